Background: an optimization exercise with open tools, aiming at a short achievable clock period and few clock cycles. Do not read the settings as production practice. RTL that was checked went through simulation tests only; none was proved equivalent to the original. Order is by start time. A run may have started before the one above it ended, and the first run may already hold edits. Not every run is shown, and edits may drop behaviour that the tests do not exercise. Only the layout flow was run in runs 5 to 7, 9 to 12, 22 and 23; the RTL was not checked for function there.

--- design/flow/design.v ---
module alu(
    output[16 - 1:0] data_out,
	 output 							  valid_out,
	 output 							  cmd_out,
	 input [16 - 1:0] data_in,
	 input 							  valid_in,
	 input 							  cmd_in,
	 output 									 amm_read,
	 output[8 - 1:0] amm_address,
	 input [8 - 1:0] amm_readdata,
	 input 									 amm_waitrequest,
	 input[1:0] 							 amm_response,
	 input clk,
	 input rst_n
    );
	reg[2:0] state;
	reg[5:0] nof_operands; 				 
	reg[3:0] opcode; 						 
	reg[7:0] operand[0:63];				 
	reg error;								 
	reg[11:0] result;						 
	reg[5:0] last_index;					 
	reg[5:0] current_index;				 
	reg[5:0] nof;							 
	reg      first_indirect;			 
	reg[7:0] shiftop1, shiftop2;
	wire[1:0] mod = data_in[9:8];		 
	wire[7:0] operand_dir = data_in[7:0];
	wire[7:0] cur_address = operand[current_index];
	wire      bad_address = (cur_address > 'h0F && cur_address < 'h30) || (cur_address > 'h7F && cur_address < 'hA0);
	wire      payload_beat = valid_in && !cmd_in;
	always @(posedge clk) begin
		if(!rst_n) begin
			state <= 3'd0;
		end
		else begin
		case(state)
			3'd0: begin
						if(cmd_in == 1 && valid_in == 1) begin
							opcode <= data_in[11:8];
							nof_operands <= data_in[5:0];
							nof <= data_in[5:0];
							last_index <= 0;
							current_index <= 0;
							first_indirect <= 0;
							shiftop1 <= 0;
							shiftop2 <= 0;
							error <= 0;
							result <= (data_in[11:8] == 1) ? 12'hFFF : 12'h000;
							state <= 3'd1;
							if(data_in[5:0] == 0) begin
								error <= 1;
								state <= 3'd2;
							end
							if(data_in[5:0] != 1 && (data_in[11:8] == 4 || data_in[11:8] == 5 || data_in[11:8] == 6 || data_in[11:8] == 7)) begin
								error <= 1;
								state <= 3'd2;
							end
							if(data_in[5:0] != 2 && (data_in[11:8] == 8 || data_in[11:8] == 9))
								error <= 1;
						end
			end
			3'd1: begin
						if(payload_beat) begin
							if(mod == 2'b00) begin
								case(opcode)
									0: result <= result + operand_dir;
									1: result <= result & operand_dir;
									2:  result <= result | operand_dir;
									3: result <= result ^ operand_dir;
									4: result <= ~{4'b0, operand_dir};
									5: result <= operand_dir + 12'd1;
									6: result <= operand_dir - 12'd1;
									7: result <= ~{4'b0, operand_dir} + 12'd1;
									8, 9: begin
										if(nof == nof_operands) shiftop1 <= operand_dir;
										else shiftop2 <= operand_dir;
									end
									default: ;
								endcase
							end
							if(mod == 2'b01) begin
								operand[last_index] <= operand_dir;
								last_index <= last_index + 1;
								if(nof == nof_operands) first_indirect <= 1;
							end
							nof <= nof - 1;
							if(nof == 1) begin
								if(error || (last_index == 0 && mod != 2'b01))
									state <= 3'd2;
								else
									state <= 3'd4;
							end
						end
			end
			3'd4: begin
				if(bad_address) begin
					error <= 1;
					state <= 3'd2;
				end
				else if(amm_waitrequest == 0) begin
					if(amm_response != 2'b00) begin
						error <= 1;
						state <= 3'd2;
					end
					else begin
						current_index <= current_index + 1;
						case(opcode)
							0: result <= result + amm_readdata;
							1: result <= result & amm_readdata;
							2:  result <= result | amm_readdata;
							3: result <= result ^ amm_readdata;
							4: result <= ~{4'b0, amm_readdata};
							5: result <= amm_readdata + 12'd1;
							6: result <= amm_readdata - 12'd1;
							7: result <= ~{4'b0, amm_readdata} + 12'd1;
							8, 9: begin
								if(first_indirect && current_index == 0) shiftop1 <= amm_readdata;
								else shiftop2 <= amm_readdata;
							end
							default: ;
						endcase
						if(current_index + 1 == last_index)
							state <= 3'd2;
					end
				end
			end
			3'd2: state <= 3'd3;
			default: state <= 3'd0;
		endcase
		end
	end
	reg[16 - 1:0]  		reg_data_out;
	reg 							  		reg_valid_out;
	reg 							  		reg_cmd_out;
	reg[11:0]                     final_result;
	always @(*) begin
		final_result = result;
		if(opcode == 4 || opcode == 7)
			final_result = {4'b0, result[7:0]};
		if(opcode == 8)
			final_result = {4'b0, shiftop1} >> shiftop2;
		if(opcode == 9)
			final_result = {4'b0, shiftop1 << shiftop2};
		if(error == 1)
			final_result = 12'hBAD;
		reg_data_out = 0;
		reg_valid_out = 0;
		reg_cmd_out = 0;
		if(state == 3'd2) begin
			reg_data_out[4] = error;
			reg_data_out[3:0] = opcode;
			reg_valid_out = 1;
			reg_cmd_out = 1;
		end
		if(state == 3'd3) begin
			reg_data_out[11:0] = final_result;
			reg_valid_out = 1;
		end
	end
	assign data_out = reg_data_out;
	assign valid_out = reg_valid_out;
	assign cmd_out = reg_cmd_out;
	assign amm_address = cur_address;
	assign amm_read = (state == 3'd4) && !bad_address;
endmodule
--- design/flow/run.sh ---
#!/bin/bash
# synth_recipe.tcl (not shown) runs the flow's synth.tcl, then flattens the netlist and writes it again
# the make line also repeats each setting of config.mk as NAME=value (left out here)
make -C /OpenROAD-flow-scripts/flow DESIGN_CONFIG=/design/flow/config.mk WORK_HOME=/design/flow/orfs CLKGATE_MAP_FILE= SYNTH_SCRIPT=/design/flow/synth_recipe.tcl finish
--- design/flow/config.mk ---
export PLATFORM = sky130hd
export DESIGN_NAME = alu
export DESIGN_NICKNAME = alu
export VERILOG_FILES = /design/flow/design.v
export SDC_FILE = /design/flow/constraint.sdc
export NUM_CORES = 4
export LEC_CHECK = 0
export CAP_MARGIN = 20
export CORE_MARGIN = 2
export CORE_UTILIZATION = 40
export PLACE_DENSITY = 0.6
export SLEW_MARGIN = 20
--- design/flow/constraint.sdc ---
create_clock -name core_clock -period 6.5 [get_ports {clk}]
set_input_delay 1.3000 -clock core_clock [delete_from_list [all_inputs] [get_ports {clk}]]
set_output_delay 1.3000 -clock core_clock [all_outputs]
set_load 0.01 [all_outputs]
==> results.json, run 1 <==
{
  "reg2reg_to": "result[5]",
  "io_pins": 58,
  "synth-async-reset-ratio": 0,
  "rsz0062_at_grt": "false",
  "place_ws_ps": 1250,
  "ys_seq_elements": 579,
  "rows": 94,
  "via_per_inst": 5.88,
  "crit_required_ps": 5200,
  "fmax_mhz": 170,
  "seq_area_mm2": 0.0173,
  "synth_ff_type": "edfxtp_1",
  "die_w_um": 262,
  "setup_ws_ps": 627,
  "slew_headroom": 0.302,
  "fin_tns_setup_ps": 0,
  "fin_crit_sh": 0.904,
  "grt_pass1_vias": 15400,
  "cp.arrival_ps": 4570,
  "grt_antenna_before_repair": 2,
  "clk_path_buf_depth": 3,
  "antenna_cells": 0,
  "crit_path_start_kind": "register",
  "ant_nets": 0,
  "worstHoldStart": "current_index[1]",
  "drc": 0,
  "wirelength_um": 67900,
  "layout_min_cycle_time_ps": 5870,
  "grt_overflow_total": 0,
  "drt_pass1_iterations": 5,
  "drv_slew": 0,
  "grtUsageTotal": 0.199,
  "grt_max_degree": 73,
  "synth_warnings": 1,
  "drt_iter0_drc": 1769,
  "netlist_instances": 1709,
  "dieHeight_um": 262,
  "endpoint_kind": "primary output",
  "synth_area_leaders": "edfxtp_1 (64%), mux4_2 (13%), nor2_1 (2.2%), ha_1 (2.1%), xnor2_1 (1.3%)",
  "final_cell_mix": "edfxtp_1 (570), nor2_1 (154), mux4_2 (152)",
  "cts_setup_buffers": 0,
  "worst_pin_slew_ps": 1050,
  "postSynthAreaPerCell_um2": 15.6,
  "vias": 15700,
  "multi_input_comb_area_mm2": 0.00861,
  "layout_commonest_cell": "edfxtp_1",
  "holdCritPathClass": "reg2reg",
  "htree_levels": 2,
  "portBuffers": 49,
  "ys_seq_area_frac": 0.650,
  "gp_congestion": 0.895,
  "cts_tree": "yes",
  "yosysTopAreaCell": "edfxtp_1",
  "netlist.area_leader.share": 0.643,
  "clk_latency_ps": 650,
  "synthDistinctLibCells": 83,
  "finalHoldViolCount": 0,
  "cts_made_buffers": 59,
  "status": "timing/DRC/antenna clean",
  "area_growth_pct": 12.1,
  "dieArea_mm2": 0.0686,
  "start_util": 0.404,
  "cp-endpoint": "amm_read",
  "grt_pass1_wl_um": 101000,
  "dp_hpwl_um": 44100,
  "design.core.area_mm2": 0.0659,
  "synth_edf_count": 570,
  "fillerInstances": 5784,
  "drive_gt1_frac": 0.169,
  "path_max_fanout": 23,
  "postCtsResizedCells": 0,
  "cts.reportedPaths.clkPinSlew_ps": 60,
  "worstSetupPathType": "reg2out",
  "wl_per_cell_um": 25.4,
  "setup_viol": 0,
  "syn-cell-area_mm2": 0.0266,
  "root_buffer": "clkbuf_16",
  "cts.sinks": 579,
  "drv_cap": 0,
  "ff2ff_path_depth": 10,
  "rrSetupSlack_ps": 2030,
  "hold_buffers": 0,
  "skew_ps": 44.6,
  "finalNetCount": 1836
}
## sequential cells by signal (all words and copies together), names as in the netlist, named ones only
name and cells:
operand 512, current_index 6, last_index 6, error 1, nof 6, first_indirect 1
state 3, nof_operands 6, shiftop2 8, opcode 4, shiftop1 8, result 12
## worst max-delay path: stages (launching register included)
cell	delay, ps
dfxtp_4	660
buf_12	280
buf_4	290
mux4_2	530
mux2i_1	240
o211ai_1	200
o2bb2ai_1	210
nand2b_1	200
mux2i_4	510
nor2_1	230
clkdlybuf4s50_1	530
## kinds of logic (layout without fill, tap and decap cells)
kind of cell,after synthesis,in the layout,share of synthesized area
buf+inv,154,250,0.0280
mux,187,187,0.142
xor+xnor,56,56,0.0184
flops,579,579,0.650
fa+ha+maj,46,46,0.0222
simple gates,418,418,0.0741
compound gates,268,268,0.0652
other cells,1,4,0.000141
## Yosys cell counts (all sizes together) (3+ instances only)
cell and count:
dfxtp 9, nor3 31, mux4 152, o32ai 3, a221o 3, nand4 9
or4 10, a21boi 5, or3 12, o221ai 6, and3 9, nand3b 8
a21oi 64, xor2 15, o21a 6, nor2b 4, nand2b 20, xnor2 41
a221oi 11, nand3 35, a22oi 7, clkbuf 64, nor4 16, edfxtp 570
and2 3, o22a 3, a211oi 10, mux2 5, nor2 154, o22ai 38
ha 44, or2 6, o21ai 58, inv 45, o21bai 7, a31oi 7
nand2 93, a21o 5, o31ai 3, buf 42, clkinv 3, mux2i 30
o211ai 6
## how the worst min path moves through the flow
stage / depth (start not counted) / slack [ps] / to
after global routing: 2 / 630 / register
after floorplan: 2 / 520 / register
after CTS: 2 / 590 / register
final: 2 / 590 / register
after global placement: 2 / 560 / register
after detailed placement: 2 / 580 / register
## routing by layer
layer	wire length, um	GRT usage
met5	13	0
met4	1350	0.0480
met3	4730	0.0289
met2	32100	0.315
met1	29800	0.292
## cell type report
cell class                 count  share of cell area
clock buffer                  74              0.0513
clock inverter                36              0.0119
inverter                      48             0.00604
multi-input combinational    979               0.288
sequential                   579               0.580
tap                          864              0.0362
timing repair buffer          92              0.0263
## through the flow
stage | area [um^2] | utilization | cells | hold slack, ps
after global placement | 28000 | 0.425 | 2562 | 560
final | 29800 | 0.453 | 2672 | 591
after CTS | 29800 | 0.453 | 2672 | 594
after global routing | 29800 | 0.453 | 2672 | 630
after detailed placement | 28000 | 0.425 | 2562 | 579
after floorplan | 26600 | - | 1712 | 515
Power of run 1 is not shown: the default activity estimate is doubtful for this run.
==> run 2: changes to the inputs <==
==> design/flow/design.v (replaced) <==
module alu(
    output [15:0] data_out,
    output        valid_out,
    output        cmd_out,
    input  [15:0] data_in,
    input         valid_in,
    input         cmd_in,
    output        amm_read,
    output [7:0]  amm_address,
    input  [7:0]  amm_readdata,
    input         amm_waitrequest,
    input  [1:0]  amm_response,
    input clk,
    input rst_n
    );
    reg        idle;         
    reg        inpkt;        
    reg        vo_r, co_r;   
    reg [11:0] do_r;
    reg        ar_r;         
    reg [7:0]  aa_r;
    reg [3:0]  opc;
    reg [5:0]  rem;          
    reg        pay_done;
    reg        first;        
    reg        err;
    reg        stopq;        
    reg        killq;        
    reg        b0_ind;       
    reg        first_rd;     
    reg [7:0]  fifo [0:63];
    reg [5:0]  wptr, rptr;
    reg [7:0]  dq;  reg dq_v, dq_first;
    reg [7:0]  rq;  reg rq_v, rq_a;
    reg [11:0] acc;
    reg [7:0]  lor, lxor, lnand;
    reg        hasop;
    reg [7:0]  opa, opb;
    wire [7:0] din   = data_in[7:0];
    wire [1:0] mod   = data_in[9:8];
    wire [3:0] op_in = data_in[11:8];
    wire [5:0] nof_in = data_in[5:0];
    wire hdr_in   = valid_in & cmd_in;
    wire beat     = valid_in & ~cmd_in & inpkt & ~pay_done;
    wire dir      = beat & (mod == 2'b00);
    wire ind      = beat & (mod == 2'b01);
    wire forb     = (din[7:4] == 4'h1) | (din[7:4] == 4'h2) |
                    (din[7:4] == 4'h8) | (din[7:4] == 4'h9);
    wire last_beat = beat & (rem == 6'd1);
    wire unary_in = (op_in[3:2] == 2'b01);
    wire shift_in = (op_in == 4'd8) | (op_in == 4'd9);
    wire reject   = (nof_in == 6'd0) | (unary_in & (nof_in != 6'd1));
    wire sherr    = shift_in & (nof_in != 6'd2);
    wire rdone    = ar_r & ~amm_waitrequest;
    wire rbad     = rdone & (amm_response != 2'b00);
    wire rgood    = rdone & (amm_response == 2'b00);
    wire eng_free = ~ar_r | rdone;
    wire qne      = (rptr != wptr);
    wire good_ind = ind & ~forb & ~stopq & ~rbad;
    wire issue_q  = eng_free & qne & ~killq & ~rbad;
    wire bypass   = eng_free & ~qne & good_ind;
    wire enq      = good_ind & ~bypass;
    wire rd_next  = (ar_r & amm_waitrequest) | issue_q | bypass;
    wire comp     = inpkt & (pay_done | last_beat) & ~rd_next;
    wire err_next = err | (ind & forb) | rbad;
    wire [11:0] acc_n   = acc + {4'b0, dq} + {4'b0, rq};
    wire [7:0]  lor_n   = lor | dq | rq;
    wire [7:0]  lxor_n  = lxor ^ dq ^ rq;
    wire [7:0]  lnand_n = lnand | (dq_v ? ~dq : 8'h00) | (rq_v ? ~rq : 8'h00);
    wire        hasop_n = hasop | dq_v | rq_v;
    wire [7:0]  opa_n   = (dq_v & dq_first) ? dq : (rq_v & rq_a) ? rq : opa;
    wire [7:0]  opb_n   = (dq_v & ~dq_first) ? dq : (rq_v & ~rq_a) ? rq : opb;
    reg [11:0] res;
    always @(*) begin
        case (opc)
            4'd0: res = acc_n;
            4'd1: res = hasop_n ? {4'b0, ~lnand_n} : 12'hFFF;
            4'd2: res = {4'b0, lor_n};
            4'd3: res = {4'b0, lxor_n};
            4'd4: res = hasop_n ? {4'b0, ~lor_n} : 12'h000;
            4'd5: res = hasop_n ? {4'b0, lor_n} + 12'd1 : 12'h000;
            4'd6: res = hasop_n ? {4'b0, lor_n} - 12'd1 : 12'h000;
            4'd7: res = hasop_n ? {4'b0, 8'd0 - lor_n} : 12'h000;
            4'd8: res = {4'b0, opa_n} >> opb_n;
            4'd9: res = {4'b0, opa_n << opb_n};
            default: res = 12'h000;
        endcase
    end
    integer i;
    always @(posedge clk) begin
        if (~(ar_r & amm_waitrequest))
            aa_r <= qne ? fifo[rptr] : din;
        fifo[wptr] <= din;
        rq   <= rgood ? amm_readdata : 8'h00;
        rq_v <= rgood;
        rq_a <= first_rd & b0_ind;
        dq   <= dir ? din : 8'h00;
        dq_v <= dir;
        dq_first <= first;
        if (vo_r & co_r) begin
            vo_r <= 1'b1;
            co_r <= 1'b0;
            do_r <= err ? 12'hBAD : res;
        end else begin
            vo_r <= (idle & hdr_in & reject) | comp;
            co_r <= 1'b1;
            do_r <= {7'b0, idle | err_next, idle ? op_in : opc};
        end
        if (idle) begin
            opc      <= op_in;
            rem      <= nof_in;
            pay_done <= 1'b0;
            first    <= 1'b1;
            err      <= reject | sherr;
            stopq    <= sherr;
            killq    <= 1'b0;
            b0_ind   <= 1'b0;
            first_rd <= 1'b1;
            wptr     <= 6'd0;
            rptr     <= 6'd0;
            acc      <= 12'd0;
            lor      <= 8'd0;
            lxor     <= 8'd0;
            lnand    <= 8'd0;
            hasop    <= 1'b0;
            opa      <= 8'd0;
            opb      <= 8'd0;
        end else begin
            if (beat) begin
                rem   <= rem - 6'd1;
                first <= 1'b0;
                if (first & (mod == 2'b01)) b0_ind <= 1'b1;
            end
            if (last_beat) pay_done <= 1'b1;
            err <= err_next;
            if ((ind & forb) | rbad) stopq <= 1'b1;
            if (rbad) killq <= 1'b1;
            if (rdone) first_rd <= 1'b0;
            if (enq) wptr <= wptr + 6'd1;
            if (issue_q) rptr <= rptr + 6'd1;
            acc   <= acc_n;
            lor   <= lor_n;
            lxor  <= lxor_n;
            lnand <= lnand_n;
            hasop <= hasop_n;
            opa   <= opa_n;
            opb   <= opb_n;
        end
        if (~rst_n) begin
            idle  <= 1'b1;
            inpkt <= 1'b0;
            vo_r  <= 1'b0;
            ar_r  <= 1'b0;
        end else begin
            idle  <= (vo_r & ~co_r) | (idle & ~hdr_in);
            inpkt <= (idle & hdr_in & ~reject) | (inpkt & ~comp);
            ar_r  <= inpkt & rd_next;
        end
    end
    assign data_out    = {4'b0, do_r};
    assign valid_out   = vo_r;
    assign cmd_out     = co_r;
    assign amm_read    = ar_r;
    assign amm_address = aa_r;
endmodule
==> run 2 against run 1 <==
Still clean. Clock skew down 1.4 ps. Routed wire length down 7.7%. Non-clock buffer count down 19. Die area decreased by 0.16%. Register-to-register slack gained 710 ps. Sequential share of layout area up 2.0 points. First-iteration DRC count decreased by 25%. Area after synthesis fell by 0.16%. Critical endpoint is now wptr[4].
==> results.json, run 2 <==
{
  "reg2reg_from": "rq_v",
  "worstHoldStart": "first",
  "ant_nets": 0,
  "layout_min_cycle_time_ps": 3840,
  "portBuffers": 49,
  "slowest_stage": "nor4b_1",
  "setup_viol": 0,
  "hold-path-endpoint": "dq_first",
  "status": "timing/DRC/antenna clean",
  "postSynthAreaPerCell_um2": 16.5,
  "rsz0062_at_grt": "false",
  "cts_setup_buffers": 0,
  "synthDistinctLibCells": 63,
  "synth_edf_count": 527,
  "synth_common_cells": "edfxtp_1 (527), nor2_1 (175), mux4_2 (170)",
  "drc": 0,
  "crit_chain": "clkdlybuf4s50_1 > nand4bb_1 > nor3b_1 > nor4b_1 > nand2_1 > nor3_1 > xnor2_1 > nor2_1",
  "fmax_mhz": 260,
  "synth_warnings": 1,
  "area_growth_pct": 13.4,
  "wl_per_cell_um": 24.3,
  "cts.reportedPaths.clkPinSlew_ps": 60,
  "cts_made_buffers": 70,
  "netlist.area_leader.share": 0.595,
  "cp.arrival_ps": 4300,
  "synth-async-reset-ratio": 0,
  "finalHoldViolCount": 0,
  "dieHeight_um": 262,
  "reg2reg_to": "do_r[1]",
  "vias": 14400,
  "io_pins": 58,
  "path_max_fanout": 7,
  "synth_area_leaders": "edfxtp_1 (60%), mux4_2 (14%), dfxtp_1 (8.4%), nor2_1 (2.5%), xnor2_1 (1.1%)",
  "grtUsageTotal": 0.186,
  "grt_antenna_before_repair": 4,
  "grt_pass1_vias": 14500,
  "critical-path-max-stage-delay_ps": 780,
  "drt_iter0_drc": 1325,
  "syn-cell-area_mm2": 0.0266,
  "drt_pass1_iterations": 5,
  "synth.most_common_cell": "edfxtp_1",
  "dieArea_mm2": 0.0685,
  "slew_headroom": 0.275,
  "crit_path_start_kind": "input port",
  "cp_top_family": "simple AND/OR/NAND/NOR gates",
  "rows": 94,
  "ys_seq_area_frac": 0.680,
  "registers.top_by_ff_count": "fifo",
  "cp.depth": 8,
  "finalNonFillerCells": 2585,
  "worstSetupPathType": "in2reg",
  "rrSetupSlack_ps": 2740,
  "finalNetCount": 1719,
  "start_util": 0.404,
  "fin_tns_setup_ps": 0,
  "layout_commonest_cell": "edfxtp_1",
  "htree_levels": 3,
  "final_cell_mix": "edfxtp_1 (527), nor2_1 (175), mux4_2 (170)",
  "ys_seq_elements": 639,
  "ff2ff_path_depth": 7,
  "via_per_inst": 5.59,
  "design.core.area_mm2": 0.0657,
  "dp_hpwl_um": 39100,
  "die_w_um": 262,
  "holdCritPathClass": "reg2reg",
  "crit_buf_inv": 1,
  "drive_gt1_frac": 0.195,
  "largest_register_ffs": 512,
  "crit_required_ps": 6960,
  "drv_slew": 0,
  "cts.sinks": 639,
  "endpoint_kind": "register",
  "netlist_instances": 1613,
  "clk_latency_ps": 620,
  "root_buffer": "clkbuf_16",
  "grt_overflow_total": 0,
  "hold_buffers": 0,
  "synth_ff_type": "edfxtp_1",
  "reg.largest.list": "fifo (512), acc (12), do_r (12)",
  "fillerInstances": 5597,
  "whs_path_depth": 0,
  "placedCellCount": 2456,
  "grt_max_degree": 107,
  "fin_crit_sh": 0.591,
  "yosysTopAreaCell": "edfxtp_1",
  "clk_path_buf_depth": 3,
  "postCtsResizedCells": 0,
  "skew_ps": 43.2,
  "worst_pin_slew_ps": 1080,
  "drv_cap": 0,
  "grt_pass1_wl_um": 93700,
  "wirelength_um": 62700,
  "gp_congestion": 0.900,
  "cts_tree": "yes"
}
-- run 2: cell count changes after synthesis, moves of 16 or more --
cell	previous run	this run
nand3_1	35	17
ha_1	44	15
mux2_2	4	20
mux4_2	152	170
nand2_1	93	60
and2_1	3	22
dfxtp_1	9	112
edfxtp_1	570	527
a21oi_1	64	39
o22ai_1	38	6
nor2_1	154	175
-- run 2: layout make-up --
class                      instances  area (um^2)  share of cell area
inverter                          39          146             0.00485
timing repair buffer              73          668              0.0222
clock buffer                      92         1890              0.0625
multi-input combinational        841         7970               0.264
clock inverter                    35          323              0.0107
antenna                            2         5.00            0.000166
sequential                       639        18100               0.599
tap                              864         1080              0.0358
-- run 2: cell families after synthesis --
logic type      share of synthesized area
compound gates                     0.0444
xor+xnor                           0.0165
fa+ha+maj                          0.0138
buf+inv                            0.0209
flops                               0.680
mux                                 0.159
other cells                      0.000141
simple gates                       0.0653
-- run 2: how the worst max path moves through the flow --
stage / from / end / slack [ps]
2_1_floorplan: rptr[0] / aa_r[0] / 3550
3_3_place_gp: cmd_in / wptr[4] / 2030
3_5_place_dp: data_in[7] / wptr[4] / 1950
4_1_cts: cmd_in / wptr[4] / 2610
5_1_grt: cmd_in / wptr[4] / 2330
6_report: cmd_in / wptr[4] / 2660
-- run 2: stage by stage --
step | hold WS, ps | setup slack [ps] | instance area, um^2 | util
after global placement | 359 | 2030 | 27900 | 0.425
after CTS | 376 | 2610 | 30200 | 0.459
final | 376 | 2660 | 30200 | 0.459
after floorplan | 352 | 3550 | 26600 | -
after detailed placement | 367 | 1950 | 27900 | 0.425
after global routing | 388 | 2330 | 30200 | 0.459
-- run 2: layer usage --
metal | share of wire | routed length [um] | GRT usage | vias up
li1 | - | - | - | 6403
met1 | 0.43 | 26900 | 0.258 | 7473
met2 | 0.48 | 30100 | 0.295 | 472
met3 | 0.069 | 4300 | 0.0403 | 92
met4 | 0.022 | 1370 | 0.0574 | 0
met5 | 0 | 0 | 0 | -
-- run 2: worst reg2reg max path: stages (launching register included) --
cell	delay, ps
dfxtp_1	800
nand2b_1	580
mux2_2	450
a221o_1	430
or3_1	510
o21ai_0	280
a22oi_1	130
o41ai_1	420
Testbench counts for the RTL of run 2, summed over its fixed seeds: cycles 204,229.
Power of run 2 is not shown: the default activity estimate is doubtful for this run.
==> run 3: changes to the inputs <==
--- a/design/flow/config.mk
+++ b/design/flow/config.mk
@@ -7,2 +7,3 @@
 export LEC_CHECK = 0
+export ABC_CLOCK_PERIOD_IN_PS = 2000
 export CAP_MARGIN = 20
@@ -11,2 +12,4 @@
 export PLACE_DENSITY = 0.6
+export SETUP_SLACK_MARGIN = 4.0
 export SLEW_MARGIN = 20
+export TNS_END_PERCENT = 100
==> run 3 against run 2 <==
Still clean. Via count rose by 4.9%. Routed wire length rose by 8.0%. Non-clock buffer count rose by 70. Area after synthesis did not move. Final area rose by 6.2%. Critical endpoint is now aa_r[1].
==> results.json, run 3 <==
{
  "area_growth_pct": 20.5,
  "synthDistinctLibCells": 63,
  "design.core.area_mm2": 0.0657,
  "vias": 15100,
  "grt_antenna_before_repair": 1,
  "dieHeight_um": 262,
  "synth_mux_area_frac": 0.159,
  "status": "timing/DRC/antenna clean",
  "endpoint_kind": "register",
  "holdCritPathClass": "reg2reg",
  "fmax_mhz": 338,
  "ant_nets": 0,
  "grt_pass1_wl_um": 99400,
  "cts.reportedPaths.clkPinSlew_ps": 60,
  "drv_cap": 0,
  "synth_compound_area_frac": 0.0444,
  "synth_common_cells": "edfxtp_1 (527), nor2_1 (175), mux4_2 (170)",
  "synth_edf_count": 527,
  "htree_levels": 3,
  "worstSetupPathType": "reg2reg",
  "rows": 94,
  "synthSimpleGateAreaFrac": 0.0653,
  "root_buffer": "clkbuf_16",
  "largest_register_ffs": 512,
  "grt_overflow_total": 0,
  "reg.largest.list": "fifo (512), acc (12), do_r (12)",
  "syn-cell-area_mm2": 0.0266,
  "synth_xor_area_frac": 0.0165,
  "wl_per_cell_um": 25.5,
  "clk_path_buf_depth": 3,
  "wirelength_um": 67700,
  "setup_viol": 0,
  "registers.top_by_ff_count": "fifo",
  "netlist.area_leader.share": 0.595,
  "drive_gt1_frac": 0.315,
  "netlist_instances": 1613,
  "cp.arrival_ps": 3330,
  "gp_congestion": 0.892,
  "grt_pass1_vias": 15200,
  "synth_area_leaders": "edfxtp_1 (60%), mux4_2 (14%), dfxtp_1 (8.4%), nor2_1 (2.5%), xnor2_1 (1.1%)",
  "slew_headroom": 0.391,
  "grtUsageTotal": 0.198,
  "finalHoldViolCount": 0,
  "io_pins": 58,
  "path_max_fanout": 6,
  "cts_made_buffers": 70,
  "cts.sinks": 639,
  "synth_top_family_by_area": "multiplexers",
  "finalNetCount": 1789,
  "crit_required_ps": 6870,
  "synth_warnings": 1,
  "synth-async-reset-ratio": 0,
  "fin_tns_setup_ps": 0,
  "skew_ps": 28.1,
  "drv_slew": 0,
  "ys_seq_elements": 639,
  "layout_min_cycle_time_ps": 2960,
  "hold_buffers": 0,
  "grt_max_degree": 69,
  "rsz0062_at_grt": "true",
  "cts_tree": "yes",
  "antenna_cells": 0,
  "fin_crit_sh": 0.455,
  "die_w_um": 262,
  "clk_latency_ps": 620,
  "start_util": 0.404,
  "drt_iter0_drc": 1477,
  "synthAdderAreaFrac": 0.0138,
  "synth_ff_type": "edfxtp_1",
  "layout_commonest_cell": "edfxtp_1",
  "dieArea_mm2": 0.0685,
  "worst_pin_slew_ps": 911,
  "yosysTopAreaCell": "edfxtp_1",
  "synth.most_common_cell": "edfxtp_1",
  "postSynthAreaPerCell_um2": 16.5,
  "crit_path_start_kind": "register",
  "via_per_inst": 5.71,
  "ys_seq_area_frac": 0.680,
  "final_cell_mix": "edfxtp_1 (527), mux4_2 (170), nor2_1 (147)",
  "portBuffers": 49,
  "drc": 0,
  "dp_hpwl_um": 39000,
  "drt_pass1_iterations": 5
}
[run 3: cell counts after synthesis]
Identical to the previous run, type by type.
[run 3: final timing paths]
check,start,end,cells after the start,slack (ps)
setup / recovery,rptr[0],aa_r[1],7,3540
hold / removal,first,dq_first,0,380
setup reg to reg,rptr[0],aa_r[1],7,3540
hold reg to reg,first,dq_first,0,380
[run 3: area by class of cell]
type / instances / area, um^2
fill: 5464 / 33700
sequential: 639 / 18100
multi-input combinational: 841 / 8630
clock buffer: 92 / 1950
timing repair buffer: 143 / 1650
tap: 864 / 1080
clock inverter: 36 / 432
inverter: 39 / 146
[run 3: cells by family after synthesis]
group / count (synthesis)
and+or+nand+nor: 374
DFF: 639
AOI/OAI and AO/OA: 181
other: 1
xor gates and xnor gates: 50
muxes: 208
adders and majority gates: 24
buffers and inverters: 136
[run 3: repair_timing]
action | in CTS | in global routing
setup buffers | 35 | 19
setup endpoints to repair | 90 | 193
gates cloned | 10 | 6
gates resized for setup | 192 | 84
pin swaps | 29 | 23
[run 3: worst max-delay path, cell delays in order, from the launching register on]
cell and delay [ps]:
dfxtp_4 390, buf_12 130, buf_12 160, clkbuf_16 190
mux4_2 530, mux4_2 560, mux4_2 470, mux2_4 270
[run 3: per-stage QoR]
stage               hold slack (ps)  utilization  std cells  setup WS [ps]  area (um^2)
floorplan                       352            -       1616           3860        26800
global placement                359        0.426       2456           2820        28000
detailed placement              371        0.426       2456           2820        28000
CTS                             377        0.478       2629           3560        31400
global route                    395        0.487       2654           3510        32000
finish                          376        0.487       2654           3540        32000
[run 3: layer usage]
| metal | vias up | track usage | wire length (um) | part of all wire |
|---|---|---|---|---|
| met3 | 113 | 0.0391 | 4650 | 0.069 |
| met5 | - | 0 | 0 | 0 |
| met4 | 0 | 0.0563 | 1690 | 0.025 |
| met2 | 546 | 0.311 | 32100 | 0.47 |
| li1 | 6555 | - | - | - |
| met1 | 7935 | 0.282 | 29300 | 0.43 |
Power of run 3 is not shown: the default activity estimate is doubtful for this run.
==> run 4: changes to the inputs <==
--- a/design/flow/config.mk
+++ b/design/flow/config.mk
@@ -12,3 +12,3 @@
 export PLACE_DENSITY = 0.6
-export SETUP_SLACK_MARGIN = 4.0
+export SETUP_SLACK_MARGIN = 4.6
 export SLEW_MARGIN = 20
==> run 4 against run 3 <==
Utilization increased by 1.7 points. First-iteration DRC count is 1.5% higher. Critical path depth stayed put. Critical endpoint is now aa_r[3]. Largest cell class unchanged.
==> results.json, run 4 <==
{
  "syn-cell-area_mm2": 0.0266,
  "drive_gt1_frac": 0.380,
  "final_cell_mix": "edfxtp_1 (527), mux4_2 (170), nor2_1 (97)",
  "yosysTopAreaCell": "edfxtp_1",
  "finalNetCount": 1848,
  "wl_per_cell_um": 26.3,
  "wirelength_um": 71500,
  "synth_area_leaders": "edfxtp_1 (60%), mux4_2 (14%), dfxtp_1 (8.4%), nor2_1 (2.5%), xnor2_1 (1.1%)",
  "drt_iter0_drc": 1499,
  "synth_mux_area_frac": 0.159,
  "root_buffer": "clkbuf_16",
  "synth_ff_type": "edfxtp_1",
  "grt_pass1_wl_um": 104000,
  "cts.reportedPaths.clkPinSlew_ps": 60,
  "hold_buffers": 0,
  "fmax_mhz": 341,
  "die_w_um": 262,
  "ys_seq_elements": 639,
  "dp_hpwl_um": 40100,
  "skew_ps": 31.1,
  "reg.largest.list": "fifo (512), acc (12), do_r (12)",
  "netlist.area_leader.share": 0.595,
  "cts.sinks": 639,
  "grt_pass1_vias": 15600,
  "synth_edf_count": 527,
  "path_max_fanout": 6,
  "htree_levels": 3,
  "fin_crit_sh": 0.451,
  "grt_overflow_total": 0,
  "grt_antenna_before_repair": 2,
  "largest_register_ffs": 512,
  "setup_viol": 0,
  "io_pins": 58,
  "grtUsageTotal": 0.209,
  "layout_commonest_cell": "edfxtp_1",
  "status": "timing/DRC/antenna clean",
  "crit_required_ps": 6850,
  "synth_top_family_by_area": "multiplexers",
  "postSynthAreaPerCell_um2": 16.5,
  "finalHoldViolCount": 0,
  "drt_pass1_iterations": 8,
  "ys_seq_area_frac": 0.680,
  "clk_path_buf_depth": 3,
  "synth.most_common_cell": "edfxtp_1",
  "crit_path_start_kind": "register",
  "portBuffers": 49,
  "synthAdderAreaFrac": 0.0138,
  "area_growth_pct": 24.8,
  "slew_headroom": 0.319,
  "via_per_inst": 5.76,
  "worst_pin_slew_ps": 1010,
  "holdCritPathClass": "reg2reg",
  "rows": 94,
  "dieArea_mm2": 0.0685,
  "drv_slew": 0,
  "post-route-util": 0.504,
  "registers.top_by_ff_count": "fifo",
  "endpoint_kind": "register",
  "cts_made_buffers": 69,
  "worstSetupPathType": "reg2reg",
  "synthSimpleGateAreaFrac": 0.0653,
  "dieHeight_um": 262,
  "cts_tree": "yes",
  "synth_compound_area_frac": 0.0444,
  "clk_latency_ps": 610,
  "grt_max_degree": 68,
  "drv_cap": 0,
  "netlist_instances": 1613,
  "synthDistinctLibCells": 63,
  "synth-async-reset-ratio": 0,
  "ant_nets": 0,
  "start_util": 0.404,
  "drc": 0,
  "synth_xor_area_frac": 0.0165,
  "cp.arrival_ps": 3280,
  "layout_min_cycle_time_ps": 2930,
  "gp_congestion": 0.894,
  "synth_warnings": 1,
  "fin_tns_setup_ps": 0,
  "vias": 15600,
  "design.core.area_mm2": 0.0657,
  "synth_common_cells": "edfxtp_1 (527), nor2_1 (175), mux4_2 (170)",
  "rsz0062_at_grt": "true"
}
[run 4: cell counts after synthesis]
Identical to the previous run, type by type.
[run 4: routing by layer]
| metal | track usage | up-vias | wire length [um] |
|---|---|---|---|
| met3 | 0.0313 | 92 | 4570 |
| met1 | 0.298 | 8262 | 30700 |
| li1 | - | 6679 | - |
| met2 | 0.336 | 587 | 34700 |
| met4 | 0.0571 | 0 | 1500 |
| met5 | 0 | - | 0 |
[run 4: layout make-up]
cell class                 instances  area, um^2
antenna                            1        2.50
clock buffer                      93        1890
clock inverter                    32         262
fill                            5279       32600
inverter                          39         146
multi-input combinational        842        9230
sequential                       639       18100
tap                              864        1080
timing repair buffer             202        2420
[run 4: worst paths after layout]
kind            from       end  slack [ps]  depth (start not counted)
max          rptr[0]   aa_r[3]        3570                          7
min            first  dq_first         380                          0
max reg2reg  rptr[0]   aa_r[3]        3570                          7
min reg2reg    first  dq_first         380                          0
[run 4: worst max-delay path: stages, from the launching register on]
cell,delay [ps]
dfxtp_4,360
buf_12,150
buf_12,170
buf_12,160
mux4_2,500
mux4_2,590
mux4_2,480
mux2_2,270
[run 4: logic make-up (layout without fill, tap and decap cells)]
family,Yosys count,count (layout)
and+or+nand+nor,374,374
xor gates and xnor gates,50,50
other,1,5
adders and majority gates,24,24
AOI/OAI and AO/OA,181,182
DFF,639,639
muxes,208,208
buffers and inverters,136,366
[run 4: through the flow]
step                      std cells  setup slack, ps  hold WS, ps  area [um^2]
after floorplan                1616             3860          352        27000
after global placement         2453             2720          361        28200
after detailed placement       2453             2620          367        28200
after CTS                      2677             3590          378        32500
after global routing           2711             3530          394        33200
final                          2712             3570          376        33200
[run 4: repair_timing]
action,CTS,global route
endpoints found under the hold margin,0,0
buffers inserted,86,30
setup endpoints to repair,743,358
pin swaps,45,47
gates resized for setup,367,98
cloned,13,4
Power of run 4 is not shown: the default activity estimate is doubtful for this run.
==> run 5: changes to the inputs <==
==> design/flow/design.v (replaced) <==
module alu(
    output [15:0] data_out,
    output        valid_out,
    output        cmd_out,
    input  [15:0] data_in,
    input         valid_in,
    input         cmd_in,
    output        amm_read,
    output [7:0]  amm_address,
    input  [7:0]  amm_readdata,
    input         amm_waitrequest,
    input  [1:0]  amm_response,
    input clk,
    input rst_n
    );
    localparam QN = 63;
    reg        idle;         
    reg        inpkt;        
    reg        vo_r, co_r;   
    reg [11:0] do_r;
    reg        ar_r;         
    reg [7:0]  aa_r;
    reg [3:0]  opc;
    reg [5:0]  rem;          
    reg        pay_done;
    reg        first;        
    reg        err;
    reg        stopq;        
    reg        killq;        
    reg        b0_ind;       
    reg        first_rd;     
    reg [7:0]  q [0:QN-1];   
    reg [QN-1:0] qv;         
    reg [11:0] sum_s, sum_c;
    reg [7:0]  lor, lxor, lnand;
    reg        hasop;
    reg [7:0]  opa, opb;
    wire [7:0] din    = data_in[7:0];
    wire [1:0] mod    = data_in[9:8];
    wire [3:0] op_in  = data_in[11:8];
    wire [5:0] nof_in = data_in[5:0];
    wire hdr_in    = valid_in & cmd_in;
    wire beat      = valid_in & ~cmd_in & inpkt & ~pay_done;
    wire dir       = beat & (mod == 2'b00);
    wire ind       = beat & (mod == 2'b01);
    wire forb      = (din[7:4] == 4'h1) | (din[7:4] == 4'h2) |
                     (din[7:4] == 4'h8) | (din[7:4] == 4'h9);
    wire last_beat = beat & (rem == 6'd1);
    wire unary_in = (op_in[3:2] == 2'b01);
    wire shift_in = (op_in == 4'd8) | (op_in == 4'd9);
    wire reject   = (nof_in == 6'd0) | (unary_in & (nof_in != 6'd1));
    wire sherr    = shift_in & (nof_in != 6'd2);
    wire rdone  = ar_r & ~amm_waitrequest;
    wire rbad   = rdone & (amm_response != 2'b00);
    wire rgood  = rdone & (amm_response == 2'b00);
    wire push   = ind & ~forb & ~stopq & ~rbad;
    wire pop    = rdone;
    wire kill_n = killq | rbad;
    reg [7:0]    q_n [0:QN-1];
    reg [QN-1:0] qv_n;
    integer i;
    always @(*) begin
        for (i = 0; i < QN; i = i + 1) begin
            if (pop) begin
                q_n[i] = (i < QN-1 && qv[i < QN-1 ? i+1 : 0]) ? q[i < QN-1 ? i+1 : 0] : din;
                qv_n[i] = push ? qv[i] : (i < QN-1 ? qv[i < QN-1 ? i+1 : 0] : 1'b0);
            end else begin
                q_n[i] = qv[i] ? q[i] : din;
                qv_n[i] = push ? (i == 0 ? 1'b1 : qv[i > 0 ? i-1 : 0]) : qv[i];
            end
        end
    end
    wire rd_next  = qv_n[0] & ~kill_n;
    wire comp     = inpkt & (pay_done | last_beat) & ~rd_next;
    wire err_next = err | (ind & forb) | rbad;
    wire [7:0]  dg = dir ? din : 8'h00;
    wire [7:0]  rg = rgood ? amm_readdata : 8'h00;
    wire        rd_a = first_rd & b0_ind;
    wire [11:0] t1 = sum_s ^ sum_c ^ {4'b0, dg};
    wire [11:0] c1 = {(sum_s[10:0] & sum_c[10:0]) | (sum_s[10:0] & {3'b0, dg}) |
                      (sum_c[10:0] & {3'b0, dg}), 1'b0};
    wire [11:0] s2 = t1 ^ c1 ^ {4'b0, rg};
    wire [11:0] c2 = {(t1[10:0] & c1[10:0]) | (t1[10:0] & {3'b0, rg}) |
                      (c1[10:0] & {3'b0, rg}), 1'b0};
    wire [11:0] total = sum_s + sum_c;
    reg  [11:0] res;
    always @(*) begin
        case (opc)
            4'd0: res = total;
            4'd1: res = hasop ? {4'b0, ~lnand} : 12'hFFF;
            4'd2: res = {4'b0, lor};
            4'd3: res = {4'b0, lxor};
            4'd4: res = hasop ? {4'b0, ~lor} : 12'h000;
            4'd5: res = hasop ? {4'b0, lor} + 12'd1 : 12'h000;
            4'd6: res = hasop ? {4'b0, lor} - 12'd1 : 12'h000;
            4'd7: res = hasop ? {4'b0, 8'd0 - lor} : 12'h000;
            4'd8: res = {4'b0, opa} >> opb;
            4'd9: res = {4'b0, opa << opb};
            default: res = 12'h000;
        endcase
    end
    always @(posedge clk) begin
        for (i = 0; i < QN; i = i + 1)
            q[i] <= q_n[i];
        aa_r <= qv_n[0] ? q_n[0] : 8'h00;
        if (vo_r & co_r) begin
            vo_r <= 1'b1;
            co_r <= 1'b0;
            do_r <= err ? 12'hBAD : res;
        end else begin
            vo_r <= (idle & hdr_in & reject) | comp;
            co_r <= 1'b1;
            do_r <= {7'b0, idle | err_next, idle ? op_in : opc};
        end
        if (idle) begin
            opc      <= op_in;
            rem      <= nof_in;
            pay_done <= 1'b0;
            first    <= 1'b1;
            err      <= reject | sherr;
            stopq    <= sherr;
            killq    <= 1'b0;
            b0_ind   <= 1'b0;
            first_rd <= 1'b1;
            qv       <= {QN{1'b0}};
            sum_s    <= 12'd0;
            sum_c    <= 12'd0;
            lor      <= 8'd0;
            lxor     <= 8'd0;
            lnand    <= 8'd0;
            hasop    <= 1'b0;
            opa      <= 8'd0;
            opb      <= 8'd0;
        end else begin
            if (beat) begin
                rem   <= rem - 6'd1;
                first <= 1'b0;
                if (first & (mod == 2'b01)) b0_ind <= 1'b1;
            end
            if (last_beat) pay_done <= 1'b1;
            err <= err_next;
            if ((ind & forb) | rbad) stopq <= 1'b1;
            if (rbad) killq <= 1'b1;
            if (rdone) first_rd <= 1'b0;
            qv    <= qv_n;
            sum_s <= s2;
            sum_c <= c2;
            lor   <= lor | dg | rg;
            lxor  <= lxor ^ dg ^ rg;
            lnand <= lnand | (dir ? ~din : 8'h00) | (rgood ? ~amm_readdata : 8'h00);
            hasop <= hasop | dir | rgood;
            if (dir & first) opa <= din;
            else if (rgood & rd_a) opa <= amm_readdata;
            if (dir & ~first) opb <= din;
            else if (rgood & ~rd_a) opb <= amm_readdata;
        end
        if (~rst_n) begin
            idle  <= 1'b1;
            inpkt <= 1'b0;
            vo_r  <= 1'b0;
            ar_r  <= 1'b0;
        end else begin
            idle  <= (vo_r & ~co_r) | (idle & ~hdr_in);
            inpkt <= (idle & hdr_in & ~reject) | (inpkt & ~comp);
            ar_r  <= inpkt & rd_next;
        end
    end
    assign data_out    = {4'b0, do_r};
    assign valid_out   = vo_r;
    assign cmd_out     = co_r;
    assign amm_read    = ar_r;
    assign amm_address = aa_r;
endmodule
==> run 5 against run 4 <==
Still clean on timing, DRC and antenna. Sequential share of layout area shrank 25 points. Count of clock-buffer cells in the layout grew 14. Routed wire length grew 60%. Critical endpoint is now sum_s[4]. Largest cell class is now multi-input combinational cells.
==> results.json, run 5 <==
{
  "status": "timing/DRC/antenna clean",
  "rows": 96,
  "slew_headroom": 0.342,
  "gp_congestion": 0.870,
  "synth_warnings": 3,
  "wl_per_cell_um": 25.4,
  "dp_hpwl_um": 50800,
  "synth_common_cells": "nor2_1 (852), dfxtp_1 (666), o22ai_1 (497)",
  "layout_min_cycle_time_ps": 2740,
  "synth-async-reset-ratio": 0,
  "layout_commonest_cell": "dfxtp_1",
  "yosysTopAreaCell": "dfxtp_1",
  "design.core.area_mm2": 0.0682,
  "crit_required_ps": 7060,
  "fin_crit_sh": 0.422,
  "cts.sinks": 673,
  "portBuffers": 49,
  "worst_pin_slew_ps": 985,
  "drt_pass1_iterations": 7,
  "grt_antenna_before_repair": 1,
  "endpoint_kind": "register",
  "die_w_um": 266,
  "worstSetupPathType": "in2reg",
  "drc": 0,
  "finalHoldViolCount": 0,
  "grtUsageTotal": 0.277,
  "start_util": 0.403,
  "root_buffer": "clkbuf_16",
  "drt_iter0_drc": 2122,
  "setup_viol": 0,
  "drive_gt1_frac": 0.519,
  "fmax_mhz": 364,
  "netlist_instances": 3341,
  "vias": 28400,
  "grt_max_degree": 89,
  "grt_pass1_wl_um": 156000,
  "cts.reportedPaths.clkPinSlew_ps": 60,
  "ant_nets": 0,
  "crit_chain": "buf_8 > nand4bb_4 > nor3_4 > buf_12 > nand2_8 > fa_1 > inv_2 > fa_2 > nor2b_1",
  "drv_slew": 0,
  "cts_tree": "yes",
  "hold_buffers": 0,
  "synthAdderAreaFrac": 0.0215,
  "netlist.area_leader.share": 0.485,
  "rrSetupSlack_ps": 4110,
  "synth_top_family_by_area": "compound AO/OA/AOI/OAI gates",
  "area_growth_pct": 68.8,
  "finalNetCount": 3630,
  "ys_seq_elements": 673,
  "synth_edf_count": 7,
  "largest_register_ffs": 504,
  "synth.most_common_cell": "nor2_1",
  "synth_area_leaders": "dfxtp_1 (49%), nor2_1 (12%), o22ai_1 (11%), nand2_1 (3.4%), clkbuf_1 (3.3%)",
  "cp.arrival_ps": 3300,
  "clk_path_buf_depth": 3,
  "skew_ps": 28.2,
  "final_cell_mix": "dfxtp_1 (641), nor2_1 (548), o22ai_2 (431)",
  "htree_levels": 3,
  "synth_xor_area_frac": 0.00861,
  "grt_pass1_vias": 27300,
  "rsz0062_at_grt": "true",
  "synth_compound_area_frac": 0.211,
  "drv_cap": 0,
  "synthDistinctLibCells": 77,
  "fin_tns_setup_ps": 0,
  "crit_path_start_kind": "input port",
  "dieHeight_um": 266,
  "wirelength_um": 115000,
  "postSynthAreaPerCell_um2": 8.22,
  "critical-path-max-stage-delay_ps": 550,
  "synth_mux_area_frac": 0.0175,
  "reg.largest.list": "q (504), qv (63)",
  "ys_seq_area_frac": 0.493,
  "synth_ff_type": "dfxtp_1",
  "cts_made_buffers": 75,
  "clk_latency_ps": 640,
  "slowest_stage": "fa_1",
  "syn-cell-area_mm2": 0.0275,
  "holdCritPathClass": "reg2reg",
  "path_max_fanout": 8,
  "registers.top_by_ff_count": "q",
  "grt_overflow_total": 0,
  "via_per_inst": 6.29,
  "synthSimpleGateAreaFrac": 0.201,
  "io_pins": 58,
  "dieArea_mm2": 0.0708
}
-- run 5: changes by cell type after synthesis, moves of 52 or more --
cell | before | now
nor2_1 | 175 | 852
dfxtp_1 | 112 | 666
edfxtp_1 | 527 | 7
o22ai_1 | 6 | 497
nand2_1 | 60 | 252
clkbuf_1 | 55 | 238
mux4_2 | 170 | 8
a31oi_1 | 5 | 135
nand3_1 | 17 | 86
a22oi_1 | 1 | 58
a21oi_1 | 39 | 91
-- run 5: stage by stage --
stage / worst slack, ps / hold WS [ps] / cell area, um^2 / cells / util
floorplan: 3270 / 426 / 32300 / 3344 / -
global placement: 1840 / 435 / 31600 / 4012 / 0.464
detailed placement: 1800 / 448 / 31600 / 4012 / 0.464
CTS: 3720 / 462 / 41600 / 4411 / 0.610
global route: 3720 / 468 / 46300 / 4505 / 0.679
finish: 3760 / 460 / 46300 / 4505 / 0.679
-- run 5: per-layer routing --
layer  up-vias  part of all wire  global-route usage
met5         -                 0                   0
met4         0             0.054               0.124
met3       397             0.062              0.0473
met2      1190              0.50               0.473
met1     14200              0.39               0.341
li1      12600                 -                   -
-- run 5: layout make-up --
class / instances / area, um^2
clock buffer: 107 / 2250
antenna: 1 / 2.50
timing repair buffer: 343 / 5230
tap: 882 / 1100
multi-input combinational: 2421 / 23700
fill: 4473 / 21900
clock inverter: 30 / 304
sequential: 673 / 13600
inverter: 48 / 199
-- run 5: timing repair --
| item | in CTS | in global routing |
|---|---|---|
| buffers inserted | 165 | 68 |
| endpoints found under the setup margin | 692 | 661 |
| pin swaps | 597 | 379 |
| endpoints found under the hold margin | 0 | 0 |
| gates cloned | 97 | 25 |
| resized for setup | 1022 | 781 |
-- run 5: worst paths after layout --
kind,start,cells past startpoint,end
worst max register to register,pay_done,8,sum_s[4]
worst max-delay path,cmd_in,9,sum_s[4]
worst min-delay path,first_rd,1,first_rd
worst min register to register,first_rd,1,first_rd
-- run 5: cell families after synthesis --
logic type | Yosys count
buffers and inverters | 329
DFF | 673
and+or+nand+nor | 1333
AOI/OAI and AO/OA | 905
xor gates and xnor gates | 27
adders and majority gates | 37
muxes | 36
other | 1
-- run 5: worst max-delay path, delay by kind of cell --
kind	cells	cell delay, ps
simple gates	4	590
buf+inv	3	350
fa+ha+maj	2	1050
Power of run 5 is not shown: the default activity estimate is doubtful for this run.
==> run 6: changes to the inputs <==
==> design/flow/design.v (replaced) <==
module alu(
    output [15:0] data_out,
    output        valid_out,
    output        cmd_out,
    input  [15:0] data_in,
    input         valid_in,
    input         cmd_in,
    output        amm_read,
    output [7:0]  amm_address,
    input  [7:0]  amm_readdata,
    input         amm_waitrequest,
    input  [1:0]  amm_response,
    input clk,
    input rst_n
    );
    localparam QN = 63;
    reg        idle;         
    reg        inpkt;        
    reg        taking;       
    reg        vo_r, co_r;   
    reg [11:0] do_r;
    reg        ar_r;         
    reg [7:0]  aa_r;
    reg [3:0]  opc;
    reg [5:0]  rem;          
    reg        first;        
    reg        err;
    reg        stopq;        
    reg        killq;        
    reg        b0_ind;       
    reg        first_rd;     
    reg [7:0]  q [0:QN-1];   
    reg [5:0]  qcnt;         
    reg [7:0]  rq;
    reg        rq_v, rq_a;
    reg [11:0] sum_s, sum_c;
    reg [7:0]  lor, lxor, lnand;
    reg        hasop;
    reg [7:0]  opa, opb;
    wire [7:0] din    = data_in[7:0];
    wire [1:0] mod    = data_in[9:8];
    wire [3:0] op_in  = data_in[11:8];
    wire [5:0] nof_in = data_in[5:0];
    wire hdr_in    = valid_in & cmd_in;
    wire beat      = valid_in & ~cmd_in & taking;
    wire dir       = beat & (mod == 2'b00);
    wire ind       = beat & (mod == 2'b01);
    wire forb      = (din[7:4] == 4'h1) | (din[7:4] == 4'h2) |
                     (din[7:4] == 4'h8) | (din[7:4] == 4'h9);
    wire last_beat = beat & (rem == 6'd1);
    wire unary_in = (op_in[3:2] == 2'b01);
    wire shift_in = (op_in == 4'd8) | (op_in == 4'd9);
    wire reject   = (nof_in == 6'd0) | (unary_in & (nof_in != 6'd1));
    wire sherr    = shift_in & (nof_in != 6'd2);
    wire rdone  = ar_r & ~amm_waitrequest;
    wire rbad   = rdone & (amm_response != 2'b00);
    wire rgood  = rdone & (amm_response == 2'b00);
    wire push   = ind & ~forb & ~stopq & ~rbad;
    wire pop    = rdone;
    wire kill_n = killq | rbad;
    reg [QN:0] qv;           
    integer i;
    always @(*)
        for (i = 0; i <= QN; i = i + 1)
            qv[i] = (qcnt > i);
    reg [7:0] q_n [0:QN-1];
    always @(*)
        for (i = 0; i < QN; i = i + 1)
            if (pop)
                q_n[i] = (i < QN-1 && qv[i+1]) ? q[i < QN-1 ? i+1 : 0] : din;
            else
                q_n[i] = qv[i] ? q[i] : din;
    wire [5:0] qcnt_n = (push & ~pop) ? qcnt + 6'd1 :
                        (pop & ~push) ? qcnt - 6'd1 : qcnt;
    wire q0_n     = push | qv[1] | (qv[0] & ~pop);
    wire rd_next  = q0_n & ~kill_n;
    wire comp     = inpkt & (~taking | last_beat) & ~rd_next;
    wire err_next = err | (ind & forb) | rbad;
    wire        live = ~idle;
    wire [11:0] s0  = live ? sum_s : 12'd0;
    wire [11:0] c0  = live ? sum_c : 12'd0;
    wire [7:0]  rqg = rq_v ? rq : 8'h00;
    wire [11:0] s1 = s0 ^ c0 ^ {4'b0, rqg};
    wire [11:0] c1 = {(s0[10:0] & c0[10:0]) | (s0[10:0] & {3'b0, rqg}) |
                      (c0[10:0] & {3'b0, rqg}), 1'b0};
    wire [11:0] s2 = s1 ^ c1 ^ {4'b0, din};
    wire [11:0] c2 = {(s1[10:0] & c1[10:0]) | (s1[10:0] & {3'b0, din}) |
                      (c1[10:0] & {3'b0, din}), 1'b0};
    wire [7:0]  lor0   = live ? (lor | rqg) : 8'h00;
    wire [7:0]  lxor0  = live ? (lxor ^ rqg) : 8'h00;
    wire [7:0]  lnand0 = live ? (lnand | (rq_v ? ~rq : 8'h00)) : 8'h00;
    wire        has0   = live & (hasop | rq_v);
    wire [7:0]  opa0   = ~live ? 8'h00 : (rq_v & rq_a) ? rq : opa;
    wire [7:0]  opb0   = ~live ? 8'h00 : (rq_v & ~rq_a) ? rq : opb;
    wire [11:0] total = s1 + c1;
    reg  [11:0] res;
    always @(*) begin
        case (opc)
            4'd0: res = total;
            4'd1: res = has0 ? {4'b0, ~lnand0} : 12'hFFF;
            4'd2: res = {4'b0, lor0};
            4'd3: res = {4'b0, lxor0};
            4'd4: res = has0 ? {4'b0, ~lor0} : 12'h000;
            4'd5: res = has0 ? {4'b0, lor0} + 12'd1 : 12'h000;
            4'd6: res = has0 ? {4'b0, lor0} - 12'd1 : 12'h000;
            4'd7: res = has0 ? {4'b0, 8'd0 - lor0} : 12'h000;
            4'd8: res = {4'b0, opa0} >> opb0;
            4'd9: res = {4'b0, opa0 << opb0};
            default: res = 12'h000;
        endcase
    end
    always @(posedge clk) begin
        for (i = 0; i < QN; i = i + 1)
            q[i] <= q_n[i];
        aa_r <= q0_n ? q_n[0] : 8'h00;
        rq   <= amm_readdata;
        rq_v <= rgood;
        rq_a <= first_rd & b0_ind;
        if (vo_r & co_r) begin
            vo_r <= 1'b1;
            co_r <= 1'b0;
            do_r <= err ? 12'hBAD : res;
        end else begin
            vo_r <= (idle & hdr_in & reject) | comp;
            co_r <= 1'b1;
            do_r <= {7'b0, idle | err_next, idle ? op_in : opc};
        end
        sum_s <= dir ? s2 : s1;
        sum_c <= dir ? c2 : c1;
        lor   <= dir ? (lor0 | din) : lor0;
        lxor  <= dir ? (lxor0 ^ din) : lxor0;
        lnand <= dir ? (lnand0 | ~din) : lnand0;
        hasop <= has0 | dir;
        opa   <= (dir & first) ? din : opa0;
        opb   <= (dir & ~first) ? din : opb0;
        if (idle) begin
            opc      <= op_in;
            rem      <= nof_in;
            first    <= 1'b1;
            err      <= reject | sherr;
            stopq    <= sherr;
            killq    <= 1'b0;
            b0_ind   <= 1'b0;
            first_rd <= 1'b1;
            qcnt     <= 6'd0;
        end else begin
            if (beat) begin
                rem   <= rem - 6'd1;
                first <= 1'b0;
                if (first & (mod == 2'b01)) b0_ind <= 1'b1;
            end
            err <= err_next;
            if ((ind & forb) | rbad) stopq <= 1'b1;
            if (rbad) killq <= 1'b1;
            if (rdone) first_rd <= 1'b0;
            qcnt <= qcnt_n;
        end
        if (~rst_n) begin
            idle   <= 1'b1;
            inpkt  <= 1'b0;
            taking <= 1'b0;
            vo_r   <= 1'b0;
            ar_r   <= 1'b0;
        end else begin
            idle   <= (vo_r & ~co_r) | (idle & ~hdr_in);
            inpkt  <= (idle & hdr_in & ~reject) | (inpkt & ~comp);
            taking <= (idle & hdr_in & ~reject) | (taking & ~last_beat);
            ar_r   <= inpkt & rd_next;
        end
    end
    assign data_out    = {4'b0, do_r};
    assign valid_out   = vo_r;
    assign cmd_out     = co_r;
    assign amm_read    = ar_r;
    assign amm_address = aa_r;
endmodule
--- a/design/flow/config.mk
+++ b/design/flow/config.mk
@@ -10,4 +10,4 @@
 export CORE_MARGIN = 2
-export CORE_UTILIZATION = 40
-export PLACE_DENSITY = 0.6
+export CORE_UTILIZATION = 60
+export PLACE_DENSITY = 0.7
 export SETUP_SLACK_MARGIN = 4.6
==> run 6 against run 5 <==
The run now fails in global routing (5_1_grt). Synthesized cell count fell by 13%. Area after synthesis decreased by 7.4%.
==> results.json, run 6 <==
{
  "status": "stopped before the end",
  "stop_stage": "global routing (5_1_grt)",
  "tool.error": "[ERROR DPL-0038] Utilization greater than 100%, impossible to legalize",
  "rows": 75,
  "placed_area_mm2": 0.0277,
  "hold_buffers": 0,
  "gp_congestion": 0.914,
  "synth_area_leaders": "dfxtp_1 (49%), o22ai_1 (11%), a31oi_1 (7.4%), nor2_1 (5.0%), nand2_1 (3.1%)",
  "synth_edf_count": 7,
  "syn-cell-area_mm2": 0.0254,
  "synth_warnings": 3,
  "ys_seq_elements": 626,
  "postSynthAreaPerCell_um2": 8.76,
  "ys_seq_area_frac": 0.495,
  "portBuffers": 49,
  "htree_levels": 2,
  "netlist_instances": 2904,
  "placedCellCount": 3299,
  "dp_hpwl_um": 48900,
  "root_buffer": "clkbuf_16",
  "worstEndpointGrtRepair": "do_r[5]$_SDFF_PN0_/D",
  "synthDistinctLibCells": 78,
  "place_ws_ps": 2350,
  "clk_path_buf_depth": 3,
  "cts.sinks": 626,
  "start_util": 0.607,
  "synth-async-reset-ratio": 0,
  "yosysTopAreaCell": "dfxtp_1",
  "grt_max_degree": 50,
  "io_pins": 58,
  "dieHeight_um": 210,
  "synth_common_cells": "dfxtp_1 (619), o22ai_1 (461), nor2_1 (340)",
  "cts_made_buffers": 61,
  "synth_ff_type": "dfxtp_1",
  "endpoint_type": "register input",
  "synth.most_common_cell": "dfxtp_1",
  "netlist.area_leader.share": 0.487,
  "die_w_um": 210
}
-- run 6: cell types whose count changed after synthesis, moves of 45 or more --
| cell | change |
|---|---|
| o21ai_0 | +45 |
| nor2_1 | -512 |
| dfxtp_1 | -47 |
| a22oi_1 | -48 |
| a31oi_1 | +164 |
| nand3_1 | -63 |
| clkbuf_1 | -46 |
-- run 6: timing repair --
action,in CTS
buffers inserted,214
gates resized for setup,810
endpoints found under the setup margin,635
cloned,74
pin swaps,240
-- run 6: kinds of logic after synthesis --
group	count (synthesis)	synth area share
multiplexers	36	0.0151
buffers and inverters	299	0.0456
XOR/XNOR	50	0.0172
AND/OR/NAND/NOR	725	0.126
AO/OA/AOI/OAI	1130	0.279
other	1	0.000147
flip-flops	626	0.495
adder cells (fa/ha/maj)	37	0.0223
-- run 6: worst max path at each step --
stage                         start        to  cells after the start
floorplan                      idle   do_r[5]                     17
global placement    amm_waitrequest  q[17][3]                      6
detailed placement  amm_waitrequest  q[17][6]                      6
CTS                            rq_v   do_r[5]                     13
-- run 6: stage by stage --
step            util  hold WS, ps
4_1_cts        0.861          461
3_5_place_dp   0.660          448
3_3_place_gp   0.660          429
2_1_floorplan      -          418
==> run 7: changes to the inputs <==
--- a/design/flow/config.mk
+++ b/design/flow/config.mk
@@ -10,4 +10,4 @@
 export CORE_MARGIN = 2
-export CORE_UTILIZATION = 60
-export PLACE_DENSITY = 0.7
+export CORE_UTILIZATION = 40
+export PLACE_DENSITY = 0.6
 export SETUP_SLACK_MARGIN = 4.6
==> run 7 against run 6 <==
Synthesized cell count stayed put. Area after synthesis unchanged. Now clean on timing, DRC and antenna.
==> results.json, run 7 <==
{
  "status": "timing/DRC/antenna clean",
  "via_per_inst": 6.49,
  "rows": 92,
  "postSynthAreaPerCell_um2": 8.76,
  "crit_required_ps": 7000,
  "rrSetupSlack_ps": 3560,
  "drv_slew": 0,
  "worst_pin_slew_ps": 866,
  "cts.reportedPaths.clkPinSlew_ps": 60,
  "worstSetupPathType": "reg2reg",
  "whs_path_depth": 2,
  "yosysTopAreaCell": "dfxtp_1",
  "dieArea_mm2": 0.0656,
  "dp_hpwl_um": 49300,
  "place_ws_ps": 2330,
  "crit_path_start_kind": "register",
  "setup_ws_ps": 3560,
  "slew_headroom": 0.422,
  "drt_pass1_iterations": 7,
  "rsz0062_at_grt": "true",
  "synth_ff_type": "dfxtp_1",
  "ff2ff_path_depth": 12,
  "path_max_fanout": 4,
  "ys_seq_area_frac": 0.495,
  "dieHeight_um": 256,
  "setup_viol": 0,
  "fillerInstances": 4549,
  "finalNetCount": 3261,
  "crit_chain": "nand2_4 > fa_1 > inv_2 > ha_4 > fa_2 > nand3_2 > o211ai_1 > xor2_1 > a2111oi_4 > o221ai_2 > nand2_1 > o21ai_1",
  "grt_pass1_vias": 25200,
  "slowest_stage": "fa_1",
  "layout_min_cycle_time_ps": 2940,
  "largest_register_ffs": 504,
  "cts.sinks": 626,
  "wirelength_um": 103000,
  "cts_tree": "yes",
  "grtUsageTotal": 0.283,
  "gp_congestion": 0.894,
  "grt_antenna_before_repair": 2,
  "root_buffer": "clkbuf_16",
  "vias": 26500,
  "die_w_um": 256,
  "start_util": 0.404,
  "reg2reg_to": "do_r[5]",
  "portBuffers": 49,
  "holdCritPathClass": "reg2reg",
  "ant_nets": 0,
  "ys_seq_elements": 626,
  "fin_tns_setup_ps": 0,
  "htree_levels": 3,
  "netlist.area_leader.share": 0.487,
  "drive_gt1_frac": 0.441,
  "grt_max_degree": 44,
  "synth_warnings": 3,
  "final_cell_mix": "dfxtp_1 (591), o22ai_2 (343), a31oi_1 (287)",
  "fmax_mhz": 340,
  "skew_ps": 35.8,
  "io_pins": 58,
  "fin_crit_sh": 0.453,
  "design.core.area_mm2": 0.0630,
  "layout_commonest_cell": "dfxtp_1",
  "synth-async-reset-ratio": 0,
  "critical-path-max-stage-delay_ps": 580,
  "synth_area_leaders": "dfxtp_1 (49%), o22ai_1 (11%), a31oi_1 (7.4%), nor2_1 (5.0%), nand2_1 (3.1%)",
  "crit_buf_inv": 1,
  "synth_common_cells": "dfxtp_1 (619), o22ai_1 (461), nor2_1 (340)",
  "cp.arrival_ps": 3440,
  "syn-cell-area_mm2": 0.0254,
  "finalHoldViolCount": 0,
  "drv_cap": 0,
  "clk_latency_ps": 630,
  "drt_iter0_drc": 3182,
  "hold_buffers": 0,
  "clk_path_buf_depth": 3,
  "wl_per_cell_um": 25.2,
  "synth.most_common_cell": "dfxtp_1",
  "netlist_instances": 2904,
  "antenna_cells": 0,
  "area_growth_pct": 55.4,
  "cts_made_buffers": 68,
  "reg2reg_from": "rq_v",
  "endpoint_kind": "register",
  "synth_edf_count": 7,
  "drc": 0,
  "reg.largest.list": "q (504), do_r (12), sum_s (12)",
  "synthDistinctLibCells": 78,
  "hold-path-endpoint": "first_rd",
  "grt_overflow_total": 0,
  "registers.top_by_ff_count": "q",
  "grt_pass1_wl_um": 148000,
  "cp_top_family": "adder cells",
  "worstHoldStart": "first_rd"
}
-- run 7: cell counts after synthesis --
Identical to the previous run, type by type.
-- run 7: stage by stage --
step	cells	util	hold WS (ps)	area, um^2
floorplan	2907	-	418	28400
finish	4088	0.628	450	39500
CTS	4021	0.578	449	36400
detailed placement	3610	0.446	433	28100
global route	4088	0.628	501	39500
global placement	3610	0.446	433	28100
-- run 7: cells by family (layout without fill, tap and decap cells) --
kind of cell	Yosys count	after routing	share of synthesized area
other	1	4	0.000147
xor gates and xnor gates	50	50	0.0172
muxes	36	36	0.0151
adders and majority gates	37	37	0.0223
AOI/OAI and AO/OA	1130	1152	0.279
buffers and inverters	299	580	0.0456
DFF	626	626	0.495
and+or+nand+nor	725	757	0.126
-- run 7: worst max-delay path by stage --
stage / to / start / slack, ps / cells after the start
CTS: do_r[5] / idle / 3550 / 13
global placement: q[61][2] / amm_waitrequest / 2400 / 8
finish: do_r[5] / rq_v / 3560 / 12
global route: do_r[5] / idle / 3490 / 13
detailed placement: q[39][3] / amm_waitrequest / 2330 / 6
floorplan: do_r[5] / idle / 3260 / 17
-- run 7: worst register-to-register path, stage by stage, from the launching register on --
cell and delay [ps]:
dfxtp_4 410, nand2_4 70, fa_1 580, inv_2 60
ha_4 160, fa_2 410, nand3_2 120, o211ai_1 110
xor2_1 190, a2111oi_4 380, o221ai_2 170, nand2_1 100
o21ai_1 70
-- run 7: final cells by class --
cell class | count | area [um^2] | area share
multi-input combinational | 2036 | 18300 | 0.463
sequential | 626 | 12700 | 0.320
timing repair buffer | 379 | 4810 | 0.122
clock buffer | 97 | 1930 | 0.0488
tap | 846 | 1060 | 0.0268
inverter | 75 | 433 | 0.0109
clock inverter | 22 | 243 | 0.00614
timing repair inverter | 7 | 98.8 | 0.00250
-- run 7: repair_timing --
item                       in CTS  in global routing
setup endpoints to repair     635                634
resized for setup             843                486
gates cloned                   71                 12
buffers inserted              221                 55
pin swaps                     279                192
-- run 7: metal layers --
layer | vias up | GRT usage | wire [um]
li1 | 11600 | - | -
met1 | 13300 | 0.370 | 41700
met2 | 1294 | 0.458 | 48000
met3 | 341 | 0.0491 | 8280
met4 | 2 | 0.124 | 5080
met5 | - | 0 | 11
Power of run 7 is not shown: the default activity estimate is doubtful for this run.
==> run 8: changes to the inputs <==
--- a/design/flow/design.v
+++ b/design/flow/design.v
@@ -33,4 +33,2 @@
     reg [5:0]  qcnt;         
-    reg [7:0]  rq;
-    reg        rq_v, rq_a;
     reg [11:0] sum_s, sum_c;
@@ -72,4 +70,6 @@
                 q_n[i] = qv[i] ? q[i] : din;
-    wire [5:0] qcnt_n = (push & ~pop) ? qcnt + 6'd1 :
-                        (pop & ~push) ? qcnt - 6'd1 : qcnt;
+    wire [5:0] qb     = idle ? 6'd0 : qcnt;
+    wire [5:0] qinc   = qb + 6'd1;
+    wire [5:0] qdec   = qb - 6'd1;
+    wire [5:0] qcnt_n = push ? (pop ? qb : qinc) : (pop ? qdec : qb);
     wire q0_n     = push | qv[1] | (qv[0] & ~pop);
@@ -81,16 +81,20 @@
     wire [11:0] c0  = live ? sum_c : 12'd0;
-    wire [7:0]  rqg = rq_v ? rq : 8'h00;
-    wire [11:0] s1 = s0 ^ c0 ^ {4'b0, rqg};
-    wire [11:0] c1 = {(s0[10:0] & c0[10:0]) | (s0[10:0] & {3'b0, rqg}) |
-                      (c0[10:0] & {3'b0, rqg}), 1'b0};
-    wire [11:0] s2 = s1 ^ c1 ^ {4'b0, din};
-    wire [11:0] c2 = {(s1[10:0] & c1[10:0]) | (s1[10:0] & {3'b0, din}) |
-                      (c1[10:0] & {3'b0, din}), 1'b0};
-    wire [7:0]  lor0   = live ? (lor | rqg) : 8'h00;
-    wire [7:0]  lxor0  = live ? (lxor ^ rqg) : 8'h00;
-    wire [7:0]  lnand0 = live ? (lnand | (rq_v ? ~rq : 8'h00)) : 8'h00;
-    wire        has0   = live & (hasop | rq_v);
-    wire [7:0]  opa0   = ~live ? 8'h00 : (rq_v & rq_a) ? rq : opa;
-    wire [7:0]  opb0   = ~live ? 8'h00 : (rq_v & ~rq_a) ? rq : opb;
-    wire [11:0] total = s1 + c1;
+    wire [7:0]  rg  = rgood ? amm_readdata : 8'h00;
+    wire        rd_a = first_rd & b0_ind;
+    wire [11:0] xs = s0 ^ c0 ^ {4'b0, din};
+    wire [11:0] xc = {(s0[10:0] & c0[10:0]) | (s0[10:0] & {3'b0, din}) |
+                      (c0[10:0] & {3'b0, din}), 1'b0};
+    wire [11:0] ys = xs ^ xc ^ {4'b0, rg};
+    wire [11:0] yc = {(xs[10:0] & xc[10:0]) | (xs[10:0] & {3'b0, rg}) |
+                      (xc[10:0] & {3'b0, rg}), 1'b0};
+    wire [11:0] zs = s0 ^ c0 ^ {4'b0, rg};
+    wire [11:0] zc = {(s0[10:0] & c0[10:0]) | (s0[10:0] & {3'b0, rg}) |
+                      (c0[10:0] & {3'b0, rg}), 1'b0};
+    wire [7:0]  lor0   = live ? (lor | rg) : 8'h00;
+    wire [7:0]  lxor0  = live ? (lxor ^ rg) : 8'h00;
+    wire [7:0]  lnand0 = live ? (lnand | (rgood ? ~amm_readdata : 8'h00)) : 8'h00;
+    wire        has0   = live & (hasop | rgood);
+    wire [7:0]  opa0   = ~live ? 8'h00 : (rgood & rd_a) ? amm_readdata : opa;
+    wire [7:0]  opb0   = ~live ? 8'h00 : (rgood & ~rd_a) ? amm_readdata : opb;
+    wire [11:0] total = sum_s + sum_c;
     reg  [11:0] res;
@@ -99,11 +103,11 @@
             4'd0: res = total;
-            4'd1: res = has0 ? {4'b0, ~lnand0} : 12'hFFF;
-            4'd2: res = {4'b0, lor0};
-            4'd3: res = {4'b0, lxor0};
-            4'd4: res = has0 ? {4'b0, ~lor0} : 12'h000;
-            4'd5: res = has0 ? {4'b0, lor0} + 12'd1 : 12'h000;
-            4'd6: res = has0 ? {4'b0, lor0} - 12'd1 : 12'h000;
-            4'd7: res = has0 ? {4'b0, 8'd0 - lor0} : 12'h000;
-            4'd8: res = {4'b0, opa0} >> opb0;
-            4'd9: res = {4'b0, opa0 << opb0};
+            4'd1: res = hasop ? {4'b0, ~lnand} : 12'hFFF;
+            4'd2: res = {4'b0, lor};
+            4'd3: res = {4'b0, lxor};
+            4'd4: res = hasop ? {4'b0, ~lor} : 12'h000;
+            4'd5: res = hasop ? {4'b0, lor} + 12'd1 : 12'h000;
+            4'd6: res = hasop ? {4'b0, lor} - 12'd1 : 12'h000;
+            4'd7: res = hasop ? {4'b0, 8'd0 - lor} : 12'h000;
+            4'd8: res = {4'b0, opa} >> opb;
+            4'd9: res = {4'b0, opa << opb};
             default: res = 12'h000;
@@ -115,5 +119,2 @@
         aa_r <= q0_n ? q_n[0] : 8'h00;
-        rq   <= amm_readdata;
-        rq_v <= rgood;
-        rq_a <= first_rd & b0_ind;
         if (vo_r & co_r) begin
@@ -127,4 +128,4 @@
         end
-        sum_s <= dir ? s2 : s1;
-        sum_c <= dir ? c2 : c1;
+        sum_s <= dir ? ys : zs;
+        sum_c <= dir ? yc : zc;
         lor   <= dir ? (lor0 | din) : lor0;
@@ -133,2 +134,3 @@
         hasop <= has0 | dir;
+        qcnt  <= qcnt_n;
         opa   <= (dir & first) ? din : opa0;
@@ -144,3 +146,2 @@
             first_rd <= 1'b1;
-            qcnt     <= 6'd0;
         end else begin
@@ -155,3 +156,2 @@
             if (rdone) first_rd <= 1'b0;
-            qcnt <= qcnt_n;
         end
==> run 8 against run 7 <==
Still clean. Sequential share of layout area is 0.38 points lower. Die area is 1.0% higher. Via count is 1.5% lower. Largest cell class unchanged.
==> results.json, run 8 <==
{
  "status": "timing/DRC/antenna clean",
  "syn-cell-area_mm2": 0.0257,
  "setup_viol": 0,
  "portBuffers": 49,
  "dp_hpwl_um": 49100,
  "drive_gt1_frac": 0.438,
  "grt_max_degree": 43,
  "synth.most_common_cell": "dfxtp_1",
  "vias": 26100,
  "crit_path_start_kind": "input port",
  "finalHoldViolCount": 0,
  "synth_common_cells": "dfxtp_1 (593), o22ai_1 (443), nor2_1 (328)",
  "crit_chain": "buf_12 > nand2b_4 > buf_12 > buf_12 > nor3_4 > buf_6 > buf_12 > nand2_4 > xor2_2 > nor2_1 > xnor2_1",
  "fmax_mhz": 422,
  "drt_pass1_iterations": 10,
  "ys_seq_elements": 616,
  "clk_latency_ps": 620,
  "grt_antenna_before_repair": 1,
  "synth_edf_count": 23,
  "dieHeight_um": 258,
  "hold_buffers": 0,
  "gp_congestion": 0.894,
  "cts_made_buffers": 68,
  "synth_ff_type": "dfxtp_1",
  "worst_pin_slew_ps": 839,
  "io_pins": 58,
  "drv_slew": 0,
  "finalNetCount": 3263,
  "rsz0062_at_grt": "true",
  "ant_nets": 0,
  "synth_warnings": 3,
  "cp.arrival_ps": 2880,
  "fin_crit_sh": 0.365,
  "crit_required_ps": 7010,
  "fin_tns_setup_ps": 0,
  "htree_levels": 3,
  "cts.sinks": 616,
  "cts_tree": "yes",
  "die_w_um": 258,
  "drt_iter0_drc": 2788,
  "root_buffer": "clkbuf_16",
  "slew_headroom": 0.440,
  "rows": 92,
  "synthDistinctLibCells": 90,
  "cts.reportedPaths.clkPinSlew_ps": 50,
  "via_per_inst": 6.40,
  "reg.largest.list": "q (504), do_r (12), sum_s (12)",
  "layout_min_cycle_time_ps": 2370,
  "wl_per_cell_um": 24.9,
  "critical-path-max-stage-delay_ps": 200,
  "setup_ws_ps": 4130,
  "grt_pass1_wl_um": 147000,
  "slowest_stage": "nor3_4",
  "yosysTopAreaCell": "dfxtp_1",
  "ys_seq_area_frac": 0.489,
  "final_cell_mix": "dfxtp_1 (565), o22ai_2 (299), nor2_1 (273)",
  "drv_cap": 0,
  "area_growth_pct": 55.3,
  "netlist.area_leader.share": 0.462,
  "layout_commonest_cell": "dfxtp_1",
  "netlist_instances": 2890,
  "postSynthAreaPerCell_um2": 8.89,
  "antenna_cells": 0,
  "largest_register_ffs": 504,
  "wirelength_um": 102000,
  "skew_ps": 24.0,
  "synth-async-reset-ratio": 0,
  "start_util": 0.406,
  "dieArea_mm2": 0.0663,
  "clk_path_buf_depth": 3,
  "path_max_fanout": 6,
  "place_ws_ps": 2170,
  "registers.top_by_ff_count": "q",
  "grt_overflow_total": 0,
  "grt_pass1_vias": 25000,
  "cpMostUsedCell": "buf_12",
  "holdCritPathClass": "reg2reg",
  "design.core.area_mm2": 0.0633,
  "grtUsageTotal": 0.278,
  "endpoint_kind": "register",
  "worstSetupPathType": "in2reg",
  "synth_area_leaders": "dfxtp_1 (46%), o22ai_1 (11%), a31oi_1 (5.9%), nor2_1 (4.8%), a21oi_1 (3.1%)",
  "drc": 0
}
-- run 8: cell count changes after synthesis, sizes merged, moves of 16 or more --
cell	before	now
clkbuf	192	136
edfxtp	7	23
o22ai	461	443
o21ai	114	97
a21oi	124	160
inv	65	85
a222oi	36	56
a31oi	299	243
buf	32	91
xnor2	37	21
dfxtp	619	593
mux2i	17	40
-- run 8: final timing paths --
kind,slack [ps],to,from,depth (start not counted)
worst min register to register,440,q[62][0],q[62][0],2
worst min-delay path,440,q[62][0],q[62][0],2
worst max-delay path,4130,lxor[3],amm_waitrequest,11
worst max register to register,4270,q[16][0],qcnt[1],6
-- run 8: layout make-up --
type                    count  area [um^2]
flip-flops and latches    616        12600
clock buffers              98         2040
well taps                 846         1060
clock inverters            23          293
inverters                  87          357
repair buffers            400         5180
fillers                  4529        23400
multi-input cells        2013        18400
-- run 8: repair_timing --
item                                    4_1_cts  5_1_grt
endpoints found under the setup margin      652      640
cloned                                       68       10
pin swaps                                   325      240
buffers inserted                            214       83
resized for setup                           833      434
-- run 8: metal layers --
metal / track usage / vias up / routed length (um)
met3: 0.0533 / 361 / 7830
li1: - / 11600 / -
met4: 0.114 / 2 / 5630
met1: 0.353 / 12900 / 40700
met2: 0.464 / 1284 / 47500
met5: 0 / - / 15
-- run 8: stage by stage --
| step | hold slack, ps | cell area (um^2) | cells | util |
|---|---|---|---|---|
| floorplan | 425 | 28300 | 2893 | - |
| global placement | 436 | 28100 | 3587 | 0.443 |
| detailed placement | 439 | 28100 | 3587 | 0.443 |
| CTS | 449 | 36800 | 3990 | 0.582 |
| global route | 481 | 39900 | 4083 | 0.631 |
| finish | 445 | 39900 | 4083 | 0.631 |
-- run 8: kinds of logic (layout without fill, tap and decap cells) --
| kind of cell | Yosys count | in the layout | synth area share |
|---|---|---|---|
| simple gates | 716 | 753 | 0.126 |
| mux | 52 | 52 | 0.0217 |
| other cells | 1 | 4 | 0.000146 |
| xor+xnor | 42 | 42 | 0.0143 |
| compound gates | 1102 | 1115 | 0.274 |
| fa+ha+maj | 47 | 47 | 0.0251 |
| flops | 616 | 616 | 0.489 |
| buf+inv | 314 | 608 | 0.0506 |
-- run 8: worst max-delay path, delay by kind of cell --
family,cells,cell delay [ps]
xor+xnor,2,320
buf+inv,5,680
simple gates,4,560
Testbench counts for the RTL of run 8, summed over its fixed seeds: cycles 204,229.
Power of run 8 is not shown: the default activity estimate is doubtful for this run.
==> run 9: changes to the inputs <==
--- a/design/flow/design.v
+++ b/design/flow/design.v
@@ -15,3 +15,2 @@
     );
-    localparam QN = 63;
     reg        idle;         
@@ -31,4 +30,6 @@
     reg        first_rd;     
-    reg [7:0]  q [0:QN-1];   
-    reg [5:0]  qcnt;         
+    reg [7:0]  mem [0:63];   
+    reg [5:0]  wptr, rptr, rptr1;
+    reg [7:0]  hd;           
+    reg [7:0]  cur;          
     reg [11:0] sum_s, sum_c;
@@ -56,22 +57,12 @@
     wire push   = ind & ~forb & ~stopq & ~rbad;
-    wire pop    = rdone;
     wire kill_n = killq | rbad;
-    reg [QN:0] qv;           
-    integer i;
-    always @(*)
-        for (i = 0; i <= QN; i = i + 1)
-            qv[i] = (qcnt > i);
-    reg [7:0] q_n [0:QN-1];
-    always @(*)
-        for (i = 0; i < QN; i = i + 1)
-            if (pop)
-                q_n[i] = (i < QN-1 && qv[i+1]) ? q[i < QN-1 ? i+1 : 0] : din;
-            else
-                q_n[i] = qv[i] ? q[i] : din;
-    wire [5:0] qb     = idle ? 6'd0 : qcnt;
-    wire [5:0] qinc   = qb + 6'd1;
-    wire [5:0] qdec   = qb - 6'd1;
-    wire [5:0] qcnt_n = push ? (pop ? qb : qinc) : (pop ? qdec : qb);
-    wire q0_n     = push | qv[1] | (qv[0] & ~pop);
-    wire rd_next  = q0_n & ~kill_n;
+    wire hold    = ar_r & amm_waitrequest;      
+    wire free    = ~hold;
+    wire mne     = (rptr != wptr);              
+    wire eq1     = (rptr1 == wptr);
+    wire issue_m = free & mne & ~kill_n;        
+    wire bypass  = free & ~mne & push;          
+    wire wr      = push & ~bypass;
+    wire rd_next = hold | issue_m | bypass;
+    wire [7:0] a_next = hold ? cur : (mne ? hd : din);
     wire comp     = inpkt & (~taking | last_beat) & ~rd_next;
@@ -116,5 +107,9 @@
     always @(posedge clk) begin
-        for (i = 0; i < QN; i = i + 1)
-            q[i] <= q_n[i];
-        aa_r <= q0_n ? q_n[0] : 8'h00;
+        mem[wptr] <= din;
+        cur  <= a_next;
+        aa_r <= rd_next ? a_next : 8'h00;
+        if (issue_m)
+            hd <= eq1 ? din : mem[rptr1];
+        else
+            hd <= (rptr == wptr) ? din : mem[rptr];
         if (vo_r & co_r) begin
@@ -134,3 +129,2 @@
         hasop <= has0 | dir;
-        qcnt  <= qcnt_n;
         opa   <= (dir & first) ? din : opa0;
@@ -146,2 +140,5 @@
             first_rd <= 1'b1;
+            wptr     <= 6'd0;
+            rptr     <= 6'd0;
+            rptr1    <= 6'd1;
         end else begin
@@ -156,2 +153,7 @@
             if (rdone) first_rd <= 1'b0;
+            if (wr) wptr <= wptr + 6'd1;
+            if (issue_m) begin
+                rptr  <= rptr + 6'd1;
+                rptr1 <= rptr1 + 6'd1;
+            end
         end
==> run 9 against run 8 <==
Still clean. Register-to-register slack got worse by 310 ps. Final area increased by 5.0%. Sequential share of layout area is 13 points higher. Non-clock buffer count is 95 lower. Clock skew is 8.8 ps lower. Count of clock-buffer cells in the layout grew 1. Worst hold slack gained 7.8 ps. First-iteration DRC count is 6.9% lower. Global-route usage down 2.1 points. Worst setup slack worse by 170 ps. Synthesized cell count decreased by 23%. Maximum frequency shrank 6.8%. Critical path type is now reg2reg. Critical endpoint is now hd[7].
==> results.json, run 9 <==
{
  "vias": 22200,
  "crit_required_ps": 6970,
  "synth_ff_type": "edfxtp_1",
  "hold_buffers": 0,
  "cts_tree": "yes",
  "ff2ff_path_depth": 7,
  "ant_nets": 0,
  "die_w_um": 290,
  "largest_register_ffs": 512,
  "drv_slew": 0,
  "cts.sinks": 664,
  "skew_ps": 15.2,
  "slew_headroom": 0.401,
  "cp.arrival_ps": 3010,
  "design.core.area_mm2": 0.0807,
  "layout_min_cycle_time_ps": 2540,
  "fin_tns_setup_ps": 0,
  "gp_congestion": 0.967,
  "wl_per_cell_um": 30.3,
  "synth_common_cells": "edfxtp_1 (535), mux4_2 (227), nor2_1 (190)",
  "synthDistinctLibCells": 79,
  "synth.most_common_cell": "edfxtp_1",
  "crit_chain": "buf_12 > buf_12 > buf_12 > mux4_2 > mux4_2 > a221oi_2 > nand4_1",
  "cts_made_buffers": 72,
  "rsz0062_at_grt": "true",
  "drt_pass1_iterations": 5,
  "ys_seq_area_frac": 0.571,
  "ys_seq_elements": 664,
  "clk_path_buf_depth": 3,
  "drc": 0,
  "grt_overflow_total": 0,
  "synth_area_leaders": "edfxtp_1 (49%), mux4_2 (16%), dfxtp_1 (7.9%), mux2i_1 (3.6%), nor2_1 (2.2%)",
  "grt_pass1_vias": 22100,
  "multi_input_comb_area_mm2": 0.0153,
  "synth_warnings": 1,
  "slowest_stage": "mux4_2",
  "crit_buf_inv": 3,
  "cpMostUsedCell": "buf_12",
  "worstSetupPathType": "reg2reg",
  "final_cell_mix": "edfxtp_1 (535), mux4_2 (239), nand2_1 (128)",
  "drive_gt1_frac": 0.413,
  "netlist.area_leader.share": 0.492,
  "synth-async-reset-ratio": 0,
  "critical-path-max-stage-delay_ps": 580,
  "yosysTopAreaCell": "edfxtp_1",
  "fin_crit_sh": 0.391,
  "dieArea_mm2": 0.0840,
  "setup_viol": 0,
  "reg.largest.list": "mem (512), do_r (12), sum_s (12)",
  "root_buffer": "clkbuf_16",
  "drv_cap": 0,
  "finalHoldViolCount": 0,
  "io_pins": 58,
  "netlist_instances": 2221,
  "cts.reportedPaths.clkPinSlew_ps": 60,
  "clk_latency_ps": 620,
  "portBuffers": 49,
  "path_max_fanout": 6,
  "syn-cell-area_mm2": 0.0327,
  "endpoint_kind": "register",
  "grt_max_degree": 66,
  "synth_edf_count": 535,
  "holdCritPathClass": "reg2reg",
  "status": "timing/DRC/antenna clean",
  "fmax_mhz": 393,
  "htree_levels": 3,
  "cp.depth": 7,
  "grt_antenna_before_repair": 3,
  "finalNetCount": 2522,
  "seq_area_mm2": 0.0187,
  "dp_hpwl_um": 61500,
  "grtUsageTotal": 0.257,
  "registers.top_by_ff_count": "mem",
  "rows": 104,
  "drt_iter0_drc": 2597,
  "area_growth_pct": 28.3,
  "postSynthAreaPerCell_um2": 14.7,
  "worst_pin_slew_ps": 898,
  "grt_pass1_wl_um": 155000,
  "dieHeight_um": 290,
  "crit_path_start_kind": "register",
  "start_util": 0.405,
  "via_per_inst": 6.22,
  "wirelength_um": 108000,
  "fillerInstances": 6410,
  "whs_path_depth": 2,
  "layout_commonest_cell": "edfxtp_1",
  "cp_top_family": "multiplexers"
}
## run 9: cell types whose count changed in the layout (fill, tap and decap cells not counted), sizes merged, moves of 56 or more
cell    before  now
a222oi      56    0
edfxtp      23  535
nand2      221  159
mux4         2  251
a21oi      160   59
dfxtp      593  129
inv         90   26
nor2       331  190
a31oi      243   13
buf        370  283
o22ai      443   24
mux2i       40  119
## run 9: final cells by class
cell class                 instances  share of cell area
tap                             1060              0.0316
inverter                          24             0.00233
timing repair buffer             305              0.0983
sequential                       664               0.447
clock buffer                      99              0.0480
clock inverter                    29             0.00773
multi-input combinational       1378               0.365
antenna                            2            0.000119
## run 9: per-layer routing
metal	up-vias	GRT usage	share of wire
met5	-	0	0.00033
met4	2	0.0985	0.047
met3	250	0.0555	0.10
met2	1173	0.402	0.46
met1	11400	0.353	0.40
li1	9304	-	-
## run 9: metrics by stage
step / cells / setup WS (ps) / util / hold slack (ps) / cell area (um^2)
after detailed placement: 3206 / 2640 / 0.427 / 450 / 34400
final: 3561 / 3960 / 0.520 / 453 / 41900
after CTS: 3518 / 4020 / 0.508 / 455 / 41000
after global routing: 3559 / 3960 / 0.519 / 465 / 41900
after floorplan: 2224 / 3880 / - / 425 / 33300
after global placement: 3206 / 2670 / 0.427 / 435 / 34400
## run 9: kinds of logic (layout without fill, tap and decap cells)
kind of cell	count (synthesis)	count (layout)	share of synthesized area
adders and majority gates	46	46	0.0195
and+or+nand+nor	557	558	0.0799
buffers and inverters	183	457	0.0273
AOI/OAI and AO/OA	318	318	0.0674
DFF	664	664	0.571
xor gates and xnor gates	71	71	0.0190
muxes	381	381	0.216
other	1	6	0.000115
## run 9: tightest hold or removal path: cells and delay by family (launching register included)
kind          cells  cell delay (ps)
simple gates      2              100
flops             1              320
## run 9: worst paths after layout
| path | start | slack [ps] | end |
|---|---|---|---|
| worst min-delay path | inpkt | 450 | ar_r |
| worst max register to register | register | 3960 | hd[7] |
| worst max-delay path | register | 3960 | hd[7] |
| worst min register to register | inpkt | 450 | ar_r |
## run 9: what timing repair did
action / CTS / global route
setup endpoints to repair: 1087 / 446
gates cloned: 31 / 1
pin swaps: 112 / 93
gates resized for setup: 623 / 132
setup buffers: 153 / 40
Power of run 9 is not shown: the default activity estimate is doubtful for this run.
==> run 10: changes to the inputs <==
--- a/design/flow/design.v
+++ b/design/flow/design.v
@@ -38,2 +38,4 @@
     reg [7:0]  opa, opb;
+    reg [7:0]  dq, rq;
+    reg        dq_v, dq_f, rq_v, rq_a;
     wire [7:0] din    = data_in[7:0];
@@ -83,8 +85,10 @@
                       (c0[10:0] & {3'b0, rg}), 1'b0};
-    wire [7:0]  lor0   = live ? (lor | rg) : 8'h00;
-    wire [7:0]  lxor0  = live ? (lxor ^ rg) : 8'h00;
-    wire [7:0]  lnand0 = live ? (lnand | (rgood ? ~amm_readdata : 8'h00)) : 8'h00;
-    wire        has0   = live & (hasop | rgood);
-    wire [7:0]  opa0   = ~live ? 8'h00 : (rgood & rd_a) ? amm_readdata : opa;
-    wire [7:0]  opb0   = ~live ? 8'h00 : (rgood & ~rd_a) ? amm_readdata : opb;
+    wire [7:0]  dqg     = dq_v ? dq : 8'h00;
+    wire [7:0]  rqg     = rq_v ? rq : 8'h00;
+    wire [7:0]  lor_n   = (live ? lor : 8'h00) | dqg | rqg;
+    wire [7:0]  lxor_n  = (live ? lxor : 8'h00) ^ dqg ^ rqg;
+    wire [7:0]  lnand_n = (live ? lnand : 8'h00) | (dq_v ? ~dq : 8'h00) | (rq_v ? ~rq : 8'h00);
+    wire        has_n   = (live & hasop) | dq_v | rq_v;
+    wire [7:0]  opa_n   = (dq_v & dq_f) ? dq : (rq_v & rq_a) ? rq : (live ? opa : 8'h00);
+    wire [7:0]  opb_n   = (dq_v & ~dq_f) ? dq : (rq_v & ~rq_a) ? rq : (live ? opb : 8'h00);
     wire [11:0] total = sum_s + sum_c;
@@ -94,11 +98,11 @@
             4'd0: res = total;
-            4'd1: res = hasop ? {4'b0, ~lnand} : 12'hFFF;
-            4'd2: res = {4'b0, lor};
-            4'd3: res = {4'b0, lxor};
-            4'd4: res = hasop ? {4'b0, ~lor} : 12'h000;
-            4'd5: res = hasop ? {4'b0, lor} + 12'd1 : 12'h000;
-            4'd6: res = hasop ? {4'b0, lor} - 12'd1 : 12'h000;
-            4'd7: res = hasop ? {4'b0, 8'd0 - lor} : 12'h000;
-            4'd8: res = {4'b0, opa} >> opb;
-            4'd9: res = {4'b0, opa << opb};
+            4'd1: res = has_n ? {4'b0, ~lnand_n} : 12'hFFF;
+            4'd2: res = {4'b0, lor_n};
+            4'd3: res = {4'b0, lxor_n};
+            4'd4: res = has_n ? {4'b0, ~lor_n} : 12'h000;
+            4'd5: res = has_n ? {4'b0, lor_n} + 12'd1 : 12'h000;
+            4'd6: res = has_n ? {4'b0, lor_n} - 12'd1 : 12'h000;
+            4'd7: res = has_n ? {4'b0, 8'd0 - lor_n} : 12'h000;
+            4'd8: res = {4'b0, opa_n} >> opb_n;
+            4'd9: res = {4'b0, opa_n << opb_n};
             default: res = 12'h000;
@@ -125,8 +129,14 @@
         sum_c <= dir ? yc : zc;
-        lor   <= dir ? (lor0 | din) : lor0;
-        lxor  <= dir ? (lxor0 ^ din) : lxor0;
-        lnand <= dir ? (lnand0 | ~din) : lnand0;
-        hasop <= has0 | dir;
-        opa   <= (dir & first) ? din : opa0;
-        opb   <= (dir & ~first) ? din : opb0;
+        lor   <= lor_n;
+        lxor  <= lxor_n;
+        lnand <= lnand_n;
+        hasop <= has_n;
+        opa   <= opa_n;
+        opb   <= opb_n;
+        dq    <= din;
+        dq_v  <= dir;
+        dq_f  <= first;
+        rq    <= amm_readdata;
+        rq_v  <= rgood;
+        rq_a  <= rd_a;
         if (idle) begin
==> run 10 against run 9 <==
Utilization increased by 0.70 points. Cell count increased by 0.20%. Critical path type unchanged. Non-clock buffer count increased by 44.
==> results.json, run 10 <==
{
  "status": "timing/DRC/antenna clean",
  "synth_edf_count": 519,
  "synthDistinctLibCells": 82,
  "layout_min_cycle_time_ps": 2810,
  "root_buffer": "clkbuf_16",
  "ant_nets": 0,
  "via_per_inst": 6.17,
  "worstSetupPathType": "reg2reg",
  "reg.largest.list": "mem (512), do_r (12), sum_s (12)",
  "slew_headroom": 0.415,
  "grt_overflow_total": 0,
  "largest_register_ffs": 512,
  "fillerInstances": 6427,
  "htree_levels": 3,
  "ys_seq_elements": 684,
  "drv_slew": 0,
  "io_pins": 58,
  "area_growth_pct": 31.0,
  "finalHoldViolCount": 0,
  "drt_pass1_iterations": 5,
  "fmax_mhz": 356,
  "grtUsageTotal": 0.255,
  "synth_warnings": 1,
  "setup_viol": 0,
  "gp_congestion": 0.903,
  "clk_path_buf_depth": 3,
  "skew_ps": 28.1,
  "final_cell_mix": "edfxtp_1 (519), mux4_2 (293), buf_4 (152)",
  "dp_hpwl_um": 59100,
  "cts.sinks": 684,
  "busiest_layer": "met2",
  "cts.reportedPaths.clkPinSlew_ps": 60,
  "grt_antenna_before_repair": 5,
  "drc": 0,
  "synth-async-reset-ratio": 0,
  "grt_pass1_vias": 22100,
  "grt_max_degree": 70,
  "whs_path_depth": 0,
  "ff2ff_path_depth": 7,
  "crit_required_ps": 7010,
  "dieHeight_um": 290,
  "yosysTopAreaCell": "edfxtp_1",
  "endpoint_kind": "register",
  "holdCritPathClass": "reg2reg",
  "multi_input_comb_area_mm2": 0.0152,
  "layout_commonest_cell": "edfxtp_1",
  "design.core.area_mm2": 0.0816,
  "vias": 22000,
  "portBuffers": 49,
  "grt_pass1_wl_um": 155000,
  "wl_per_cell_um": 30.9,
  "grt.met2_usage": 0.405,
  "use_met3": 0.0611,
  "cts_made_buffers": 77,
  "post-route-util": 0.527,
  "met1_usage": 0.339,
  "postSynthAreaPerCell_um2": 15.4,
  "worst_pin_slew_ps": 875,
  "registers.top_by_ff_count": "mem",
  "synth_ff_type": "edfxtp_1",
  "syn-cell-area_mm2": 0.0328,
  "synth.most_common_cell": "edfxtp_1",
  "drv_cap": 0,
  "die_w_um": 290,
  "drt_iter0_drc": 2616,
  "dieArea_mm2": 0.0843,
  "netlist.area_leader.share": 0.475,
  "seq_area_mm2": 0.0190,
  "start_util": 0.402,
  "synth_area_leaders": "edfxtp_1 (48%), mux4_2 (20%), dfxtp_1 (10%), mux2i_1 (2.9%), nor2_1 (1.9%)",
  "crit_path_start_kind": "register",
  "fin_tns_setup_ps": 0,
  "rrSetupSlack_ps": 3690,
  "cts_tree": "yes",
  "rsz0062_at_grt": "true",
  "path_max_fanout": 8,
  "clk_latency_ps": 660,
  "drive_gt1_frac": 0.431,
  "cp.arrival_ps": 3320,
  "ys_seq_area_frac": 0.576,
  "wirelength_um": 110000,
  "finalNetCount": 2510,
  "fin_crit_sh": 0.432,
  "netlist_instances": 2131,
  "synth_common_cells": "edfxtp_1 (519), mux4_2 (293), nor2_1 (167)",
  "rows": 105
}
-- run 10: cell types whose count changed in the layout (fill, tap and decap cells not counted), sizes merged, moves of 10 or more --
cell    before  now
a211oi      17    6
a221oi      19    2
a22o        14    0
buf        283  317
clkinv      20   31
dfxtp      129  165
edfxtp     535  519
mux2i      119   95
mux4       251  293
nand2      159  122
nor2       190  167
o21a         4   14
o22ai       24   14
-- run 10: critical path, stage by stage, from the launching register on --
cell,delay (ps)
dfxtp_4,500
buf_12,180
buf_16,170
mux4_2,520
mux4_2,550
mux2i_4,270
o21ai_1,100
or3_1,350
-- run 10: layout make-up --
type / count / share of cell area
clock inverters: 43 / 0.0140
clock buffers: 97 / 0.0481
inverters: 29 / 0.00300
well taps: 1070 / 0.0312
repair buffers: 349 / 0.109
repair inverters: 1 / 0.000175
multi-input cells: 1291 / 0.353
diodes: 4 / 0.000233
flip-flops and latches: 684 / 0.442
-- run 10: stage by stage --
stage	hold WS, ps	cells	instance area (um^2)	setup WS (ps)
finish	365	3568	43000	3690
global route	375	3564	42900	3680
floorplan	344	2134	33300	3860
global placement	354	3160	34700	2620
detailed placement	364	3161	34700	2600
CTS	366	3501	41700	3760
-- run 10: cells by family after synthesis --
group	after synthesis	share of synthesized area
and+or+nand+nor	497	0.0722
muxes	399	0.234
xor gates and xnor gates	68	0.0190
AOI/OAI and AO/OA	277	0.0577
adders and majority gates	46	0.0194
DFF	684	0.576
buffers and inverters	159	0.0220
other	1	0.000114
-- run 10: final timing paths --
path,startpoint,end
worst min register to register,first,dq_f
worst min-delay path,first,dq_f
worst max-delay path,register,hd[3]
worst max register to register,register,hd[3]
-- run 10: per-layer routing --
layer  wire length, um  up-vias
li1                  -     9180
met1             42900    11400
met2             51800     1177
met3             10800      238
met4              4680        4
met5                32        -
-- run 10: repair_timing --
action,CTS,global route
setup buffers,163,57
hold buffers,0,0
endpoints found under the setup margin,774,343
pin swaps,102,89
gates cloned,37,6
gates resized for setup,577,115
Power of run 10 is not shown: the default activity estimate is doubtful for this run.
==> run 11: changes to the inputs <==
--- a/design/flow/design.v
+++ b/design/flow/design.v
@@ -15,2 +15,3 @@
     );
+    localparam QN = 63;
     reg        idle;         
@@ -30,6 +31,4 @@
     reg        first_rd;     
-    reg [7:0]  mem [0:63];   
-    reg [5:0]  wptr, rptr, rptr1;
-    reg [7:0]  hd;           
-    reg [7:0]  cur;          
+    reg [7:0]  q [0:QN-1];   
+    reg [5:0]  qcnt;         
     reg [11:0] sum_s, sum_c;
@@ -59,12 +58,22 @@
     wire push   = ind & ~forb & ~stopq & ~rbad;
+    wire pop    = rdone;
     wire kill_n = killq | rbad;
-    wire hold    = ar_r & amm_waitrequest;      
-    wire free    = ~hold;
-    wire mne     = (rptr != wptr);              
-    wire eq1     = (rptr1 == wptr);
-    wire issue_m = free & mne & ~kill_n;        
-    wire bypass  = free & ~mne & push;          
-    wire wr      = push & ~bypass;
-    wire rd_next = hold | issue_m | bypass;
-    wire [7:0] a_next = hold ? cur : (mne ? hd : din);
+    reg [QN:0] qv;           
+    integer i;
+    always @(*)
+        for (i = 0; i <= QN; i = i + 1)
+            qv[i] = (qcnt > i);
+    reg [7:0] q_n [0:QN-1];
+    always @(*)
+        for (i = 0; i < QN; i = i + 1)
+            if (pop)
+                q_n[i] = (i < QN-1 && qv[i+1]) ? q[i < QN-1 ? i+1 : 0] : din;
+            else
+                q_n[i] = qv[i] ? q[i] : din;
+    wire [5:0] qb     = idle ? 6'd0 : qcnt;
+    wire [5:0] qinc   = qb + 6'd1;
+    wire [5:0] qdec   = qb - 6'd1;
+    wire [5:0] qcnt_n = push ? (pop ? qb : qinc) : (pop ? qdec : qb);
+    wire q0_n     = push | qv[1] | (qv[0] & ~pop);
+    wire rd_next  = q0_n & ~kill_n;
     wire comp     = inpkt & (~taking | last_beat) & ~rd_next;
@@ -111,9 +120,5 @@
     always @(posedge clk) begin
-        mem[wptr] <= din;
-        cur  <= a_next;
-        aa_r <= rd_next ? a_next : 8'h00;
-        if (issue_m)
-            hd <= eq1 ? din : mem[rptr1];
-        else
-            hd <= (rptr == wptr) ? din : mem[rptr];
+        for (i = 0; i < QN; i = i + 1)
+            q[i] <= q_n[i];
+        aa_r <= q0_n ? q_n[0] : 8'h00;
         if (vo_r & co_r) begin
@@ -133,2 +138,3 @@
         hasop <= has_n;
+        qcnt  <= qcnt_n;
         opa   <= opa_n;
@@ -150,5 +156,2 @@
             first_rd <= 1'b1;
-            wptr     <= 6'd0;
-            rptr     <= 6'd0;
-            rptr1    <= 6'd1;
         end else begin
@@ -163,7 +166,2 @@
             if (rdone) first_rd <= 1'b0;
-            if (wr) wptr <= wptr + 6'd1;
-            if (issue_m) begin
-                rptr  <= rptr + 6'd1;
-                rptr1 <= rptr1 + 6'd1;
-            end
         end
==> run 11 against run 10 <==
Count of clock-buffer cells in the layout is 12 higher. Non-clock buffer count up 25. Routed wire length fell by 0.83%. Clock skew rose by 19 ps. Worst hold slack improved by 28 ps. Highest routed layer is now met4. Die area down 20%. Via count increased by 21%. Sequential cell count shrank 48. First-iteration DRC count rose by 15%. Cell count grew 15%. Global-route usage grew 4.5 points.
==> results.json, run 11 <==
{
  "hold_buffers": 0,
  "synth-async-reset-ratio": 0,
  "rrSetupSlack_ps": 4090,
  "endpoint_kind": "register",
  "fillerInstances": 4668,
  "htree_levels": 3,
  "layout_commonest_cell": "dfxtp_1",
  "dieHeight_um": 259,
  "dp_hpwl_um": 52100,
  "registers.top_by_ff_count": "q",
  "fin_tns_setup_ps": 0,
  "worst_pin_slew_ps": 817,
  "placedCellCount": 3623,
  "synth_common_cells": "dfxtp_1 (629), o22ai_1 (444), nor2_1 (298)",
  "grt_antenna_before_repair": 1,
  "grt_max_degree": 44,
  "root_buffer": "clkbuf_16",
  "syn-cell-area_mm2": 0.0260,
  "ys_seq_area_frac": 0.492,
  "finalHoldViolCount": 0,
  "synth_top_family_by_area": "compound AO/OA/AOI/OAI gates",
  "die_w_um": 259,
  "drv_slew": 0,
  "ff2ff_path_depth": 9,
  "cts_made_buffers": 69,
  "io_pins": 58,
  "setup_viol": 0,
  "cts.sinks": 636,
  "holdCritPathClass": "reg2reg",
  "postSynthAreaPerCell_um2": 8.96,
  "fin_crit_sh": 0.371,
  "clk_latency_ps": 650,
  "largest_register_ffs": 504,
  "synth_ff_type": "dfxtp_1",
  "wl_per_cell_um": 26.6,
  "cp.arrival_ps": 2910,
  "drt_pass1_iterations": 9,
  "synth_edf_count": 7,
  "status": "timing/DRC/antenna clean",
  "drv_cap": 0,
  "grt_overflow_total": 0,
  "gp_congestion": 0.908,
  "synth_area_leaders": "dfxtp_1 (48%), o22ai_1 (11%), a31oi_1 (6.5%), nor2_1 (4.3%), nand2_1 (2.8%)",
  "synth_mux_area_frac": 0.0129,
  "critPathLaunch": "rq_v",
  "drive_gt1_frac": 0.431,
  "portBuffers": 49,
  "yosysTopAreaCell": "dfxtp_1",
  "rows": 93,
  "grt_pass1_wl_um": 156000,
  "path_max_fanout": 7,
  "crit_path_start_kind": "register",
  "area_growth_pct": 55.6,
  "via_per_inst": 6.51,
  "post-route-util": 0.629,
  "start_util": 0.404,
  "cp-endpoint": "do_r[4]",
  "reg2reg_from": "rq_v",
  "ant_nets": 0,
  "ys_seq_elements": 636,
  "seq_area_mm2": 0.0129,
  "crit_required_ps": 7000,
  "synth_compound_area_frac": 0.284,
  "vias": 26700,
  "finalNetCount": 3274,
  "worstSetupPathType": "reg2reg",
  "grtUsageTotal": 0.299,
  "grt_pass1_vias": 25900,
  "slew_headroom": 0.455,
  "netlist_instances": 2903,
  "rsz0062_at_grt": "true",
  "clk_path_buf_depth": 3,
  "reg.largest.list": "q (504), do_r (12), sum_s (12)",
  "finalNonFillerCells": 4106,
  "synthAdderAreaFrac": 0.0252,
  "synth_warnings": 3,
  "netlist.area_leader.share": 0.484,
  "reg2reg_to": "do_r[4]",
  "dieArea_mm2": 0.0671,
  "layout_min_cycle_time_ps": 2410,
  "synthSimpleGateAreaFrac": 0.123,
  "synthDistinctLibCells": 95,
  "cts_tree": "yes",
  "design.core.area_mm2": 0.0643,
  "synth_xor_area_frac": 0.0158,
  "cts.reportedPaths.clkPinSlew_ps": 60,
  "fmax_mhz": 414,
  "drt_iter0_drc": 3004,
  "wirelength_um": 109000,
  "drc": 0,
  "multi_input_comb_area_mm2": 0.0185,
  "skew_ps": 47.2,
  "synth.most_common_cell": "dfxtp_1",
  "final_cell_mix": "dfxtp_1 (599), o22ai_2 (273), nor2_1 (245)"
}
## run 11: cell types whose count changed in the layout (fill, tap and decap cells not counted), sizes merged, moves of 25 or more
| cell | delta |
|---|---|
| mux4 | -293 |
| a31oi | +259 |
| mux2i | -75 |
| nand2 | +107 |
| a222oi | +56 |
| dfxtp | +464 |
| nor2 | +134 |
| o22ai | +430 |
| xor2 | -25 |
| a21oi | +84 |
| inv | +74 |
| edfxtp | -512 |
## run 11: what timing repair did
item / 4_1_cts / 5_1_grt
setup buffers: 208 / 62
resized for setup: 875 / 357
cloned: 80 / 8
setup endpoints to repair: 610 / 584
pin swaps: 246 / 165
## run 11: logic make-up (layout without fill, tap and decap cells)
| group | count (synthesis) | in the layout |
|---|---|---|
| other cells | 1 | 5 |
| flops | 636 | 636 |
| fa+ha+maj | 48 | 48 |
| compound gates | 1127 | 1134 |
| xor+xnor | 47 | 47 |
| buf+inv | 311 | 610 |
| mux | 32 | 32 |
| simple gates | 701 | 739 |
## run 11: area by class of cell
class | count | share of cell area
Clock inverter | 15 | 0.00622
Inverter | 102 | 0.0134
Timing Repair Buffer | 374 | 0.124
Timing Repair inverter | 10 | 0.00257
Clock buffer | 109 | 0.0511
Multi-Input combinational cell | 2004 | 0.458
Antenna cell | 1 | 0.0000618
Tap cell | 855 | 0.0264
Sequential cell | 636 | 0.318
## run 11: worst min path at each step
stage	startpoint	to	slack [ps]	depth (start not counted)
6_report	first	dq_f	390	0
5_1_grt	first	dq_f	410	0
4_1_cts	first	dq_f	400	0
3_5_place_dp	first	dq_f	390	0
3_3_place_gp	first	dq_f	390	0
2_1_floorplan	first	dq_f	350	0
## run 11: metrics by stage
| stage | area, um^2 | hold WS (ps) | worst slack (ps) |
|---|---|---|---|
| 2_1_floorplan | 28800 | 351 | 3720 |
| 3_3_place_gp | 28700 | 390 | 2040 |
| 3_5_place_dp | 28700 | 387 | 2040 |
| 4_1_cts | 37800 | 400 | 4090 |
| 5_1_grt | 40500 | 414 | 4040 |
| 6_report | 40500 | 393 | 4090 |
## run 11: critical path, stage by stage, from the launching register on
cell       delay, ps
dfxtp_4          420
buf_8            150
buf_12           110
nand2b_4          80
a311oi_2         320
or2_4            260
mux2i_2          260
o22a_1           270
a2111oi_2         90
a221o_1          320
## run 11: layer usage
metal,GRT usage,vias to the layer above,part of all wire
met4,0.160,0,0.063
li1,-,11700,-
met5,0,-,0
met3,0.0561,441,0.082
met2,0.499,1377,0.47
met1,0.367,13200,0.39
Power of run 11 is not shown: the default activity estimate is doubtful for this run.
==> run 12: changes to the inputs <==
--- a/design/flow/design.v
+++ b/design/flow/design.v
@@ -15,3 +15,2 @@
     );
-    localparam QN = 63;
     reg        idle;         
@@ -31,4 +30,8 @@
     reg        first_rd;     
-    reg [7:0]  q [0:QN-1];   
-    reg [5:0]  qcnt;         
+    reg [7:0]  mem [0:63];   
+    reg [5:0]  wptr;
+    reg [63:0] roh;          
+    reg [5:0]  cnt;          
+    reg [7:0]  hd;           
+    reg [7:0]  cur;          
     reg [11:0] sum_s, sum_c;
@@ -37,4 +40,2 @@
     reg [7:0]  opa, opb;
-    reg [7:0]  dq, rq;
-    reg        dq_v, dq_f, rq_v, rq_a;
     wire [7:0] din    = data_in[7:0];
@@ -58,22 +59,25 @@
     wire push   = ind & ~forb & ~stopq & ~rbad;
-    wire pop    = rdone;
     wire kill_n = killq | rbad;
-    reg [QN:0] qv;           
+    wire hold    = ar_r & amm_waitrequest;      
+    wire free    = ~hold;
+    wire [5:0] cb = idle ? 6'd0 : cnt;
+    wire mne     = (cb != 6'd0);                
+    wire eq1     = (cb == 6'd1);
+    wire issue_m = free & mne & ~kill_n;        
+    wire bypass  = free & ~mne & push;          
+    wire wr      = push & ~bypass;
+    wire rd_next = hold | issue_m | bypass;
+    wire [7:0] a_next = hold ? cur : (mne ? hd : din);
+    reg [7:0] m0, m1;
     integer i;
-    always @(*)
-        for (i = 0; i <= QN; i = i + 1)
-            qv[i] = (qcnt > i);
-    reg [7:0] q_n [0:QN-1];
-    always @(*)
-        for (i = 0; i < QN; i = i + 1)
-            if (pop)
-                q_n[i] = (i < QN-1 && qv[i+1]) ? q[i < QN-1 ? i+1 : 0] : din;
-            else
-                q_n[i] = qv[i] ? q[i] : din;
-    wire [5:0] qb     = idle ? 6'd0 : qcnt;
-    wire [5:0] qinc   = qb + 6'd1;
-    wire [5:0] qdec   = qb - 6'd1;
-    wire [5:0] qcnt_n = push ? (pop ? qb : qinc) : (pop ? qdec : qb);
-    wire q0_n     = push | qv[1] | (qv[0] & ~pop);
-    wire rd_next  = q0_n & ~kill_n;
+    always @(*) begin
+        m0 = 8'h00;
+        m1 = 8'h00;
+        for (i = 0; i < 64; i = i + 1) begin
+            m0 = m0 | ({8{roh[i]}} & mem[i]);
+            m1 = m1 | ({8{roh[i]}} & mem[(i + 1) % 64]);
+        end
+    end
+    wire [5:0] cinc   = cb + 6'd1;
+    wire [5:0] cdec   = cb - 6'd1;
     wire comp     = inpkt & (~taking | last_beat) & ~rd_next;
@@ -94,10 +98,8 @@
                       (c0[10:0] & {3'b0, rg}), 1'b0};
-    wire [7:0]  dqg     = dq_v ? dq : 8'h00;
-    wire [7:0]  rqg     = rq_v ? rq : 8'h00;
-    wire [7:0]  lor_n   = (live ? lor : 8'h00) | dqg | rqg;
-    wire [7:0]  lxor_n  = (live ? lxor : 8'h00) ^ dqg ^ rqg;
-    wire [7:0]  lnand_n = (live ? lnand : 8'h00) | (dq_v ? ~dq : 8'h00) | (rq_v ? ~rq : 8'h00);
-    wire        has_n   = (live & hasop) | dq_v | rq_v;
-    wire [7:0]  opa_n   = (dq_v & dq_f) ? dq : (rq_v & rq_a) ? rq : (live ? opa : 8'h00);
-    wire [7:0]  opb_n   = (dq_v & ~dq_f) ? dq : (rq_v & ~rq_a) ? rq : (live ? opb : 8'h00);
+    wire [7:0]  lor0   = live ? (lor | rg) : 8'h00;
+    wire [7:0]  lxor0  = live ? (lxor ^ rg) : 8'h00;
+    wire [7:0]  lnand0 = live ? (lnand | (rgood ? ~amm_readdata : 8'h00)) : 8'h00;
+    wire        has0   = live & (hasop | rgood);
+    wire [7:0]  opa0   = ~live ? 8'h00 : (rgood & rd_a) ? amm_readdata : opa;
+    wire [7:0]  opb0   = ~live ? 8'h00 : (rgood & ~rd_a) ? amm_readdata : opb;
     wire [11:0] total = sum_s + sum_c;
@@ -107,11 +109,11 @@
             4'd0: res = total;
-            4'd1: res = has_n ? {4'b0, ~lnand_n} : 12'hFFF;
-            4'd2: res = {4'b0, lor_n};
-            4'd3: res = {4'b0, lxor_n};
-            4'd4: res = has_n ? {4'b0, ~lor_n} : 12'h000;
-            4'd5: res = has_n ? {4'b0, lor_n} + 12'd1 : 12'h000;
-            4'd6: res = has_n ? {4'b0, lor_n} - 12'd1 : 12'h000;
-            4'd7: res = has_n ? {4'b0, 8'd0 - lor_n} : 12'h000;
-            4'd8: res = {4'b0, opa_n} >> opb_n;
-            4'd9: res = {4'b0, opa_n << opb_n};
+            4'd1: res = hasop ? {4'b0, ~lnand} : 12'hFFF;
+            4'd2: res = {4'b0, lor};
+            4'd3: res = {4'b0, lxor};
+            4'd4: res = hasop ? {4'b0, ~lor} : 12'h000;
+            4'd5: res = hasop ? {4'b0, lor} + 12'd1 : 12'h000;
+            4'd6: res = hasop ? {4'b0, lor} - 12'd1 : 12'h000;
+            4'd7: res = hasop ? {4'b0, 8'd0 - lor} : 12'h000;
+            4'd8: res = {4'b0, opa} >> opb;
+            4'd9: res = {4'b0, opa << opb};
             default: res = 12'h000;
@@ -120,5 +122,10 @@
     always @(posedge clk) begin
-        for (i = 0; i < QN; i = i + 1)
-            q[i] <= q_n[i];
-        aa_r <= q0_n ? q_n[0] : 8'h00;
+        mem[wptr] <= din;
+        cur  <= a_next;
+        aa_r <= rd_next ? a_next : 8'h00;
+        if (issue_m)
+            hd <= eq1 ? din : m1;
+        else
+            hd <= mne ? m0 : din;
+        cnt <= wr ? (issue_m ? cb : cinc) : (issue_m ? cdec : cb);
         if (vo_r & co_r) begin
@@ -134,15 +141,8 @@
         sum_c <= dir ? yc : zc;
-        lor   <= lor_n;
-        lxor  <= lxor_n;
-        lnand <= lnand_n;
-        hasop <= has_n;
-        qcnt  <= qcnt_n;
-        opa   <= opa_n;
-        opb   <= opb_n;
-        dq    <= din;
-        dq_v  <= dir;
-        dq_f  <= first;
-        rq    <= amm_readdata;
-        rq_v  <= rgood;
-        rq_a  <= rd_a;
+        lor   <= dir ? (lor0 | din) : lor0;
+        lxor  <= dir ? (lxor0 ^ din) : lxor0;
+        lnand <= dir ? (lnand0 | ~din) : lnand0;
+        hasop <= has0 | dir;
+        opa   <= (dir & first) ? din : opa0;
+        opb   <= (dir & ~first) ? din : opb0;
         if (idle) begin
@@ -156,2 +156,4 @@
             first_rd <= 1'b1;
+            wptr     <= 6'd0;
+            roh      <= 64'd1;
         end else begin
@@ -166,2 +168,4 @@
             if (rdone) first_rd <= 1'b0;
+            if (wr) wptr <= wptr + 6'd1;
+            if (issue_m) roh <= {roh[62:0], roh[63]};
         end
==> run 12 against run 11 <==
Still clean on timing, DRC and antenna. Final area is 8.6% higher. Worst setup slack worse by 2.5 ps. Critical path depth is 1 higher. Register-to-register slack better by 50 ps. Die area is 21% higher. Clock skew is 0.74 ps lower. Sequential share of layout area is 13 points higher. Worst hold slack better by 78 ps. Critical path type is now in2reg.
==> results.json, run 12 <==
{
  "clk_path_buf_depth": 3,
  "root_buffer": "clkbuf_16",
  "start_util": 0.405,
  "skew_ps": 46.4,
  "grt_max_degree": 73,
  "synth_area_leaders": "edfxtp_1 (51%), dfxtp_1 (11%), a22oi_1 (7.3%), nand2_1 (2.9%), a22o_1 (2.9%)",
  "finalNonFillerCells": 4089,
  "drive_gt1_frac": 0.397,
  "cp.arrival_ps": 2950,
  "netlist_instances": 2586,
  "wl_per_cell_um": 40.5,
  "netlist.area_leader.share": 0.511,
  "vias": 29100,
  "finalNetCount": 3064,
  "design.core.area_mm2": 0.0776,
  "layout_commonest_cell": "edfxtp_1",
  "drt_iter0_drc": 5323,
  "drv_slew": 0,
  "rsz0062_at_grt": "true",
  "ant_nets": 0,
  "holdCritPathClass": "reg2reg",
  "worstSetupPathType": "in2reg",
  "ys_seq_area_frac": 0.622,
  "registers.top_by_ff_count": "mem",
  "drv_cap": 0,
  "status": "timing/DRC/antenna clean",
  "post-route-util": 0.566,
  "layout_min_cycle_time_ps": 2420,
  "portBuffers": 49,
  "gp_congestion": 1.00,
  "slowest_stage": "nor3_4",
  "critical-path-max-stage-delay_ps": 350,
  "path_max_fanout": 6,
  "grt_overflow_total": 0,
  "crit_required_ps": 7030,
  "largest_register_ffs": 512,
  "drc": 0,
  "place_ws_ps": 2270,
  "wirelength_um": 166000,
  "dp_hpwl_um": 88300,
  "io_pins": 58,
  "synth.most_common_cell": "edfxtp_1",
  "fmax_mhz": 414,
  "finalHoldViolCount": 0,
  "hold_buffers": 0,
  "synth_common_cells": "edfxtp_1 (535), a22oi_1 (306), nand2_1 (244)",
  "grt_antenna_before_repair": 4,
  "syn-cell-area_mm2": 0.0315,
  "grtUsageTotal": 0.391,
  "worst_pin_slew_ps": 843,
  "placedCellCount": 3568,
  "synth-async-reset-ratio": 0,
  "area_growth_pct": 39.6,
  "cts.sinks": 710,
  "postSynthAreaPerCell_um2": 12.2,
  "dieHeight_um": 284,
  "yosysTopAreaCell": "edfxtp_1",
  "setup_ws_ps": 4080,
  "cts_made_buffers": 77,
  "synth_ff_type": "edfxtp_1",
  "die_w_um": 284,
  "rows": 102,
  "drt_pass1_iterations": 7,
  "grt_pass1_vias": 27300,
  "endpoint_kind": "register",
  "crit_chain": "buf_6 > or2_4 > buf_12 > a21oi_4 > buf_6 > o21ai_4 > buf_12 > buf_4 > nor3_4 > a211oi_2",
  "via_per_inst": 7.12,
  "dieArea_mm2": 0.0809,
  "cts_tree": "yes",
  "synth_warnings": 1,
  "fin_crit_sh": 0.372,
  "crit_path_start_kind": "input port",
  "reg.largest.list": "mem (512), roh (64)",
  "ys_seq_elements": 710,
  "cts.reportedPaths.clkPinSlew_ps": 60,
  "final_cell_mix": "edfxtp_1 (535), a22oi_1 (297), buf_4 (254)",
  "grt_pass1_wl_um": 219000,
  "setup_viol": 0,
  "synth_edf_count": 535,
  "synthDistinctLibCells": 86,
  "fin_tns_setup_ps": 0,
  "clk_latency_ps": 670,
  "slew_headroom": 0.436,
  "htree_levels": 3
}
[run 12: cell types whose count changed in the layout (fill, tap and decap cells not counted), moves of 56 or more]
cell and delta:
nand4_1 +67, a31oi_1 -234, nor2_1 -155, o22ai_2 -273, a221oi_1 +80, a22o_1 +100, dfxtp_1 -478, edfxtp_1 +528
buf_4 +121, o22ai_1 -122, a22oi_1 +294, a222oi_1 -56, inv_1 -56
[run 12: cell type report]
| type | count | area (um^2) |
|---|---|---|
| Fill cell | 6070 | 33700 |
| Sequential cell | 710 | 19700 |
| Multi-Input combinational cell | 1651 | 14100 |
| Timing Repair Buffer | 515 | 6160 |
| Clock buffer | 98 | 2090 |
| Tap cell | 1040 | 1300 |
| Clock inverter | 41 | 412 |
| Inverter | 31 | 139 |
| Antenna cell | 3 | 7.51 |
[run 12: routing by layer]
layer	part of all wire	track usage	wire length, um	up-vias
met5	0.00072	0.00833	120	-
met4	0.091	0.267	15100	6
met3	0.18	0.188	29600	872
met2	0.40	0.541	66400	2980
met1	0.33	0.479	54600	14200
li1	-	-	-	11000
[run 12: timing repair]
item | 4_1_cts | 5_1_grt
resized for setup | 660 | 332
gates cloned | 26 | 8
pin swaps | 206 | 194
setup buffers | 269 | 76
endpoints found under the setup margin | 824 | 367
[run 12: cells by family (layout without fill, tap and decap cells)]
group	Yosys count	after routing	synth area share
AO/OA/AOI/OAI	773	774	0.185
XOR/XNOR	54	54	0.0150
adder cells (fa/ha/maj)	47	47	0.0206
buffers and inverters	243	685	0.0323
flip-flops	710	710	0.622
multiplexers	37	37	0.0141
other	1	7	0.000119
AND/OR/NAND/NOR	721	735	0.110
[run 12: worst paths after layout]
path / from / to / slack [ps] / cells after the start
max: amm_response[0] / hd[3] / 4080 / 10
min: inpkt / ar_r / 470 / 2
max reg2reg: roh[51] / hd[0] / 4140 / 8
min reg2reg: inpkt / ar_r / 470 / 2
[run 12: worst max-delay path, delay by kind of cell]
family / cells / cell delay [ps]
simple gates: 2 / 620
compound gates: 3 / 290
buf+inv: 5 / 710
[run 12: through the flow]
stage	instance area (um^2)	hold slack (ps)
3_5_place_dp	33700	435
3_3_place_gp	33600	432
6_report	43900	471
4_1_cts	41700	448
5_1_grt	43900	494
2_1_floorplan	32100	421
Power of run 12 is not shown: the default activity estimate is doubtful for this run.
==> run 13: changes to the inputs <==
==> design/flow/design.v: back to that of run 8 <==
--- a/design/flow/config.mk
+++ b/design/flow/config.mk
@@ -11,2 +11,4 @@
 export CORE_UTILIZATION = 40
+export CTS_CLUSTER_DIAMETER = 100
+export CTS_CLUSTER_SIZE = 30
 export PLACE_DENSITY = 0.6
==> run 13 against run 12 <==
Sequential share of layout area fell by 12 points. Count of clock-buffer cells in the layout decreased by 69. Global-route usage fell by 13 points. Cell count is 2.5% lower. Largest cell class is now multi-input combinational cells.
==> results.json, run 13 <==
{
  "registers.top_by_ff_count": "q",
  "busiest_layer": "met2",
  "grt_pass1_wl_um": 142000,
  "synth_edf_count": 23,
  "cts.sinks": 616,
  "rsz0062_at_grt": "true",
  "portBuffers": 49,
  "rows": 92,
  "rrSetupSlack_ps": 4200,
  "netlist.area_leader.share": 0.462,
  "synth_warnings": 3,
  "grt_max_degree": 47,
  "design.core.area_mm2": 0.0633,
  "synth_area_leaders": "dfxtp_1 (46%), o22ai_1 (11%), a31oi_1 (5.9%), nor2_1 (4.8%), a21oi_1 (3.1%)",
  "drt_iter0_drc": 2599,
  "gp_congestion": 0.894,
  "fillerInstances": 4820,
  "area_growth_pct": 49.3,
  "dieHeight_um": 258,
  "crit_buf_inv": 1,
  "cts_tree": "yes",
  "grt_antenna_before_repair": 0,
  "status": "timing/DRC/antenna clean",
  "syn-cell-area_mm2": 0.0257,
  "clk_path_buf_depth": 3,
  "endpoint_kind": "primary output",
  "synth-async-reset-ratio": 0,
  "grt_pass1_vias": 24100,
  "worstSetupPathType": "reg2out",
  "reg.largest.list": "q (504), do_r (12), sum_s (12)",
  "synth_common_cells": "dfxtp_1 (593), o22ai_1 (443), nor2_1 (328)",
  "wl_per_cell_um": 24.7,
  "wirelength_um": 98500,
  "worstHoldStart": "q[16][1]",
  "holdCritPathClass": "reg2reg",
  "root_buffer": "clkbuf_16",
  "via_per_inst": 6.41,
  "netlist_instances": 2890,
  "slowest_stage": "dfxtp_4",
  "finalNetCount": 3209,
  "reg2reg_from": "qcnt[2]",
  "grt.met2_usage": 0.454,
  "use_met3": 0.0394,
  "hold-path-endpoint": "q[16][1]",
  "crit_required_ps": 5200,
  "dp_hpwl_um": 49100,
  "finalHoldViolCount": 0,
  "layout_commonest_cell": "dfxtp_1",
  "fin_tns_setup_ps": 0,
  "crit_path_start_kind": "register",
  "htree_levels": 1,
  "final_cell_mix": "dfxtp_1 (557), nor2_1 (287), o22ai_2 (285)",
  "cp_top_family": "flip-flops",
  "skew_ps": 28.5,
  "final_area_mm2": 0.0384,
  "io_pins": 58,
  "vias": 25600,
  "reg2reg_to": "qcnt[5]",
  "ant_nets": 0,
  "largest_register_ffs": 504,
  "cts_made_buffers": 27,
  "ff2ff_path_depth": 6,
  "whs_path_depth": 2,
  "path_max_fanout": 2,
  "drc": 0,
  "clk_latency_ps": 640,
  "multi_input_comb_area_mm2": 0.0186,
  "crit_chain": "buf_6",
  "fin_crit_sh": 0.367,
  "fmax_mhz": 419,
  "cts.reportedPaths.clkPinSlew_ps": 120,
  "setup_viol": 0,
  "antenna_cells": 0,
  "drt_pass1_iterations": 8,
  "synth.most_common_cell": "dfxtp_1",
  "dieArea_mm2": 0.0663,
  "place_ws_ps": 2170,
  "placed_area_mm2": 0.0281,
  "postSynthAreaPerCell_um2": 8.89,
  "die_w_um": 258,
  "hold_buffers": 0,
  "met1_usage": 0.343,
  "slew_headroom": 0.335,
  "ys_seq_area_frac": 0.489,
  "layout_min_cycle_time_ps": 2380,
  "critical-path-max-stage-delay_ps": 360,
  "ys_seq_elements": 616,
  "synthDistinctLibCells": 90,
  "grt_overflow_total": 0,
  "start_util": 0.406,
  "grtUsageTotal": 0.266,
  "drive_gt1_frac": 0.424,
  "worst_pin_slew_ps": 997,
  "drv_slew": 0,
  "setup_ws_ps": 4120,
  "cp.arrival_ps": 1080,
  "drv_cap": 0,
  "synth_ff_type": "dfxtp_1",
  "yosysTopAreaCell": "dfxtp_1",
  "seq_area_mm2": 0.0126
}
run 13: changes by cell type in the layout (fill, tap and decap cells not counted), moves of 102 or more:
cell	before	now
a22oi_1	297	10
edfxtp_1	535	23
buf_4	254	144
nor2_1	90	287
o22ai_1	10	112
o22ai_2	0	285
dfxtp_1	121	557
a31oi_1	10	215
run 13: metal layers:
layer | share of wire | vias to the layer above
met1 | 0.40 | 12700
met2 | 0.48 | 1189
li1 | - | 11400
met4 | 0.044 | 0
met5 | 0 | -
met3 | 0.071 | 247
run 13: timing repair:
| action | 4_1_cts | 5_1_grt |
|---|---|---|
| gates resized for setup | 834 | 430 |
| gates cloned | 59 | 17 |
| setup endpoints to repair | 652 | 636 |
| pin swaps | 326 | 261 |
| setup buffers | 217 | 69 |
run 13: kinds of logic (layout without fill, tap and decap cells):
logic type | count (synthesis) | after routing | share of synthesized area
AO/OA/AOI/OAI | 1102 | 1116 | 0.274
AND/OR/NAND/NOR | 716 | 751 | 0.126
flip-flops | 616 | 616 | 0.489
buffers and inverters | 314 | 512 | 0.0506
multiplexers | 52 | 52 | 0.0217
adder cells (fa/ha/maj) | 47 | 47 | 0.0251
XOR/XNOR | 42 | 42 | 0.0143
other | 1 | 4 | 0.000146
run 13: layout make-up:
type / instances / area share
sequential: 616 / 0.329
multi-input combinational: 2012 / 0.484
inverter: 87 / 0.00922
tap: 846 / 0.0276
timing repair buffer: 388 / 0.129
clock inverter: 8 / 0.00319
clock buffer: 29 / 0.0178
run 13: how the worst max path moves through the flow:
stage | startpoint | to | slack (ps) | depth (start not counted)
after floorplan | data_in[7] | qcnt[4] | 3790 | 7
after global placement | amm_waitrequest | qcnt[4] | 2240 | 7
after detailed placement | amm_waitrequest | inpkt | 2170 | 7
after CTS | ar_r | amm_read | 4090 | 1
after global routing | cmd_in | qcnt[4] | 4090 | 8
final | ar_r | amm_read | 4120 | 1
run 13: worst register-to-register path, cell delays in order, from the launching register on:
cell and delay, ps:
dfxtp_4 460, or3_4 630, or3_4 540, nor2_1 250, mux2i_4 110, nand3b_1 100, o211ai_1 100
run 13: through the flow:
step / std cells / util / hold WS [ps]
2_1_floorplan: 2893 / - / 425
3_3_place_gp: 3587 / 0.443 / 436
3_5_place_dp: 3587 / 0.443 / 439
4_1_cts: 3900 / 0.556 / 457
5_1_grt: 3986 / 0.606 / 487
6_report: 3986 / 0.606 / 460
Testbench counts for the RTL of run 13, summed over its fixed seeds: cycles 204,229.
Power of run 13 is not shown: the default activity estimate is doubtful for this run.
==> run 14: changes to the inputs <==
--- a/design/flow/config.mk
+++ b/design/flow/config.mk
@@ -10,6 +10,4 @@
 export CORE_MARGIN = 2
-export CORE_UTILIZATION = 40
-export CTS_CLUSTER_DIAMETER = 100
-export CTS_CLUSTER_SIZE = 30
-export PLACE_DENSITY = 0.6
+export CORE_UTILIZATION = 45
+export PLACE_DENSITY = 0.65
 export SETUP_SLACK_MARGIN = 4.6
==> run 14 against run 13 <==
Still clean on timing, DRC and antenna. Sequential cell count is the same. Critical path depth grew 9. Worst hold slack improved by 5.4 ps. Critical endpoint is now qcnt[3]. Highest routed layer unchanged.
==> results.json, run 14 <==
{
  "postSynthAreaPerCell_um2": 8.89,
  "wl_met1_um": 39900,
  "dieArea_mm2": 0.0591,
  "rsz0062_at_grt": "true",
  "htree_levels": 3,
  "grt_overflow_total": 0,
  "fin_tns_setup_ps": 0,
  "setup_viol": 0,
  "final_area_mm2": 0.0398,
  "design.core.area_mm2": 0.0564,
  "dp_hpwl_um": 47800,
  "start_util": 0.456,
  "root_buffer": "clkbuf_16",
  "synth_edf_count": 23,
  "antenna_cells": 0,
  "drv_cap": 0,
  "io_pins": 58,
  "netlist_instances": 2890,
  "ant_nets": 0,
  "ys_seq_elements": 616,
  "grt_antenna_before_repair": 0,
  "via_per_inst": 6.89,
  "syn-cell-area_mm2": 0.0257,
  "synth.most_common_cell": "dfxtp_1",
  "finalHoldViolCount": 0,
  "cp.arrival_ps": 2940,
  "layout_commonest_cell": "dfxtp_1",
  "grt_max_degree": 56,
  "final_cell_mix": "dfxtp_1 (556), o22ai_2 (274), nor2_1 (241)",
  "critPathLaunch": "cmd_in",
  "status": "timing/DRC/antenna clean",
  "endpoint_kind": "register",
  "worstSetupPathType": "in2reg",
  "rows": 87,
  "clk_latency_ps": 630,
  "ys_seq_area_frac": 0.489,
  "worstHoldStart": "q[2][2]",
  "post-route-util": 0.705,
  "drt_iter0_drc": 3403,
  "portBuffers": 49,
  "vias": 27500,
  "netlist.area_leader.share": 0.462,
  "synth_common_cells": "dfxtp_1 (593), o22ai_1 (443), nor2_1 (328)",
  "crit_path_start_kind": "input port",
  "layout_min_cycle_time_ps": 2450,
  "wl_met3_um": 10900,
  "placed_area_mm2": 0.0280,
  "crit_required_ps": 6980,
  "synth-async-reset-ratio": 0,
  "synth_warnings": 3,
  "path_max_fanout": 4,
  "finalNetCount": 3260,
  "die_w_um": 243,
  "wirelength_um": 109000,
  "fin_crit_sh": 0.377,
  "slew_headroom": 0.500,
  "fmax_mhz": 408,
  "cts.sinks": 616,
  "maxUsedRoutingLayer": "met4",
  "drive_gt1_frac": 0.448,
  "yosysTopAreaCell": "dfxtp_1",
  "wl_per_cell_um": 27.3,
  "cts_tree": "yes",
  "synth_area_leaders": "dfxtp_1 (46%), o22ai_1 (11%), a31oi_1 (5.9%), nor2_1 (4.8%), a21oi_1 (3.1%)",
  "wl_met2_um": 50800,
  "drt_pass1_iterations": 13,
  "drv_slew": 0,
  "skew_ps": 28.2,
  "synth_ff_type": "dfxtp_1",
  "drc": 0,
  "grtUsageTotal": 0.307,
  "cts_made_buffers": 67,
  "synthDistinctLibCells": 90,
  "gp_congestion": 0.892,
  "worst_pin_slew_ps": 750,
  "grt_pass1_vias": 25000,
  "dieHeight_um": 243,
  "cts.reportedPaths.clkPinSlew_ps": 60,
  "clk_path_buf_depth": 3,
  "holdCritPathClass": "reg2reg",
  "grt_pass1_wl_um": 145000,
  "reg2reg_from": "qcnt[2]",
  "reg.largest.list": "q (504), do_r (12), sum_s (12)",
  "largest_register_ffs": 504,
  "registers.top_by_ff_count": "q",
  "area_growth_pct": 54.7
}
-- run 14: cell types whose count changed in the layout (fill, tap and decap cells not counted), moves of 8 or more --
cell	change
nor2_1	-46
clkbuf_16	+43
nor2_2	+23
nor2_4	+23
o21ai_2	+16
clkinv_2	+15
clkbuf_8	+13
nand2_1	+13
o22ai_2	-11
a31oi_1	+10
nand2_2	-10
o21ai_1	-9
a31oi_4	-8
-- run 14: layout make-up --
type	instances	area (um^2)
tap	756	946
clock inverter	26	203
inverter	87	387
multi-input combinational	2014	18600
fill	3567	16600
sequential	616	12600
clock buffer	91	1950
timing repair buffer	397	5070
-- run 14: kinds of logic (layout without fill, tap and decap cells) --
| group | Yosys count | after routing | synth area share |
|---|---|---|---|
| compound gates | 1102 | 1115 | 0.274 |
| xor+xnor | 42 | 42 | 0.0143 |
| fa+ha+maj | 47 | 47 | 0.0251 |
| buf+inv | 314 | 601 | 0.0506 |
| flops | 616 | 616 | 0.489 |
| mux | 52 | 52 | 0.0217 |
| other cells | 1 | 4 | 0.000146 |
| simple gates | 716 | 754 | 0.126 |
-- run 14: worst paths after layout --
check	slack (ps)	to	cells past startpoint
worst max-delay path	4050	qcnt[3]	10
worst min-delay path	460	q[2][2]	2
worst max register to register	4120	q[21][2]	7
worst min register to register	460	q[2][2]	2
-- run 14: timing repair --
action,in CTS,in global routing
endpoints found under the hold margin,0,0
cloned,63,14
resized for setup,853,457
pin swaps,334,239
hold buffers,0,0
setup buffers,199,98
setup endpoints to repair,650,639
-- run 14: worst max-delay path: stages --
cell      delay [ps]
buf_8            100
nand3b_4         180
nor3b_4          220
nor4b_4          260
buf_4            180
buf_12           120
buf_12           110
nor2_4            40
a22oi_2          230
o221ai_2         180
-- run 14: through the flow --
stage / hold slack (ps) / worst slack, ps / instances
after floorplan: 425 / 3790 / 2893
after global placement: 438 / 2400 / 3496
after detailed placement: 447 / 2330 / 3496
after CTS: 457 / 4110 / 3875
after global routing: 483 / 3970 / 3987
final: 465 / 4050 / 3987
-- run 14: per-layer routing --
layer,up-vias,global-route usage
met1,13400,0.392
met5,-,0
met3,594,0.0608
met4,0,0.125
li1,11600,-
met2,1872,0.509
Power of run 14 is not shown: the default activity estimate is doubtful for this run.
==> run 15: changes to the inputs <==
--- a/design/flow/config.mk
+++ b/design/flow/config.mk
@@ -10,5 +10,5 @@
 export CORE_MARGIN = 2
-export CORE_UTILIZATION = 45
-export PLACE_DENSITY = 0.65
-export SETUP_SLACK_MARGIN = 4.6
+export CORE_UTILIZATION = 50
+export PLACE_DENSITY = 0.7
+export SETUP_SLACK_MARGIN = 4.4
 export SLEW_MARGIN = 20
==> run 15 against run 14 <==
Register-to-register slack got worse by 130 ps. Maximum frequency decreased by 8.1%. Global-route usage decreased by 0.18 points. Worst setup slack worse by 220 ps. Utilization increased by 1.7 points. Synthesized cell count did not move. Sequential cell count unchanged. First-iteration DRC count down 3.8%.
==> results.json, run 15 <==
{
  "dp_hpwl_um": 47100,
  "clk_latency_ps": 620,
  "dieArea_mm2": 0.0532,
  "layout_commonest_cell": "dfxtp_1",
  "grt_pass1_vias": 23700,
  "io_pins": 58,
  "seq_area_mm2": 0.0126,
  "holdCritPathClass": "reg2reg",
  "vias": 27000,
  "layout_min_cycle_time_ps": 2670,
  "crit_required_ps": 6980,
  "start_util": 0.503,
  "cts_made_buffers": 66,
  "fin_tns_setup_ps": 0,
  "fin_hold_ws_ps": 460,
  "synth_common_cells": "dfxtp_1 (593), o22ai_1 (443), nor2_1 (328)",
  "synth_ff_type": "dfxtp_1",
  "ys_seq_elements": 616,
  "netlist.area_leader.share": 0.462,
  "rows": 83,
  "clk_path_buf_depth": 3,
  "status": "timing/DRC/antenna clean",
  "crit_chain": "clkdlybuf4s15_2 > nor3b_4 > nor4b_4 > buf_4 > buf_8 > mux2i_4 > mux2_4 > o32ai_2",
  "gp_congestion": 0.878,
  "fmax_mhz": 374,
  "drv_slew": 0,
  "yosysTopAreaCell": "dfxtp_1",
  "postSynthAreaPerCell_um2": 8.89,
  "slowest_stage": "nor3b_4",
  "synth_area_leaders": "dfxtp_1 (46%), o22ai_1 (11%), a31oi_1 (5.9%), nor2_1 (4.8%), a21oi_1 (3.1%)",
  "root_buffer": "clkbuf_16",
  "slew_headroom": 0.298,
  "design.core.area_mm2": 0.0511,
  "hold_buffers": 0,
  "synth_edf_count": 23,
  "drv_cap": 0,
  "path_max_fanout": 7,
  "dieHeight_um": 231,
  "synthDistinctLibCells": 90,
  "area_growth_pct": 43.4,
  "cp_top_family": "buffers and inverters",
  "finalHoldViolCount": 0,
  "endpoint_kind": "register",
  "grt_overflow_total": 0,
  "syn-cell-area_mm2": 0.0257,
  "portBuffers": 49,
  "ant_nets": 0,
  "grt_pass1_wl_um": 130000,
  "multi_input_comb_area_mm2": 0.0167,
  "setup_viol": 0,
  "crit_buf_inv": 3,
  "critical-path-max-stage-delay_ps": 330,
  "drt_pass1_iterations": 15,
  "synth_warnings": 3,
  "registers.top_by_ff_count": "q",
  "grt_max_degree": 44,
  "reg.largest.list": "q (504), do_r (12), sum_s (12)",
  "drive_gt1_frac": 0.355,
  "fin_crit_sh": 0.411,
  "cts_tree": "yes",
  "grtUsageTotal": 0.305,
  "cts.reportedPaths.clkPinSlew_ps": 70,
  "htree_levels": 3,
  "ys_seq_area_frac": 0.489,
  "wl_per_cell_um": 26.5,
  "largest_register_ffs": 504,
  "worstSetupPathType": "in2reg",
  "crit_path_start_kind": "input port",
  "finalNetCount": 3197,
  "netlist_instances": 2890,
  "synth.most_common_cell": "dfxtp_1",
  "rsz0062_at_grt": "true",
  "final_cell_mix": "dfxtp_1 (575), nor2_1 (294), a31oi_1 (237)",
  "die_w_um": 231,
  "cts.sinks": 616,
  "drc": 0,
  "wirelength_um": 102000,
  "synth-async-reset-ratio": 0,
  "via_per_inst": 7.02,
  "grt_antenna_before_repair": 1,
  "drt_iter0_drc": 3272,
  "worst_pin_slew_ps": 1040,
  "skew_ps": 28.9,
  "cp.arrival_ps": 3150,
  "fillerInstances": 3153
}
==> run 15: cell types whose count changed in the layout (fill, tap and decap cells not counted), moves of 16 or more <==
cell | before | now
a21oi_1 | 67 | 83
o21ai_0 | 10 | 27
nor2_4 | 52 | 23
o22ai_4 | 53 | 17
nor2_2 | 38 | 14
o21ai_2 | 43 | 16
buf_6 | 91 | 69
dfxtp_1 | 556 | 575
o22ai_1 | 116 | 196
o22ai_2 | 274 | 230
nor2_1 | 241 | 294
==> run 15: layer usage <==
metal  wire [um]  track usage
met5           8            0
met4        7030        0.118
met3       10700       0.0688
met2       47300        0.509
met1       37100        0.385
==> run 15: timing repair <==
action                                  in CTS  in global routing
buffers inserted                           142                118
cloned                                      22                 32
gates resized for setup                    434                448
endpoints found under the setup margin     643                547
pin swaps                                  113                180
==> run 15: cell families (layout without fill, tap and decap cells) <==
| family | Yosys count | after routing | synth area share |
|---|---|---|---|
| adder cells (fa/ha/maj) | 47 | 47 | 0.0251 |
| other | 1 | 7 | 0.000146 |
| AO/OA/AOI/OAI | 1102 | 1111 | 0.274 |
| multiplexers | 52 | 52 | 0.0217 |
| AND/OR/NAND/NOR | 716 | 746 | 0.126 |
| buffers and inverters | 314 | 552 | 0.0506 |
| XOR/XNOR | 42 | 42 | 0.0143 |
| flip-flops | 616 | 616 | 0.489 |
==> run 15: cell type report <==
cell class / instances / share of cell area
inverters: 87 / 0.00947
flip-flops and latches: 616 / 0.342
well taps: 680 / 0.0231
clock inverters: 22 / 0.00811
clock buffers: 96 / 0.0529
multi-input cells: 2002 / 0.452
repair buffers: 347 / 0.113
diodes: 3 / 0.000204
==> run 15: final timing paths <==
path	to	startpoint	slack, ps	cells past startpoint
worst max-delay path	qcnt[4]	data_in[9]	3830	8
worst min-delay path	q[62][1]	q[62][1]	460	2
worst max register to register	q[19][2]	qcnt[0]	3990	6
worst min register to register	q[62][1]	q[62][1]	460	2
==> run 15: stage by stage <==
stage | setup WS [ps] | utilization | std cells | cell area (um^2)
3_5_place_dp | 2300 | 0.545 | 3418 | 27800
3_3_place_gp | 2320 | 0.545 | 3418 | 27800
4_1_cts | 4150 | 0.647 | 3700 | 33100
2_1_floorplan | 3790 | - | 2893 | 28100
6_report | 3830 | 0.722 | 3853 | 36900
5_1_grt | 3820 | 0.721 | 3850 | 36900
==> run 15: worst min-delay path, stage by stage, from the launching register on <==
cell,delay (ps)
dfxtp_1,310
nand2_1,50
o21ai_1,50
Power of run 15 is not shown: the default activity estimate is doubtful for this run.
==> run 16: changes to the inputs <==
==> design/flow/flow/run.sh (new file) <==
#!/bin/bash
# Standard layout, with the clock tree built from larger sink clusters.
set -uo pipefail
export CTS_ARGS="-sink_clustering_enable -repair_clock_nets -sink_clustering_size 50 -sink_clustering_max_diameter 50"
bash standard.sh > standard_flow.log 2>&1
==> design/flow/standard.sh (new file) <==
#!/bin/bash
# synth_recipe.tcl (not shown) runs the flow's synth.tcl, then flattens the netlist and writes it again
# the make line also repeats each setting of config.mk as NAME=value (left out here)
make -C /OpenROAD-flow-scripts/flow DESIGN_CONFIG=/design/flow/config.mk WORK_HOME=/design/flow/orfs CLKGATE_MAP_FILE= SYNTH_SCRIPT=/design/flow/synth_recipe.tcl "${@:-finish}"
--- a/design/flow/config.mk
+++ b/design/flow/config.mk
@@ -10,5 +10,5 @@
 export CORE_MARGIN = 2
-export CORE_UTILIZATION = 50
-export PLACE_DENSITY = 0.7
-export SETUP_SLACK_MARGIN = 4.4
+export CORE_UTILIZATION = 40
+export PLACE_DENSITY = 0.6
+export SETUP_SLACK_MARGIN = 4.6
 export SLEW_MARGIN = 20
removed: design/flow/run.sh
==> run 16 against run 15 <==
Register-to-register slack improved by 310 ps. Maximum frequency increased by 10%. Count of clock-buffer cells in the layout decreased by 27. Area after synthesis unchanged. Routed wire length decreased by 2.6%. Largest cell class unchanged. Highest routed layer is now met4.
==> results.json, run 16 <==
{
  "ant_nets": 0,
  "grt_overflow_total": 0,
  "hold_buffers": 0,
  "start_util": 0.406,
  "largest_register_ffs": 504,
  "busiest_layer": "met2",
  "grt.met2_usage": 0.455,
  "netlist_instances": 2890,
  "dp_hpwl_um": 49100,
  "drv_slew": 0,
  "dieArea_mm2": 0.0663,
  "slowest_stage": "dfxtp_1",
  "rsz0062_at_grt": "true",
  "final_cell_mix": "dfxtp_1 (566), o22ai_2 (283), nor2_1 (268)",
  "synth-async-reset-ratio": 0,
  "fin_crit_sh": 0.372,
  "grt_pass1_wl_um": 144000,
  "io_pins": 58,
  "clk_latency_ps": 640,
  "synth_xor_area_frac": 0.0143,
  "use_met3": 0.0403,
  "cts_made_buffers": 60,
  "grt_pass1_vias": 24600,
  "synth_area_leaders": "dfxtp_1 (46%), o22ai_1 (11%), a31oi_1 (5.9%), nor2_1 (4.8%), a21oi_1 (3.1%)",
  "registers.top_by_ff_count": "q",
  "worstHoldStart": "q[16][1]",
  "grtUsageTotal": 0.270,
  "worst_pin_slew_ps": 1020,
  "synth_common_cells": "dfxtp_1 (593), o22ai_1 (443), nor2_1 (328)",
  "design.core.area_mm2": 0.0633,
  "fin_tns_setup_ps": 0,
  "met1_usage": 0.350,
  "endpoint_kind": "primary output",
  "yosysTopAreaCell": "dfxtp_1",
  "holdCritPathClass": "reg2reg",
  "wl_per_cell_um": 24.5,
  "vias": 25800,
  "postSynthAreaPerCell_um2": 8.89,
  "drc": 0,
  "cts_tree": "yes",
  "synthAdderAreaFrac": 0.0251,
  "synth_top_family_by_area": "compound AO/OA/AOI/OAI gates",
  "netlist.area_leader.share": 0.462,
  "slew_headroom": 0.322,
  "grt_antenna_before_repair": 0,
  "clk_path_buf_depth": 3,
  "ys_seq_elements": 616,
  "antenna_cells": 0,
  "root_buffer": "clkbuf_16",
  "ys_seq_area_frac": 0.489,
  "drive_gt1_frac": 0.433,
  "synth_edf_count": 23,
  "syn-cell-area_mm2": 0.0257,
  "layout_commonest_cell": "dfxtp_1",
  "finalHoldViolCount": 0,
  "drt_iter0_drc": 2572,
  "finalNetCount": 3238,
  "crit_chain": "buf_2",
  "gp_congestion": 0.894,
  "synth.most_common_cell": "dfxtp_1",
  "setup_viol": 0,
  "critPathLaunch": "do_r[3]",
  "drt_pass1_iterations": 9,
  "synth_ff_type": "dfxtp_1",
  "crit_required_ps": 5200,
  "status": "timing/DRC/antenna clean",
  "drv_cap": 0,
  "fmax_mhz": 414,
  "synthSimpleGateAreaFrac": 0.126,
  "layout_min_cycle_time_ps": 2420,
  "area_growth_pct": 53.5,
  "wirelength_um": 99600,
  "cts.sinks": 616,
  "synth_mux_area_frac": 0.0217,
  "htree_levels": 2,
  "portBuffers": 49,
  "cts.reportedPaths.clkPinSlew_ps": 70,
  "crit_buf_inv": 1,
  "crit_path_start_kind": "register",
  "synth_warnings": 3,
  "cp.arrival_ps": 1120,
  "critical-path-max-stage-delay_ps": 340,
  "fin_hold_ws_ps": 459,
  "dieHeight_um": 258,
  "cp_top_family": "flip-flops",
  "rows": 92,
  "path_max_fanout": 1,
  "via_per_inst": 6.37,
  "die_w_um": 258,
  "skew_ps": 34.7,
  "grt_max_degree": 47,
  "reg.largest.list": "q (504), do_r (12), sum_s (12)",
  "worstSetupPathType": "reg2out",
  "reg2reg_from": "qcnt[3]",
  "synthDistinctLibCells": 90,
  "synth_compound_area_frac": 0.274
}
-- run 16: changes by cell type in the layout (fill, tap and decap cells not counted), moves of 14 or more --
cell | previous run | this run
a21oi_1 | 83 | 59
o22ai_4 | 17 | 42
o22ai_1 | 196 | 118
buf_6 | 69 | 95
o22ai_2 | 230 | 283
o21ai_2 | 16 | 31
a21oi_2 | 63 | 82
nand2_2 | 13 | 32
clkbuf_1 | 17 | 1
buf_4 | 141 | 125
nor2_4 | 23 | 41
nor2_1 | 294 | 268
o21ai_0 | 27 | 13
nand2_1 | 117 | 97
-- run 16: cell type report --
| type | count | area (um^2) |
|---|---|---|
| repair buffers | 382 | 4960 |
| well taps | 846 | 1060 |
| clock buffers | 69 | 1640 |
| clock inverters | 43 | 518 |
| inverters | 87 | 364 |
| multi-input cells | 2014 | 18300 |
| flip-flops and latches | 616 | 12600 |
| fillers | 4640 | 23900 |
-- run 16: per-stage QoR --
stage               area [um^2]  utilization  std cells  setup WS [ps]
CTS                       36200        0.572       3965           4090
global placement          28100        0.443       3587           2240
global route              39500        0.623       4057           4070
finish                    39500        0.623       4057           4080
floorplan                 28300            -       2893           3790
detailed placement        28100        0.443       3587           2170
-- run 16: repair_timing --
action | CTS | global route
gates cloned | 58 | 19
gates resized for setup | 796 | 438
endpoints found under the setup margin | 652 | 637
buffers inserted | 208 | 73
pin swaps | 286 | 265
hold endpoints to repair | 0 | 0
-- run 16: logic make-up after synthesis --
| family | after synthesis |
|---|---|
| compound gates | 1102 |
| other cells | 1 |
| xor+xnor | 42 |
| simple gates | 716 |
| flops | 616 |
| fa+ha+maj | 47 |
| buf+inv | 314 |
| mux | 52 |
-- run 16: layer usage --
| layer | part of all wire | vias to the layer above |
|---|---|---|
| li1 | - | 11500 |
| met1 | 0.41 | 12800 |
| met2 | 0.47 | 1233 |
| met3 | 0.074 | 292 |
| met4 | 0.045 | 0 |
| met5 | 0 | - |
-- run 16: tightest hold or removal path, cell delays in order, from the launching register on --
cell	delay, ps
dfxtp_1	310
inv_1	50
a21oi_1	50
-- run 16: path summary, 6_finish.rpt --
path                                     to  slack (ps)  depth (start not counted)
worst min register to register     q[16][1]         460                          2
worst min-delay path               q[16][1]         460                          2
worst max-delay path            data_out[3]        4080                          1
worst max register to register      q[4][7]        4300                          7
Power of run 16 is not shown: the default activity estimate is doubtful for this run.
==> run 17: changes to the inputs <==
==> design/flow/flow/run.sh (replaced) <==
#!/bin/bash
# Standard layout, with the clock tree built from larger sink clusters.
set -uo pipefail
export CTS_ARGS="-sink_clustering_enable -repair_clock_nets -sink_clustering_size 30 -sink_clustering_max_diameter 60"
bash standard.sh > standard_flow.log 2>&1
==> run 17 against run 16 <==
Still clean on timing, DRC and antenna. Routed wire length fell by 1.5%. Clock skew is essentially flat. Final area down 1.5%. Worst setup slack worse by 130 ps. First-iteration DRC count rose by 3.3%. Utilization shrank 0.96 points. Via count down 1.7%. Highest routed layer unchanged.
==> results.json, run 17 <==
{
  "status": "timing/DRC/antenna clean",
  "slew_headroom": 0.558,
  "ys_seq_elements": 616,
  "drv_slew": 0,
  "finalHoldViolCount": 0,
  "worst_pin_slew_ps": 662,
  "synth_area_leaders": "dfxtp_1 (46%), o22ai_1 (11%), a31oi_1 (5.9%), nor2_1 (4.8%), a21oi_1 (3.1%)",
  "synth-async-reset-ratio": 0,
  "synth_ff_type": "dfxtp_1",
  "synth.most_common_cell": "dfxtp_1",
  "rows": 92,
  "clk_latency_ps": 620,
  "cts_made_buffers": 43,
  "clk_path_buf_depth": 3,
  "fin_crit_sh": 0.392,
  "crit_required_ps": 7000,
  "layout_commonest_cell": "dfxtp_1",
  "htree_levels": 2,
  "start_util": 0.406,
  "place_ws_ps": 2170,
  "holdCritPathClass": "reg2reg",
  "cp.arrival_ps": 3050,
  "registers.top_by_ff_count": "q",
  "wirelength_um": 98100,
  "ys_seq_area_frac": 0.489,
  "portBuffers": 49,
  "grt_pass1_wl_um": 143000,
  "synth_common_cells": "dfxtp_1 (593), o22ai_1 (443), nor2_1 (328)",
  "design.core.area_mm2": 0.0633,
  "grt_overflow_total": 0,
  "synth_warnings": 3,
  "syn-cell-area_mm2": 0.0257,
  "drv_cap": 0,
  "drt_iter0_drc": 2656,
  "cts_tree": "yes",
  "netlist.area_leader.share": 0.462,
  "worstSetupPathType": "in2reg",
  "wl_per_cell_um": 24.4,
  "grtUsageTotal": 0.270,
  "yosysTopAreaCell": "dfxtp_1",
  "drt_pass1_iterations": 10,
  "endpoint_kind": "register",
  "gp_congestion": 0.894,
  "dp_hpwl_um": 49100,
  "root_buffer": "clkbuf_16",
  "synthDistinctLibCells": 90,
  "setup_viol": 0,
  "area_growth_pct": 51.1,
  "vias": 25400,
  "largest_register_ffs": 504,
  "cts.sinks": 616,
  "via_per_inst": 6.32,
  "fin_tns_setup_ps": 0,
  "finalNetCount": 3213,
  "dieHeight_um": 258,
  "rsz0062_at_grt": "true",
  "grt_antenna_before_repair": 1,
  "grt_pass1_vias": 24300,
  "die_w_um": 258,
  "dieArea_mm2": 0.0663,
  "setup_ws_ps": 3950,
  "io_pins": 58,
  "reg.largest.list": "q (504), do_r (12), sum_s (12)",
  "crit_path_start_kind": "input port",
  "final_cell_mix": "dfxtp_1 (563), o22ai_2 (283), nor2_1 (271)",
  "skew_ps": 34.6,
  "synth_edf_count": 23,
  "ant_nets": 0,
  "layout_min_cycle_time_ps": 2550,
  "drive_gt1_frac": 0.421,
  "fmax_mhz": 392,
  "netlist_instances": 2890,
  "path_max_fanout": 6,
  "drc": 0,
  "fillerInstances": 4685,
  "cts.reportedPaths.clkPinSlew_ps": 80,
  "grt_max_degree": 49,
  "postSynthAreaPerCell_um2": 8.89
}
-- run 17: layout make-up --
type,count,area (um^2),area share
Antenna cell,1,2.50,0.0000644
Clock buffer,49,1160,0.0299
Clock inverter,30,429,0.0110
Inverter,87,372,0.00957
Multi-Input combinational cell,2007,18200,0.470
Sequential cell,616,12600,0.325
Tap cell,846,1060,0.0273
Timing Repair Buffer,381,4950,0.127
-- run 17: worst paths after layout --
kind             from       end  slack [ps]  cells after the start
max            cmd_in   qcnt[5]        3950                      9
min          q[16][1]  q[16][1]         450                      2
max reg2reg   qcnt[2]   qcnt[5]        4230                      6
min reg2reg  q[16][1]  q[16][1]         450                      2
-- run 17: repair_timing --
item,in CTS,in global routing
setup buffers,209,69
hold endpoints to repair,0,0
resized for setup,814,409
pin swaps,353,228
hold buffers,0,0
cloned,64,8
setup endpoints to repair,652,638
-- run 17: cell families after synthesis --
logic type | count (synthesis) | share of synthesized area
flip-flops | 616 | 0.489
AND/OR/NAND/NOR | 716 | 0.126
other | 1 | 0.000146
XOR/XNOR | 42 | 0.0143
adder cells (fa/ha/maj) | 47 | 0.0251
buffers and inverters | 314 | 0.0506
AO/OA/AOI/OAI | 1102 | 0.274
multiplexers | 52 | 0.0217
-- run 17: critical path, stage by stage --
cell and delay [ps]:
buf_8 100, nand3b_4 170, nor3b_4 290, nor4b_4 290, buf_4 180, buf_12 120, mux2i_1 300, nand3b_1 160
o211ai_1 140
-- run 17: routing by layer --
metal	up-vias	share of wire	GRT usage
li1	11500	-	-
met1	12500	0.40	0.350
met4	0	0.044	0.0981
met3	254	0.075	0.0391
met2	1145	0.48	0.456
met5	-	0	0
-- run 17: metrics by stage --
| stage | util | cells | hold WS [ps] | area (um^2) |
|---|---|---|---|---|
| 2_1_floorplan | - | 2893 | 425 | 28300 |
| 3_3_place_gp | 0.443 | 3587 | 436 | 28100 |
| 3_5_place_dp | 0.443 | 3587 | 439 | 28100 |
| 4_1_cts | 0.566 | 3939 | 451 | 35800 |
| 5_1_grt | 0.613 | 4016 | 474 | 38800 |
| 6_report | 0.614 | 4017 | 454 | 38800 |
Power of run 17 is not shown: the default activity estimate is doubtful for this run.
==> run 18: changes to the inputs <==
==> design/flow/run.sh (new file) <==
#!/bin/bash
# synth_recipe.tcl (not shown) runs the flow's synth.tcl, then flattens the netlist and writes it again
# the make line also repeats each setting of config.mk as NAME=value (left out here)
make -C /OpenROAD-flow-scripts/flow DESIGN_CONFIG=/design/flow/config.mk WORK_HOME=/design/flow/orfs CLKGATE_MAP_FILE= SYNTH_SCRIPT=/design/flow/synth_recipe.tcl finish
--- a/design/flow/config.mk
+++ b/design/flow/config.mk
@@ -12,3 +12,3 @@
 export PLACE_DENSITY = 0.6
-export SETUP_SLACK_MARGIN = 4.6
+export SETUP_SLACK_MARGIN = 4.35
 export SLEW_MARGIN = 20
removed: design/flow/flow/run.sh
removed: design/flow/standard.sh
==> run 18 against run 17 <==
Die area unchanged. Final area down 9.7%. Worst hold slack about the same. Still clean. Register-to-register slack improved by 70 ps. Count of clock-buffer cells in the layout up 47. Via count shrank 4.2%. Critical path depth up 2.
==> results.json, run 18 <==
{
  "dp_hpwl_um": 49300,
  "reg2reg_from": "qcnt[4]",
  "drt_pass1_iterations": 13,
  "hold-path-endpoint": "q[16][6]",
  "finalNetCount": 3114,
  "fin_tns_setup_ps": 0,
  "synth_edf_count": 23,
  "wirelength_um": 87100,
  "ff2ff_path_depth": 6,
  "path_max_fanout": 5,
  "synthDistinctLibCells": 90,
  "io_pins": 58,
  "crit_path_start_kind": "input port",
  "netlist_instances": 2890,
  "htree_levels": 3,
  "cp.arrival_ps": 2960,
  "final_cell_mix": "dfxtp_1 (566), nor2_1 (289), o22ai_1 (269)",
  "dieArea_mm2": 0.0663,
  "holdCritPathClass": "reg2reg",
  "fin_crit_sh": 0.376,
  "portBuffers": 49,
  "postSynthAreaPerCell_um2": 8.89,
  "grt_pass1_wl_um": 130000,
  "drv_cap": 0,
  "cts_tree": "yes",
  "grt_max_degree": 50,
  "slew_headroom": 0.493,
  "cts.reportedPaths.clkPinSlew_ps": 60,
  "wl_met3_um": 5120,
  "antenna_cells": 0,
  "ant_nets": 0,
  "status": "timing/DRC/antenna clean",
  "ys_seq_elements": 616,
  "synth-async-reset-ratio": 0,
  "place_ws_ps": 2320,
  "whs_path_depth": 2,
  "rsz0062_at_grt": "true",
  "reg2reg_to": "aa_r[7]",
  "registers.top_by_ff_count": "q",
  "drive_gt1_frac": 0.309,
  "synth_warnings": 3,
  "cts_made_buffers": 67,
  "finalHoldViolCount": 0,
  "layout_min_cycle_time_ps": 2440,
  "largest_register_ffs": 504,
  "yosysTopAreaCell": "dfxtp_1",
  "wl_per_cell_um": 22.1,
  "worstHoldStart": "q[16][6]",
  "wl_met1_um": 38300,
  "ys_seq_area_frac": 0.489,
  "synth_ff_type": "dfxtp_1",
  "gp_congestion": 0.908,
  "synth.most_common_cell": "dfxtp_1",
  "wl_met2_um": 41400,
  "dieHeight_um": 258,
  "endpoint_kind": "register",
  "die_w_um": 258,
  "design.core.area_mm2": 0.0633,
  "hold_buffers": 0,
  "drt_iter0_drc": 2605,
  "area_growth_pct": 36.5,
  "clk_path_buf_depth": 3,
  "setup_viol": 0,
  "start_util": 0.406,
  "crit_required_ps": 7020,
  "synth_area_leaders": "dfxtp_1 (46%), o22ai_1 (11%), a31oi_1 (5.9%), nor2_1 (4.8%), a21oi_1 (3.1%)",
  "grtUsageTotal": 0.244,
  "root_buffer": "clkbuf_16",
  "reg.largest.list": "q (504), do_r (12), sum_s (12)",
  "vias": 24300,
  "setup_ws_ps": 4060,
  "netlist.area_leader.share": 0.462,
  "rows": 92,
  "maxUsedRoutingLayer": "met5",
  "skew_ps": 31.7,
  "cts.sinks": 616,
  "drv_slew": 0,
  "layout_commonest_cell": "dfxtp_1",
  "clk_latency_ps": 630,
  "worst_pin_slew_ps": 754,
  "synth_common_cells": "dfxtp_1 (593), o22ai_1 (443), nor2_1 (328)",
  "via_per_inst": 6.18,
  "syn-cell-area_mm2": 0.0257,
  "grt_pass1_vias": 22700,
  "fmax_mhz": 409,
  "grt_overflow_total": 0,
  "drc": 0,
  "rrSetupSlack_ps": 4300,
  "fillerInstances": 5354,
  "grt_antenna_before_repair": 1,
  "worstSetupPathType": "in2reg"
}
-- run 18: critical path: stages --
cell and delay (ps):
buf_12 100, buf_12 120, o21a_1 190, nor3_4 270
nor4b_4 90, buf_4 160, buf_8 150, buf_6 120
o21ai_4 170, nand3b_1 100, a31oi_1 180
-- run 18: final cells by class --
cell class | instances | area [um^2] | share of cell area
tap | 846 | 1060 | 0.0302
inverter | 87 | 348 | 0.00992
clock inverter | 26 | 298 | 0.00849
sequential | 616 | 12600 | 0.360
timing repair buffer | 273 | 3170 | 0.0905
clock buffer | 96 | 1920 | 0.0547
multi-input combinational | 1992 | 15700 | 0.447
-- run 18: worst max path at each step --
stage / start / to / slack (ps) / cells after the start
finish: data_in[4] / vo_r / 4060 / 11
floorplan: data_in[7] / qcnt[4] / 3790 / 7
global route: data_in[4] / vo_r / 4010 / 11
CTS: vo_r / valid_out / 4100 / 1
global placement: amm_waitrequest / lxor[7] / 2450 / 8
detailed placement: amm_waitrequest / q[53][5] / 2320 / 7
-- run 18: repair_timing --
item                       in CTS  in global routing
setup buffers                 115                 67
resized for setup             416                281
cloned                         21                 22
setup endpoints to repair     643                459
pin swaps                      56                134
-- run 18: routing by layer --
layer	track usage	vias to the layer above
met5	0	-
met4	0.0792	2
met3	0.0396	162
met2	0.399	842
met1	0.329	12100
li1	-	11200
-- run 18: kinds of logic after synthesis --
group | after synthesis | synth area share
other cells | 1 | 0.000146
simple gates | 716 | 0.126
mux | 52 | 0.0217
buf+inv | 314 | 0.0506
flops | 616 | 0.489
xor+xnor | 42 | 0.0143
fa+ha+maj | 47 | 0.0251
compound gates | 1102 | 0.274
-- run 18: per-stage QoR --
stage	std cells	hold WS, ps	util	cell area, um^2
global placement	3589	439	0.444	28100
CTS	3847	449	0.520	32900
global route	3936	475	0.554	35100
finish	3936	454	0.554	35100
detailed placement	3589	441	0.444	28100
floorplan	2893	425	-	28100
Power of run 18 is not shown: the default activity estimate is doubtful for this run.
==> run 19: changes to the inputs <==
--- a/design/flow/config.mk
+++ b/design/flow/config.mk
@@ -12,3 +12,3 @@
 export PLACE_DENSITY = 0.6
-export SETUP_SLACK_MARGIN = 4.35
+export SETUP_SLACK_MARGIN = 4.2
 export SLEW_MARGIN = 20
==> run 19 against run 18 <==
Final area down 7.6%. Critical endpoint is now qcnt[5]. Maximum frequency about the same. Still clean on timing, DRC and antenna. Highest routed layer is now met4. Register-to-register slack worse by 80 ps. Sequential cell count unchanged.
==> results.json, run 19 <==
{
  "rows": 92,
  "drt_iter0_drc": 2144,
  "fin_crit_sh": 0.375,
  "registers.top_by_ff_count": "q",
  "crit_path_start_kind": "input port",
  "start_util": 0.406,
  "slowest_stage": "nor4b_4",
  "cts_tree": "yes",
  "synthDistinctLibCells": 90,
  "postSynthAreaPerCell_um2": 8.89,
  "drt_pass1_iterations": 8,
  "path_max_fanout": 5,
  "synth_warnings": 3,
  "netlist.area_leader.share": 0.462,
  "skew_ps": 20.0,
  "critical-path-max-stage-delay_ps": 310,
  "largest_register_ffs": 504,
  "worstSetupPathType": "in2reg",
  "dp_hpwl_um": 49900,
  "wl_per_cell_um": 21.6,
  "io_pins": 58,
  "cp.arrival_ps": 2970,
  "dieHeight_um": 258,
  "endpoint_kind": "register",
  "grt_overflow_total": 0,
  "area_growth_pct": 26.1,
  "synth_ff_type": "dfxtp_1",
  "syn-cell-area_mm2": 0.0257,
  "final_cell_mix": "dfxtp_1 (577), o22ai_1 (377), nor2_1 (302)",
  "yosysTopAreaCell": "dfxtp_1",
  "drc": 0,
  "grtUsageTotal": 0.239,
  "crit_chain": "buf_12 > buf_12 > nor3_4 > nor3_4 > nor4b_4 > buf_4 > buf_8 > buf_6 > mux2i_4 > nand3b_1 > o211ai_1",
  "status": "timing/DRC/antenna clean",
  "layout_commonest_cell": "dfxtp_1",
  "hold_buffers": 0,
  "reg2reg_from": "qcnt[1]",
  "rsz0062_at_grt": "true",
  "design.core.area_mm2": 0.0633,
  "final_area_mm2": 0.0324,
  "via_per_inst": 6.05,
  "wirelength_um": 82700,
  "cts.reportedPaths.clkPinSlew_ps": 60,
  "setup_viol": 0,
  "slew_headroom": 0.338,
  "antenna_cells": 0,
  "gp_congestion": 0.856,
  "crit_required_ps": 7030,
  "netlist_instances": 2890,
  "synth-async-reset-ratio": 0,
  "finalNetCount": 3007,
  "holdCritPathClass": "reg2reg",
  "finalHoldViolCount": 0,
  "place_ws_ps": 2130,
  "drv_slew": 0,
  "ys_seq_elements": 616,
  "cts.sinks": 616,
  "worst_pin_slew_ps": 991,
  "synth_common_cells": "dfxtp_1 (593), o22ai_1 (443), nor2_1 (328)",
  "ys_seq_area_frac": 0.489,
  "clk_latency_ps": 610,
  "synth.most_common_cell": "dfxtp_1",
  "die_w_um": 258,
  "synth_area_leaders": "dfxtp_1 (46%), o22ai_1 (11%), a31oi_1 (5.9%), nor2_1 (4.8%), a21oi_1 (3.1%)",
  "ant_nets": 0,
  "synth_edf_count": 23,
  "htree_levels": 3,
  "clk_path_buf_depth": 3,
  "critPathLaunch": "data_in[4]",
  "vias": 23200,
  "reg.largest.list": "q (504), do_r (12), sum_s (12)",
  "grt_pass1_wl_um": 127000,
  "fin_tns_setup_ps": 0,
  "worstHoldStart": "q[62][1]",
  "placed_area_mm2": 0.0280,
  "drive_gt1_frac": 0.218,
  "portBuffers": 49,
  "fmax_mhz": 410,
  "grt_max_degree": 60,
  "root_buffer": "clkbuf_16",
  "cts_made_buffers": 70,
  "grt_antenna_before_repair": 0,
  "dieArea_mm2": 0.0663,
  "grt_pass1_vias": 22100,
  "drv_cap": 0,
  "setup_ws_ps": 4060,
  "layout_min_cycle_time_ps": 2440
}
## run 19: changes by cell type in the layout (fill, tap and decap cells not counted), moves of 11 or more
cell	delta
buf_4	-34
a21oi_2	-21
nand2_1	+14
buf_6	-33
a21oi_1	+29
o22ai_2	-101
nor2_1	+13
o21ai_0	+13
dfxtp_1	+11
buf_12	-23
o22ai_1	+108
nand2_8	-13
## run 19: routing by layer
layer  vias to the layer above  wire (um)  GRT usage
li1                      11000          -          -
met3                       173       4970     0.0392
met1                     11200      36400      0.318
met5                         -          0          0
met2                       771      38700      0.389
met4                         0       2700     0.0870
## run 19: path summary, 6_finish.rpt
path | end | slack, ps | cells past startpoint
hold / removal | q[62][1] | 450 | 2
hold reg to reg | q[62][1] | 450 | 2
setup / recovery | qcnt[5] | 4060 | 11
setup reg to reg | q[20][2] | 4220 | 7
## run 19: cells by family (layout without fill, tap and decap cells)
logic type	count (synthesis)	in the layout	share of synthesized area
other cells	1	4	0.000146
xor+xnor	42	42	0.0143
fa+ha+maj	47	47	0.0251
simple gates	716	724	0.126
mux	52	52	0.0217
flops	616	616	0.489
buf+inv	314	398	0.0506
compound gates	1102	1102	0.274
## run 19: cell type report
class | instances | area (um^2)
Fill cell | 5653 | 30900
Clock inverter | 29 | 348
Clock buffer | 98 | 2060
Inverter | 87 | 339
Timing Repair Buffer | 184 | 1960
Tap cell | 846 | 1060
Multi-Input combinational cell | 1971 | 14000
Sequential cell | 616 | 12600
## run 19: worst max-delay path, delay by kind of cell
kind	cells	cell delay, ps
multiplexers	1	220
AO/OA/AOI/OAI	1	110
AND/OR/NAND/NOR	4	690
buffers and inverters	5	630
## run 19: stage by stage
step | hold slack, ps | cells | utilization
2_1_floorplan | 425 | 2893 | -
3_3_place_gp | 437 | 3588 | 0.442
3_5_place_dp | 445 | 3588 | 0.442
4_1_cts | 453 | 3805 | 0.501
5_1_grt | 471 | 3831 | 0.512
6_report | 448 | 3831 | 0.512
## run 19: timing repair
item	4_1_cts	5_1_grt
cloned	13	4
setup buffers	77	22
resized for setup	256	105
pin swaps	23	28
setup endpoints to repair	640	345
Power of run 19 is not shown: the default activity estimate is doubtful for this run.
==> run 20: changes to the inputs <==
--- a/design/flow/config.mk
+++ b/design/flow/config.mk
@@ -7,3 +7,3 @@
 export LEC_CHECK = 0
-export ABC_CLOCK_PERIOD_IN_PS = 2000
+export ABC_CLOCK_PERIOD_IN_PS = 1200
 export CAP_MARGIN = 20
@@ -12,3 +12,3 @@
 export PLACE_DENSITY = 0.6
-export SETUP_SLACK_MARGIN = 4.2
+export SETUP_SLACK_MARGIN = 4.6
 export SLEW_MARGIN = 20
==> run 20 against run 19 <==
Critical path depth unchanged. Clock skew increased by 4.0 ps. Count of clock-buffer cells in the layout unchanged. Maximum frequency grew 3.0%. Final area up 23%. Utilization rose by 12 points.
==> results.json, run 20 <==
{
  "htree_levels": 3,
  "portBuffers": 49,
  "ys_seq_area_frac": 0.489,
  "critical-path-max-stage-delay_ps": 200,
  "root_buffer": "clkbuf_16",
  "fin_tns_setup_ps": 0,
  "yosysTopAreaCell": "dfxtp_1",
  "grtUsageTotal": 0.278,
  "postSynthAreaPerCell_um2": 8.89,
  "ys_seq_elements": 616,
  "seq_area_mm2": 0.0126,
  "worstHoldStart": "q[62][0]",
  "grt_pass1_vias": 25000,
  "reg2reg_from": "qcnt[1]",
  "rsz0062_at_grt": "true",
  "worstSetupPathType": "in2reg",
  "area_growth_pct": 55.3,
  "synth-async-reset-ratio": 0,
  "synth.most_common_cell": "dfxtp_1",
  "io_pins": 58,
  "grt_max_degree": 43,
  "wl_per_cell_um": 24.9,
  "crit_path_start_kind": "input port",
  "hold-path-endpoint": "q[62][0]",
  "design.core.area_mm2": 0.0633,
  "status": "timing/DRC/antenna clean",
  "critPathLaunch": "amm_waitrequest",
  "cts_made_buffers": 68,
  "placed_area_mm2": 0.0281,
  "layout_commonest_cell": "dfxtp_1",
  "cp.arrival_ps": 2880,
  "cts.sinks": 616,
  "slowest_stage": "nor3_4",
  "setup_viol": 0,
  "reg2reg_to": "q[16][0]",
  "netlist.area_leader.share": 0.462,
  "layout_min_cycle_time_ps": 2370,
  "fin_hold_ws_ps": 445,
  "holdCritPathClass": "reg2reg",
  "finalHoldViolCount": 0,
  "dieHeight_um": 258,
  "dieArea_mm2": 0.0663,
  "antenna_cells": 0,
  "crit_required_ps": 7010,
  "reg.largest.list": "q (504), do_r (12), sum_s (12)",
  "ant_nets": 0,
  "synth_area_leaders": "dfxtp_1 (46%), o22ai_1 (11%), a31oi_1 (5.9%), nor2_1 (4.8%), a21oi_1 (3.1%)",
  "synth_common_cells": "dfxtp_1 (593), o22ai_1 (443), nor2_1 (328)",
  "drive_gt1_frac": 0.438,
  "gp_congestion": 0.894,
  "grt_overflow_total": 0,
  "dp_hpwl_um": 49100,
  "drt_iter0_drc": 2788,
  "endpoint_kind": "register",
  "fin_crit_sh": 0.365,
  "vias": 26100,
  "synth_compound_area_frac": 0.274,
  "ff2ff_path_depth": 6,
  "synthDistinctLibCells": 90,
  "grt_antenna_before_repair": 1,
  "synth_mux_area_frac": 0.0217,
  "drv_slew": 0,
  "cts_tree": "yes",
  "netlist_instances": 2890,
  "final_area_mm2": 0.0399,
  "wirelength_um": 102000,
  "drv_cap": 0,
  "synthSimpleGateAreaFrac": 0.126,
  "clk_path_buf_depth": 3,
  "synth_xor_area_frac": 0.0143,
  "synth_edf_count": 23,
  "final_cell_mix": "dfxtp_1 (565), o22ai_2 (299), nor2_1 (273)",
  "crit_chain": "buf_12 > nand2b_4 > buf_12 > buf_12 > nor3_4 > buf_6 > buf_12 > nand2_4 > xor2_2 > nor2_1 > xnor2_1",
  "post-route-util": 0.631,
  "slew_headroom": 0.440,
  "drt_pass1_iterations": 10,
  "synth_warnings": 3,
  "drc": 0,
  "registers.top_by_ff_count": "q",
  "whs_path_depth": 2,
  "cpMostUsedCell": "buf_12",
  "synth_top_family_by_area": "compound AO/OA/AOI/OAI gates",
  "largest_register_ffs": 504,
  "grt_pass1_wl_um": 147000,
  "hold_buffers": 0,
  "worst_pin_slew_ps": 839,
  "path_max_fanout": 6,
  "finalNetCount": 3263,
  "fillerInstances": 4529,
  "clk_latency_ps": 620,
  "synthAdderAreaFrac": 0.0251,
  "rrSetupSlack_ps": 4270,
  "syn-cell-area_mm2": 0.0257,
  "start_util": 0.406,
  "multi_input_comb_area_mm2": 0.0184,
  "cts.reportedPaths.clkPinSlew_ps": 50,
  "skew_ps": 24.0,
  "die_w_um": 258,
  "synth_ff_type": "dfxtp_1",
  "fmax_mhz": 422,
  "rows": 92,
  "via_per_inst": 6.40
}
[run 20: how the worst max path moves through the flow]
stage,end,cells past startpoint
2_1_floorplan,qcnt[4],7
3_3_place_gp,qcnt[4],7
6_report,lxor[3],11
5_1_grt,lxor[3],11
4_1_cts,amm_read,1
3_5_place_dp,inpkt,7
[run 20: layer usage]
metal,part of all wire,GRT usage,up-vias
met5,0.00015,0,-
met4,0.055,0.114,2
met3,0.077,0.0533,361
met2,0.47,0.464,1284
met1,0.40,0.353,12900
li1,-,-,11600
[run 20: area by class of cell]
type / count / share of cell area
Timing Repair Buffer: 400 / 0.130
Multi-Input combinational cell: 2013 / 0.460
Sequential cell: 616 / 0.316
Tap cell: 846 / 0.0265
Clock buffer: 98 / 0.0510
Inverter: 87 / 0.00893
Clock inverter: 23 / 0.00733
[run 20: per-stage QoR]
step / setup slack (ps) / instances
2_1_floorplan: 3790 / 2893
3_3_place_gp: 2240 / 3587
3_5_place_dp: 2170 / 3587
4_1_cts: 4120 / 3990
5_1_grt: 4070 / 4083
6_report: 4130 / 4083
[run 20: logic make-up (layout without fill, tap and decap cells)]
family          after synthesis  count (layout)
compound gates             1102            1115
mux                          52              52
simple gates                716             753
other cells                   1               4
xor+xnor                     42              42
flops                       616             616
fa+ha+maj                    47              47
buf+inv                     314             608
[run 20: repair_timing]
action,CTS,global route
cloned,68,10
pin swaps,325,240
hold endpoints to repair,0,0
setup endpoints to repair,652,640
gates resized for setup,833,434
setup buffers,214,83
[run 20: critical path, delay by kind of cell]
family	cells	cell delay [ps]
and+or+nand+nor	4	560
buffers and inverters	5	680
xor gates and xnor gates	2	320
Power of run 20 is not shown: the default activity estimate is doubtful for this run.
==> run 21: changes to the inputs <==
--- a/design/flow/config.mk
+++ b/design/flow/config.mk
@@ -7,3 +7,3 @@
 export LEC_CHECK = 0
-export ABC_CLOCK_PERIOD_IN_PS = 1200
+export ABC_CLOCK_PERIOD_IN_PS = 2000
 export CAP_MARGIN = 20
@@ -12,3 +12,3 @@
 export PLACE_DENSITY = 0.6
-export SETUP_SLACK_MARGIN = 4.6
+export SETUP_SLACK_MARGIN = 5.0
 export SLEW_MARGIN = 20
==> run 21 against run 20 <==
First-iteration DRC count up 2.1%. Register-to-register slack worse by 90 ps. Via count up 1.4%. Maximum frequency down 6.4%. Utilization up 0.88 points. Global-route usage down 0.29 points. Synthesized cell count unchanged. Worst hold slack better by 7.0 ps. Clock skew up 7.6 ps. Sequential cell count unchanged. Critical endpoint is now qcnt[5].
==> results.json, run 21 <==
{
  "status": "timing/DRC/antenna clean",
  "grt_pass1_vias": 25100,
  "fmax_mhz": 395,
  "synth_area_leaders": "dfxtp_1 (46%), o22ai_1 (11%), a31oi_1 (5.9%), nor2_1 (4.8%), a21oi_1 (3.1%)",
  "path_max_fanout": 10,
  "grt_overflow_total": 0,
  "drt_iter0_drc": 2846,
  "rows": 92,
  "synth_edf_count": 23,
  "portBuffers": 49,
  "fillerInstances": 4533,
  "worstSetupPathType": "in2reg",
  "clk_path_buf_depth": 3,
  "clk_latency_ps": 630,
  "crit_path_start_kind": "input port",
  "wirelength_um": 104000,
  "via_per_inst": 6.46,
  "cp.arrival_ps": 3040,
  "reg.largest.list": "q (504), do_r (12), sum_s (12)",
  "fin_crit_sh": 0.390,
  "netlist.area_leader.share": 0.462,
  "endpoint_kind": "register",
  "cts.sinks": 616,
  "gp_congestion": 0.884,
  "synth_common_cells": "dfxtp_1 (593), o22ai_1 (443), nor2_1 (328)",
  "start_util": 0.406,
  "holdCritPathClass": "reg2reg",
  "yosysTopAreaCell": "dfxtp_1",
  "ys_seq_area_frac": 0.489,
  "fin_tns_setup_ps": 0,
  "grt_max_degree": 42,
  "hold_buffers": 0,
  "final_cell_mix": "dfxtp_1 (551), o22ai_2 (306), nor2_1 (267)",
  "ys_seq_elements": 616,
  "largest_register_ffs": 504,
  "vias": 26500,
  "root_buffer": "clkbuf_16",
  "grt_pass1_wl_um": 145000,
  "cts_tree": "yes",
  "worst_pin_slew_ps": 857,
  "synth-async-reset-ratio": 0,
  "setup_viol": 0,
  "skew_ps": 31.6,
  "rsz0062_at_grt": "true",
  "layout_min_cycle_time_ps": 2530,
  "drt_pass1_iterations": 12,
  "dieHeight_um": 258,
  "drive_gt1_frac": 0.457,
  "area_growth_pct": 57.5,
  "drv_slew": 0,
  "layout_commonest_cell": "dfxtp_1",
  "die_w_um": 258,
  "syn-cell-area_mm2": 0.0257,
  "synth_ff_type": "dfxtp_1",
  "htree_levels": 3,
  "cts.reportedPaths.clkPinSlew_ps": 70,
  "finalHoldViolCount": 0,
  "io_pins": 58,
  "cts_made_buffers": 69,
  "finalNetCount": 3279,
  "netlist_instances": 2890,
  "registers.top_by_ff_count": "q",
  "grt_antenna_before_repair": 1,
  "drc": 0,
  "postSynthAreaPerCell_um2": 8.89,
  "slew_headroom": 0.428,
  "dieArea_mm2": 0.0663,
  "antenna_cells": 0,
  "synthDistinctLibCells": 90,
  "ant_nets": 0,
  "synth_warnings": 3,
  "design.core.area_mm2": 0.0633,
  "dp_hpwl_um": 49400,
  "synth.most_common_cell": "dfxtp_1",
  "drv_cap": 0,
  "grtUsageTotal": 0.275,
  "crit_required_ps": 7000,
  "wl_per_cell_um": 25.3
}
run 21: logic make-up after synthesis:
family	after synthesis	share of synthesized area
adder cells (fa/ha/maj)	47	0.0251
buffers and inverters	314	0.0506
multiplexers	52	0.0217
AND/OR/NAND/NOR	716	0.126
AO/OA/AOI/OAI	1102	0.274
flip-flops	616	0.489
other	1	0.000146
XOR/XNOR	42	0.0143
run 21: cell type report:
class                           instances  area, um^2  area share
Timing Repair Buffer                  411        5380       0.133
Tap cell                              846        1060      0.0261
Clock buffer                           97        1990      0.0492
Multi-Input combinational cell       2014       18700       0.461
Sequential cell                       616       12600       0.312
Clock inverter                         26         305     0.00754
Inverter                               87         392     0.00967
Timing Repair inverter                  3        33.8    0.000834
run 21: path summary, 6_finish.rpt:
kind                    from       end  slack, ps  cells past startpoint
max          amm_waitrequest   qcnt[5]       3970                     10
min                 q[16][6]  q[16][6]        450                      2
max reg2reg          qcnt[4]   qcnt[5]       4180                      7
min reg2reg         q[16][6]  q[16][6]        450                      2
run 21: per-layer routing:
layer	wire, um	GRT usage	part of all wire
met5	9	0	0.000087
met4	5890	0.120	0.057
met3	7280	0.0416	0.070
met2	50300	0.471	0.48
met1	40400	0.343	0.39
run 21: critical path, cell delays in order:
cell	delay, ps
buf_8	70
nand2b_4	220
buf_6	140
buf_16	130
buf_4	170
nand2_2	180
nor3_2	400
mux2i_4	150
nand3b_1	130
o211ai_1	110
run 21: timing repair:
| item | 4_1_cts | 5_1_grt |
|---|---|---|
| cloned | 62 | 16 |
| endpoints found under the setup margin | 661 | 651 |
| buffers inserted | 226 | 87 |
| pin swaps | 336 | 282 |
| resized for setup | 855 | 456 |
run 21: per-stage QoR:
| step | std cells | hold WS (ps) | instance area [um^2] | setup WS [ps] | utilization |
|---|---|---|---|---|---|
| global placement | 3586 | 435 | 28300 | 2500 | 0.447 |
| CTS | 3997 | 449 | 37000 | 4120 | 0.584 |
| floorplan | 2893 | 423 | 28500 | 3790 | - |
| global route | 4100 | 459 | 40500 | 4030 | 0.639 |
| finish | 4100 | 452 | 40500 | 3970 | 0.639 |
| detailed placement | 3586 | 438 | 28300 | 2430 | 0.447 |
Power of run 21 is not shown: the default activity estimate is doubtful for this run.
==> run 22: changes to the inputs <==
--- a/design/flow/design.v
+++ b/design/flow/design.v
@@ -55,3 +55,3 @@
     wire rgood  = rdone & (amm_response == 2'b00);
-    wire push   = ind & ~forb & ~stopq & ~rbad;
+    wire push   = ind & ~forb & ~stopq;    
     wire pop    = rdone;
--- a/design/flow/config.mk
+++ b/design/flow/config.mk
@@ -12,3 +12,3 @@
 export PLACE_DENSITY = 0.6
-export SETUP_SLACK_MARGIN = 5.0
+export SETUP_SLACK_MARGIN = 4.6
 export SLEW_MARGIN = 20
==> run 22 against run 21 <==
Sequential share of layout area increased by 0.89 points. Die area shrank 0.69%. Cell count decreased by 1.4%. Final area decreased by 3.0%. Utilization is 1.7 points lower.
==> results.json, run 22 <==
{
  "wl_per_cell_um": 24.6,
  "syn-cell-area_mm2": 0.0255,
  "met1_usage": 0.352,
  "registers.top_by_ff_count": "q",
  "rrSetupSlack_ps": 4190,
  "finalNetCount": 3224,
  "yosysTopAreaCell": "dfxtp_1",
  "busiest_layer": "met2",
  "largest_register_ffs": 504,
  "reg2reg_from": "qcnt[5]",
  "use_met3": 0.0476,
  "fin_crit_sh": 0.404,
  "grt_pass1_vias": 24300,
  "synth-async-reset-ratio": 0,
  "ant_nets": 0,
  "slowest_stage": "or3b_4",
  "path_max_fanout": 7,
  "postSynthAreaPerCell_um2": 8.89,
  "wirelength_um": 99400,
  "grt.met2_usage": 0.440,
  "area_growth_pct": 53.9,
  "fin_tns_setup_ps": 0,
  "setup_viol": 0,
  "clk_latency_ps": 620,
  "hold_buffers": 0,
  "drt_pass1_iterations": 13,
  "cp.arrival_ps": 3100,
  "portBuffers": 49,
  "root_buffer": "clkbuf_16",
  "synth.most_common_cell": "dfxtp_1",
  "hold-path-endpoint": "q[1][5]",
  "endpoint_kind": "register",
  "layout_commonest_cell": "dfxtp_1",
  "layout_min_cycle_time_ps": 2630,
  "critical-path-max-stage-delay_ps": 450,
  "reg2reg_to": "aa_r[1]",
  "ys_seq_area_frac": 0.492,
  "grt_antenna_before_repair": 1,
  "final_cell_mix": "dfxtp_1 (566), o22ai_2 (280), a31oi_1 (259)",
  "place_ws_ps": 2230,
  "drv_cap": 0,
  "fillerInstances": 4730,
  "ys_seq_elements": 616,
  "synth_area_leaders": "dfxtp_1 (47%), o22ai_1 (11%), a31oi_1 (6.7%), nor2_1 (4.7%), a21oi_1 (2.8%)",
  "htree_levels": 3,
  "drive_gt1_frac": 0.435,
  "clk_path_buf_depth": 3,
  "dp_hpwl_um": 48900,
  "dieHeight_um": 257,
  "status": "timing/DRC/antenna clean",
  "start_util": 0.405,
  "setup_ws_ps": 3870,
  "netlist.area_leader.share": 0.465,
  "slew_headroom": 0.478,
  "holdCritPathClass": "reg2reg",
  "via_per_inst": 6.40,
  "grtUsageTotal": 0.269,
  "gp_congestion": 0.868,
  "synth_common_cells": "dfxtp_1 (593), o22ai_1 (435), nor2_1 (317)",
  "netlist_instances": 2872,
  "drt_iter0_drc": 2703,
  "worstSetupPathType": "in2reg",
  "crit_chain": "buf_2 > or3b_4 > or3_4 > or4_4 > nand4_1 > o211ai_1",
  "worst_pin_slew_ps": 782,
  "grt_max_degree": 48,
  "synth_warnings": 3,
  "crit_required_ps": 6980,
  "worstHoldStart": "q[2][5]",
  "die_w_um": 257,
  "cts.sinks": 616,
  "dieArea_mm2": 0.0659,
  "ff2ff_path_depth": 6,
  "cts.reportedPaths.clkPinSlew_ps": 60,
  "design.core.area_mm2": 0.0631,
  "rows": 92,
  "drc": 0,
  "io_pins": 58,
  "skew_ps": 20.7,
  "synth_ff_type": "dfxtp_1",
  "reg.largest.list": "q (504), do_r (12), sum_s (12)",
  "rsz0062_at_grt": "true",
  "fmax_mhz": 381,
  "drv_slew": 0,
  "cts_tree": "yes",
  "whs_path_depth": 2,
  "finalHoldViolCount": 0,
  "crit_path_start_kind": "input port",
  "grt_pass1_wl_um": 141000,
  "synth_edf_count": 23,
  "multi_input_comb_area_mm2": 0.0181,
  "synthDistinctLibCells": 79,
  "vias": 25900,
  "seq_area_mm2": 0.0126,
  "antenna_cells": 0,
  "grt_overflow_total": 0,
  "cts_made_buffers": 68
}
==> run 22: cell types whose count changed after synthesis, sizes merged, moves of 13 or more <==
cell,previous run,this run
a21oi,160,141
a31oi,243,273
buf,91,52
clkbuf,136,187
nand2,196,181
nor2,331,317
nor3,24,37
==> run 22: cell type report <==
class | count | share of cell area
Clock buffer | 101 | 0.0493
Clock inverter | 20 | 0.00803
Inverter | 74 | 0.00834
Multi-Input combinational cell | 2005 | 0.461
Sequential cell | 616 | 0.321
Tap cell | 846 | 0.0269
Timing Repair Buffer | 381 | 0.125
Timing Repair inverter | 1 | 0.000127
==> run 22: critical path, delay by kind of cell <==
family / cells / cell delay, ps
simple gates: 4 / 1410
buf+inv: 1 / 260
compound gates: 1 / 120
==> run 22: cells by family after synthesis <==
family | count (synthesis) | share of synthesized area
compound gates | 1104 | 0.275
simple gates | 705 | 0.124
flops | 616 | 0.492
buf+inv | 313 | 0.0485
fa+ha+maj | 46 | 0.0249
mux | 45 | 0.0209
xor+xnor | 42 | 0.0144
other cells | 1 | 0.000147
==> run 22: metrics by stage <==
| stage | instances | cell area (um^2) | hold slack, ps | util |
|---|---|---|---|---|
| final | 4044 | 39300 | 473 | 0.623 |
| after global routing | 4044 | 39300 | 488 | 0.623 |
| after CTS | 3945 | 36000 | 446 | 0.571 |
| after detailed placement | 3560 | 28000 | 442 | 0.443 |
| after global placement | 3559 | 27900 | 438 | 0.443 |
| after floorplan | 2875 | 28200 | 426 | - |
==> run 22: worst max path at each step <==
stage	startpoint	end	slack (ps)
after CTS	cmd_in	qcnt[5]	3930
after global routing	data_in[8]	qcnt[5]	3890
after detailed placement	amm_waitrequest	qcnt[5]	2230
final	data_in[8]	qcnt[5]	3870
after global placement	amm_waitrequest	qcnt[5]	2300
after floorplan	cmd_in	qcnt[5]	3470
==> run 22: timing repair <==
action,CTS,global route
cloned,64,19
setup endpoints to repair,656,644
gates resized for setup,855,454
buffers inserted,200,80
pin swaps,234,218
==> run 22: metal layers <==
metal	share of wire	routed length, um	vias to the layer above
met2	0.47	46600	1178
met5	0	0	-
met4	0.049	4900	0
li1	-	-	11600
met3	0.078	7750	288
met1	0.40	40200	12800
Power of run 22 is not shown: the default activity estimate is doubtful for this run.
==> run 23: changes to the inputs <==
--- a/design/flow/design.v
+++ b/design/flow/design.v
@@ -37,2 +37,4 @@
     reg [7:0]  opa, opb;
+    reg [7:0]  dq, rq;
+    reg        dq_v, dq_f, rq_v, rq_a;
     wire [7:0] din    = data_in[7:0];
@@ -92,8 +94,10 @@
                       (c0[10:0] & {3'b0, rg}), 1'b0};
-    wire [7:0]  lor0   = live ? (lor | rg) : 8'h00;
-    wire [7:0]  lxor0  = live ? (lxor ^ rg) : 8'h00;
-    wire [7:0]  lnand0 = live ? (lnand | (rgood ? ~amm_readdata : 8'h00)) : 8'h00;
-    wire        has0   = live & (hasop | rgood);
-    wire [7:0]  opa0   = ~live ? 8'h00 : (rgood & rd_a) ? amm_readdata : opa;
-    wire [7:0]  opb0   = ~live ? 8'h00 : (rgood & ~rd_a) ? amm_readdata : opb;
+    wire [7:0]  dqg     = dq_v ? dq : 8'h00;
+    wire [7:0]  rqg     = rq_v ? rq : 8'h00;
+    wire [7:0]  lor_n   = (live ? lor : 8'h00) | dqg | rqg;
+    wire [7:0]  lxor_n  = (live ? lxor : 8'h00) ^ dqg ^ rqg;
+    wire [7:0]  lnand_n = (live ? lnand : 8'h00) | (dq_v ? ~dq : 8'h00) | (rq_v ? ~rq : 8'h00);
+    wire        has_n   = (live & hasop) | dq_v | rq_v;
+    wire [7:0]  opa_n   = (dq_v & dq_f) ? dq : (rq_v & rq_a) ? rq : (live ? opa : 8'h00);
+    wire [7:0]  opb_n   = (dq_v & ~dq_f) ? dq : (rq_v & ~rq_a) ? rq : (live ? opb : 8'h00);
     wire [11:0] total = sum_s + sum_c;
@@ -103,11 +107,11 @@
             4'd0: res = total;
-            4'd1: res = hasop ? {4'b0, ~lnand} : 12'hFFF;
-            4'd2: res = {4'b0, lor};
-            4'd3: res = {4'b0, lxor};
-            4'd4: res = hasop ? {4'b0, ~lor} : 12'h000;
-            4'd5: res = hasop ? {4'b0, lor} + 12'd1 : 12'h000;
-            4'd6: res = hasop ? {4'b0, lor} - 12'd1 : 12'h000;
-            4'd7: res = hasop ? {4'b0, 8'd0 - lor} : 12'h000;
-            4'd8: res = {4'b0, opa} >> opb;
-            4'd9: res = {4'b0, opa << opb};
+            4'd1: res = has_n ? {4'b0, ~lnand_n} : 12'hFFF;
+            4'd2: res = {4'b0, lor_n};
+            4'd3: res = {4'b0, lxor_n};
+            4'd4: res = has_n ? {4'b0, ~lor_n} : 12'h000;
+            4'd5: res = has_n ? {4'b0, lor_n} + 12'd1 : 12'h000;
+            4'd6: res = has_n ? {4'b0, lor_n} - 12'd1 : 12'h000;
+            4'd7: res = has_n ? {4'b0, 8'd0 - lor_n} : 12'h000;
+            4'd8: res = {4'b0, opa_n} >> opb_n;
+            4'd9: res = {4'b0, opa_n << opb_n};
             default: res = 12'h000;
@@ -130,9 +134,15 @@
         sum_c <= dir ? yc : zc;
-        lor   <= dir ? (lor0 | din) : lor0;
-        lxor  <= dir ? (lxor0 ^ din) : lxor0;
-        lnand <= dir ? (lnand0 | ~din) : lnand0;
-        hasop <= has0 | dir;
+        lor   <= lor_n;
+        lxor  <= lxor_n;
+        lnand <= lnand_n;
+        hasop <= has_n;
         qcnt  <= qcnt_n;
-        opa   <= (dir & first) ? din : opa0;
-        opb   <= (dir & ~first) ? din : opb0;
+        opa   <= opa_n;
+        opb   <= opb_n;
+        dq    <= din;
+        dq_v  <= dir;
+        dq_f  <= first;
+        rq    <= amm_readdata;
+        rq_v  <= rgood;
+        rq_a  <= rd_a;
         if (idle) begin
==> run 23 against run 22 <==
Cell count is 2.3% higher. Utilization is 0.48 points lower. Synthesized cell count is 1.7% higher. Global-route usage is 0.71 points higher. Area after synthesis is 2.5% higher. Via count is 1.9% higher. Clock skew is 22 ps higher. Worst hold slack worse by 81 ps. Worst setup slack better by 140 ps. Sequential cell count is 20 higher.
==> results.json, run 23 <==
{
  "layout_min_cycle_time_ps": 2480,
  "holdCritPathClass": "reg2reg",
  "netlist_instances": 2921,
  "worst_pin_slew_ps": 897,
  "rsz0062_at_grt": "true",
  "fin_crit_sh": 0.382,
  "drv_cap": 0,
  "reg2reg_from": "rq_v",
  "path_max_fanout": 4,
  "area_growth_pct": 52.6,
  "gp_congestion": 0.904,
  "synth_edf_count": 7,
  "multi_input_comb_area_mm2": 0.0180,
  "grt_pass1_vias": 25000,
  "cp-endpoint": "do_r[0]",
  "io_pins": 58,
  "setup_viol": 0,
  "rrSetupSlack_ps": 4020,
  "via_per_inst": 6.38,
  "yosysTopAreaCell": "dfxtp_1",
  "synth.most_common_cell": "dfxtp_1",
  "fmax_mhz": 402,
  "critPathLaunch": "rq_v",
  "crit_path_start_kind": "register",
  "dp_hpwl_um": 51500,
  "netlist.area_leader.share": 0.481,
  "drc": 0,
  "cts.reportedPaths.clkPinSlew_ps": 60,
  "worstSetupPathType": "reg2reg",
  "registers.top_by_ff_count": "q",
  "wirelength_um": 103000,
  "rows": 93,
  "htree_levels": 3,
  "drt_pass1_iterations": 10,
  "layout_commonest_cell": "dfxtp_1",
  "synth_warnings": 3,
  "grt_overflow_total": 0,
  "skew_ps": 43.0,
  "reg2reg_to": "do_r[0]",
  "synth-async-reset-ratio": 0,
  "final_cell_mix": "dfxtp_1 (606), a31oi_1 (274), o22ai_2 (256)",
  "fin_tns_setup_ps": 0,
  "synth_common_cells": "dfxtp_1 (629), o22ai_1 (446), nor2_1 (300)",
  "dieHeight_um": 260,
  "wl_per_cell_um": 24.8,
  "dieArea_mm2": 0.0675,
  "drv_slew": 0,
  "largest_register_ffs": 504,
  "portBuffers": 49,
  "finalHoldViolCount": 0,
  "drive_gt1_frac": 0.411,
  "synthDistinctLibCells": 92,
  "finalNetCount": 3305,
  "ys_seq_area_frac": 0.489,
  "postSynthAreaPerCell_um2": 8.96,
  "reg.largest.list": "q (504), do_r (12), sum_s (12)",
  "synth_ff_type": "dfxtp_1",
  "clk_latency_ps": 640,
  "grtUsageTotal": 0.276,
  "ff2ff_path_depth": 12,
  "cts.sinks": 636,
  "cp.arrival_ps": 3040,
  "syn-cell-area_mm2": 0.0262,
  "endpoint_kind": "register",
  "synth_area_leaders": "dfxtp_1 (48%), o22ai_1 (11%), a31oi_1 (7.1%), nor2_1 (4.3%), nand2_1 (2.9%)",
  "root_buffer": "clkbuf_16",
  "slew_headroom": 0.402,
  "ys_seq_elements": 636,
  "vias": 26400,
  "cts_tree": "yes",
  "cts_made_buffers": 71,
  "grt_antenna_before_repair": 0,
  "crit_required_ps": 7050,
  "clk_path_buf_depth": 3,
  "die_w_um": 260,
  "design.core.area_mm2": 0.0646,
  "drt_iter0_drc": 2592,
  "ant_nets": 0,
  "start_util": 0.405,
  "grt_max_degree": 43,
  "seq_area_mm2": 0.0129,
  "grt_pass1_wl_um": 146000,
  "fillerInstances": 4900,
  "status": "timing/DRC/antenna clean"
}
==> run 23: layout make-up <==
cell class,instances,area share
inverters,91,0.0102
flip-flops and latches,636,0.322
clock buffers,104,0.0522
diodes,1,0.0000627
clock inverters,23,0.00793
multi-input cells,2019,0.450
repair inverters,1,0.000219
repair buffers,408,0.130
well taps,855,0.0268
==> run 23: kinds of logic (layout without fill, tap and decap cells) <==
group                    after synthesis  count (layout)  share of synthesized area
buffers and inverters                311             627                     0.0474
multiplexers                          34              34                     0.0154
other                                  1               5                   0.000143
adder cells (fa/ha/maj)               48              48                     0.0251
XOR/XNOR                              43              43                     0.0154
flip-flops                           636             636                      0.489
AND/OR/NAND/NOR                      713             748                      0.123
AO/OA/AOI/OAI                       1135            1142                      0.285
==> run 23: per-layer routing <==
layer,GRT usage,vias to the layer above,part of all wire,routed length (um)
met4,0.109,0,0.049,5040
li1,-,11800,-,-
met5,0,-,0,0
met1,0.363,13000,0.41,42100
met3,0.0488,315,0.081,8270
met2,0.449,1271,0.46,47200
==> run 23: timing repair <==
| item | CTS | global route |
|---|---|---|
| pin swaps | 214 | 228 |
| buffers inserted | 208 | 94 |
| gates resized for setup | 812 | 381 |
| hold buffers | 0 | 0 |
| endpoints found under the setup margin | 616 | 565 |
| cloned | 54 | 16 |
==> run 23: worst min path at each step <==
stage	slack, ps	endpoint	depth (start not counted)	startpoint
after floorplan	350	dq_f	0	first
after global placement	360	dq_f	0	first
after detailed placement	370	dq_f	0	first
after CTS	380	dq_f	0	first
after global routing	400	dq_f	0	first
final	390	dq_f	0	first
==> run 23: worst max-delay path: stages, from the launching register on <==
cell      delay (ps)
dfxtp_4          370
buf_12           140
buf_6            110
and2b_2          200
o211ai_1         340
buf_4            180
buf_4            100
nand4_1          180
buf_4            210
a21oi_1          130
a22o_1           160
o221ai_2         140
a21oi_2          160
==> run 23: metrics by stage <==
| stage | setup WS, ps | instance area [um^2] | util | hold slack (ps) | cells |
|---|---|---|---|---|---|
| floorplan | 3810 | 28400 | - | 351 | 2924 |
| global placement | 2100 | 28300 | 0.439 | 363 | 3638 |
| detailed placement | 1970 | 28300 | 0.439 | 367 | 3638 |
| CTS | 4040 | 36700 | 0.568 | 377 | 4027 |
| global route | 3900 | 39900 | 0.618 | 397 | 4137 |
| finish | 4020 | 39900 | 0.618 | 392 | 4138 |
Power of run 23 is not shown: the default activity estimate is doubtful for this run.

## separate check: timing with driven ports
The flow's constraints put no driver on any port. The routed layouts listed below were extracted and timed again, unchanged, in two steps.
Step 1: set_driving_cell puts a clkbuf_16 on clk and a buf_2 on each other input, an assumption about the parent block.
Step 2 times the ports against the registers' clock, not the clock port: input delays grow and output delays shrink by t, the midpoint of the rising clock arrivals with the driver on.
Slacks: ideal / step 1 / step 2; pairs: ideal / step 1.
run | t, ns | setup slack, ns | worst register clock-pin slew, ns | worst data-port slew with drivers (ns)
run 1 | 0.686 | 0.627 / 0.563 / 1.249 | 0.07 / 0.07 | 0.10
run 2 | 0.658 | 2.658 / 2.689 / 2.031 | 0.06 / 0.06 | 0.04
run 3 | 0.663 | 3.541 / 3.541 / 3.388 | 0.07 / 0.07 | 0.05
run 4 | 0.657 | 3.570 / 3.570 / 3.494 | 0.06 / 0.06 | 0.06
run 5 | 0.695 | 3.757 / 3.696 / 3.001 | 0.08 / 0.08 | 0.26
run 7 | 0.677 | 3.555 / 3.555 / 3.094 | 0.07 / 0.07 | 0.08
run 8 | 0.663 | 4.130 / 4.079 / 3.477 | 0.06 / 0.06 | 0.19
run 9 | 0.686 | 3.958 / 3.958 / 3.439 | 0.07 / 0.07 | 0.26
run 10 | 0.704 | 3.692 / 3.692 / 3.492 | 0.06 / 0.06 | 0.12
run 11 | 0.684 | 4.087 / 4.044 / 3.397 | 0.07 / 0.07 | 0.21
run 12 | 0.712 | 4.084 / 4.023 / 3.383 | 0.07 / 0.07 | 0.26
run 13 | 0.676 | 4.116 / 4.060 / 3.463 | 0.12 / 0.12 | 0.21
run 14 | 0.675 | 4.046 / 4.030 / 3.380 | 0.07 / 0.07 | 0.09
run 15 | 0.659 | 3.830 / 3.847 / 3.189 | 0.07 / 0.07 | 0.07
run 16 | 0.680 | 4.082 / 4.025 / 3.481 | 0.08 / 0.08 | 0.20
run 17 | 0.663 | 3.950 / 3.949 / 3.286 | 0.11 / 0.11 | 0.19
run 18 | 0.674 | 4.057 / 4.049 / 3.375 | 0.06 / 0.06 | 0.10
run 19 | 0.670 | 4.060 / 4.032 / 3.376 | 0.06 / 0.06 | 0.09
run 20 | 0.663 | 4.130 / 4.079 / 3.477 | 0.06 / 0.06 | 0.19
run 21 | 0.675 | 3.968 / 3.971 / 3.296 | 0.07 / 0.07 | 0.07
run 22 | 0.676 | 3.875 / 3.892 / 3.216 | 0.06 / 0.06 | 0.06
run 23 | 0.679 | 4.015 / 4.001 / 3.427 | 0.07 / 0.07 | 0.27
After both steps every run listed still meets setup and hold. The setup slack of run 5, which loses most, moves by -0.061 ns with the drivers and by -0.756 ns with both steps.
